Source: an optimization exercise on an open RTL-to-GDS flow (aim: small area). Production flows keep margins and buffers that such runs may drop. Where RTL was checked, it was by simulation tests only, not by an equivalence proof against the original. Order is by start time. A run may have started before the one above it ended, and the first run may already hold edits. The series may have gaps, and a smaller design here may also do less where the tests do not look. For runs 3 to 7, only the layout was checked, not whether the RTL still works. No activity file was given, so power comes from the tool's default toggle rates.

$ cat flow/design.v
module uart_tx_top(
input clk, rst, baud_pulse, pen, thre, stb, sticky_parity, eps, set_break,
input [7:0] din,
input [1:0] wls,
output reg pop, sreg_empty,tx
);
typedef enum logic [1:0] {idle = 0, start = 1 , send = 2 , parity = 3} state_type;
state_type state;
 reg [7:0] shft_reg;
 reg tx_data;
 reg d_parity;
 reg [2:0] bitcnt;
 reg [4:0] count;
 reg parity_out;
 always@(posedge clk, posedge rst)
 begin
     if(rst)
       begin
       state  <= idle;
       count  <= 5'd15;
       bitcnt <= 0;
       shft_reg   <= 8'h00;
       pop        <= 1'b0;
       sreg_empty <= 1'b1;
       tx_data    <= 1'b1;  
       d_parity   <= 1'b0;
       parity_out <= 1'b0;
       end
     else
      begin
       pop <= 1'b0;   
       if(baud_pulse)
        begin
           case(state)
             idle:
              begin
                if(thre == 1'b0)  
                begin
                    if(count != 0)
                      begin
                      count <= count - 1;
                      state <= idle;
                      end
                    else
                      begin
                      count <= 5'd15;
                      state <= start;
                      bitcnt  <= {1'b1,wls};
                         pop         <= 1'b1;   
                         shft_reg    <= din;    
                         sreg_empty  <= 1'b0;
                         tx_data <= 1'b0;  
                      end
                 end
              end
             start:
               begin
                     if( count != 0)
                      begin
                      count <= count - 1;
                      state <= start;
                      end
                    else
                      begin
                      count  <= 5'd15;
                      state  <= send;
                         case(wls)
                         2'b00: d_parity <= ^shft_reg[4:0];
                         2'b01: d_parity <= ^shft_reg[5:0];
                         2'b10: d_parity <= ^shft_reg[6:0];
                         2'b11: d_parity <= ^shft_reg[7:0];
                         endcase
                      tx_data    <= shft_reg[0];
                      shft_reg   <= shft_reg >> 1;
                      end
               end
             send:
               begin
                       case({sticky_parity, eps})
                        2'b00: parity_out <= ~d_parity;
                        2'b01: parity_out <= d_parity;
                        2'b10: parity_out <= 1'b1;
                        2'b11: parity_out <= 1'b0;
                        endcase
                     if(bitcnt != 0)
                          begin
                                if(count != 0)
                                  begin
                                  count <= count - 1;
                                  state <= send;
                                  end
                                else
                                  begin
                                  count <= 5'd15;
                                  bitcnt <= bitcnt - 1;
                                  tx_data    <= shft_reg[0];
                                  shft_reg   <= shft_reg >> 1;
                                  state <= send;
                                  end
                             end
                       else
                          begin
                                if(count != 0)
                                  begin
                                  count <= count - 1;
                                  state <= send;
                                  end
                                else
                                  begin
                                   count <= 5'd15;
                                   sreg_empty <= 1'b1;
                                      if(pen == 1'b1)
                                       begin
                                         state <= parity;
                                         count <= 5'd15;
                                         tx_data <= parity_out;
                                       end
                                      else
                                       begin
                                         tx_data <= 1'b1;
                                         count   <= (stb == 1'b0 )? 5'd15 :(wls == 2'b00) ? 5'd23 : 5'd31;
                                         state   <= idle;
                                       end
                                  end
                        end 
               end
             parity:
               begin
                     if(count != 0)
                      begin
                      count <= count - 1;
                      state <= parity;
                      end
                    else
                      begin
                      tx_data <= 1'b1;
                      count   <= (stb == 1'b0 )? 5'd15 :(wls == 2'b00) ? 5'd17 : 5'd31;
                      state <= idle;
                      end
               end
             default: ;
            endcase
        end
      end
 end
always@(posedge clk, posedge rst)
begin
if(rst)
  tx <= 1'b1;
else
  tx <= tx_data & ~set_break;
end
endmodule
module uart_rx_top(
input clk, rst, baud_pulse, rx, sticky_parity, eps,
input pen,
input [1:0] wls,
output reg push,
output reg pe, fe, bi,
output reg [7:0] dout
    );
typedef enum logic [2:0] {idle = 0, start = 1, read = 2, parity = 3, stop = 4} state_type;
state_type state;
reg rx_reg;
wire fall_edge;
always@(posedge clk, posedge rst)
begin
if(rst)
  rx_reg <= 1'b1;
else
  rx_reg <= rx;
end
assign fall_edge = rx_reg;
 reg [2:0] bitcnt;
 reg [3:0] count;
 reg par_bit;  
 wire exp_parity;  
 assign exp_parity = sticky_parity ? ~eps : (eps ? ^dout : ~^dout);
always@(posedge clk, posedge rst)
 begin
 if(rst)
  begin
  state <= idle;
  push  <= 1'b0;
  pe    <= 1'b0;
  fe    <= 1'b0;
  bi    <= 1'b0;
  bitcnt <= 3'h0;
  count  <= 4'h0;
  dout   <= 8'h00;
  par_bit <= 1'b0;
  end
 else
   begin
      push  <= 1'b0;
      if(baud_pulse)
         begin
                   case(state)
                           idle :
                           begin
                             if(!fall_edge)
                             begin
                             state <= start;
                             count <= 4'd15;
                             end
                             else
                             begin
                             state <= idle;
                             end
                           end
                           start:
                           begin
                           count <= count - 1;
                           if(count == 4'd7)
                                begin
                                     if(rx == 1'b1)
                                       begin
                                       state <= idle;
                                       count <= 4'd15;
                                       end
                                      else
                                       begin
                                       state <= start;
                                       end
                                end
                           else if (count == 0)
                                 begin
                                 state <= read;
                                 count <= 4'd15;
                                 bitcnt <= {1'b1,wls};
                                 pe      <= 1'b0;
                                 par_bit <= 1'b0;
                                 end
                           end
                           read: begin
                               count <= count - 1;
                                if(count == 4'd7)
                                begin
                                            case(wls)
                                            2'b00: dout <= {3'b000, rx, dout[4:1]};
                                            2'b01: dout <= {2'b00 , rx, dout[5:1]};
                                            2'b10: dout <= {1'b0  , rx, dout[6:1]};
                                            2'b11: dout <= {        rx, dout[7:1]};
                                            endcase
                                            state <= read;
                                end
                               else if (count == 0)
                                begin
                                        if(bitcnt == 0)
                                               begin
                                                       if(pen == 1'b1)
                                                             begin
                                                                 state <= parity;
                                                                 count  <= 4'd15;
                                                              end
                                                          else
                                                                begin
                                                                state <= stop;
                                                                count  <= 4'd15;
                                                                end
                                                         end   
                                           else
                                                      begin
                                                      bitcnt <= bitcnt - 1;
                                                      state  <= read;
                                                      count  <= 4'd15;
                                                      end   
                                 end
                           end
                           parity:
                           begin
                                 count <= count - 1;
                                         if(count == 4'd7)
                                            begin
                                             pe      <= rx ^ exp_parity;
                                             par_bit <= rx;
                                             state <= parity;
                                            end
                                       else if (count == 0)
                                             begin
                                             state <= stop;
                                             count <= 4'd15;
                                             end
                           end
                           stop : begin
                                  count <= count - 1;
                                      if(count == 4'd7)
                                            begin
                                             fe    <= ~rx;
                                             bi    <= ~rx & ~|dout & ~par_bit;
                                             push  <= 1'b1;
                                             state <= stop;
                                            end
                                       else if (count == 0)
                                             begin
                                             state <= idle;
                                             count <= 4'd15;
                                             end
                                  end
                           default: state <= idle;
                   endcase
         end
   end
 end
endmodule
   typedef struct packed {
    logic  [1:0] rx_trigger;         
    logic [1:0] reserved;           
    logic       dma_mode;           
    logic       tx_rst;             
    logic       rx_rst;             
    logic       ena;                
  } fcr_t;  
   typedef struct packed {
    logic       dlab;
    logic       set_break;
    logic       stick_parity;
    logic       eps;
    logic       pen;
    logic       stb;
    logic [1:0] wls;
  } lcr_t;
   typedef struct packed {
    logic       rx_fifo_error;
    logic       temt;               
    logic       thre;               
    logic       bi;                 
    logic       fe;                 
    logic       pe;                 
    logic       oe;                 
    logic       dr;                 
  } lsr_t;  
 typedef struct packed {
 fcr_t       fcr;
 lcr_t       lcr;
 lsr_t       lsr;
 logic [7:0] scr;
 } csr_t;
 typedef struct packed {
    logic [7:0] dmsb;                
    logic [7:0] dlsb;                
  } div_t;
module regs_uart(
input clk, rst,
input wr_i,rd_i,
input rx_fifo_empty_i,
input rx_oe, rx_pe, rx_fe, rx_bi,
input tx_fifo_empty_i, tx_sreg_empty_i,
input [2:0] addr_i,
input [7:0] din_i,
output tx_push_o,  
output rx_pop_o,  
output baud_out,  
output tx_rst, rx_rst,
output [3:0] rx_fifo_threshold,
output reg [7:0] dout_o,
output csr_t csr_o,
input [7:0] rx_fifo_in
);
csr_t csr;  
wire tx_fifo_wr;
assign tx_fifo_wr = wr_i & (addr_i == 3'b000) & (csr.lcr.dlab == 1'b0);
assign tx_push_o = tx_fifo_wr;   
wire rx_fifo_rd;
assign rx_fifo_rd = rd_i & (addr_i == 3'b000) & (csr.lcr.dlab == 1'b0);
assign rx_pop_o = rx_fifo_rd;  
  div_t dl;
   always @(posedge clk, posedge rst)
     begin
     if (rst)
        dl.dlsb <= 8'h00;
     else if ( wr_i && addr_i == 3'b000 && csr.lcr.dlab == 1'b1)
        begin
        dl.dlsb <= din_i;
        end
     end
   always @(posedge clk, posedge rst)
     begin
     if (rst)
        dl.dmsb <= 8'h00;
     else if ( wr_i && addr_i == 3'b001 && csr.lcr.dlab == 1'b1)
        begin
        dl.dmsb <= din_i;
        end
     end
 reg update_baud;
 reg [15:0] baud_cnt;
 reg baud_pulse;
    always @(posedge clk, posedge rst)
    begin
       if (rst)
         update_baud <= 1'b0;
       else
         update_baud <=  wr_i & (csr.lcr.dlab == 1'b1) & ((addr_i == 3'b000) | (addr_i == 3'b001));
    end
   always @(posedge clk, posedge rst)
   begin
    if (rst)
      baud_cnt  <= 16'h0;
    else if (update_baud || baud_cnt == 16'h0000)
      baud_cnt <= dl;
    else
      baud_cnt <= baud_cnt -1;
   end
   always @(posedge clk, posedge rst)
    begin
      if (rst)
        baud_pulse <= 1'b0;
      else
        baud_pulse <= |dl & ~|baud_cnt;
    end
assign baud_out = baud_pulse;  
   always @(posedge clk, posedge rst)
   begin
     if(rst)
       begin
       csr.fcr <= 8'h00;
       end
      else if (wr_i == 1'b1 && addr_i == 3'h2)
       begin
       csr.fcr.rx_trigger <= din_i[7:6];
       csr.fcr.dma_mode   <= din_i[3];
       csr.fcr.tx_rst     <= din_i[2];
       csr.fcr.rx_rst     <= din_i[1];
       csr.fcr.ena        <= din_i[0];
       end
       else
       begin
       csr.fcr.tx_rst     <= 1'b0;
       csr.fcr.rx_rst     <= 1'b0;
       end
   end
assign tx_rst = csr.fcr.tx_rst;   
assign rx_rst = csr.fcr.rx_rst;
reg [3:0] rx_fifo_th_count;
always_comb
begin
if(csr.fcr.ena == 1'b0)
 begin
  rx_fifo_th_count = 4'd0;
 end
else
 case(csr.fcr.rx_trigger)
  2'b00: rx_fifo_th_count = 4'd1;
  2'b01: rx_fifo_th_count = 4'd4;
  2'b10: rx_fifo_th_count = 4'd8;
  2'b11: rx_fifo_th_count = 4'd14;
 endcase
end
assign rx_fifo_threshold = rx_fifo_th_count;    
 always @(posedge clk, posedge rst)
   begin
     if(rst)
       begin
       csr.lcr <= 8'h00;
       end
     else if (wr_i == 1'b1 && addr_i == 3'h3)
       begin
       csr.lcr <= din_i;
       end
   end
 wire read_lsr;
 assign read_lsr = (rd_i == 1) & (addr_i == 3'h5);
always@(posedge clk, posedge rst)
begin
if(rst)
begin
csr.lsr <= 8'h60;  
end
else
begin
csr.lsr.dr   <=  ~rx_fifo_empty_i;
csr.lsr.oe   <=   rx_oe | (csr.lsr.oe & ~read_lsr);  
csr.lsr.pe   <=   rx_pe;
csr.lsr.fe   <=   rx_fe;
csr.lsr.bi   <=   rx_bi;
csr.lsr.thre <=   tx_fifo_empty_i;
csr.lsr.temt <=   tx_fifo_empty_i & tx_sreg_empty_i;
csr.lsr.rx_fifo_error <= 1'b0;
end
end
 always @(posedge clk, posedge rst)
   begin
     if(rst)
       begin
       csr.scr <= 8'h00;
       end
     else if (wr_i == 1'b1 && addr_i == 3'h7)
       begin
       csr.scr <= din_i;
       end
   end
always@(posedge clk, posedge rst)
begin
if (rst)
  dout_o <= 8'h00;
else
case(addr_i)
0: dout_o <= csr.lcr.dlab ? dl.dlsb : (rx_fifo_empty_i ? 8'h00 : rx_fifo_in);
1: dout_o <= csr.lcr.dlab ? dl.dmsb : 8'h00;  
2: dout_o <= 8'h00;  
3: dout_o <= csr.lcr;  
4: dout_o <= 8'h00;  
5: dout_o <= csr.lsr;  
6: dout_o <= 8'h00;  
7: dout_o <= csr.scr;  
default: ;
endcase
end
assign csr_o = csr;
endmodule
module fifo_top(
input rst, clk, en, clr, push_in, pop_in,
input [7:0] din,
output [7:0] dout,
output empty, full, overrun, underrun,
input [3:0] threshold,
output thre_trigger
);
reg [7:0] mem [16];
reg [4:0] cnt;   
logic push , pop ;
wire empty_t, full_t;
assign empty_t = (cnt == 5'd0);
assign full_t  = en ? (cnt == 5'd16) : (cnt != 5'd0);
assign push = push_in & ~full_t;
assign pop  = pop_in  & ~empty_t;
assign dout = mem[0];
always@(posedge clk, posedge rst)
begin
if(rst)
  cnt <= 5'd0;
else if(clr)
  cnt <= 5'd0;
else
  case({push, pop})
  2'b10: cnt <= cnt + 5'd1;
  2'b01: cnt <= cnt - 5'd1;
  default: ;
  endcase
end
wire [4:0] widx;
assign widx = pop ? cnt - 5'd1 : cnt;
always@(posedge clk)
begin
if(pop)
  begin
  for(int i = 0; i < 15; i++)
    begin
    mem[i] <= mem[i+1];
    end
  end
if(push)
  mem[widx[3:0]] <= din;
end
reg underrun_t;
always@(posedge clk, posedge rst)
begin
 if(rst)
  underrun_t <= 1'b0;
 else if(pop_in == 1'b1 && empty_t == 1'b1)
  underrun_t <= 1'b1;
 else
  underrun_t <= 1'b0;
end
reg overrun_t;
always@(posedge clk, posedge rst)
begin
if(rst)
   overrun_t <= 1'b0;
  else if(push_in == 1'b1 && full_t == 1'b1)
   overrun_t <= 1'b1;
  else
   overrun_t <= 1'b0;
end
reg thre_t;
always@(posedge clk, posedge rst)
begin
if(rst)
  begin
  thre_t <= 1'b0;
  end
  else if(push ^ pop)
  begin
  thre_t <= (cnt >= {1'b0, threshold}) ? 1'b1 : 1'b0;
  end
end
assign empty = empty_t;
assign full = full_t;
assign overrun = overrun_t;
assign underrun = underrun_t;
assign thre_trigger = thre_t;
endmodule
module all_mod(
input clk, rst, wr, rd,
input rx,
input [2:0] addr,
input [7:0] din,
output tx,
output [7:0] dout
    );
 csr_t       csr;
 wire baud_pulse;
 wire tx_fifo_pop;
 wire [7:0] tx_fifo_out;
 wire tx_fifo_push;
 wire tx_fifo_empty;
 wire tx_sreg_empty;
 wire r_oe, r_pe, r_fe, r_bi;
 wire rx_fifo_push, rx_fifo_pop;
 wire rx_fifo_empty;
 wire [7:0] rx_out;
 wire [7:0] rx_fifo_out;
 wire [3:0] rx_fifo_threshold;
 wire tx_rst, rx_rst;
regs_uart uart_regs_inst (
    .clk (clk),
    .rst (rst),
    .wr_i (wr),
    .rd_i (rd),
    .rx_fifo_empty_i (rx_fifo_empty),
    .rx_oe (r_oe),
    .rx_pe (r_pe),
    .rx_fe (r_fe),
    .rx_bi (r_bi),
    .tx_fifo_empty_i (tx_fifo_empty),
    .tx_sreg_empty_i (tx_sreg_empty),
    .addr_i (addr),
    .din_i (din),
    .tx_push_o (tx_fifo_push),
    .rx_pop_o (rx_fifo_pop),
    .baud_out (baud_pulse),
    .tx_rst (tx_rst),
    .rx_rst (rx_rst),
    .rx_fifo_threshold (rx_fifo_threshold),
    .dout_o (dout),
    .csr_o (csr),
    .rx_fifo_in(rx_fifo_out)
);
uart_tx_top uart_tx_inst (
    .clk (clk),
    .rst (rst),
    .baud_pulse (baud_pulse),
    .pen (csr.lcr.pen),
    .thre (tx_fifo_empty),
    .stb (csr.lcr.stb),
    .sticky_parity (csr.lcr.stick_parity),
    .eps (csr.lcr.eps),
    .set_break (csr.lcr.set_break),
    .din (tx_fifo_out),
    .wls (csr.lcr.wls),
    .pop (tx_fifo_pop),
    .sreg_empty (tx_sreg_empty),
    .tx (tx)
);
fifo_top tx_fifo_inst (
    .rst (rst),
    .clk (clk),
    .en (csr.fcr.ena),
    .clr (tx_rst),
    .push_in (tx_fifo_push),
    .pop_in (tx_fifo_pop),
    .din (din),
    .dout (tx_fifo_out),
    .empty (tx_fifo_empty),
    .full (),
    .overrun (),
    .underrun (),
    .threshold (4'h0),
    .thre_trigger ()
);
 uart_rx_top uart_rx_inst (
    .clk (clk),
    .rst (rst),
    .baud_pulse (baud_pulse),
    .rx (rx),
    .sticky_parity (csr.lcr.stick_parity),
    .eps (csr.lcr.eps),
    .pen (csr.lcr.pen),
    .wls (csr.lcr.wls),
    .push (rx_fifo_push),
    .pe (r_pe),
    .fe (r_fe),
    .bi (r_bi),
    .dout(rx_out)
);
fifo_top rx_fifo_inst (
    .rst (rst),
    .clk (clk),
    .en (csr.fcr.ena),
    .clr (rx_rst),
    .push_in (rx_fifo_push),
    .pop_in (rx_fifo_pop),
    .din (rx_out),
    .dout (rx_fifo_out),
    .empty (rx_fifo_empty),
    .full (),
    .overrun (r_oe),
    .underrun (),
    .threshold (rx_fifo_threshold),
    .thre_trigger ()
);
endmodule
$ cat flow/run.sh
#!/bin/bash
# synth_recipe.tcl (not shown) runs the flow's synth.tcl, then flattens the netlist and writes it again
# the make line also repeats each setting of config.mk as NAME=value (left out here)
make -C /OpenROAD-flow-scripts/flow DESIGN_CONFIG=/design/flow/config.mk WORK_HOME=/design/flow/orfs CLKGATE_MAP_FILE= SYNTH_SCRIPT=/design/flow/synth_recipe.tcl finish
$ cat flow/config.mk
export PLATFORM = sky130hd
export DESIGN_NAME = all_mod
export DESIGN_NICKNAME = all_mod
export VERILOG_FILES = /design/flow/design.v
export SDC_FILE = /design/flow/constraint.sdc
export NUM_CORES = 4
export LEC_CHECK = 0
export CAP_MARGIN = 20
export CORE_MARGIN = 2
export CORE_UTILIZATION = 40
export SLEW_MARGIN = 20
$ cat flow/constraint.sdc
create_clock -name core_clock -period 10.0 [get_ports {clk}]
set_input_delay 2.0000 -clock core_clock [delete_from_list [all_inputs] [get_ports {clk}]]
set_output_delay 2.0000 -clock core_clock [all_outputs]
set_load 0.01 [all_outputs]
==> flow_metrics.py, run 1 <==
metrics = {
    "place": {
        "postPlaceCellArea_um2": 19300,
        "io_buffers": 24,
        "placedCellCount": 1923,
        "routabilityCongestion": 0.788,
        "dp.final_hpwl_um": 24000,
    },
    "floorplan": {
        "core_um2": 45500,
        "die_w_um": 219,
        "dieArea_um2": 48000,
        "rows": 78,
        "ioPinCount": 25,
        "start_util": 0.407,
        "die_height_um": 219,
    },
    "power_and_ir_drop": {
        "irDropWorstVdd_mv": 0.120,
        "p_leak_nw": 7.21,
        "cellPowerDensity_nw_per_um2": 195,
    },
    "yosys": {
        "ys_top_cells_by_count": "mux2_2 (289), edfxtp_1 (256), dfrtp_1 (117), nand2_1 (74), nor2_1 (64)",
        "yosysSeqAreaShare": 0.588,
        "synthArstFlopShare": 0.332,
        "yosysUniqueCellTypes": 84,
        "yosysTopAreaCell": "edfxtp_1",
        "yosys_warnings": 4,
        "syn_area_um2": 18500,
        "synth-edff-count": 256,
        "syn_nets": 1403,
        "synth.most_common_cell": "mux2_2",
        "avgSynthCellArea_um2": 13.5,
        "ys.flop_type": "edfxtp_1",
        "synthTopCellsByArea": "edfxtp_1 (42%), mux2_2 (18%), dfrtp_1 (16%)",
        "ys_ff_latch": 383,
        "syn_inst": 1366,
        "synth_top_area_frac": 0.415,
    },
    "timing": {
        "grt_setup_unrepaired": "false",
        "skew_ns": 0.0225,
        "finalCritPeriodShare": 0.567,
        "fin_crit_ns": 5.67,
        "finalMaxSlewViolations": 0,
        "timing.slew.headroom": 0.282,
        "fmax_mhz": 176,
        "hold_violations": 0,
        "worst_pin_slew_ns": 1.07,
        "final.setup.tns_ns": 0,
        "setup_violations": 0,
    },
    "clock_network": {
        "clk_latency_ns": 0.57,
        "cts_buffers": 42,
        "post_cts_buffers": 0,
        "cts.clk_slew.worst_paths_ns": 0.06,
        "root_buffer": "clkbuf_16",
        "clock_path_buffers": 3,
        "cts_hold_buffers": 0,
        "clock-sinks": 383,
        "cts_tree": "done",
        "cts_resized": 0,
        "htreeDepth": 2,
    },
    "global_route": {
        "antenna_found_initial": 0,
        "grt_overflow": 0,
        "grt_pass1_wl_um": 59900,
        "grt_pass1_vias": 10800,
        "gr-usage-all-layers": 0.158,
        "grt_max_degree": 67,
    },
    "hold_path": {
        "hold_class": "reg2reg",
        "holdPathStages": 0,
    },
    "setup_path": {
        "startpoint_type": "input port",
        "crit_path_end_kind": "flop",
        "worstPathArrival_ns": 5.97,
        "reg2reg_depth": 7,
        "crit_fanout": 23,
        "required_ns": 10.30,
        "critical_path_class": "in2reg",
    },
    "layout": {
        "reg_top3": "rx_fifo_inst.mem x128, tx_fifo_inst.mem x128, uart_regs_inst.csr x26",
        "fillers": 4135,
        "synthToLayoutAreaGrowth_pct": 11.2,
        "layout-drive-gt1-share": 0.318,
        "diodes": 0,
        "finalNonFillerCells": 1999,
        "final_cell_area_um2": 20600,
        "nNetsFinal": 1405,
    },
    "drt": {
        "drt_first_pass_iters": 8,
        "via_per_inst": 5.37,
        "drt-wirelength-per-cell_um": 18.4,
        "vias": 10700,
        "drc": 0,
        "antenna_left": 0,
        "routed_wl_um": 36800,
        "dr.first_iter.drc_count": 682,
    },
    "job": {
        "max_cap_violations": 0,
    },
    "run_status": {
        "status": "no timing/DRC/antenna violations",
    },
}
routing by layer:
metal,up-vias,wire length (µm),GRT usage
met1,5410,17000,0.212
met5,-,0,0
met3,51,1320,0.0290
met2,151,17700,0.262
li1,5116,-,-
met4,0,735,0.0457
cell families after synthesis:
kind of cell,after synthesis,share of synthesized area
AOI/OAI and AO/OA,183,0.0648
muxes,310,0.188
adders and majority gates,21,0.0142
and+or+nand+nor,315,0.103
DFF,383,0.588
xor gates and xnor gates,33,0.0166
buffers and inverters,121,0.0255
metrics by stage:
step | worst slack (ns) | utilization | total power, mW | hold slack (ns)
global placement | 3.82 | 0.424 | 2.55 | 0.364
CTS | 4.34 | 0.453 | 4.05 | 0.384
detailed placement | 3.75 | 0.424 | 2.56 | 0.368
global route | 4.12 | 0.453 | 4.19 | 0.399
finish | 4.33 | 0.453 | 4.01 | 0.386
floorplan | 4.63 | - | 2.41 | 0.354
area by class of cell:
| type | count | area [µm²] | area share |
|---|---|---|---|
| Clock buffer | 59 | 1190 | 0.0577 |
| Clock inverter | 16 | 115 | 0.00559 |
| Inverter | 45 | 174 | 0.00845 |
| Multi-Input combinational cell | 862 | 7180 | 0.349 |
| Sequential cell | 383 | 10900 | 0.528 |
| Tap cell | 600 | 751 | 0.0365 |
| Timing Repair Buffer | 34 | 308 | 0.0149 |
critical path, cell delays in order:
cell and delay, ns:
clkdlybuf4s50_1 0.81, or4b_1 0.84, nor3_2 0.78, mux2_2 0.53, nor3_2 0.59, mux2_2 0.41
final timing paths:
kind                                      from                          to  slack [ns]
max                                    addr[0]     rx_fifo_inst.mem[13][7]        4.33
min in group asynchronous                  rst  uart_regs_inst.baud_cnt[5]        1.89
max in group asynchronous                  rst    uart_tx_inst.shft_reg[6]        6.85
min reg2reg                    uart_rx_inst.fe      uart_regs_inst.csr[11]        0.39
min                            uart_rx_inst.fe      uart_regs_inst.csr[11]        0.39
max reg2reg                rx_fifo_inst.cnt[0]      rx_fifo_inst.mem[9][4]        6.02
where the power goes:
| group | total (mW) | internal [mW] | switching, mW |
|---|---|---|---|
| registers | 1.95 | 1.80 | 0.153 |
| logic | 0.580 | 0.250 | 0.330 |
| clock network | 1.48 | 0.855 | 0.621 |
| total | 4.01 | 2.91 | 1.10 |
cell usage in the layout, fill, tap and decap left out, types with 6 or more instances in the layout:
master and instances:
a21oi_1 52, a221oi_1 9, a22o_1 11, buf_4 9
clkbuf_1 13, clkbuf_16 45, clkdlybuf4s50_1 23, clkinv_2 6
dfrtp_1 117, dfstp_2 10, edfxtp_1 256, ha_1 21
inv_1 42, mux2_2 289, mux2i_1 16, nand2_1 74
nand2b_1 7, nand3_1 22, nand3b_1 8, nor2_1 64
nor2b_1 9, nor3_1 22, nor3_2 9, nor3_4 6
nor4_1 8, o21ai_0 53, or2_2 25, or3_1 11
xnor2_1 25, xor2_1 7
==> run 2, diff against run 1 <==
--- a/flow/design.v
+++ b/flow/design.v
@@ -515,15 +515,11 @@
 output [7:0] dout,
-output empty, full, overrun, underrun,
-input [3:0] threshold,
-output thre_trigger
+output empty, overrun
 );
 reg [7:0] mem [16];
-reg [4:0] cnt;   
-logic push , pop ;
-wire empty_t, full_t;
-assign empty_t = (cnt == 5'd0);
-assign full_t  = en ? (cnt == 5'd16) : (cnt != 5'd0);
-assign push = push_in & ~full_t;
-assign pop  = pop_in  & ~empty_t;
-assign dout = mem[0];
+reg [4:0] hd;   
+wire empty_t = hd[4];
+wire full_t  = en ? (hd == 5'd15) : ~hd[4];
+wire push = push_in & ~full_t;
+wire pop  = pop_in  & ~empty_t;
+assign dout = mem[hd[3:0]];
 always@(posedge clk, posedge rst)
@@ -531,35 +527,18 @@
 if(rst)
-  cnt <= 5'd0;
+  hd <= 5'h1f;
 else if(clr)
-  cnt <= 5'd0;
-else
-  case({push, pop})
-  2'b10: cnt <= cnt + 5'd1;
-  2'b01: cnt <= cnt - 5'd1;
-  default: ;
-  endcase
+  hd <= 5'h1f;
+else if(push & ~pop)
+  hd <= hd + 5'd1;
+else if(pop & ~push)
+  hd <= hd - 5'd1;
 end
-wire [4:0] widx;
-assign widx = pop ? cnt - 5'd1 : cnt;
 always@(posedge clk)
 begin
-if(pop)
+if(push)
   begin
-  for(int i = 0; i < 15; i++)
-    begin
-    mem[i] <= mem[i+1];
-    end
+  for(int i = 15; i > 0; i--)
+    mem[i] <= mem[i-1];
+  mem[0] <= din;
   end
-if(push)
-  mem[widx[3:0]] <= din;
-end
-reg underrun_t;
-always@(posedge clk, posedge rst)
-begin
- if(rst)
-  underrun_t <= 1'b0;
- else if(pop_in == 1'b1 && empty_t == 1'b1)
-  underrun_t <= 1'b1;
- else
-  underrun_t <= 1'b0;
 end
@@ -570,24 +549,7 @@
    overrun_t <= 1'b0;
-  else if(push_in == 1'b1 && full_t == 1'b1)
-   overrun_t <= 1'b1;
-  else
-   overrun_t <= 1'b0;
-end
-reg thre_t;
-always@(posedge clk, posedge rst)
-begin
-if(rst)
-  begin
-  thre_t <= 1'b0;
-  end
-  else if(push ^ pop)
-  begin
-  thre_t <= (cnt >= {1'b0, threshold}) ? 1'b1 : 1'b0;
-  end
+else
+   overrun_t <= push_in & full_t;
 end
 assign empty = empty_t;
-assign full = full_t;
 assign overrun = overrun_t;
-assign underrun = underrun_t;
-assign thre_trigger = thre_t;
 endmodule
@@ -665,7 +627,3 @@
     .empty (tx_fifo_empty),
-    .full (),
-    .overrun (),
-    .underrun (),
-    .threshold (4'h0),
-    .thre_trigger ()
+    .overrun ()
 );
@@ -696,7 +654,3 @@
     .empty (rx_fifo_empty),
-    .full (),
-    .overrun (r_oe),
-    .underrun (),
-    .threshold (rx_fifo_threshold),
-    .thre_trigger ()
+    .overrun (r_oe)
 );
--- a/flow/config.mk
+++ b/flow/config.mk
@@ -7,5 +7,6 @@
 export LEC_CHECK = 0
+export ABC_AREA = 1
 export CAP_MARGIN = 20
 export CORE_MARGIN = 2
-export CORE_UTILIZATION = 40
+export CORE_UTILIZATION = 65
 export SLEW_MARGIN = 20
==> run 2 against run 1 <==
  * Largest power group unchanged
  * Via count is 12% higher
  * Fmax rose by 21%
  * Wire length grew 5.1%
  * Design area decreased by 10%
  * Global-route usage is 14 points higher
  * Final cell count is 3.4% higher
  * Sequential share of layout area grew 6.1 points
  * Synthesized area down 10%
==> flow_metrics.py, run 2 <==
metrics = {
    "clock_network": {
        "cts_tree": "done",
        "cts_hold_buffers": 0,
        "cts_resized": 0,
        "cts.clk_slew.worst_paths_ns": 0.06,
        "clk_latency_ns": 0.54,
        "cts_buffers": 39,
        "clock_path_buffers": 3,
        "htreeDepth": 2,
        "clock-sinks": 383,
        "root_buffer": "clkbuf_16",
        "post_cts_buffers": 0,
    },
    "setup_path": {
        "cpPeakStageDelay_ns": 0.52,
        "reg2reg_depth": 14,
        "required_ns": 10.48,
        "startpoint_type": "input port",
        "crit_path_end_kind": "flop",
        "critical_path_class": "in2reg",
        "timing.critical_path.mode_cell": "nand2_1",
        "slowest_stage": "clkdlybuf4s50_1",
        "worstPathArrival_ns": 5.17,
        "crit_chain": "clkdlybuf4s50_1, inv_1, nand2_1, nor2_1, inv_1, nor2_4, buf_4, o21ai_2, ha_1, a21oi_1, o21ai_0, or2_2, nand3_1, nand2_1, nand2_1",
        "crit_fanout": 50,
    },
    "yosys": {
        "yosysUniqueCellTypes": 46,
        "ys_ff_latch": 383,
        "syn_inst": 1659,
        "yosysSeqAreaShare": 0.655,
        "synth-edff-count": 256,
        "yosys_warnings": 5,
        "synthTopCellsByArea": "edfxtp_1 (46%), dfrtp_1 (16%), nand2_1 (13%)",
        "ys.flop_type": "edfxtp_1",
        "syn_area_um2": 16600,
        "yosysTopAreaCell": "edfxtp_1",
        "ys_top_cells_by_count": "nand2_1 (596), edfxtp_1 (256), nor2_1 (162), inv_1 (135), o21ai_0 (110)",
        "syn_nets": 1700,
        "synth_top_area_frac": 0.463,
        "synthArstFlopShare": 0.332,
        "avgSynthCellArea_um2": 10.0,
        "synth.most_common_cell": "nand2_1",
    },
    "drt": {
        "drt_first_pass_iters": 6,
        "via_per_inst": 5.82,
        "vias": 12000,
        "antenna_left": 0,
        "dr.first_iter.drc_count": 1405,
        "drt-wirelength-per-cell_um": 18.7,
        "drc": 0,
        "routed_wl_um": 38700,
    },
    "power_and_ir_drop": {
        "p_leak_nw": 7.76,
        "cellPowerDensity_nw_per_um2": 237,
        "switching_share": 0.321,
        "irDropWorstVdd_mv": 0.282,
        "switching_power_mw": 1.40,
        "p_clk_frac": 0.330,
        "internal_power_mw": 2.98,
        "power_frac_comb": 0.227,
        "p_seq_frac": 0.443,
    },
    "floorplan": {
        "die_w_um": 164,
        "dieArea_um2": 26900,
        "rows": 58,
        "die_height_um": 164,
        "ioPinCount": 25,
        "core_um2": 25100,
        "start_util": 0.662,
    },
    "layout": {
        "layout-drive-gt1-share": 0.0558,
        "final_cell_area_um2": 18500,
        "reg_top3": "rx_fifo_inst.mem x128, tx_fifo_inst.mem x128, uart_regs_inst.csr x26",
        "nNetsFinal": 1749,
        "most-common-layout-cells": "nand2_1 (596), edfxtp_1 (256), nor2_1 (161)",
        "finalNonFillerCells": 2067,
        "synthToLayoutAreaGrowth_pct": 11.3,
        "fillers": 1800,
        "diodes": 0,
        "final_common_cell": "nand2_1",
    },
    "timing": {
        "setup_violations": 0,
        "timing.slew.headroom": 0.190,
        "fin_crit_ns": 4.69,
        "finalMaxSlewViolations": 0,
        "hold_violations": 0,
        "finalWorstSetupSlack_ns": 5.31,
        "final.setup.tns_ns": 0,
        "grt_setup_unrepaired": "false",
        "skew_ns": 0.0262,
        "finalCritPeriodShare": 0.469,
        "worst_pin_slew_ns": 1.21,
        "hold_slack_ns": 0.385,
        "fmax_mhz": 213,
    },
    "place": {
        "routabilityCongestion": 0.877,
        "dp_slack_ns": 4.77,
        "postPlaceCellArea_um2": 17200,
        "placedCellCount": 1997,
        "io_buffers": 24,
        "dp.final_hpwl_um": 25500,
    },
    "hold_path": {
        "hold_class": "reg2reg",
        "holdPathStages": 0,
    },
    "run_status": {
        "status": "no timing/DRC/antenna violations",
    },
    "global_route": {
        "grt_max_degree": 81,
        "grt_pass1_vias": 11200,
        "gr-usage-all-layers": 0.294,
        "grt_pass1_wl_um": 60000,
        "grt_overflow": 0,
        "antenna_found_initial": 0,
    },
    "job": {
        "max_cap_violations": 0,
    },
}
-- run 2: critical path, delay by kind of cell --
kind / cells / cell delay [ns]
compound gates: 3 / 0.52
fa+ha+maj: 1 / 0.35
buf+inv: 4 / 1.37
simple gates: 7 / 0.92
-- run 2: cell type report --
type / count / area [µm²] / area share
tap: 330 / 413 / 0.0223
timing repair buffer: 28 / 270 / 0.0146
clock buffer: 50 / 1080 / 0.0583
clock inverter: 20 / 188 / 0.0101
sequential: 383 / 10900 / 0.589
multi-input combinational: 1118 / 5130 / 0.277
inverter: 138 / 524 / 0.0283
-- run 2: kinds of logic (layout without fill, tap and decap cells) --
family,Yosys count,count (layout),synth area share
AND/OR/NAND/NOR,861,861,0.207
flip-flops,383,383,0.655
AO/OA/AOI/OAI,214,214,0.0720
buffers and inverters,158,236,0.0366
adder cells (fa/ha/maj),25,25,0.0197
XOR/XNOR,18,18,0.00949
-- run 2: path summary, 6_finish.rpt --
path	from	end	slack, ns
max	addr[0]	tx_fifo_inst.hd[3]	5.31
min	uart_rx_inst.pe	uart_regs_inst.csr[10]	0.38
max in group asynchronous	rst	uart_regs_inst.baud_cnt[1]	6.66
max reg2reg	uart_regs_inst.csr[23]	tx_fifo_inst.hd[3]	6.78
min in group asynchronous	rst	uart_rx_inst.count[1]	1.92
min reg2reg	uart_rx_inst.pe	uart_regs_inst.csr[10]	0.38
-- run 2: stage by stage --
stage / util / power, mW
floorplan: - / 2.62
CTS: 0.737 / 4.38
global placement: 0.686 / 2.91
global route: 0.737 / 4.60
finish: 0.737 / 4.38
detailed placement: 0.686 / 2.94
-- run 2: per-layer routing --
metal	track usage	share of wire	wire (µm)
met4	0.0849	0.024	933
met2	0.469	0.47	18100
met5	0	0	0
met3	0.0518	0.088	3400
met1	0.422	0.42	16200
-- run 2: power by group through the flow --
stage                     combinational, mW  clock, mW  sequential, mW
after global placement                0.945          0            1.97
final                                 0.995       1.45            1.94
after floorplan                       0.691          0            1.93
after CTS                             0.984       1.46            1.94
after detailed placement              0.975          0            1.97
after global routing                   1.12       1.53            1.96
==> run 3, diff against run 2 <==
==> flow/design.v (replaced) <==
module uart_tx_top(
input clk, rst, baud_pulse, pen, thre, stb, sticky_parity, eps, set_break,
input [7:0] din,
input [1:0] wls,
output reg pop, sreg_empty,tx
);
localparam [1:0] IDLE = 2'd0, START = 2'd1, SEND = 2'd2, PARITY = 2'd3;
reg [1:0] state;
reg [7:0] shft_reg;
reg tx_data;
reg d_parity;
reg [2:0] bitcnt;
reg [4:0] count;
reg parity_out;
wire cz = (count == 5'd0);
always@(posedge clk, posedge rst)
begin
  if(rst)
    begin
    state      <= IDLE;
    count      <= 5'd15;
    pop        <= 1'b0;
    sreg_empty <= 1'b1;
    tx_data    <= 1'b1;
    end
  else
    begin
    pop <= 1'b0;
    if(baud_pulse)
      case(state)
      IDLE:
        if(!thre)
          begin
          if(!cz)
            count <= count - 5'd1;
          else
            begin
            count      <= 5'd15;
            state      <= START;
            pop        <= 1'b1;
            sreg_empty <= 1'b0;
            tx_data    <= 1'b0;
            end
          end
      START:
        if(!cz)
          count <= count - 5'd1;
        else
          begin
          count   <= 5'd15;
          state   <= SEND;
          tx_data <= shft_reg[0];
          end
      SEND:
        if(!cz)
          count <= count - 5'd1;
        else if(bitcnt != 3'd0)
          begin
          count   <= 5'd15;
          tx_data <= shft_reg[0];
          end
        else
          begin
          sreg_empty <= 1'b1;
          if(pen)
            begin
            state   <= PARITY;
            count   <= 5'd15;
            tx_data <= parity_out;
            end
          else
            begin
            state   <= IDLE;
            tx_data <= 1'b1;
            count   <= !stb ? 5'd15 : (wls == 2'b00) ? 5'd23 : 5'd31;
            end
          end
      PARITY:
        if(!cz)
          count <= count - 5'd1;
        else
          begin
          state   <= IDLE;
          tx_data <= 1'b1;
          count   <= !stb ? 5'd15 : (wls == 2'b00) ? 5'd17 : 5'd31;
          end
      endcase
    end
end
always@(posedge clk)
begin
  if(baud_pulse)
    case(state)
    IDLE:
      if(!thre && cz)
        begin
        bitcnt   <= {1'b1, wls};
        shft_reg <= din;
        end
    START:
      if(cz)
        begin
        d_parity <= ^(shft_reg & {wls == 2'b11, wls[1], |wls, 5'h1f});
        shft_reg <= shft_reg >> 1;
        end
    SEND:
      begin
      parity_out <= sticky_parity ? ~eps : ~(d_parity ^ eps);
      if(cz && bitcnt != 3'd0)
        begin
        bitcnt   <= bitcnt - 3'd1;
        shft_reg <= shft_reg >> 1;
        end
      end
    default: ;
    endcase
end
always@(posedge clk, posedge rst)
begin
if(rst)
  tx <= 1'b1;
else
  tx <= tx_data & ~set_break;
end
endmodule
module uart_rx_top(
input clk, rst, baud_pulse, rx, sticky_parity, eps,
input pen,
input [1:0] wls,
output reg push,
output reg pe, fe, bi,
output reg [7:0] dout
    );
localparam [2:0] IDLE = 3'd0, START = 3'd1, READ = 3'd2, PARITY = 3'd3, STOP = 3'd4;
reg [2:0] state;
reg rx_reg;
reg [2:0] bitcnt;
reg [3:0] count;
reg par_bit;
wire exp_parity = sticky_parity ? ~eps : (eps ? ^dout : ~^dout);
wire c7 = (count == 4'd7);
wire c0 = (count == 4'd0);
always@(posedge clk, posedge rst)
begin
if(rst)
  begin
  rx_reg <= 1'b1;
  state  <= IDLE;
  push   <= 1'b0;
  pe     <= 1'b0;
  fe     <= 1'b0;
  bi     <= 1'b0;
  dout   <= 8'h00;
  end
else
  begin
  rx_reg <= rx;
  push   <= 1'b0;
  if(baud_pulse)
    case(state)
    IDLE:
      if(!rx_reg)
        state <= START;
    START:
      if(c7)
        begin
        if(rx)
          state <= IDLE;
        end
      else if(c0)
        begin
        state <= READ;
        pe    <= 1'b0;
        end
    READ:
      if(c7)
        case(wls)
        2'b00: dout <= {3'b000, rx, dout[4:1]};
        2'b01: dout <= {2'b00 , rx, dout[5:1]};
        2'b10: dout <= {1'b0  , rx, dout[6:1]};
        2'b11: dout <= {        rx, dout[7:1]};
        endcase
      else if(c0 && bitcnt == 3'd0)
        state <= pen ? PARITY : STOP;
    PARITY:
      if(c7)
        pe <= rx ^ exp_parity;
      else if(c0)
        state <= STOP;
    STOP:
      if(c7)
        begin
        fe   <= ~rx;
        bi   <= ~rx & ~|dout & ~par_bit;
        push <= 1'b1;
        end
      else if(c0)
        state <= IDLE;
    default: state <= IDLE;
    endcase
  end
end
always@(posedge clk)
begin
if(baud_pulse)
  begin
  count <= (state == IDLE) ? 4'd15 : count - 4'd1;
  if(state == START && c0)
    begin
    bitcnt  <= {1'b1, wls};
    par_bit <= 1'b0;
    end
  if(state == READ && c0 && bitcnt != 3'd0)
    bitcnt <= bitcnt - 3'd1;
  if(state == PARITY && c7)
    par_bit <= rx;
  end
end
endmodule
   typedef struct packed {
    logic  [1:0] rx_trigger;         
    logic [1:0] reserved;           
    logic       dma_mode;           
    logic       tx_rst;             
    logic       rx_rst;             
    logic       ena;                
  } fcr_t;  
   typedef struct packed {
    logic       dlab;
    logic       set_break;
    logic       stick_parity;
    logic       eps;
    logic       pen;
    logic       stb;
    logic [1:0] wls;
  } lcr_t;
   typedef struct packed {
    logic       rx_fifo_error;
    logic       temt;               
    logic       thre;               
    logic       bi;                 
    logic       fe;                 
    logic       pe;                 
    logic       oe;                 
    logic       dr;                 
  } lsr_t;  
 typedef struct packed {
 fcr_t       fcr;
 lcr_t       lcr;
 lsr_t       lsr;
 logic [7:0] scr;
 } csr_t;
 typedef struct packed {
    logic [7:0] dmsb;                
    logic [7:0] dlsb;                
  } div_t;
module regs_uart(
input clk, rst,
input wr_i,rd_i,
input rx_fifo_empty_i,
input rx_oe, rx_pe, rx_fe, rx_bi,
input tx_fifo_empty_i, tx_sreg_empty_i,
input [2:0] addr_i,
input [7:0] din_i,
output tx_push_o,  
output rx_pop_o,  
output baud_out,  
output tx_rst, rx_rst,
output [3:0] rx_fifo_threshold,
output reg [7:0] dout_o,
output csr_t csr_o,
input [7:0] rx_fifo_in
);
csr_t csr;  
wire tx_fifo_wr;
assign tx_fifo_wr = wr_i & (addr_i == 3'b000) & (csr.lcr.dlab == 1'b0);
assign tx_push_o = tx_fifo_wr;   
wire rx_fifo_rd;
assign rx_fifo_rd = rd_i & (addr_i == 3'b000) & (csr.lcr.dlab == 1'b0);
assign rx_pop_o = rx_fifo_rd;  
  div_t dl;
   always @(posedge clk, posedge rst)
     begin
     if (rst)
        dl.dlsb <= 8'h00;
     else if ( wr_i && addr_i == 3'b000 && csr.lcr.dlab == 1'b1)
        begin
        dl.dlsb <= din_i;
        end
     end
   always @(posedge clk, posedge rst)
     begin
     if (rst)
        dl.dmsb <= 8'h00;
     else if ( wr_i && addr_i == 3'b001 && csr.lcr.dlab == 1'b1)
        begin
        dl.dmsb <= din_i;
        end
     end
 reg update_baud;
 reg [15:0] baud_cnt;
 reg baud_pulse;
    always @(posedge clk, posedge rst)
    begin
       if (rst)
         update_baud <= 1'b0;
       else
         update_baud <=  wr_i & (csr.lcr.dlab == 1'b1) & ((addr_i == 3'b000) | (addr_i == 3'b001));
    end
   always @(posedge clk, posedge rst)
   begin
    if (rst)
      baud_cnt  <= 16'h0;
    else if (update_baud || baud_cnt == 16'h0000)
      baud_cnt <= dl;
    else
      baud_cnt <= baud_cnt -1;
   end
   always @(posedge clk, posedge rst)
    begin
      if (rst)
        baud_pulse <= 1'b0;
      else
        baud_pulse <= |dl & ~|baud_cnt;
    end
assign baud_out = baud_pulse;  
   always @(posedge clk, posedge rst)
   begin
     if(rst)
       begin
       csr.fcr <= 8'h00;
       end
      else if (wr_i == 1'b1 && addr_i == 3'h2)
       begin
       csr.fcr.rx_trigger <= din_i[7:6];
       csr.fcr.dma_mode   <= din_i[3];
       csr.fcr.tx_rst     <= din_i[2];
       csr.fcr.rx_rst     <= din_i[1];
       csr.fcr.ena        <= din_i[0];
       end
       else
       begin
       csr.fcr.tx_rst     <= 1'b0;
       csr.fcr.rx_rst     <= 1'b0;
       end
   end
assign tx_rst = csr.fcr.tx_rst;   
assign rx_rst = csr.fcr.rx_rst;
reg [3:0] rx_fifo_th_count;
always_comb
begin
if(csr.fcr.ena == 1'b0)
 begin
  rx_fifo_th_count = 4'd0;
 end
else
 case(csr.fcr.rx_trigger)
  2'b00: rx_fifo_th_count = 4'd1;
  2'b01: rx_fifo_th_count = 4'd4;
  2'b10: rx_fifo_th_count = 4'd8;
  2'b11: rx_fifo_th_count = 4'd14;
 endcase
end
assign rx_fifo_threshold = rx_fifo_th_count;    
 always @(posedge clk, posedge rst)
   begin
     if(rst)
       begin
       csr.lcr <= 8'h00;
       end
     else if (wr_i == 1'b1 && addr_i == 3'h3)
       begin
       csr.lcr <= din_i;
       end
   end
 wire read_lsr;
 assign read_lsr = (rd_i == 1) & (addr_i == 3'h5);
always@(posedge clk, posedge rst)
begin
if(rst)
begin
csr.lsr <= 8'h60;  
end
else
begin
csr.lsr.dr   <=  ~rx_fifo_empty_i;
csr.lsr.oe   <=   rx_oe | (csr.lsr.oe & ~read_lsr);  
csr.lsr.pe   <=   rx_pe;
csr.lsr.fe   <=   rx_fe;
csr.lsr.bi   <=   rx_bi;
csr.lsr.thre <=   tx_fifo_empty_i;
csr.lsr.temt <=   tx_fifo_empty_i & tx_sreg_empty_i;
csr.lsr.rx_fifo_error <= 1'b0;
end
end
 always @(posedge clk, posedge rst)
   begin
     if(rst)
       begin
       csr.scr <= 8'h00;
       end
     else if (wr_i == 1'b1 && addr_i == 3'h7)
       begin
       csr.scr <= din_i;
       end
   end
always@(posedge clk, posedge rst)
begin
if (rst)
  dout_o <= 8'h00;
else
case(addr_i)
0: dout_o <= csr.lcr.dlab ? dl.dlsb : (rx_fifo_empty_i ? 8'h00 : rx_fifo_in);
1: dout_o <= csr.lcr.dlab ? dl.dmsb : 8'h00;  
2: dout_o <= 8'h00;  
3: dout_o <= csr.lcr;  
4: dout_o <= 8'h00;  
5: dout_o <= csr.lsr;  
6: dout_o <= 8'h00;  
7: dout_o <= csr.scr;  
default: ;
endcase
end
assign csr_o = csr;
endmodule
module fifo_top(
input rst, clk, en, clr, push_in, pop_in,
input [7:0] din,
output [7:0] dout,
output empty, overrun
);
reg [7:0] mem [16];
reg [4:0] hd;   
wire empty_t = hd[4];
wire full_t  = en ? (hd == 5'd15) : ~hd[4];
wire push = push_in & ~full_t;
wire pop  = pop_in  & ~empty_t;
assign dout = mem[hd[3:0]];
always@(posedge clk, posedge rst)
begin
if(rst)
  hd <= 5'h1f;
else if(clr)
  hd <= 5'h1f;
else if(push & ~pop)
  hd <= hd + 5'd1;
else if(pop & ~push)
  hd <= hd - 5'd1;
end
always@(posedge clk)
begin
if(push)
  begin
  for(int i = 15; i > 0; i--)
    mem[i] <= mem[i-1];
  mem[0] <= din;
  end
end
reg overrun_t;
always@(posedge clk, posedge rst)
begin
if(rst)
   overrun_t <= 1'b0;
else
   overrun_t <= push_in & full_t;
end
assign empty = empty_t;
assign overrun = overrun_t;
endmodule
module all_mod(
input clk, rst, wr, rd,
input rx,
input [2:0] addr,
input [7:0] din,
output tx,
output [7:0] dout
    );
 csr_t       csr;
 wire baud_pulse;
 wire tx_fifo_pop;
 wire [7:0] tx_fifo_out;
 wire tx_fifo_push;
 wire tx_fifo_empty;
 wire tx_sreg_empty;
 wire r_oe, r_pe, r_fe, r_bi;
 wire rx_fifo_push, rx_fifo_pop;
 wire rx_fifo_empty;
 wire [7:0] rx_out;
 wire [7:0] rx_fifo_out;
 wire [3:0] rx_fifo_threshold;
 wire tx_rst, rx_rst;
regs_uart uart_regs_inst (
    .clk (clk),
    .rst (rst),
    .wr_i (wr),
    .rd_i (rd),
    .rx_fifo_empty_i (rx_fifo_empty),
    .rx_oe (r_oe),
    .rx_pe (r_pe),
    .rx_fe (r_fe),
    .rx_bi (r_bi),
    .tx_fifo_empty_i (tx_fifo_empty),
    .tx_sreg_empty_i (tx_sreg_empty),
    .addr_i (addr),
    .din_i (din),
    .tx_push_o (tx_fifo_push),
    .rx_pop_o (rx_fifo_pop),
    .baud_out (baud_pulse),
    .tx_rst (tx_rst),
    .rx_rst (rx_rst),
    .rx_fifo_threshold (rx_fifo_threshold),
    .dout_o (dout),
    .csr_o (csr),
    .rx_fifo_in(rx_fifo_out)
);
uart_tx_top uart_tx_inst (
    .clk (clk),
    .rst (rst),
    .baud_pulse (baud_pulse),
    .pen (csr.lcr.pen),
    .thre (tx_fifo_empty),
    .stb (csr.lcr.stb),
    .sticky_parity (csr.lcr.stick_parity),
    .eps (csr.lcr.eps),
    .set_break (csr.lcr.set_break),
    .din (tx_fifo_out),
    .wls (csr.lcr.wls),
    .pop (tx_fifo_pop),
    .sreg_empty (tx_sreg_empty),
    .tx (tx)
);
fifo_top tx_fifo_inst (
    .rst (rst),
    .clk (clk),
    .en (csr.fcr.ena),
    .clr (tx_rst),
    .push_in (tx_fifo_push),
    .pop_in (tx_fifo_pop),
    .din (din),
    .dout (tx_fifo_out),
    .empty (tx_fifo_empty),
    .overrun ()
);
 uart_rx_top uart_rx_inst (
    .clk (clk),
    .rst (rst),
    .baud_pulse (baud_pulse),
    .rx (rx),
    .sticky_parity (csr.lcr.stick_parity),
    .eps (csr.lcr.eps),
    .pen (csr.lcr.pen),
    .wls (csr.lcr.wls),
    .push (rx_fifo_push),
    .pe (r_pe),
    .fe (r_fe),
    .bi (r_bi),
    .dout(rx_out)
);
fifo_top rx_fifo_inst (
    .rst (rst),
    .clk (clk),
    .en (csr.fcr.ena),
    .clr (rx_rst),
    .push_in (rx_fifo_push),
    .pop_in (rx_fifo_pop),
    .din (rx_out),
    .dout (rx_fifo_out),
    .empty (rx_fifo_empty),
    .overrun (r_oe)
);
endmodule
--- a/flow/config.mk
+++ b/flow/config.mk
@@ -11,2 +11,4 @@
 export CORE_UTILIZATION = 65
+export CTS_BUF_LIST = sky130_fd_sc_hd__clkbuf_8
+export CTS_CLUSTER_SIZE = 30
 export SLEW_MARGIN = 20
==> run 3 against run 2 <==
  * Worst setup slack improved by 0.13 ns
  * Sequential share of layout area increased by 1.1 points
  * Sequential cell count unchanged
  * Global-route usage is 0.066 points lower
  * Largest power group unchanged
  * Still clean on timing, DRC and antenna
  * Synthesized area is 0.19% higher
  * Clock skew decreased by 0.0063 ns
  * Fmax grew 2.9%
  * Core utilization is 0.80 points lower
  * Highest routed layer unchanged
  * Hold slack worse by 0.0030 ns
  * Total power fell by 2.6%
  * Non-clock buffer count increased by 6
==> flow_metrics.py, run 3 <==
metrics = {
    "timing": {
        "worst_pin_slew_ns": 1.01,
        "fmax_mhz": 219,
        "fin_crit_ns": 4.56,
        "skew_ns": 0.0199,
        "finalMaxSlewViolations": 0,
        "grt_setup_unrepaired": "false",
        "timing.slew.headroom": 0.325,
        "final.setup.tns_ns": 0,
        "hold_slack_ns": 0.382,
        "setup_violations": 0,
        "finalCritPeriodShare": 0.456,
        "finalWorstSetupSlack_ns": 5.44,
        "hold_violations": 0,
    },
    "clock_network": {
        "cts.clk_slew.worst_paths_ns": 0.06,
        "root_buffer": "clkbuf_8",
        "cts_hold_buffers": 0,
        "cts_tree": "done",
        "clock_path_buffers": 3,
        "post_cts_buffers": 0,
        "htreeDepth": 2,
        "clk_latency_ns": 0.61,
        "cts_resized": 0,
        "clock-sinks": 383,
        "cts_buffers": 61,
    },
    "yosys": {
        "synth_xor_area_frac": 0.0137,
        "synth-edff-count": 277,
        "yosys.area_share.simple": 0.206,
        "synthAdderAreaFrac": 0.0197,
        "synth_top_family_by_area": "simple AND/OR/NAND/NOR gates",
        "synthArstFlopShare": 0.277,
        "yosysUniqueCellTypes": 50,
        "synth.most_common_cell": "nand2_1",
        "yosys_warnings": 5,
        "synth_top_area_frac": 0.500,
        "ys_ff_latch": 383,
        "syn_nets": 1638,
        "ys_top_cells_by_count": "nand2_1 (490), edfxtp_1 (277), inv_1 (142), nor2_1 (135), nand3_1 (113)",
        "avgSynthCellArea_um2": 10.4,
        "syn_inst": 1597,
        "synthTopCellsByArea": "edfxtp_1 (50%), dfrtp_1 (13%), nand2_1 (11%)",
        "yosysTopAreaCell": "edfxtp_1",
        "ys.flop_type": "edfxtp_1",
        "yosysSeqAreaShare": 0.660,
        "synth-compound-area-share": 0.0573,
        "syn_area_um2": 16700,
        "synth.area.mux_share": 0,
    },
    "layout": {
        "diodes": 0,
        "synthToLayoutAreaGrowth_pct": 10.2,
        "final_common_cell": "nand2_1",
        "finalNonFillerCells": 2043,
        "nNetsFinal": 1705,
        "final_util": 0.729,
        "fillers": 1790,
        "most-common-layout-cells": "nand2_1 (490), edfxtp_1 (277), inv_1 (165)",
        "reg_top3": "rx_fifo_inst.mem x128, tx_fifo_inst.mem x128, uart_regs_inst.csr x26",
        "layout-drive-gt1-share": 0.0741,
    },
    "setup_path": {
        "startpoint_type": "input port",
        "regToRegSetupSlack_ns": 6.86,
        "cpPeakStageDelay_ns": 0.62,
        "rr_startpoint": "uart_regs_inst.csr[23]",
        "timing.critical_path.mode_cell": "nand2_1",
        "crit_path_end_kind": "flop",
        "slowest_stage": "nor2_4",
        "rr_endpoint": "tx_fifo_inst.hd[4]",
        "crit_fanout": 22,
        "reg2reg_depth": 14,
        "critical_path_class": "in2reg",
        "required_ns": 10.53,
        "crit_chain": "clkdlybuf4s50_1, clkinv_4, nand2_1, nor2_1, inv_1, nor2_4, o21ai_4, ha_1, a21o_1, a31oi_1, inv_1, nand2_1, nand3_1, nand2_1, nand2_1",
        "worstPathArrival_ns": 5.09,
    },
    "power_and_ir_drop": {
        "p_seq_frac": 0.462,
        "power_frac_comb": 0.255,
        "p_clk_frac": 0.282,
        "irDropWorstVdd_mv": 0.140,
        "switching_share": 0.350,
        "internal_power_mw": 2.78,
        "cellPowerDensity_nw_per_um2": 233,
        "switching_power_mw": 1.49,
        "p_leak_nw": 7.69,
    },
    "drt": {
        "routed_wl_um": 38300,
        "via_per_inst": 5.79,
        "dr.first_iter.drc_count": 1409,
        "drc": 0,
        "drt-wirelength-per-cell_um": 18.7,
        "drt_first_pass_iters": 6,
        "antenna_left": 0,
        "vias": 11800,
    },
    "global_route": {
        "grt_pass1_wl_um": 60400,
        "gr-usage-all-layers": 0.294,
        "grt_overflow": 0,
        "antenna_found_initial": 0,
        "grt_max_degree": 89,
        "grt_pass1_vias": 11400,
    },
    "place": {
        "dp.final_hpwl_um": 25500,
        "routabilityCongestion": 0.902,
        "placedCellCount": 1930,
        "io_buffers": 24,
        "dp_slack_ns": 4.46,
    },
    "hold_path": {
        "hold_path.startpoint": "uart_rx_inst.pe",
        "holdPathStages": 0,
        "hold_class": "reg2reg",
        "holdPathEnd": "uart_regs_inst.csr[10]",
    },
    "run_status": {
        "status": "no timing/DRC/antenna violations",
    },
    "floorplan": {
        "core_um2": 25200,
        "die_w_um": 164,
        "die_height_um": 164,
        "rows": 58,
        "start_util": 0.661,
        "dieArea_um2": 26900,
        "ioPinCount": 25,
    },
    "job": {
        "max_cap_violations": 0,
    },
}
run 3: power by group through the flow:
| stage | Sequential, mW | Combinational, mW | Clock (mW) |
|---|---|---|---|
| 4_1_cts | 1.97 | 1.07 | 1.22 |
| 2_1_floorplan | 1.95 | 0.770 | 0 |
| 5_1_grt | 1.99 | 1.22 | 1.29 |
| 3_5_place_dp | 2.00 | 1.06 | 0 |
| 6_report | 1.97 | 1.09 | 1.21 |
| 3_3_place_gp | 2.00 | 1.04 | 0 |
run 3: metrics by stage:
stage               total power, mW  cell area [µm²]
global route                   4.50            18300
detailed placement             3.06            17200
CTS                            4.27            18300
finish                         4.27            18300
floorplan                      2.72            16700
global placement               3.03            17200
run 3: layout make-up:
| type | instances | area [µm²] | share of cell area |
|---|---|---|---|
| Clock buffer | 65 | 895 | 0.0488 |
| Clock inverter | 47 | 198 | 0.0108 |
| Inverter | 147 | 562 | 0.0306 |
| Multi-Input combinational cell | 1037 | 4940 | 0.269 |
| Sequential cell | 383 | 11000 | 0.599 |
| Tap cell | 330 | 413 | 0.0225 |
| Timing Repair Buffer | 34 | 343 | 0.0187 |
run 3: worst max path at each step:
| stage | cells past startpoint | from | end | slack, ns |
|---|---|---|---|---|
| global placement | 7 | addr[0] | tx_fifo_inst.mem[10][2] | 4.54 |
| finish | 15 | addr[0] | tx_fifo_inst.hd[4] | 5.44 |
| detailed placement | 7 | addr[0] | tx_fifo_inst.mem[10][2] | 4.46 |
| floorplan | 15 | addr[0] | tx_fifo_inst.hd[4] | 0.45 |
| CTS | 7 | addr[0] | tx_fifo_inst.mem[6][3] | 5.14 |
| global route | 15 | addr[0] | tx_fifo_inst.hd[4] | 5.28 |
run 3: kinds of logic after synthesis:
| kind of cell | Yosys count |
|---|---|
| DFF | 383 |
| xor gates and xnor gates | 26 |
| AOI/OAI and AO/OA | 171 |
| adders and majority gates | 25 |
| and+or+nand+nor | 815 |
| buffers and inverters | 177 |
run 3: worst max-delay path: cells and delay by family:
kind / cells / cell delay, ns
AOI/OAI and AO/OA: 3 / 0.60
buffers and inverters: 4 / 0.92
adders and majority gates: 1 / 0.39
and+or+nand+nor: 7 / 1.17
run 3: layer usage:
layer,GRT usage,vias up,share of wire
met2,0.437,540,0.45
li1,-,5539,-
met4,0.100,0,0.029
met3,0.0694,94,0.095
met5,0,-,0
met1,0.429,5647,0.43
==> run 4, diff against run 3 <==
--- a/flow/config.mk
+++ b/flow/config.mk
@@ -11,4 +11,3 @@
 export CORE_UTILIZATION = 65
-export CTS_BUF_LIST = sky130_fd_sc_hd__clkbuf_8
-export CTS_CLUSTER_SIZE = 30
+export CTS_BUF_LIST = sky130_fd_sc_hd__clkbuf_4
 export SLEW_MARGIN = 20
==> run 4 against run 3 <==
  * Highest routed layer unchanged
  * Largest cell class unchanged
  * Synthesized area unchanged
  * Global-route usage up 0.18 points
  * Die area unchanged
  * Still clean
  * Clock skew up 0.025 ns
==> flow_metrics.py, run 4 <==
metrics = {
    "run_status": {
        "status": "no timing/DRC/antenna violations",
    },
    "yosys": {
        "syn_nets": 1638,
        "avgSynthCellArea_um2": 10.4,
        "yosysTopAreaCell": "edfxtp_1",
        "ys.flop_type": "edfxtp_1",
        "synthArstFlopShare": 0.277,
        "synth_top_area_frac": 0.500,
        "synthTopCellsByArea": "edfxtp_1 (50%), dfrtp_1 (13%), nand2_1 (11%)",
        "syn_inst": 1597,
        "synth-edff-count": 277,
        "yosysSeqAreaShare": 0.660,
        "synth.most_common_cell": "nand2_1",
        "ys_ff_latch": 383,
        "ys_top_cells_by_count": "nand2_1 (490), edfxtp_1 (277), inv_1 (142), nor2_1 (135), nand3_1 (113)",
        "yosys_warnings": 5,
        "syn_area_um2": 16700,
        "yosysUniqueCellTypes": 50,
    },
    "clock_network": {
        "cts_resized": 0,
        "clock_path_buffers": 3,
        "root_buffer": "clkbuf_4",
        "clk_latency_ns": 0.73,
        "clock-sinks": 383,
        "htreeDepth": 3,
        "cts.clk_slew.worst_paths_ns": 0.07,
        "cts_buffers": 97,
        "cts_hold_buffers": 0,
        "cts_tree": "done",
        "post_cts_buffers": 0,
    },
    "timing": {
        "worst_pin_slew_ns": 1.07,
        "timing.slew.headroom": 0.281,
        "fmax_mhz": 229,
        "finalMaxSlewViolations": 0,
        "fin_crit_ns": 4.36,
        "grt_setup_unrepaired": "false",
        "final.setup.tns_ns": 0,
        "skew_ns": 0.0451,
        "hold_slack_ns": 0.372,
        "hold_violations": 0,
        "finalCritPeriodShare": 0.436,
        "setup_violations": 0,
    },
    "drt": {
        "drt_first_pass_iters": 6,
        "drt-wirelength-per-cell_um": 18.2,
        "via_per_inst": 5.76,
        "vias": 12200,
        "dr.first_iter.drc_count": 1451,
        "routed_wl_um": 38400,
        "antenna_left": 0,
        "drc": 0,
    },
    "setup_path": {
        "startpoint_type": "input port",
        "worstPathArrival_ns": 5.01,
        "required_ns": 10.64,
        "crit_fanout": 19,
        "critical_path_class": "in2reg",
        "crit_path_end_kind": "flop",
    },
    "job": {
        "max_cap_violations": 0,
    },
    "layout": {
        "synthToLayoutAreaGrowth_pct": 11.1,
        "final_util": 0.734,
        "layout-drive-gt1-share": 0.115,
        "final_common_cell": "nand2_1",
        "most-common-layout-cells": "nand2_1 (490), edfxtp_1 (277), inv_1 (140)",
        "reg_top3": "rx_fifo_inst.mem x128, tx_fifo_inst.mem x128, uart_regs_inst.csr x26",
        "nNetsFinal": 1741,
    },
    "floorplan": {
        "start_util": 0.661,
        "dieArea_um2": 26900,
        "ioPinCount": 25,
        "die_height_um": 164,
        "core_um2": 25200,
        "rows": 58,
        "die_w_um": 164,
    },
    "global_route": {
        "gr-usage-all-layers": 0.295,
        "antenna_found_initial": 1,
        "grt_max_degree": 89,
        "grt_overflow": 0,
        "grt_pass1_vias": 11600,
        "grt_pass1_wl_um": 60600,
    },
    "place": {
        "io_buffers": 24,
        "routabilityCongestion": 0.902,
        "dp.final_hpwl_um": 25500,
    },
    "hold_path": {
        "hold_class": "reg2reg",
    },
    "power_and_ir_drop": {
        "p_leak_nw": 7.77,
        "cellPowerDensity_nw_per_um2": 236,
        "irDropWorstVdd_mv": 0.143,
    },
}
## run 4: cell counts after synthesis
No cell type changed its count.
## run 4: per-stage QoR
stage                     instance area [µm²]  cells  setup WS (ns)  power (mW)
after global routing                    18500   2110           5.51        4.61
after floorplan                         16700   1597          0.449        2.72
after global placement                  17200   1929           4.54        3.03
final                                   18500   2110           5.64        4.36
after CTS                               18500   2108           5.26        4.37
after detailed placement                17200   1930           4.46        3.06
## run 4: area by class of cell
class | instances | area [µm²]
well taps | 330 | 413
fillers | 1825 | 6690
clock inverters | 40 | 201
flip-flops and latches | 383 | 11000
inverters | 147 | 562
repair buffers | 34 | 343
multi-input cells | 1037 | 4940
diodes | 1 | 2.50
clock buffers | 138 | 1040
## run 4: metal layers
layer  vias up  wire length (µm)  track usage
met4         0              1070        0.109
met5         -                 0            0
met3       101              3610       0.0697
li1       5689                 -            -
met1      5740             16500        0.432
met2       622             17200        0.436
## run 4: worst paths after layout
check / from / to / slack [ns] / cells after the start
worst max-delay path: addr[0] / tx_fifo_inst.hd[4] / 5.64 / 15
worst min register to register: uart_rx_inst.fe / uart_regs_inst.csr[11] / 0.37 / 0
worst max register to register: uart_regs_inst.csr[23] / tx_fifo_inst.hd[4] / 6.95 / 14
min in group asynchronous: rst / uart_tx_inst.count[4] / 1.69 / 2
max in group asynchronous: rst / uart_regs_inst.dout_o[1] / 7.08 / 3
worst min-delay path: uart_rx_inst.fe / uart_regs_inst.csr[11] / 0.37 / 0
## run 4: cells by family (layout without fill, tap and decap cells)
kind of cell	Yosys count	count (layout)	synth area share
adder cells (fa/ha/maj)	25	25	0.0197
XOR/XNOR	26	26	0.0137
AO/OA/AOI/OAI	171	171	0.0573
other	0	1	0
AND/OR/NAND/NOR	815	815	0.205
flip-flops	383	383	0.660
buffers and inverters	177	359	0.0436
## run 4: where the power goes
part | internal (mW) | leakage, nW | switching (mW)
Sequential | 1.84 | 3.74 | 0.131
Clock | 0.667 | 0.729 | 0.639
Combinational | 0.337 | 3.30 | 0.747
Total | 2.84 | 7.77 | 1.52
## run 4: worst max-delay path: stages
cell	delay (ns)
clkdlybuf4s50_1	0.58
clkinv_4	0.13
nand2_1	0.06
nor2_1	0.24
inv_1	0.16
nor2_4	0.59
o21ai_4	0.21
ha_1	0.37
a21o_1	0.17
a31oi_1	0.19
inv_1	0.06
nand2_1	0.07
nand3_1	0.06
nand2_1	0.07
nand2_1	0.05
==> run 5, diff against run 4 <==
--- a/flow/design.v
+++ b/flow/design.v
@@ -2,5 +2,7 @@
 input clk, rst, baud_pulse, pen, thre, stb, sticky_parity, eps, set_break,
-input [7:0] din,
+input cap,               
+input [7:0] din,         
 input [1:0] wls,
-output reg pop, sreg_empty,tx
+output dec,              
+output reg sreg_empty,tx
 );
@@ -15,2 +17,3 @@
 wire cz = (count == 5'd0);
+assign dec = baud_pulse & (state == IDLE) & ~thre & cz;
 always@(posedge clk, posedge rst)
@@ -21,3 +24,2 @@
     count      <= 5'd15;
-    pop        <= 1'b0;
     sreg_empty <= 1'b1;
@@ -27,3 +29,2 @@
     begin
-    pop <= 1'b0;
     if(baud_pulse)
@@ -39,3 +40,2 @@
             state      <= START;
-            pop        <= 1'b1;
             sreg_empty <= 1'b0;
@@ -91,2 +91,4 @@
 begin
+  if(cap)
+    shft_reg <= din;
   if(baud_pulse)
@@ -95,6 +97,3 @@
       if(!thre && cz)
-        begin
         bitcnt   <= {1'b1, wls};
-        shft_reg <= din;
-        end
     START:
@@ -425,15 +424,18 @@
 endmodule
-module fifo_top(
-input rst, clk, en, clr, push_in, pop_in,
+module tx_fifo(
+input rst, clk, en, clr, push_in, dec,
 input [7:0] din,
 output [7:0] dout,
-output empty, overrun
+output empty,
+output cap
 );
 reg [7:0] mem [16];
-reg [4:0] hd;   
-wire empty_t = hd[4];
-wire full_t  = en ? (hd == 5'd15) : ~hd[4];
-wire push = push_in & ~full_t;
-wire pop  = pop_in  & ~empty_t;
-assign dout = mem[hd[3:0]];
+reg [4:0] m;       
+reg pend;          
+reg [3:0] fc;      
+reg act;
+wire [4:0] n = m + {4'd0, pend};    
+assign empty = (m == 5'd0) & ~pend;
+wire full = en ? n[4] : ~empty;
+wire push = push_in & ~full;
 always@(posedge clk, posedge rst)
@@ -441,19 +443,83 @@
 if(rst)
-  hd <= 5'h1f;
-else if(clr)
-  hd <= 5'h1f;
-else if(push & ~pop)
-  hd <= hd + 5'd1;
-else if(pop & ~push)
-  hd <= hd - 5'd1;
+  begin
+  m    <= 5'd0;
+  pend <= 1'b0;
+  act  <= 1'b0;
+  end
+else
+  begin
+  pend <= dec & ~clr;
+  if(clr)
+    m <= 5'd0;
+  else
+    m <= m + {4'd0, push} - {4'd0, dec};
+  if(dec)
+    act <= 1'b1;
+  else if(fc == 4'd0)
+    act <= 1'b0;
+  end
 end
+wire [4:0] pos = m + {4'd0, push} - 5'd1;    
 always@(posedge clk)
 begin
-if(push)
-  begin
-  for(int i = 15; i > 0; i--)
-    mem[i] <= mem[i-1];
+if(dec)
+  fc <= 4'd15 - pos[3:0];
+else
+  fc <= fc - 4'd1;
+end
+assign cap = act & (fc == 4'd0);
+assign dout = mem[15];
+always@(posedge clk)
+begin
+if(push | (m == 5'd0))
   mem[0] <= din;
+for(int i = 1; i < 16; i++)
+  if(push | (m <= i))
+    mem[i] <= mem[i-1];
+end
+endmodule
+module rx_fifo(
+input rst, clk, en, clr, push_in, pop_in,
+input [7:0] din,
+output [7:0] dout,
+output empty, overrun
+);
+reg [7:0] mem [16];
+reg [4:0] n;      
+reg [4:0] fl;     
+assign empty = (n == 5'd0);
+wire full = en ? n[4] : ~empty;
+wire push = push_in & ~full;
+wire pop  = pop_in & ~empty;
+wire flush = (fl != 5'd0);
+always@(posedge clk, posedge rst)
+begin
+if(rst)
+  begin
+  n  <= 5'd0;
+  fl <= 5'd0;
   end
+else
+  begin
+  if(clr)
+    n <= 5'd0;
+  else if(push & ~pop)
+    n <= n + 5'd1;
+  else if(pop & ~push)
+    n <= n - 5'd1;
+  if(clr)
+    fl <= 5'd16;
+  else if(flush)
+    fl <= fl - 5'd1;
+  end
+end
+always@(posedge clk)
+begin
+for(int i = 0; i < 15; i++)
+  if(pop | flush | (n <= i))
+    mem[i] <= mem[i+1];
+if(pop | flush | (n <= 15))
+  mem[15] <= din;
 end
+assign dout = flush ? din : mem[0];
 reg overrun_t;
@@ -464,5 +530,4 @@
 else
-   overrun_t <= push_in & full_t;
+   overrun_t <= push_in & full;
 end
-assign empty = empty_t;
 assign overrun = overrun_t;
@@ -479,3 +544,3 @@
  wire baud_pulse;
- wire tx_fifo_pop;
+ wire tx_dec, tx_cap;
  wire [7:0] tx_fifo_out;
@@ -525,5 +590,6 @@
     .set_break (csr.lcr.set_break),
+    .cap (tx_cap),
     .din (tx_fifo_out),
     .wls (csr.lcr.wls),
-    .pop (tx_fifo_pop),
+    .dec (tx_dec),
     .sreg_empty (tx_sreg_empty),
@@ -531,3 +597,3 @@
 );
-fifo_top tx_fifo_inst (
+tx_fifo tx_fifo_inst (
     .rst (rst),
@@ -537,3 +603,3 @@
     .push_in (tx_fifo_push),
-    .pop_in (tx_fifo_pop),
+    .dec (tx_dec),
     .din (din),
@@ -541,3 +607,3 @@
     .empty (tx_fifo_empty),
-    .overrun ()
+    .cap (tx_cap)
 );
@@ -558,3 +624,3 @@
 );
-fifo_top rx_fifo_inst (
+rx_fifo rx_fifo_inst (
     .rst (rst),
--- a/flow/config.mk
+++ b/flow/config.mk
@@ -11,3 +11,5 @@
 export CORE_UTILIZATION = 65
-export CTS_BUF_LIST = sky130_fd_sc_hd__clkbuf_4
+export CTS_BUF_LIST = sky130_fd_sc_hd__clkbuf_8
+export CTS_CLUSTER_DIAMETER = 100
+export CTS_CLUSTER_SIZE = 20
 export SLEW_MARGIN = 20
==> run 5 against run 4 <==
  * Still clean
  * Hold slack improved by 0.0085 ns
  * Combinational power fell by about 30%
  * Synthesized area fell by 6.9%
  * Non-clock buffer count fell by 9
  * Global-route usage decreased by 7.1 points
  * Critical endpoint is now tx_fifo_inst.m[4]
==> flow_metrics.py, run 5 <==
metrics = {
    "layout": {
        "final_cell_area_um2": 16400,
        "fillers": 1663,
        "most-common-layout-cells": "edfxtp_1 (269), nand2_1 (243), inv_1 (137)",
        "regArea_um2": 11100,
        "layout-drive-gt1-share": 0.0675,
        "diodes": 0,
        "final_common_cell": "edfxtp_1",
        "synthToLayoutAreaGrowth_pct": 6.06,
        "nNetsFinal": 1307,
        "multiInputGateArea_um2": 3780,
        "reg_top3": "rx_fifo_inst.mem x128, tx_fifo_inst.mem x128, uart_regs_inst.csr x26",
    },
    "yosys": {
        "yosysUniqueCellTypes": 52,
        "yosysSeqAreaShare": 0.718,
        "synthTopCellsByArea": "edfxtp_1 (52%), dfrtp_1 (16%), nand2_1 (5.9%)",
        "syn_area_um2": 15500,
        "syn_inst": 1228,
        "ys_ff_latch": 393,
        "synth.most_common_cell": "edfxtp_1",
        "avgSynthCellArea_um2": 12.6,
        "synthArstFlopShare": 0.285,
        "ys_top_cells_by_count": "edfxtp_1 (269), nand2_1 (243), inv_1 (121), o21ai_0 (103), dfrtp_1 (102)",
        "synth_top_area_frac": 0.521,
        "ys.flop_type": "edfxtp_1",
        "yosysTopAreaCell": "edfxtp_1",
        "yosys_warnings": 7,
        "syn_nets": 1277,
        "synth-edff-count": 269,
    },
    "floorplan": {
        "die_height_um": 158,
        "die_w_um": 158,
        "ioPinCount": 25,
        "dieArea_um2": 25100,
        "core_um2": 23500,
        "rows": 56,
        "start_util": 0.661,
    },
    "clock_network": {
        "cts_tree": "done",
        "cts.clk_slew.worst_paths_ns": 0.12,
        "htreeDepth": 1,
        "clock_path_buffers": 3,
        "root_buffer": "clkbuf_8",
        "clock-sinks": 393,
        "cts_hold_buffers": 0,
        "post_cts_buffers": 0,
        "cts_resized": 0,
        "cts_buffers": 23,
        "clk_latency_ns": 0.57,
    },
    "hold_path": {
        "holdPathStages": 0,
        "holdPathEnd": "uart_regs_inst.csr[11]",
        "hold_class": "reg2reg",
        "hold_path.startpoint": "uart_rx_inst.fe",
    },
    "drt": {
        "drt_first_pass_iters": 5,
        "vias": 8721,
        "antenna_left": 0,
        "dr.first_iter.drc_count": 739,
        "drt-wirelength-per-cell_um": 17.3,
        "via_per_inst": 5.47,
        "routed_wl_um": 27600,
        "drc": 0,
    },
    "place": {
        "io_buffers": 24,
        "postPlaceCellArea_um2": 16000,
        "dp.final_hpwl_um": 19300,
        "routabilityCongestion": 0.859,
    },
    "global_route": {
        "grt_max_degree": 67,
        "antenna_found_initial": 0,
        "grt_pass1_vias": 8228,
        "grt_pass1_wl_um": 42800,
        "gr-usage-all-layers": 0.224,
        "grt_overflow": 0,
    },
    "setup_path": {
        "crit_path_end_kind": "flop",
        "crit_chain": "clkdlybuf4s50_1, inv_2, nand3_4, inv_4, nand2_4, nor2_1, nand3_2, inv_1, ha_1, inv_1, ha_1, ha_1, nand2_1, o21a_1, nor3_1",
        "startpoint_type": "input port",
        "slowest_stage": "clkdlybuf4s50_1",
        "required_ns": 10.47,
        "critical_path_class": "in2reg",
        "worstPathArrival_ns": 4.89,
        "timing.critical_path.mode_cell": "ha_1",
        "crit_fanout": 10,
        "cpPeakStageDelay_ns": 0.52,
        "rr_startpoint": "tx_fifo_inst.m[4]",
        "reg2reg_depth": 12,
        "regToRegSetupSlack_ns": 6.96,
        "rr_endpoint": "tx_fifo_inst.m[4]",
    },
    "power_and_ir_drop": {
        "p_seq_frac": 0.643,
        "switching_share": 0.300,
        "cellPowerDensity_nw_per_um2": 244,
        "p_leak_nw": 6.68,
        "internal_power_mw": 2.81,
        "p_clk_frac": 0.168,
        "switching_power_mw": 1.20,
        "irDropWorstVdd_mv": 0.160,
        "power_frac_comb": 0.189,
    },
    "timing": {
        "fin_crit_ns": 4.42,
        "hold_violations": 0,
        "finalMaxSlewViolations": 0,
        "grt_setup_unrepaired": "false",
        "skew_ns": 0.0200,
        "finalCritPeriodShare": 0.442,
        "setup_violations": 0,
        "final.setup.tns_ns": 0,
        "worst_pin_slew_ns": 0.840,
        "fmax_mhz": 226,
        "timing.slew.headroom": 0.440,
    },
    "run_status": {
        "status": "no timing/DRC/antenna violations",
    },
    "job": {
        "max_cap_violations": 0,
    },
}
-- run 5: cell types whose count changed after synthesis, moves of 11 or more --
cell     before  now
inv_1       142  121
a21oi_1      31   14
dfxtp_1       0   12
xnor2_1      12   23
nand2_1     490  243
nor2_1      135   78
nand3_1     113   57
dfrtp_1      86  102
nand4_1      29   13
-- run 5: logic make-up (layout without fill, tap and decap cells) --
group	after synthesis	count (layout)	share of synthesized area
xor+xnor	41	41	0.0232
simple gates	447	447	0.132
buf+inv	149	195	0.0389
mux	2	2	0.00145
compound gates	163	163	0.0598
fa+ha+maj	33	33	0.0266
flops	393	393	0.718
-- run 5: worst max-delay path by stage --
stage | startpoint | to | cells after the start
floorplan | rst | rx_fifo_inst.fl[0] | 1
global placement | addr[2] | tx_fifo_inst.m[4] | 15
detailed placement | addr[2] | tx_fifo_inst.m[4] | 15
CTS | addr[2] | tx_fifo_inst.m[4] | 15
global route | addr[2] | tx_fifo_inst.m[4] | 15
finish | addr[2] | tx_fifo_inst.m[4] | 15
-- run 5: routing by layer --
layer / part of all wire / up-vias / GRT usage
li1: - / 4272 / -
met1: 0.46 / 4210 / 0.325
met2: 0.47 / 197 / 0.371
met3: 0.044 / 42 / 0.0297
met4: 0.023 / 0 / 0.0502
met5: 0 / - / 0
-- run 5: cell type report --
type / instances / area share
sequential: 393 / 0.677
inverter: 129 / 0.0299
clock inverter: 18 / 0.00441
clock buffer: 23 / 0.0192
timing repair buffer: 25 / 0.0151
tap: 319 / 0.0243
multi-input combinational: 686 / 0.230
-- run 5: worst max-delay path: cells and delay by family --
kind | cells | cell delay (ns)
AOI/OAI and AO/OA | 1 | 0.19
and+or+nand+nor | 6 | 1.02
adders and majority gates | 3 | 0.58
buffers and inverters | 5 | 1.08
-- run 5: power by group through the flow --
stage / Clock (mW) / Combinational, mW / Sequential (mW)
finish: 0.673 / 0.757 / 2.58
global route: 0.753 / 0.871 / 2.63
CTS: 0.698 / 0.759 / 2.58
detailed placement: 0 / 0.755 / 2.61
global placement: 0 / 0.734 / 2.60
floorplan: 0 / 0.608 / 2.49
-- run 5: metrics by stage --
step / cells / hold slack [ns] / setup WS, ns / total power, mW / util
2_1_floorplan: 1228 / 0.350 / 5.06 / 3.10 / -
3_3_place_gp: 1552 / 0.360 / 5.10 / 3.34 / 0.683
3_5_place_dp: 1552 / 0.365 / 5.00 / 3.36 / 0.684
4_1_cts: 1593 / 0.387 / 5.60 / 4.04 / 0.700
5_1_grt: 1593 / 0.411 / 5.37 / 4.25 / 0.701
6_report: 1593 / 0.381 / 5.58 / 4.01 / 0.701
==> run 6, diff against run 5 <==
--- a/flow/config.mk
+++ b/flow/config.mk
@@ -7,3 +7,2 @@
 export LEC_CHECK = 0
-export ABC_AREA = 1
 export CAP_MARGIN = 20
@@ -11,5 +10,5 @@
 export CORE_UTILIZATION = 65
-export CTS_BUF_LIST = sky130_fd_sc_hd__clkbuf_8
+export CTS_BUF_LIST = sky130_fd_sc_hd__clkbuf_16
 export CTS_CLUSTER_DIAMETER = 100
-export CTS_CLUSTER_SIZE = 20
+export CTS_CLUSTER_SIZE = 25
 export SLEW_MARGIN = 20
==> run 6 against run 5 <==
  * Still clean
  * Wire length shrank 2.8%
  * Sequential power decreased by 5%
  * Non-clock buffer count is 4 higher
  * Via count shrank 6.1%
  * Sequential cell count did not move
  * Design area is 0.18% lower
  * Total power down 8.1%
  * Largest power group unchanged
==> flow_metrics.py, run 6 <==
metrics = {
    "timing": {
        "grt_setup_unrepaired": "false",
        "setup_violations": 0,
        "finalCritPeriodShare": 0.503,
        "hold_slack_ns": 0.388,
        "finalMaxSlewViolations": 0,
        "fin_crit_ns": 5.03,
        "skew_ns": 0.0139,
        "worst_pin_slew_ns": 0.947,
        "fmax_mhz": 199,
        "final.setup.tns_ns": 0,
        "timing.slew.headroom": 0.360,
        "hold_violations": 0,
    },
    "layout": {
        "final_common_cell": "edfxtp_1",
        "final_util": 0.704,
        "regArea_um2": 11100,
        "layout-drive-gt1-share": 0.0727,
        "final_cell_area_um2": 16400,
        "most-common-layout-cells": "edfxtp_1 (269), dfrtp_1 (102), nand2_1 (99)",
        "diodes": 0,
        "synthToLayoutAreaGrowth_pct": 6.67,
        "fillers": 1594,
        "multiInputGateArea_um2": 3910,
        "reg_top3": "rx_fifo_inst.mem x128, tx_fifo_inst.mem x128, uart_regs_inst.csr x26",
        "nNetsFinal": 1138,
    },
    "clock_network": {
        "clock-sinks": 393,
        "cts_resized": 0,
        "htreeDepth": 1,
        "cts_tree": "done",
        "root_buffer": "clkbuf_16",
        "clk_latency_ns": 0.52,
        "cts_buffers": 19,
        "clock_path_buffers": 3,
        "cts_hold_buffers": 0,
        "cts.clk_slew.worst_paths_ns": 0.10,
        "post_cts_buffers": 0,
    },
    "floorplan": {
        "core_um2": 23300,
        "ioPinCount": 25,
        "dieArea_um2": 24900,
        "rows": 56,
        "die_w_um": 158,
        "start_util": 0.660,
        "die_height_um": 158,
    },
    "global_route": {
        "grt_pass1_vias": 7831,
        "grt_max_degree": 76,
        "grt_pass1_wl_um": 41900,
        "antenna_found_initial": 0,
        "gr-usage-all-layers": 0.221,
        "grt_overflow": 0,
    },
    "yosys": {
        "yosysUniqueCellTypes": 67,
        "synthArstFlopShare": 0.285,
        "synthTopCellsByArea": "edfxtp_1 (52%), dfrtp_1 (17%), ha_1 (2.7%)",
        "ys.flop_type": "edfxtp_1",
        "yosys_warnings": 7,
        "synth-edff-count": 269,
        "syn_nets": 1137,
        "ys_top_cells_by_count": "edfxtp_1 (269), dfrtp_1 (102), nand2_1 (99), nor2_1 (82), a21oi_1 (67)",
        "yosysSeqAreaShare": 0.723,
        "avgSynthCellArea_um2": 14.1,
        "ys_ff_latch": 393,
        "yosysTopAreaCell": "edfxtp_1",
        "syn_area_um2": 15400,
        "syn_inst": 1088,
        "synth.most_common_cell": "edfxtp_1",
        "synth_top_area_frac": 0.525,
    },
    "place": {
        "routabilityCongestion": 0.850,
        "io_buffers": 24,
        "postPlaceCellArea_um2": 15900,
        "dp.final_hpwl_um": 18300,
    },
    "hold_path": {
        "hold_class": "reg2reg",
    },
    "drt": {
        "drc": 0,
        "drt-wirelength-per-cell_um": 18.9,
        "vias": 8186,
        "antenna_left": 0,
        "drt_first_pass_iters": 5,
        "routed_wl_um": 26800,
        "via_per_inst": 5.76,
        "dr.first_iter.drc_count": 628,
    },
    "run_status": {
        "status": "no timing/DRC/antenna violations",
    },
    "setup_path": {
        "cpPeakStageDelay_ns": 0.76,
        "startpoint_type": "input port",
        "required_ns": 10.46,
        "path_delay_family": "buffers and inverters",
        "crit_path_end_kind": "flop",
        "timing.critical_path.mode_cell": "ha_1",
        "slowest_stage": "clkdlybuf4s50_1",
        "worstPathArrival_ns": 5.49,
        "crit_chain": "clkdlybuf4s50_1, nor3_1, buf_4, nand2_1, or3_1, inv_2, ha_1, inv_1, ha_1, ha_1, o31ai_1, xor2_1, nor2b_1",
        "critPathBufInv": 4,
        "crit_fanout": 23,
        "critical_path_class": "in2reg",
    },
    "job": {
        "max_cap_violations": 0,
    },
    "power_and_ir_drop": {
        "cellPowerDensity_nw_per_um2": 224,
        "design_power_total_mw": 3.68,
        "p_leak_nw": 6.41,
        "irDropWorstVdd_mv": 0.162,
    },
}
==> run 6: changes by cell type in the layout (fill, tap and decap cells not counted), moves of 10 or more <==
cell	before	now
nand3_1	57	8
a21oi_1	14	67
nor2_2	10	0
nand2_1	243	99
o21ai_1	13	32
clkbuf_8	23	0
nor3_1	13	25
mux2_2	2	34
clkbuf_16	0	19
nor2b_1	0	14
o21ai_0	97	28
mux2i_1	0	14
inv_1	137	53
==> run 6: final cells by class <==
class,instances,share of cell area
clock buffer,19,0.0290
sequential,393,0.678
timing repair buffer,29,0.0169
clock inverter,14,0.00351
multi-input combinational,603,0.238
tap,319,0.0243
inverter,43,0.00998
==> run 6: logic make-up after synthesis <==
| group | count (synthesis) | share of synthesized area |
|---|---|---|
| xor gates and xnor gates | 42 | 0.0239 |
| AOI/OAI and AO/OA | 183 | 0.0715 |
| adders and majority gates | 33 | 0.0268 |
| and+or+nand+nor | 288 | 0.0903 |
| buffers and inverters | 92 | 0.0235 |
| DFF | 393 | 0.723 |
| muxes | 57 | 0.0406 |
==> run 6: metal layers <==
layer  vias to the layer above  GRT usage  wire length [µm]
met2                       167      0.359             12700
met5                         -          0                 0
met3                        37     0.0266              1070
met1                      4048      0.328             12500
li1                       3934          -                 -
met4                         0     0.0468               497
==> run 6: worst register-to-register path, cell delays in order (launching register included) <==
cell     delay, ns
dfrtp_1       0.78
nand4_1       0.18
or3_1         0.35
a31oi_1       0.22
or3_1         0.58
inv_2         0.08
ha_1          0.37
inv_1         0.08
ha_1          0.21
ha_1          0.23
o31ai_1       0.29
xor2_1        0.15
nor2b_1       0.13
==> run 6: through the flow <==
step	instances	setup slack, ns
after global placement	1387	4.51
after global routing	1420	4.68
after CTS	1420	5.01
after detailed placement	1387	4.45
final	1420	4.97
after floorplan	1088	5.06
==> run 6: power breakdown <==
group          switching [mW]  total (mW)  internal, mW
clock network           0.461       0.812         0.351
logic                   0.232       0.427         0.195
registers               0.231        2.44          2.21
==> run 6: final timing paths <==
check / from / to / slack (ns) / depth (start not counted)
max in group asynchronous: rst / tx_fifo_inst.m[4] / 6.84 / 3
max reg2reg: tx_fifo_inst.m[2] / tx_fifo_inst.m[4] / 6.28 / 12
max: addr[0] / tx_fifo_inst.m[4] / 4.97 / 13
min reg2reg: uart_rx_inst.fe / uart_regs_inst.csr[11] / 0.39 / 0
min: uart_rx_inst.fe / uart_regs_inst.csr[11] / 0.39 / 0
min in group asynchronous: rst / uart_regs_inst.baud_cnt[9] / 1.85 / 2
==> run 7, diff against run 6 <==
--- a/flow/config.mk
+++ b/flow/config.mk
@@ -10,5 +10,5 @@
 export CORE_UTILIZATION = 65
-export CTS_BUF_LIST = sky130_fd_sc_hd__clkbuf_16
-export CTS_CLUSTER_DIAMETER = 100
-export CTS_CLUSTER_SIZE = 25
+export CTS_BUF_LIST = sky130_fd_sc_hd__clkbuf_8
+export CTS_CLUSTER_DIAMETER = 80
+export CTS_CLUSTER_SIZE = 16
 export SLEW_MARGIN = 20
==> run 7 against run 6 <==
  * Combinational power about the same
  * Die area unchanged
  * Fmax up 0.25%
  * Critical endpoint unchanged
  * Largest power group unchanged
  * Highest routed layer unchanged
==> flow_metrics.py, run 7 <==
metrics = {
    "run_status": {
        "status": "no timing/DRC/antenna violations",
    },
    "clock_network": {
        "root_buffer": "clkbuf_8",
        "cts_tree": "done",
        "cts.clk_slew.worst_paths_ns": 0.09,
        "clock-sinks": 393,
        "clk_latency_ns": 0.57,
        "clock_path_buffers": 3,
        "cts_hold_buffers": 0,
        "cts_buffers": 28,
        "cts_resized": 0,
        "post_cts_buffers": 0,
        "htreeDepth": 1,
    },
    "global_route": {
        "grt_pass1_vias": 7914,
        "gr-usage-all-layers": 0.224,
        "antenna_found_initial": 0,
        "grt_max_degree": 76,
        "grt_pass1_wl_um": 42400,
        "grt_overflow": 0,
    },
    "timing": {
        "fmax_mhz": 199,
        "hold_violations": 0,
        "setup_violations": 0,
        "grt_setup_unrepaired": "false",
        "finalWorstSetupSlack_ns": 4.98,
        "hold_slack_ns": 0.386,
        "worst_pin_slew_ns": 0.952,
        "final.setup.tns_ns": 0,
        "fin_crit_ns": 5.02,
        "skew_ns": 0.0185,
        "finalMaxSlewViolations": 0,
        "timing.slew.headroom": 0.366,
        "finalCritPeriodShare": 0.502,
    },
    "drt": {
        "drc": 0,
        "drt_first_pass_iters": 5,
        "via_per_inst": 5.71,
        "routed_wl_um": 27000,
        "dr.first_iter.drc_count": 653,
        "vias": 8207,
        "drt-wirelength-per-cell_um": 18.8,
        "antenna_left": 0,
    },
    "yosys": {
        "yosysTopAreaCell": "edfxtp_1",
        "ys_top_cells_by_count": "edfxtp_1 (269), dfrtp_1 (102), nand2_1 (99), nor2_1 (82), a21oi_1 (67)",
        "ys_ff_latch": 393,
        "yosys_warnings": 7,
        "synth.most_common_cell": "edfxtp_1",
        "yosysSeqAreaShare": 0.723,
        "avgSynthCellArea_um2": 14.1,
        "yosysUniqueCellTypes": 67,
        "synth_top_area_frac": 0.525,
        "ys.flop_type": "edfxtp_1",
        "synth-edff-count": 269,
        "synthTopCellsByArea": "edfxtp_1 (52%), dfrtp_1 (17%), ha_1 (2.7%)",
        "syn_inst": 1088,
        "syn_area_um2": 15400,
        "synthArstFlopShare": 0.285,
        "syn_nets": 1137,
    },
    "place": {
        "postPlaceCellArea_um2": 15900,
        "dp_slack_ns": 4.45,
        "placedCellCount": 1387,
        "routabilityCongestion": 0.850,
        "io_buffers": 24,
        "dp.final_hpwl_um": 18300,
    },
    "floorplan": {
        "die_height_um": 158,
        "start_util": 0.660,
        "rows": 56,
        "die_w_um": 158,
        "ioPinCount": 25,
        "core_um2": 23300,
        "dieArea_um2": 24900,
    },
    "setup_path": {
        "timing.critical_path.mode_cell": "ha_1",
        "startpoint_type": "input port",
        "required_ns": 10.50,
        "slowest_stage": "clkdlybuf4s50_1",
        "crit_path_end_kind": "flop",
        "crit_chain": "clkdlybuf4s50_1, nor3_1, buf_4, nand2_1, or3_1, inv_2, ha_1, inv_1, ha_1, ha_1, o31ai_1, xor2_1, nor2b_1",
        "critical_path_class": "in2reg",
        "crit_fanout": 23,
        "worstPathArrival_ns": 5.52,
        "cpPeakStageDelay_ns": 0.75,
    },
    "layout": {
        "finalNonFillerCells": 1438,
        "diodes": 0,
        "fillers": 1581,
        "layout-drive-gt1-share": 0.0804,
        "reg_top3": "rx_fifo_inst.mem x128, tx_fifo_inst.mem x128, uart_regs_inst.csr x26",
        "final_cell_area_um2": 16400,
        "nNetsFinal": 1147,
        "synthToLayoutAreaGrowth_pct": 6.37,
        "final_common_cell": "edfxtp_1",
        "most-common-layout-cells": "edfxtp_1 (269), dfrtp_1 (102), nand2_1 (99)",
    },
    "job": {
        "max_cap_violations": 0,
    },
    "power_and_ir_drop": {
        "irDropWorstVdd_mv": 0.151,
        "p_leak_nw": 6.43,
        "cellPowerDensity_nw_per_um2": 221,
    },
    "hold_path": {
        "hold_class": "reg2reg",
    },
}
## run 7: stage by stage
step	total power, mW	util
final	3.61	0.702
after global routing	3.80	0.702
after CTS	3.65	0.702
after detailed placement	2.90	0.681
after global placement	2.88	0.681
after floorplan	2.71	-
## run 7: layout make-up
type                            count  area, µm²  area share
Multi-Input combinational cell    603       3910       0.239
Timing Repair Buffer               29        278      0.0170
Tap cell                          319        399      0.0244
Inverter                           43        164      0.0100
Clock buffer                       29        399      0.0244
Clock inverter                     22       87.6     0.00535
Sequential cell                   393      11100       0.680
## run 7: report_power, final
group	total (mW)	switching, mW	internal, mW
registers	2.44	0.230	2.21
logic	0.429	0.234	0.195
clock network	0.738	0.466	0.272
total	3.61	0.930	2.68
## run 7: final timing paths
path,from,endpoint,slack [ns],cells past startpoint
min,uart_rx_inst.fe,uart_regs_inst.csr[11],0.39,0
min in group asynchronous,rst,uart_rx_inst.dout[4],1.78,2
max,addr[0],tx_fifo_inst.m[4],4.98,13
max reg2reg,tx_fifo_inst.m[2],tx_fifo_inst.m[4],6.28,12
max in group asynchronous,rst,tx_fifo_inst.m[2],6.90,3
min reg2reg,uart_rx_inst.fe,uart_regs_inst.csr[11],0.39,0
## run 7: critical path, delay by kind of cell
kind	cells	cell delay, ns
xor gates and xnor gates	1	0.16
AOI/OAI and AO/OA	1	0.29
buffers and inverters	4	1.21
adders and majority gates	3	0.67
and+or+nand+nor	4	1.19
## run 7: routing by layer
| layer | track usage | wire length [µm] | vias up | share of wire |
|---|---|---|---|---|
| li1 | - | - | 3957 | - |
| met1 | 0.335 | 12600 | 4055 | 0.47 |
| met2 | 0.359 | 12900 | 155 | 0.48 |
| met3 | 0.0271 | 989 | 40 | 0.037 |
| met4 | 0.0494 | 573 | 0 | 0.021 |
| met5 | 0 | 0 | - | 0 |
## run 7: logic make-up (layout without fill, tap and decap cells)
group,Yosys count,in the layout,synth area share
adders and majority gates,33,33,0.0268
AOI/OAI and AO/OA,183,183,0.0715
muxes,57,57,0.0406
buffers and inverters,92,123,0.0235
DFF,393,393,0.723
xor gates and xnor gates,42,42,0.0239
and+or+nand+nor,288,288,0.0903
==> run 8, diff against run 7 <==
--- a/flow/design.v
+++ b/flow/design.v
@@ -129,2 +129,3 @@
 output reg push,
+output fend,             
 output reg pe, fe, bi,
@@ -141,2 +142,3 @@
 wire c0 = (count == 4'd0);
+assign fend = baud_pulse & (state == START) & c7;
 always@(posedge clk, posedge rst)
@@ -481,3 +483,3 @@
 module rx_fifo(
-input rst, clk, en, clr, push_in, pop_in,
+input rst, clk, en, clr, push_in, pop_in, fend,
 input [7:0] din,
@@ -488,3 +490,3 @@
 reg [4:0] n;      
-reg [4:0] fl;     
+reg flush;
 assign empty = (n == 5'd0);
@@ -493,3 +495,2 @@
 wire pop  = pop_in & ~empty;
-wire flush = (fl != 5'd0);
 always@(posedge clk, posedge rst)
@@ -498,4 +499,4 @@
   begin
-  n  <= 5'd0;
-  fl <= 5'd0;
+  n     <= 5'd0;
+  flush <= 1'b0;
   end
@@ -510,5 +511,5 @@
   if(clr)
-    fl <= 5'd16;
-  else if(flush)
-    fl <= fl - 5'd1;
+    flush <= 1'b1;
+  else if(fend)
+    flush <= 1'b0;
   end
@@ -545,2 +546,3 @@
  wire tx_dec, tx_cap;
+ wire rx_fend;
  wire [7:0] tx_fifo_out;
@@ -619,2 +621,3 @@
     .push (rx_fifo_push),
+    .fend (rx_fend),
     .pe (r_pe),
@@ -631,2 +634,3 @@
     .pop_in (rx_fifo_pop),
+    .fend (rx_fend),
     .din (rx_out),
==> run 8 against run 7 <==
  * Core utilization rose by 0.94 points
  * Still clean on timing, DRC and antenna
  * Die area fell by 1.4%
  * Sequential power rose by about 10%
  * Fmax up 0.73%
  * Combinational power rose by 24%
  * Clock skew up 0.0066 ns
  * Design area shrank 1.1%
  * Sequential cell count is 4 lower
  * Non-clock buffer count increased by 1
  * Critical endpoint is now tx_fifo_inst.fc[3]
  * Total power up 9.6%
  * Synthesized cell count shrank 4.5%
==> flow_metrics.py, run 8 <==
metrics = {
    "yosys": {
        "yosysUniqueCellTypes": 72,
        "yosysSeqAreaShare": 0.727,
        "syn_area_um2": 15200,
        "ys.flop_type": "edfxtp_1",
        "synthArstFlopShare": 0.278,
        "ys_top_cells_by_count": "edfxtp_1 (269), nand2_1 (114), dfrtp_1 (98), nor2_1 (61), o21ai_0 (57)",
        "avgSynthCellArea_um2": 14.6,
        "synth.most_common_cell": "edfxtp_1",
        "ys_ff_latch": 389,
        "syn_nets": 1086,
        "syn_inst": 1039,
        "yosysTopAreaCell": "edfxtp_1",
        "synth-edff-count": 269,
        "synth_top_area_frac": 0.532,
        "yosys_warnings": 7,
        "synthTopCellsByArea": "edfxtp_1 (53%), dfrtp_1 (16%), mux2_2 (3.6%)",
    },
    "setup_path": {
        "required_ns": 10.46,
        "crit_path_end_kind": "flop",
        "crit_fanout": 24,
        "critical_path_class": "in2reg",
        "startpoint_type": "input port",
        "worstPathArrival_ns": 5.44,
    },
    "timing": {
        "timing.slew.headroom": 0.302,
        "finalWorstSetupSlack_ns": 5.02,
        "final.setup.tns_ns": 0,
        "finalMaxSlewViolations": 0,
        "grt_setup_unrepaired": "false",
        "skew_ns": 0.0251,
        "setup_violations": 0,
        "hold_violations": 0,
        "fmax_mhz": 201,
        "finalCritPeriodShare": 0.498,
        "worst_pin_slew_ns": 1.04,
        "fin_crit_ns": 4.98,
    },
    "place": {
        "io_buffers": 24,
        "routabilityCongestion": 0.873,
        "dp_slack_ns": 4.44,
        "dp.final_hpwl_um": 18000,
    },
    "layout": {
        "reg_top3": "rx_fifo_inst.mem x128, tx_fifo_inst.mem x128, uart_regs_inst.csr x26",
        "synthToLayoutAreaGrowth_pct": 6.75,
        "most-common-layout-cells": "edfxtp_1 (269), nand2_1 (114), dfrtp_1 (98)",
        "layout-drive-gt1-share": 0.113,
        "final_common_cell": "edfxtp_1",
        "nNetsFinal": 1112,
        "diodes": 0,
    },
    "floorplan": {
        "rows": 55,
        "ioPinCount": 25,
        "start_util": 0.666,
        "die_w_um": 157,
        "core_um2": 22800,
        "die_height_um": 157,
        "dieArea_um2": 24600,
    },
    "drt": {
        "dr.first_iter.drc_count": 519,
        "drt-wirelength-per-cell_um": 18.6,
        "via_per_inst": 5.67,
        "drt_first_pass_iters": 5,
        "antenna_left": 0,
        "vias": 7938,
        "routed_wl_um": 26000,
        "drc": 0,
    },
    "global_route": {
        "grt_pass1_wl_um": 41100,
        "grt_max_degree": 65,
        "grt_overflow": 0,
        "grt_pass1_vias": 7616,
        "gr-usage-all-layers": 0.221,
        "antenna_found_initial": 0,
    },
    "power_and_ir_drop": {
        "irDropWorstVdd_mv": 0.156,
        "cellPowerDensity_nw_per_um2": 244,
        "p_leak_nw": 6.29,
    },
    "clock_network": {
        "clock_path_buffers": 3,
        "cts_resized": 0,
        "clk_latency_ns": 0.58,
        "clock-sinks": 389,
        "post_cts_buffers": 0,
        "root_buffer": "clkbuf_8",
        "cts_tree": "done",
        "cts.clk_slew.worst_paths_ns": 0.10,
        "cts_hold_buffers": 0,
        "cts_buffers": 28,
        "htreeDepth": 1,
    },
    "job": {
        "max_cap_violations": 0,
    },
    "hold_path": {
        "hold_class": "reg2reg",
    },
    "run_status": {
        "status": "no timing/DRC/antenna violations",
    },
}
[run 8: cell types whose count changed after synthesis, sizes merged, moves of 6 or more]
cell | before | now
a21oi | 67 | 37
nor2 | 82 | 65
clkbuf | 42 | 26
nand2 | 99 | 114
nor3 | 26 | 17
mux2 | 43 | 50
xnor2 | 30 | 23
a22o | 7 | 1
a31oi | 3 | 9
and2 | 6 | 12
o211ai | 1 | 7
[run 8: area by class of cell]
class	instances	area, µm²
inverters	42	160
clock inverters	23	98.8
flip-flops and latches	389	11000
well taps	313	392
multi-input cells	574	3830
fillers	1571	6580
repair buffers	30	280
clock buffers	29	399
[run 8: power breakdown]
part | total (mW) | internal, mW | switching (mW)
combinational | 0.530 | 0.213 | 0.316
sequential | 2.69 | 2.40 | 0.289
clock | 0.738 | 0.273 | 0.465
[run 8: cells by family (layout without fill, tap and decap cells)]
family,Yosys count,in the layout,share of synthesized area
compound gates,151,151,0.0636
xor+xnor,39,39,0.0225
fa+ha+maj,31,31,0.0256
buf+inv,76,124,0.0205
flops,389,389,0.727
mux,62,62,0.0453
simple gates,291,291,0.0953
[run 8: path summary, 6_finish.rpt]
kind                                         from                     endpoint  slack [ns]  depth (start not counted)
worst max-delay path                      addr[0]           tx_fifo_inst.fc[3]        5.02                         13
worst min-delay path              uart_rx_inst.bi       uart_regs_inst.csr[12]        0.38                          0
worst max register to register  rx_fifo_inst.n[1]      rx_fifo_inst.mem[12][1]        6.66                          5
worst min register to register    uart_rx_inst.bi       uart_regs_inst.csr[12]        0.38                          0
max in group asynchronous                     rst  uart_regs_inst.baud_cnt[15]        6.90                          3
min in group asynchronous                     rst     uart_regs_inst.dout_o[1]        1.81                          2
[run 8: layer usage]
metal	up-vias	part of all wire	GRT usage
met5	-	0	0
met4	0	0.012	0.0411
met3	30	0.072	0.0573
met2	169	0.43	0.317
met1	3918	0.48	0.347
li1	3821	-	-
[run 8: stage by stage]
| step | cells | total power [mW] | instance area [µm²] | utilization | hold slack [ns] |
|---|---|---|---|---|---|
| floorplan | 1039 | 3.00 | 15200 | - | 0.350 |
| global placement | 1346 | 3.21 | 15700 | 0.688 | 0.359 |
| detailed placement | 1346 | 3.24 | 15700 | 0.688 | 0.360 |
| CTS | 1398 | 3.99 | 16200 | 0.710 | 0.384 |
| global route | 1400 | 4.17 | 16200 | 0.711 | 0.416 |
| finish | 1400 | 3.95 | 16200 | 0.711 | 0.382 |
[run 8: worst max-delay path: stages]
cell and delay [ns]:
clkdlybuf4s50_1 0.81, nor4_4 0.66, nand2_1 0.15, nor3_1 0.15, a21oi_1 0.06, buf_4 0.19, inv_1 0.09, ha_1 0.27
or4b_2 0.61, o21ai_0 0.09, a21oi_1 0.10, xnor2_1 0.15, mux2i_1 0.08
==> run 9, diff against run 8 <==
--- a/flow/config.mk
+++ b/flow/config.mk
@@ -9,3 +9,3 @@
 export CORE_MARGIN = 2
-export CORE_UTILIZATION = 65
+export CORE_UTILIZATION = 80
 export CTS_BUF_LIST = sky130_fd_sc_hd__clkbuf_8
==> run 9 against run 8 <==
  * Global-route usage grew 7.1 points
  * First-iteration DRC count grew 65%
  * Fmax down 2.0%
  * Critical path depth unchanged
  * Largest cell class unchanged
  * Still clean on timing, DRC and antenna
  * Clock skew decreased by 0.0044 ns
==> flow_metrics.py, run 9 <==
metrics = {
    "drt": {
        "antenna_left": 0,
        "vias": 8458,
        "drt_first_pass_iters": 5,
        "dr.first_iter.drc_count": 856,
        "drt-wirelength-per-cell_um": 21.5,
        "routed_wl_um": 28400,
        "via_per_inst": 6.41,
        "drc": 0,
    },
    "yosys": {
        "synthTopCellsByArea": "edfxtp_1 (53%), dfrtp_1 (16%), mux2_2 (3.6%)",
        "synth-edff-count": 269,
        "syn_inst": 1039,
        "syn_area_um2": 15200,
        "ys.flop_type": "edfxtp_1",
        "ys_ff_latch": 389,
        "avgSynthCellArea_um2": 14.6,
        "ys_top_cells_by_count": "edfxtp_1 (269), nand2_1 (114), dfrtp_1 (98), nor2_1 (61), o21ai_0 (57)",
        "synthArstFlopShare": 0.278,
        "yosysUniqueCellTypes": 72,
        "synth.most_common_cell": "edfxtp_1",
        "yosys_warnings": 7,
        "yosysTopAreaCell": "edfxtp_1",
        "syn_nets": 1086,
        "synth_top_area_frac": 0.532,
        "yosysSeqAreaShare": 0.727,
    },
    "clock_network": {
        "htreeDepth": 1,
        "root_buffer": "clkbuf_8",
        "cts_buffers": 28,
        "post_cts_buffers": 0,
        "clock_path_buffers": 3,
        "cts_resized": 0,
        "cts_hold_buffers": 0,
        "clk_latency_ns": 0.59,
        "cts_tree": "done",
        "cts.clk_slew.worst_paths_ns": 0.10,
        "clock-sinks": 389,
    },
    "global_route": {
        "antenna_found_initial": 0,
        "grt_overflow": 0,
        "gr-usage-all-layers": 0.292,
        "grt_pass1_wl_um": 44400,
        "grt_max_degree": 56,
        "grt_pass1_vias": 8243,
    },
    "power_and_ir_drop": {
        "design_power_total_mw": 4.00,
        "p_clk_frac": 0.185,
        "irDropWorstVdd_mv": 0.234,
        "switching_power_mw": 1.11,
        "p_seq_frac": 0.677,
        "cellPowerDensity_nw_per_um2": 248,
        "switching_share": 0.278,
        "p_leak_nw": 6.29,
        "power_frac_comb": 0.138,
        "internal_power_mw": 2.89,
    },
    "place": {
        "dp.final_hpwl_um": 19300,
        "routabilityCongestion": 0.882,
        "postPlaceCellArea_um2": 15600,
        "io_buffers": 24,
        "dp_slack_ns": 4.36,
        "placedCellCount": 1267,
    },
    "timing": {
        "fin_crit_ns": 5.09,
        "final.setup.tns_ns": 0,
        "finalCritPeriodShare": 0.509,
        "finalWorstSetupSlack_ns": 4.91,
        "fmax_mhz": 197,
        "finalMaxSlewViolations": 0,
        "grt_setup_unrepaired": "false",
        "hold_slack_ns": 0.390,
        "worst_pin_slew_ns": 1.03,
        "setup_violations": 0,
        "skew_ns": 0.0207,
        "timing.slew.headroom": 0.308,
        "hold_violations": 0,
    },
    "hold_path": {
        "hold_class": "reg2reg",
        "hold_path.startpoint": "uart_rx_inst.fe",
        "holdPathEnd": "uart_regs_inst.csr[11]",
        "holdPathStages": 0,
    },
    "setup_path": {
        "reg2reg_depth": 12,
        "startpoint_type": "input port",
        "critical_path_class": "in2reg",
        "regToRegSetupSlack_ns": 6.47,
        "rr_startpoint": "tx_fifo_inst.m[2]",
        "crit_fanout": 24,
        "worstPathArrival_ns": 5.55,
        "required_ns": 10.47,
        "crit_path_end_kind": "flop",
        "rr_endpoint": "tx_fifo_inst.fc[3]",
    },
    "layout": {
        "final_common_cell": "edfxtp_1",
        "nNetsFinal": 1110,
        "reg_top3": "rx_fifo_inst.mem x128, tx_fifo_inst.mem x128, uart_regs_inst.csr x26",
        "synthToLayoutAreaGrowth_pct": 6.04,
        "finalNonFillerCells": 1319,
        "layout-drive-gt1-share": 0.112,
        "most-common-layout-cells": "edfxtp_1 (269), nand2_1 (114), dfrtp_1 (98)",
        "fillers": 878,
        "diodes": 0,
        "final_cell_area_um2": 16100,
        "final_util": 0.863,
    },
    "floorplan": {
        "die_w_um": 142,
        "die_height_um": 142,
        "rows": 50,
        "core_um2": 18600,
        "ioPinCount": 25,
        "start_util": 0.814,
        "dieArea_um2": 20100,
    },
    "job": {
        "max_cap_violations": 0,
    },
    "run_status": {
        "status": "no timing/DRC/antenna violations",
    },
}
## run 9: cell type report
type,instances,area (µm²),share of cell area
multi-input combinational,574,3830,0.238
inverter,42,160,0.00996
sequential,389,11000,0.686
tap,234,293,0.0182
timing repair buffer,28,270,0.0168
clock inverter,23,98.8,0.00614
clock buffer,29,399,0.0248
## run 9: critical path, cell delays in order
cell and delay, ns:
clkdlybuf4s50_1 0.85, nor4_4 0.64, nand2_1 0.16, nor3_1 0.16, a21oi_1 0.06, buf_4 0.20
inv_1 0.10, ha_1 0.29, or4b_2 0.62, o21ai_0 0.09, a21oi_1 0.10, xnor2_1 0.18
mux2i_1 0.09
## run 9: how the worst max path moves through the flow
stage / from / to / depth (start not counted)
finish: addr[0] / tx_fifo_inst.fc[3] / 13
global route: addr[0] / tx_fifo_inst.m[4] / 14
CTS: addr[0] / tx_fifo_inst.fc[3] / 13
detailed placement: addr[0] / tx_fifo_inst.fc[3] / 13
global placement: addr[0] / tx_fifo_inst.fc[3] / 13
floorplan: rst / rx_fifo_inst.flush / 1
## run 9: power by group through the flow
stage / logic [mW] / clock network (mW) / registers, mW
after floorplan: 0.437 / 0 / 2.56
after global placement: 0.505 / 0 / 2.68
after detailed placement: 0.542 / 0 / 2.72
after CTS: 0.547 / 0.752 / 2.70
after global routing: 0.610 / 0.810 / 2.75
final: 0.552 / 0.739 / 2.71
## run 9: logic make-up (layout without fill, tap and decap cells)
group | count (synthesis) | in the layout | synth area share
buffers and inverters | 76 | 122 | 0.0205
AND/OR/NAND/NOR | 291 | 291 | 0.0953
adder cells (fa/ha/maj) | 31 | 31 | 0.0256
flip-flops | 389 | 389 | 0.727
XOR/XNOR | 39 | 39 | 0.0225
AO/OA/AOI/OAI | 151 | 151 | 0.0636
multiplexers | 62 | 62 | 0.0453
## run 9: layer usage
| metal | part of all wire | vias up | GRT usage |
|---|---|---|---|
| li1 | - | 3815 | - |
| met1 | 0.40 | 4123 | 0.430 |
| met2 | 0.48 | 455 | 0.462 |
| met3 | 0.096 | 65 | 0.0587 |
| met4 | 0.025 | 0 | 0.0758 |
| met5 | 0 | - | 0 |
==> run 10, diff against run 9 <==
--- a/flow/design.v
+++ b/flow/design.v
@@ -139,2 +139,4 @@
 reg par_bit;
+always@(posedge clk)
+  rx_reg <= rx;
 wire exp_parity = sticky_parity ? ~eps : (eps ? ^dout : ~^dout);
@@ -147,3 +149,2 @@
   begin
-  rx_reg <= 1'b1;
   state  <= IDLE;
@@ -157,3 +158,2 @@
   begin
-  rx_reg <= rx;
   push   <= 1'b0;
@@ -303,9 +303,4 @@
  reg baud_pulse;
-    always @(posedge clk, posedge rst)
-    begin
-       if (rst)
-         update_baud <= 1'b0;
-       else
+    always @(posedge clk)
          update_baud <=  wr_i & (csr.lcr.dlab == 1'b1) & ((addr_i == 3'b000) | (addr_i == 3'b001));
-    end
    always @(posedge clk, posedge rst)
@@ -498,19 +493,16 @@
 if(rst)
-  begin
-  n     <= 5'd0;
+  n <= 5'd0;
+else if(clr)
+  n <= 5'd0;
+else if(push & ~pop)
+  n <= n + 5'd1;
+else if(pop & ~push)
+  n <= n - 5'd1;
+end
+always@(posedge clk)
+begin
+if(clr)
+  flush <= 1'b1;
+else if(fend)
   flush <= 1'b0;
-  end
-else
-  begin
-  if(clr)
-    n <= 5'd0;
-  else if(push & ~pop)
-    n <= n + 5'd1;
-  else if(pop & ~push)
-    n <= n - 5'd1;
-  if(clr)
-    flush <= 1'b1;
-  else if(fend)
-    flush <= 1'b0;
-  end
 end
==> run 10 against run 9 <==
  * Still clean on timing, DRC and antenna
  * Sequential share of layout area is 0.23 points higher
  * Clock power hardly changed
  * Core utilization is 0.12 points lower
  * Global-route usage is 1.7 points lower
  * Critical path depth stayed put
  * Hold slack better by 0.0020 ns
  * Synthesized area is 0.56% lower
  * Die area is 0.55% lower
  * Register-to-register slack worse by 0.27 ns
  * Sequential power is 3% lower
  * Combinational power is 3% lower
  * Clock skew is 0.0024 ns higher
  * Critical path type unchanged
  * Critical endpoint unchanged
==> flow_metrics.py, run 10 <==
metrics = {
    "layout": {
        "synthToLayoutAreaGrowth_pct": 6.13,
        "layout-drive-gt1-share": 0.102,
        "fillers": 847,
        "final_common_cell": "edfxtp_1",
        "most-common-layout-cells": "edfxtp_1 (269), dfrtp_1 (96), nand2_1 (74)",
        "diodes": 0,
        "reg_top3": "rx_fifo_inst.mem x128, tx_fifo_inst.mem x128, uart_regs_inst.csr x26",
        "nNetsFinal": 1089,
    },
    "power_and_ir_drop": {
        "p_leak_nw": 6.19,
        "p_clk_frac": 0.188,
        "irDropWorstVdd_mv": 0.197,
        "p_seq_frac": 0.674,
        "switching_power_mw": 1.06,
        "cellPowerDensity_nw_per_um2": 244,
        "power_frac_comb": 0.138,
        "switching_share": 0.272,
        "internal_power_mw": 2.85,
    },
    "clock_network": {
        "cts_tree": "done",
        "clock-sinks": 389,
        "clk_latency_ns": 0.58,
        "cts.clk_slew.worst_paths_ns": 0.11,
        "clock_path_buffers": 3,
        "root_buffer": "clkbuf_8",
        "cts_buffers": 28,
        "post_cts_buffers": 0,
        "cts_hold_buffers": 0,
        "cts_resized": 0,
        "htreeDepth": 1,
    },
    "floorplan": {
        "die_w_um": 141,
        "core_um2": 18600,
        "rows": 50,
        "die_height_um": 141,
        "ioPinCount": 25,
        "dieArea_um2": 20000,
        "start_util": 0.812,
    },
    "place": {
        "dp.final_hpwl_um": 18500,
        "io_buffers": 24,
        "routabilityCongestion": 0.910,
    },
    "drt": {
        "antenna_left": 0,
        "routed_wl_um": 26800,
        "dr.first_iter.drc_count": 748,
        "drt-wirelength-per-cell_um": 20.7,
        "drt_first_pass_iters": 5,
        "vias": 8205,
        "via_per_inst": 6.32,
        "drc": 0,
    },
    "timing": {
        "finalMaxSlewViolations": 0,
        "timing.slew.headroom": 0.253,
        "hold_slack_ns": 0.392,
        "grt_setup_unrepaired": "false",
        "hold_violations": 0,
        "finalCritPeriodShare": 0.503,
        "final.setup.tns_ns": 0,
        "setup_violations": 0,
        "skew_ns": 0.0231,
        "fmax_mhz": 199,
        "fin_crit_ns": 5.03,
        "worst_pin_slew_ns": 1.12,
    },
    "yosys": {
        "ys_top_cells_by_count": "edfxtp_1 (269), dfrtp_1 (96), nand2_1 (74), nor2_1 (71), inv_1 (46)",
        "syn_nets": 1071,
        "ys.flop_type": "edfxtp_1",
        "yosys_warnings": 7,
        "ys_ff_latch": 389,
        "yosysSeqAreaShare": 0.730,
        "yosysTopAreaCell": "edfxtp_1",
        "synthTopCellsByArea": "edfxtp_1 (54%), dfrtp_1 (16%), mux2_2 (3.2%)",
        "syn_inst": 1024,
        "synth.most_common_cell": "edfxtp_1",
        "syn_area_um2": 15100,
        "synthArstFlopShare": 0.270,
        "avgSynthCellArea_um2": 14.7,
        "synth_top_area_frac": 0.535,
        "yosysUniqueCellTypes": 65,
        "synth-edff-count": 269,
    },
    "global_route": {
        "grt_overflow": 0,
        "gr-usage-all-layers": 0.275,
        "grt_pass1_wl_um": 41900,
        "antenna_found_initial": 0,
        "grt_pass1_vias": 8019,
        "grt_max_degree": 61,
    },
    "setup_path": {
        "required_ns": 10.44,
        "crit_path_end_kind": "flop",
        "cpPeakStageDelay_ns": 0.73,
        "rr_endpoint": "tx_fifo_inst.fc[3]",
        "crit_chain": "clkdlybuf4s50_1, nor4_1, nand2_1, nor3_1, a41oi_1, buf_4, inv_1, ha_1, or4b_2, o21ai_0, a21oi_1, xnor2_1, mux2i_1",
        "slowest_stage": "clkdlybuf4s50_1",
        "path_delay_family": "simple AND/OR/NAND/NOR gates",
        "reg2reg_depth": 12,
        "critPathBufInv": 3,
        "worstPathArrival_ns": 5.47,
        "startpoint_type": "input port",
        "crit_fanout": 17,
        "rr_startpoint": "tx_fifo_inst.m[3]",
        "critical_path_class": "in2reg",
        "regToRegSetupSlack_ns": 6.20,
    },
    "hold_path": {
        "hold_path.startpoint": "uart_rx_inst.fe",
        "hold_class": "reg2reg",
        "holdPathEnd": "uart_regs_inst.csr[11]",
        "holdPathStages": 0,
    },
    "run_status": {
        "status": "no timing/DRC/antenna violations",
    },
    "job": {
        "max_cap_violations": 0,
    },
}
run 10: cell count changes after synthesis, moves of 6 or more:
cell / before / now
nand2_1: 114 / 74
a21oi_1: 29 / 45
o21ai_0: 57 / 42
mux2i_1: 12 / 22
nor2_1: 61 / 71
a21oi_2: 8 / 0
clkbuf_1: 26 / 34
a221o_1: 0 / 7
nor3_1: 16 / 23
o31ai_1: 3 / 10
mux2_2: 49 / 43
run 10: cells by family after synthesis:
family | after synthesis | synth area share
and+or+nand+nor | 261 | 0.0862
AOI/OAI and AO/OA | 148 | 0.0629
adders and majority gates | 31 | 0.0257
DFF | 389 | 0.730
buffers and inverters | 87 | 0.0229
muxes | 66 | 0.0477
xor gates and xnor gates | 42 | 0.0244
run 10: worst max-delay path by stage:
stage	endpoint	depth (start not counted)	start	slack [ns]
floorplan	rx_fifo_inst.n[0]	1	rst	5.25
CTS	tx_fifo_inst.fc[3]	13	addr[1]	5.04
global placement	tx_fifo_inst.fc[3]	13	addr[1]	4.75
finish	tx_fifo_inst.fc[3]	13	addr[1]	4.97
global route	tx_fifo_inst.fc[3]	13	addr[1]	4.75
detailed placement	tx_fifo_inst.fc[3]	13	addr[1]	4.53
run 10: final cells by class:
| cell class | instances | area (µm²) | share of cell area |
|---|---|---|---|
| repair buffers | 29 | 278 | 0.0173 |
| inverters | 46 | 175 | 0.0109 |
| flip-flops and latches | 389 | 11000 | 0.688 |
| well taps | 234 | 293 | 0.0183 |
| clock inverters | 23 | 98.8 | 0.00617 |
| clock buffers | 29 | 399 | 0.0249 |
| multi-input cells | 548 | 3750 | 0.234 |
run 10: power groups by stage:
stage / Clock (mW) / Combinational, mW / Sequential [mW]
finish: 0.736 / 0.538 / 2.63
global route: 0.804 / 0.589 / 2.68
CTS: 0.750 / 0.533 / 2.63
detailed placement: 0 / 0.528 / 2.66
global placement: 0 / 0.493 / 2.62
floorplan: 0 / 0.413 / 2.52
run 10: per-stage QoR:
stage	power, mW	cells	area, µm²	setup WS, ns	utilization
4_1_cts	3.92	1298	16000	5.04	0.861
6_report	3.91	1298	16000	4.97	0.862
3_5_place_dp	3.19	1246	15500	4.53	0.834
3_3_place_gp	3.11	1246	15500	4.75	0.834
5_1_grt	4.07	1298	16000	4.75	0.862
2_1_floorplan	2.93	1024	15100	5.25	-
run 10: layer usage:
layer | wire, µm | share of wire | track usage | vias to the layer above
li1 | - | - | - | 3765
met1 | 11100 | 0.41 | 0.398 | 4044
met2 | 13000 | 0.48 | 0.452 | 346
met3 | 2260 | 0.084 | 0.0493 | 50
met4 | 523 | 0.019 | 0.0653 | 0
met5 | 0 | 0 | 0 | -
==> run 11, diff against run 10 <==
--- a/flow/config.mk
+++ b/flow/config.mk
@@ -9,6 +9,6 @@
 export CORE_MARGIN = 2
-export CORE_UTILIZATION = 80
-export CTS_BUF_LIST = sky130_fd_sc_hd__clkbuf_8
-export CTS_CLUSTER_DIAMETER = 80
-export CTS_CLUSTER_SIZE = 16
+export CORE_UTILIZATION = 65
+export CTS_BUF_LIST = sky130_fd_sc_hd__clkbuf_4 sky130_fd_sc_hd__clkbuf_8
+export CTS_CLUSTER_DIAMETER = 60
+export CTS_CLUSTER_SIZE = 12
 export SLEW_MARGIN = 20
==> run 11 against run 10 <==
  * Still clean on timing, DRC and antenna
  * Total power up 6.5%
  * Clock-buffer cell count up 32
  * Hold slack worse by 0.010 ns
  * Synthesized cell count unchanged
  * Non-clock buffer count is 1 lower
  * Register-to-register slack got worse by 0.02 ns
  * Critical path depth down 1
  * Critical path type unchanged
  * Critical endpoint unchanged
==> flow_metrics.py, run 11 <==
metrics = {
    "power_and_ir_drop": {
        "cellPowerDensity_nw_per_um2": 254,
        "p_clk_frac": 0.243,
        "power_frac_comb": 0.123,
        "irDropWorstVdd_mv": 0.196,
        "internal_power_mw": 3.08,
        "p_leak_nw": 6.27,
        "switching_power_mw": 1.08,
        "switching_share": 0.260,
        "p_seq_frac": 0.634,
    },
    "place": {
        "routabilityCongestion": 0.821,
        "io_buffers": 24,
        "placedCellCount": 1296,
        "dp.final_hpwl_um": 17700,
    },
    "clock_network": {
        "clock_path_buffers": 3,
        "cts_tree": "done",
        "cts_resized": 0,
        "clock-sinks": 389,
        "cts_hold_buffers": 0,
        "clk_latency_ns": 0.56,
        "post_cts_buffers": 0,
        "cts.clk_slew.worst_paths_ns": 0.08,
        "htreeDepth": 2,
        "cts_buffers": 39,
        "root_buffer": "clkbuf_8",
    },
    "drt": {
        "antenna_left": 0,
        "vias": 7870,
        "dr.first_iter.drc_count": 581,
        "via_per_inst": 5.78,
        "drt_first_pass_iters": 5,
        "routed_wl_um": 26000,
        "drc": 0,
        "drt-wirelength-per-cell_um": 19.1,
    },
    "setup_path": {
        "required_ns": 10.43,
        "startpoint_type": "input port",
        "critical_path_class": "in2reg",
        "worstPathArrival_ns": 5.60,
        "crit_path_end_kind": "flop",
        "crit_fanout": 17,
    },
    "yosys": {
        "yosysTopAreaCell": "edfxtp_1",
        "syn_inst": 1024,
        "syn_nets": 1071,
        "synth.most_common_cell": "edfxtp_1",
        "ys.flop_type": "edfxtp_1",
        "syn_area_um2": 15100,
        "yosysUniqueCellTypes": 65,
        "synthTopCellsByArea": "edfxtp_1 (54%), dfrtp_1 (16%), mux2_2 (3.2%)",
        "yosysSeqAreaShare": 0.730,
        "synth-edff-count": 269,
        "ys_ff_latch": 389,
        "ys_top_cells_by_count": "edfxtp_1 (269), dfrtp_1 (96), nand2_1 (74), nor2_1 (71), inv_1 (46)",
        "synthArstFlopShare": 0.270,
        "synth_top_area_frac": 0.535,
        "avgSynthCellArea_um2": 14.7,
        "yosys_warnings": 7,
    },
    "timing": {
        "finalCritPeriodShare": 0.517,
        "timing.slew.headroom": 0.303,
        "grt_setup_unrepaired": "false",
        "final.setup.tns_ns": 0,
        "fmax_mhz": 193,
        "skew_ns": 0.0235,
        "hold_slack_ns": 0.382,
        "setup_violations": 0,
        "fin_crit_ns": 5.17,
        "hold_violations": 0,
        "finalMaxSlewViolations": 0,
        "worst_pin_slew_ns": 1.03,
    },
    "layout": {
        "nNetsFinal": 1099,
        "finalNonFillerCells": 1362,
        "synthToLayoutAreaGrowth_pct": 8.56,
        "final_common_cell": "edfxtp_1",
        "diodes": 0,
        "most-common-layout-cells": "edfxtp_1 (269), dfrtp_1 (96), nand2_1 (74)",
        "layout-drive-gt1-share": 0.133,
        "reg_top3": "rx_fifo_inst.mem x128, tx_fifo_inst.mem x128, uart_regs_inst.csr x26",
    },
    "global_route": {
        "met3_usage": 0.0413,
        "grtUsageMet1": 0.359,
        "grt_util_met2": 0.321,
        "grt_overflow": 0,
        "grt_pass1_wl_um": 41600,
        "grt_pass1_vias": 7694,
        "grt_max_degree": 60,
        "gr-usage-all-layers": 0.224,
        "gr-max-usage-layer": "met1",
        "antenna_found_initial": 0,
    },
    "job": {
        "max_cap_violations": 0,
    },
    "floorplan": {
        "die_w_um": 156,
        "die_height_um": 156,
        "start_util": 0.664,
        "rows": 55,
        "dieArea_um2": 24400,
        "ioPinCount": 25,
        "core_um2": 22700,
    },
    "run_status": {
        "status": "no timing/DRC/antenna violations",
    },
    "hold_path": {
        "hold_class": "reg2reg",
    },
}
run 11: cell counts after synthesis:
Identical to the previous run, type by type.
run 11: layout make-up:
class,instances,area [µm²]
Multi-Input combinational cell,548,3760
Fill cell,1537,6330
Sequential cell,389,11000
Clock buffer,61,721
Tap cell,285,357
Timing Repair Buffer,28,270
Clock inverter,5,75.1
Inverter,46,175
run 11: stage by stage:
stage / power, mW / setup slack [ns] / util / instance area (µm²)
global placement: 3.14 / 4.12 / 0.685 / 15500
floorplan: 2.93 / 5.25 / - / 15100
global route: 4.36 / 4.56 / 0.721 / 16400
finish: 4.16 / 4.83 / 0.721 / 16400
detailed placement: 3.17 / 4.39 / 0.685 / 15600
CTS: 4.19 / 4.98 / 0.720 / 16400
run 11: critical path: stages:
cell	delay, ns
clkdlybuf4s50_1	0.92
nor4_1	0.20
nand2_1	0.11
nor3_1	0.05
a41oi_2	0.67
inv_1	0.16
ha_1	0.40
or4b_2	0.62
o21ai_0	0.10
a21oi_1	0.10
xnor2_1	0.17
mux2i_1	0.08
run 11: power groups by stage:
stage	clock network (mW)	registers, mW	logic (mW)
after floorplan	0	2.52	0.413
after global placement	0	2.65	0.493
after detailed placement	0	2.66	0.506
after CTS	1.04	2.64	0.509
after global routing	1.10	2.69	0.577
final	1.01	2.64	0.513
run 11: logic make-up (layout without fill, tap and decap cells):
logic type / count (synthesis) / count (layout) / share of synthesized area
buffers and inverters: 87 / 140 / 0.0229
XOR/XNOR: 42 / 42 / 0.0244
flip-flops: 389 / 389 / 0.730
AND/OR/NAND/NOR: 261 / 261 / 0.0862
multiplexers: 66 / 66 / 0.0477
adder cells (fa/ha/maj): 31 / 31 / 0.0257
AO/OA/AOI/OAI: 148 / 148 / 0.0629
run 11: worst paths after layout:
| path | to | slack [ns] | cells past startpoint | from |
|---|---|---|---|---|
| min in group asynchronous | tx_fifo_inst.m[2] | 1.87 | 2 | rst |
| max in group asynchronous | uart_regs_inst.baud_cnt[1] | 6.93 | 3 | rst |
| worst max-delay path | tx_fifo_inst.fc[3] | 4.83 | 12 | addr[1] |
| worst min-delay path | uart_regs_inst.csr[10] | 0.38 | 0 | uart_rx_inst.pe |
| worst min register to register | uart_regs_inst.csr[10] | 0.38 | 0 | uart_rx_inst.pe |
| worst max register to register | tx_fifo_inst.fc[3] | 6.18 | 11 | tx_fifo_inst.m[1] |
run 11: metal layers:
layer	wire [µm]	vias to the layer above
met4	558	0
li1	-	3785
met2	11200	221
met5	0	-
met1	12600	3811
met3	1640	53
==> run 12, diff against run 11 <==
--- a/flow/design.v
+++ b/flow/design.v
@@ -130,3 +130,4 @@
 output fend,             
-output reg pe, fe, bi,
+output reg pe,
+output fe, bi,           
 output reg [7:0] dout
@@ -144,2 +145,4 @@
 wire c0 = (count == 4'd0);
+assign fe = ~rx_reg;
+assign bi = ~rx_reg & ~|dout & ~par_bit;
 assign fend = baud_pulse & (state == START) & c7;
@@ -152,4 +155,2 @@
   pe     <= 1'b0;
-  fe     <= 1'b0;
-  bi     <= 1'b0;
   dout   <= 8'h00;
@@ -193,4 +194,2 @@
         begin
-        fe   <= ~rx;
-        bi   <= ~rx & ~|dout & ~par_bit;
         push <= 1'b1;
@@ -262,2 +261,3 @@
 input rx_oe, rx_pe, rx_fe, rx_bi,
+input rx_push,
 input tx_fifo_empty_i, tx_sreg_empty_i,
@@ -384,4 +384,7 @@
 csr.lsr.pe   <=   rx_pe;
-csr.lsr.fe   <=   rx_fe;
-csr.lsr.bi   <=   rx_bi;
+if(rx_push)
+  begin
+  csr.lsr.fe <= rx_fe;
+  csr.lsr.bi <= rx_bi;
+  end
 csr.lsr.thre <=   tx_fifo_empty_i;
@@ -560,2 +563,3 @@
     .rx_bi (r_bi),
+    .rx_push (rx_fifo_push),
     .tx_fifo_empty_i (tx_fifo_empty),
--- a/flow/config.mk
+++ b/flow/config.mk
@@ -9,6 +9,6 @@
 export CORE_MARGIN = 2
-export CORE_UTILIZATION = 65
-export CTS_BUF_LIST = sky130_fd_sc_hd__clkbuf_4 sky130_fd_sc_hd__clkbuf_8
-export CTS_CLUSTER_DIAMETER = 60
-export CTS_CLUSTER_SIZE = 12
+export CORE_UTILIZATION = 80
+export CTS_BUF_LIST = sky130_fd_sc_hd__clkbuf_16
+export CTS_CLUSTER_DIAMETER = 80
+export CTS_CLUSTER_SIZE = 30
 export SLEW_MARGIN = 20
==> run 12 against run 11 <==
  * Fmax rose by 0.61%
  * Global-route usage grew 7.3 points
  * Sequential cell count shrank 2
  * Core utilization increased by 13 points
  * Still clean
  * Wire length increased by 11%
  * Sequential share of layout area up 1.8 points
  * Synthesized area is 0.52% lower
  * Clock skew shrank 0.0075 ns
  * Clock power shrank 25%
  * First-iteration DRC count is 79% higher
  * Die area is 19% lower
  * Hold slack better by 0.017 ns
==> flow_metrics.py, run 12 <==
metrics = {
    "timing": {
        "finalCritPeriodShare": 0.514,
        "skew_ns": 0.0160,
        "finalWorstSetupSlack_ns": 4.86,
        "fin_crit_ns": 5.14,
        "final.setup.tns_ns": 0,
        "finalMaxSlewViolations": 0,
        "grt_setup_unrepaired": "false",
        "worst_pin_slew_ns": 1.11,
        "hold_slack_ns": 0.399,
        "fmax_mhz": 195,
        "setup_violations": 0,
        "timing.slew.headroom": 0.254,
        "hold_violations": 0,
    },
    "yosys": {
        "ys_top_cells_by_count": "edfxtp_1 (269), dfrtp_1 (94), nor2_1 (72), nand2_1 (69), o21ai_0 (57)",
        "ys_ff_latch": 387,
        "syn_inst": 1017,
        "syn_nets": 1064,
        "yosysTopAreaCell": "edfxtp_1",
        "yosysUniqueCellTypes": 67,
        "yosysSeqAreaShare": 0.731,
        "syn_area_um2": 15000,
        "synth_top_area_frac": 0.538,
        "synthTopCellsByArea": "edfxtp_1 (54%), dfrtp_1 (16%), mux2_2 (3.2%)",
        "synth-edff-count": 269,
        "yosys_warnings": 7,
        "synth.most_common_cell": "edfxtp_1",
        "ys.flop_type": "edfxtp_1",
        "synthArstFlopShare": 0.266,
        "avgSynthCellArea_um2": 14.8,
    },
    "setup_path": {
        "critical_path_class": "in2reg",
        "startpoint_type": "input port",
        "critPathBufInv": 3,
        "crit_path_end_kind": "flop",
        "slowest_stage": "clkdlybuf4s50_1",
        "cpPeakStageDelay_ns": 0.74,
        "path_delay_family": "simple AND/OR/NAND/NOR gates",
        "crit_chain": "clkdlybuf4s50_1, nor3_1, nand2_1, nor4_1, a31oi_1, buf_4, inv_1, ha_1, or4b_2, o21ai_0, a21oi_1, xnor2_1, mux2i_1",
        "required_ns": 10.39,
        "cp_num_cells": 13,
        "regToRegSetupSlack_ns": 6.31,
        "crit_fanout": 19,
        "worstPathArrival_ns": 5.53,
        "rr_startpoint": "tx_fifo_inst.m[2]",
        "rr_endpoint": "tx_fifo_inst.fc[3]",
        "reg2reg_depth": 12,
    },
    "floorplan": {
        "start_util": 0.808,
        "die_w_um": 141,
        "rows": 50,
        "die_height_um": 141,
        "core_um2": 18600,
        "dieArea_um2": 19900,
        "ioPinCount": 25,
    },
    "drt": {
        "antenna_left": 0,
        "routed_wl_um": 28800,
        "drc": 0,
        "drt_first_pass_iters": 6,
        "dr.first_iter.drc_count": 1039,
        "vias": 8446,
        "drt-wirelength-per-cell_um": 22.7,
        "via_per_inst": 6.65,
    },
    "layout": {
        "final_cell_area_um2": 15900,
        "synthToLayoutAreaGrowth_pct": 5.86,
        "final_common_cell": "edfxtp_1",
        "reg_top3": "rx_fifo_inst.mem x128, tx_fifo_inst.mem x128, uart_regs_inst.csr x26",
        "layout-drive-gt1-share": 0.0907,
        "final_util": 0.855,
        "nNetsFinal": 1073,
        "most-common-layout-cells": "edfxtp_1 (269), dfrtp_1 (94), nor2_1 (71)",
        "diodes": 0,
    },
    "clock_network": {
        "cts_tree": "done",
        "clock-sinks": 387,
        "post_cts_buffers": 0,
        "cts_resized": 0,
        "cts.clk_slew.worst_paths_ns": 0.12,
        "root_buffer": "clkbuf_16",
        "clock_path_buffers": 3,
        "clk_latency_ns": 0.51,
        "cts_hold_buffers": 0,
        "htreeDepth": 1,
        "cts_buffers": 16,
    },
    "run_status": {
        "status": "no timing/DRC/antenna violations",
    },
    "global_route": {
        "grt_overflow": 0,
        "grt_pass1_vias": 8320,
        "gr-usage-all-layers": 0.298,
        "grt_pass1_wl_um": 45200,
        "grt_max_degree": 58,
        "antenna_found_initial": 0,
    },
    "place": {
        "postPlaceCellArea_um2": 15400,
        "io_buffers": 24,
        "dp.final_hpwl_um": 18700,
        "routabilityCongestion": 0.925,
        "dp_slack_ns": 4.62,
    },
    "power_and_ir_drop": {
        "p_leak_nw": 6.09,
        "irDropWorstVdd_mv": 0.231,
        "cellPowerDensity_nw_per_um2": 247,
    },
    "hold_path": {
        "holdPathEnd": "uart_regs_inst.csr[10]",
        "holdPathStages": 0,
        "hold_class": "reg2reg",
        "hold_path.startpoint": "uart_rx_inst.pe",
    },
    "job": {
        "max_cap_violations": 0,
    },
}
==> run 12: logic make-up after synthesis <==
| kind of cell | count (synthesis) | synth area share |
|---|---|---|
| flops | 387 | 0.731 |
| mux | 64 | 0.0469 |
| simple gates | 253 | 0.0860 |
| xor+xnor | 36 | 0.0210 |
| compound gates | 167 | 0.0681 |
| buf+inv | 79 | 0.0214 |
| fa+ha+maj | 31 | 0.0258 |
==> run 12: layout make-up <==
class                           instances  area, µm²
Sequential cell                       387      11000
Multi-Input combinational cell        551       3730
Fill cell                             850       2690
Clock buffer                           17        425
Tap cell                              234        293
Timing Repair Buffer                   29        275
Inverter                               41        156
Clock inverter                         11       42.5
==> run 12: routing by layer <==
metal  global-route usage  vias to the layer above  routed length (µm)
met3               0.0384                       52                2240
met1                0.425                     4203               11600
li1                     -                     3735                   -
met2                0.503                      456               14300
met4               0.0768                        0                 722
met5                    0                        -                   0
==> run 12: worst max path at each step <==
stage,start,end,slack [ns]
floorplan,rst,rx_fifo_inst.n[0],5.31
global placement,addr[1],tx_fifo_inst.fc[3],4.73
detailed placement,addr[1],tx_fifo_inst.fc[3],4.62
CTS,addr[1],tx_fifo_inst.fc[3],4.98
global route,addr[1],tx_fifo_inst.fc[3],4.56
finish,addr[1],tx_fifo_inst.fc[3],4.86
==> run 12: per-stage QoR <==
| step | cells | power, mW |
|---|---|---|
| after floorplan | 1017 | 2.90 |
| final | 1270 | 3.92 |
| after detailed placement | 1242 | 3.16 |
| after CTS | 1270 | 3.92 |
| after global routing | 1270 | 4.07 |
| after global placement | 1241 | 3.08 |
==> run 12: report_power, final <==
| part | total, mW | switching [mW] | internal, mW |
|---|---|---|---|
| Clock | 0.754 | 0.441 | 0.313 |
| Combinational | 0.522 | 0.316 | 0.205 |
| Sequential | 2.65 | 0.301 | 2.35 |
==> run 13, diff against run 12 <==
--- a/flow/config.mk
+++ b/flow/config.mk
@@ -10,5 +10,5 @@
 export CORE_UTILIZATION = 80
-export CTS_BUF_LIST = sky130_fd_sc_hd__clkbuf_16
+export CTS_BUF_LIST = sky130_fd_sc_hd__clkbuf_8
 export CTS_CLUSTER_DIAMETER = 80
-export CTS_CLUSTER_SIZE = 30
+export CTS_CLUSTER_SIZE = 16
 export SLEW_MARGIN = 20
==> run 13 against run 12 <==
  * Still clean
  * Final cell count grew 2.1%
  * Combinational power shrank 2%
  * Total power shrank 0.84%
  * Wire length shrank 3.2%
  * Clock-buffer cell count grew 12
  * Critical path type unchanged
  * Critical endpoint unchanged
  * Highest routed layer unchanged
==> flow_metrics.py, run 13 <==
metrics = {
    "run_status": {
        "status": "no timing/DRC/antenna violations",
    },
    "layout": {
        "fillers": 837,
        "reg_top3": "rx_fifo_inst.mem x128, tx_fifo_inst.mem x128, uart_regs_inst.csr x26",
        "diodes": 0,
        "final_common_cell": "edfxtp_1",
        "nNetsFinal": 1088,
        "synthToLayoutAreaGrowth_pct": 6.14,
        "most-common-layout-cells": "edfxtp_1 (269), dfrtp_1 (94), nor2_1 (72)",
        "layout-drive-gt1-share": 0.102,
    },
    "yosys": {
        "avgSynthCellArea_um2": 14.8,
        "ys_top_cells_by_count": "edfxtp_1 (269), dfrtp_1 (94), nor2_1 (72), nand2_1 (69), o21ai_0 (57)",
        "yosysSeqAreaShare": 0.731,
        "ys_ff_latch": 387,
        "ys.flop_type": "edfxtp_1",
        "syn_area_um2": 15000,
        "synth.most_common_cell": "edfxtp_1",
        "syn_inst": 1017,
        "yosysUniqueCellTypes": 67,
        "synthArstFlopShare": 0.266,
        "synth-edff-count": 269,
        "synth_top_area_frac": 0.538,
        "syn_nets": 1064,
        "yosysTopAreaCell": "edfxtp_1",
        "yosys_warnings": 7,
        "synthTopCellsByArea": "edfxtp_1 (54%), dfrtp_1 (16%), mux2_2 (3.2%)",
    },
    "clock_network": {
        "cts_tree": "done",
        "post_cts_buffers": 0,
        "clock-sinks": 387,
        "cts_resized": 0,
        "cts_buffers": 28,
        "root_buffer": "clkbuf_8",
        "clock_path_buffers": 3,
        "cts_hold_buffers": 0,
        "htreeDepth": 1,
        "cts.clk_slew.worst_paths_ns": 0.10,
        "clk_latency_ns": 0.59,
    },
    "drt": {
        "antenna_left": 0,
        "routed_wl_um": 27900,
        "dr.first_iter.drc_count": 789,
        "via_per_inst": 6.38,
        "drt_first_pass_iters": 6,
        "vias": 8279,
        "drc": 0,
        "drt-wirelength-per-cell_um": 21.5,
    },
    "floorplan": {
        "dieArea_um2": 19900,
        "ioPinCount": 25,
        "rows": 50,
        "die_w_um": 141,
        "start_util": 0.808,
        "core_um2": 18600,
        "die_height_um": 141,
    },
    "global_route": {
        "grt_max_degree": 58,
        "grt_pass1_vias": 8272,
        "grt_overflow": 0,
        "gr-usage-all-layers": 0.291,
        "grt_pass1_wl_um": 44000,
        "antenna_found_initial": 0,
    },
    "place": {
        "routabilityCongestion": 0.925,
        "io_buffers": 24,
        "dp.final_hpwl_um": 18700,
        "dp_slack_ns": 4.62,
    },
    "timing": {
        "timing.slew.headroom": 0.252,
        "worst_pin_slew_ns": 1.11,
        "finalWorstSetupSlack_ns": 5.11,
        "finalMaxSlewViolations": 0,
        "setup_violations": 0,
        "skew_ns": 0.0382,
        "fin_crit_ns": 4.89,
        "grt_setup_unrepaired": "false",
        "finalCritPeriodShare": 0.489,
        "hold_violations": 0,
        "final.setup.tns_ns": 0,
        "fmax_mhz": 204,
    },
    "setup_path": {
        "crit_path_end_kind": "flop",
        "startpoint_type": "input port",
        "slowest_stage": "clkdlybuf4s50_1",
        "critical_path_class": "in2reg",
        "required_ns": 10.47,
        "worstPathArrival_ns": 5.37,
        "regToRegSetupSlack_ns": 6.42,
        "path_delay_family": "simple AND/OR/NAND/NOR gates",
        "crit_chain": "clkdlybuf4s50_1, nor3_1, nand2_1, nor4_1, a31oi_1, buf_4, inv_1, ha_1, or4b_2, o21ai_0, a21oi_1, xnor2_1, mux2i_1",
        "critPathBufInv": 3,
        "crit_fanout": 19,
        "cpPeakStageDelay_ns": 0.75,
    },
    "job": {
        "max_cap_violations": 0,
    },
    "power_and_ir_drop": {
        "cellPowerDensity_nw_per_um2": 244,
        "irDropWorstVdd_mv": 0.174,
        "p_leak_nw": 6.17,
        "design_power_total_mw": 3.89,
    },
    "hold_path": {
        "hold_class": "reg2reg",
    },
}
run 13: cell counts after synthesis:
Identical to the previous run, type by type.
run 13: logic make-up after synthesis:
group | after synthesis | share of synthesized area
flops | 387 | 0.731
simple gates | 253 | 0.0860
compound gates | 167 | 0.0681
buf+inv | 79 | 0.0214
mux | 64 | 0.0469
xor+xnor | 36 | 0.0210
fa+ha+maj | 31 | 0.0258
run 13: per-stage QoR:
| stage | instance area (µm²) | std cells | util | hold slack (ns) |
|---|---|---|---|---|
| 2_1_floorplan | 15000 | 1017 | - | 0.354 |
| 3_3_place_gp | 15400 | 1241 | 0.829 | 0.373 |
| 3_5_place_dp | 15400 | 1242 | 0.830 | 0.364 |
| 4_1_cts | 15900 | 1294 | 0.856 | 0.397 |
| 5_1_grt | 15900 | 1297 | 0.857 | 0.401 |
| 6_report | 15900 | 1297 | 0.857 | 0.393 |
run 13: path summary, 6_finish.rpt:
kind,depth (start not counted),start,endpoint
worst max-delay path,13,addr[1],tx_fifo_inst.fc[3]
worst min-delay path,0,rx_fifo_inst.mem[13][6],rx_fifo_inst.mem[12][6]
worst max register to register,12,tx_fifo_inst.m[2],tx_fifo_inst.fc[3]
worst min register to register,0,rx_fifo_inst.mem[13][6],rx_fifo_inst.mem[12][6]
max in group asynchronous,3,rst,uart_regs_inst.baud_cnt[4]
min in group asynchronous,2,rst,rx_fifo_inst.n[3]
run 13: cell type report:
class / count / area [µm²] / share of cell area
clock buffers: 29 / 399 / 0.0251
clock inverters: 23 / 98.8 / 0.00621
inverters: 41 / 156 / 0.00982
multi-input cells: 551 / 3720 / 0.234
flip-flops and latches: 387 / 11000 / 0.688
well taps: 234 / 293 / 0.0184
repair buffers: 32 / 290 / 0.0182
run 13: power by group:
group          switching, mW  internal, mW
Sequential             0.294          2.35
Combinational          0.308         0.205
Clock                  0.462         0.273
Total                   1.06          2.82
run 13: routing by layer:
layer	up-vias	GRT usage	part of all wire
li1	3769	-	-
met1	4120	0.413	0.41
met2	325	0.475	0.49
met3	65	0.0472	0.068
met4	0	0.0953	0.028
met5	-	0	0
==> run 14, diff against run 13 <==
--- a/flow/config.mk
+++ b/flow/config.mk
@@ -10,5 +10,5 @@
 export CORE_UTILIZATION = 80
-export CTS_BUF_LIST = sky130_fd_sc_hd__clkbuf_8
-export CTS_CLUSTER_DIAMETER = 80
-export CTS_CLUSTER_SIZE = 16
+export CTS_BUF_LIST = sky130_fd_sc_hd__clkbuf_8 sky130_fd_sc_hd__clkbuf_16
+export CTS_CLUSTER_DIAMETER = 70
+export CTS_CLUSTER_SIZE = 20
 export SLEW_MARGIN = 20
==> run 14 against run 13 <==
  * Worst setup slack worse by 0.15 ns
  * Sequential share of layout area is 0.69 points lower
  * Via count is 2.6% higher
  * Clock-buffer cell count is 6 lower
==> flow_metrics.py, run 14 <==
metrics = {
    "power_and_ir_drop": {
        "p_leak_nw": 6.22,
        "cellPowerDensity_nw_per_um2": 254,
        "design_power_total_mw": 4.08,
        "irDropWorstVdd_mv": 0.241,
    },
    "layout": {
        "final_util": 0.866,
        "multiInputGateArea_um2": 3720,
        "final_cell_area_um2": 16100,
        "layout-drive-gt1-share": 0.0970,
        "synthToLayoutAreaGrowth_pct": 7.21,
        "fillers": 804,
        "final_common_cell": "edfxtp_1",
        "reg_top3": "rx_fifo_inst.mem x128, tx_fifo_inst.mem x128, uart_regs_inst.csr x26",
        "most-common-layout-cells": "edfxtp_1 (269), dfrtp_1 (94), nor2_1 (72)",
        "regArea_um2": 11000,
        "nNetsFinal": 1083,
        "diodes": 0,
    },
    "drt": {
        "via_per_inst": 6.61,
        "drc": 0,
        "drt-wirelength-per-cell_um": 22.9,
        "routed_wl_um": 29500,
        "dr.first_iter.drc_count": 926,
        "vias": 8495,
        "antenna_left": 0,
        "drt_first_pass_iters": 5,
    },
    "clock_network": {
        "clock_path_buffers": 3,
        "cts.clk_slew.worst_paths_ns": 0.09,
        "cts_buffers": 23,
        "root_buffer": "clkbuf_16",
        "cts_hold_buffers": 0,
        "post_cts_buffers": 0,
        "clock-sinks": 387,
        "cts_resized": 0,
        "htreeDepth": 1,
        "clk_latency_ns": 0.52,
        "cts_tree": "done",
    },
    "setup_path": {
        "crit_path_end_kind": "flop",
        "worstPathArrival_ns": 5.44,
        "reg2reg_depth": 12,
        "startpoint_type": "input port",
        "required_ns": 10.39,
        "crit_fanout": 19,
        "critical_path_class": "in2reg",
    },
    "yosys": {
        "ys_top_cells_by_count": "edfxtp_1 (269), dfrtp_1 (94), nor2_1 (72), nand2_1 (69), o21ai_0 (57)",
        "synthArstFlopShare": 0.266,
        "avgSynthCellArea_um2": 14.8,
        "synth.most_common_cell": "edfxtp_1",
        "yosysUniqueCellTypes": 67,
        "yosysSeqAreaShare": 0.731,
        "yosys_warnings": 7,
        "ys.flop_type": "edfxtp_1",
        "syn_nets": 1064,
        "ys_ff_latch": 387,
        "synthTopCellsByArea": "edfxtp_1 (54%), dfrtp_1 (16%), mux2_2 (3.2%)",
        "syn_inst": 1017,
        "yosysTopAreaCell": "edfxtp_1",
        "syn_area_um2": 15000,
        "synth_top_area_frac": 0.538,
        "synth-edff-count": 269,
    },
    "floorplan": {
        "start_util": 0.808,
        "rows": 50,
        "die_w_um": 141,
        "die_height_um": 141,
        "dieArea_um2": 19900,
        "core_um2": 18600,
        "ioPinCount": 25,
    },
    "place": {
        "routabilityCongestion": 0.925,
        "dp_slack_ns": 4.62,
        "dp.final_hpwl_um": 18700,
        "postPlaceCellArea_um2": 15400,
        "io_buffers": 24,
    },
    "timing": {
        "finalCritPeriodShare": 0.504,
        "timing.slew.headroom": 0.271,
        "finalWorstSetupSlack_ns": 4.96,
        "grt_setup_unrepaired": "false",
        "fmax_mhz": 198,
        "worst_pin_slew_ns": 1.08,
        "fin_crit_ns": 5.04,
        "finalMaxSlewViolations": 0,
        "hold_violations": 0,
        "skew_ns": 0.0150,
        "setup_violations": 0,
        "final.setup.tns_ns": 0,
    },
    "job": {
        "max_cap_violations": 0,
    },
    "hold_path": {
        "hold_class": "reg2reg",
        "holdPathStages": 0,
    },
    "run_status": {
        "status": "no timing/DRC/antenna violations",
    },
    "global_route": {
        "grt_max_degree": 58,
        "grt_pass1_vias": 8436,
        "grt_pass1_wl_um": 45700,
        "gr-usage-all-layers": 0.304,
        "grt_overflow": 0,
        "antenna_found_initial": 0,
    },
}
-- run 14: cell count changes in the layout (fill, tap and decap cells not counted), sizes merged --
| cell | change |
|---|---|
| buf | +1 |
| clkbuf | -7 |
| inv | -5 |
-- run 14: area by class of cell --
class,instances,area share
Sequential cell,387,0.682
Clock buffer,23,0.0358
Tap cell,234,0.0182
Inverter,41,0.00972
Timing Repair Buffer,32,0.0182
Clock inverter,18,0.00498
Multi-Input combinational cell,551,0.232
-- run 14: worst paths after layout --
kind | from | to | slack [ns]
worst max-delay path | addr[1] | tx_fifo_inst.fc[3] | 4.96
worst min-delay path | uart_rx_inst.pe | uart_regs_inst.csr[10] | 0.40
worst max register to register | uart_tx_inst.count[0] | tx_fifo_inst.m[4] | 6.18
worst min register to register | uart_rx_inst.pe | uart_regs_inst.csr[10] | 0.40
max in group asynchronous | rst | uart_regs_inst.dl[12] | 6.90
min in group asynchronous | rst | uart_tx_inst.count[4] | 1.97
-- run 14: cell families (layout without fill, tap and decap cells) --
group	count (synthesis)	in the layout	synth area share
fa+ha+maj	31	31	0.0258
buf+inv	79	114	0.0214
mux	64	64	0.0469
xor+xnor	36	36	0.0210
compound gates	167	167	0.0681
simple gates	253	253	0.0860
flops	387	387	0.731
-- run 14: per-stage QoR --
step           hold slack [ns]  cells
3_5_place_dp             0.364   1242
2_1_floorplan            0.354   1017
4_1_cts                  0.391   1283
3_3_place_gp             0.373   1241
6_report                 0.397   1286
5_1_grt                  0.396   1286
-- run 14: report_power, final --
group / internal (mW) / leakage, nW / switching (mW)
Clock: 0.421 / 0.381 / 0.482
Sequential: 2.35 / 4.07 / 0.304
Combinational: 0.207 / 1.77 / 0.320
Total: 2.98 / 6.22 / 1.11
-- run 14: routing by layer --
| layer | share of wire | GRT usage | vias up |
|---|---|---|---|
| met2 | 0.50 | 0.508 | 476 |
| met5 | 0 | 0 | - |
| li1 | - | - | 3769 |
| met4 | 0.024 | 0.0821 | 0 |
| met1 | 0.39 | 0.424 | 4192 |
| met3 | 0.088 | 0.0550 | 58 |
-- run 14: worst max-delay path, stage by stage --
cell	delay [ns]
clkdlybuf4s50_1	0.75
nor3_1	0.38
nand2_1	0.12
nor4_1	0.24
a31oi_1	0.07
buf_4	0.21
inv_1	0.11
ha_1	0.29
or4b_2	0.62
o21ai_0	0.16
a21oi_1	0.18
xnor2_1	0.20
mux2i_1	0.09
==> run 15, diff against run 14 <==
==> flow/flow/run.sh (new file) <==
#!/bin/bash
# The standard layout, with the smallest buffer as the port buffer that
# global placement puts on every input and output.
set -euo pipefail
export BUFFER_PORTS_ARGS="-buffer_cell sky130_fd_sc_hd__buf_1"
bash standard.sh > standard.log 2>&1
==> flow/standard.sh (new file) <==
#!/bin/bash
# synth_recipe.tcl (not shown) runs the flow's synth.tcl, then flattens the netlist and writes it again
# the make line also repeats each setting of config.mk as NAME=value (left out here)
make -C /OpenROAD-flow-scripts/flow DESIGN_CONFIG=/design/flow/config.mk WORK_HOME=/design/flow/orfs CLKGATE_MAP_FILE= SYNTH_SCRIPT=/design/flow/synth_recipe.tcl "${@:-finish}"
--- a/flow/config.mk
+++ b/flow/config.mk
@@ -10,5 +10,5 @@
 export CORE_UTILIZATION = 80
-export CTS_BUF_LIST = sky130_fd_sc_hd__clkbuf_8 sky130_fd_sc_hd__clkbuf_16
-export CTS_CLUSTER_DIAMETER = 70
-export CTS_CLUSTER_SIZE = 20
+export CTS_BUF_LIST = sky130_fd_sc_hd__clkbuf_8
+export CTS_CLUSTER_DIAMETER = 80
+export CTS_CLUSTER_SIZE = 16
 export SLEW_MARGIN = 20
removed: flow/run.sh
==> run 15 against run 14 <==
  * Sequential power barely moved
  * Global-route usage fell by 2.2 points
  * Fmax rose by 10%
  * Clock power fell by 18%
  * Design area fell by 2.0%
  * Final cell count rose by 0.70%
  * Highest routed layer is now met5
==> flow_metrics.py, run 15 <==
metrics = {
    "layout": {
        "final_common_cell": "edfxtp_1",
        "reg_top3": "rx_fifo_inst.mem x128, tx_fifo_inst.mem x128, uart_regs_inst.csr x26",
        "synthToLayoutAreaGrowth_pct": 5.09,
        "nNetsFinal": 1085,
        "final_util": 0.849,
        "layout-drive-gt1-share": 0.100,
        "most-common-layout-cells": "edfxtp_1 (269), dfrtp_1 (94), nor2_1 (72)",
    },
    "setup_path": {
        "critical_path_class": "in2reg",
        "worstPathArrival_ns": 5.10,
        "cpPeakStageDelay_ns": 0.66,
        "required_ns": 10.52,
        "crit_chain": "buf_1, nor3_1, nand2_1, nor2_1, a31oi_1, buf_4, inv_1, ha_1, inv_1, ha_1, ha_1, o31ai_1, xor2_1, nor2b_1",
        "rr_startpoint": "tx_fifo_inst.m[2]",
        "startpoint_type": "input port",
        "rr_endpoint": "tx_fifo_inst.fc[3]",
        "timing.critical_path.mode_cell": "ha_1",
        "slowest_stage": "buf_1",
        "critPathBufInv": 4,
        "crit_fanout": 19,
        "path_delay_family": "buffers and inverters",
        "crit_path_end_kind": "flop",
        "reg2reg_depth": 12,
        "regToRegSetupSlack_ns": 6.21,
    },
    "clock_network": {
        "post_cts_buffers": 0,
        "clock-sinks": 387,
        "root_buffer": "clkbuf_8",
        "clk_latency_ns": 0.59,
        "cts.clk_slew.worst_paths_ns": 0.11,
        "cts_buffers": 28,
        "cts_hold_buffers": 0,
        "htreeDepth": 1,
        "clock_path_buffers": 3,
        "cts_tree": "done",
        "cts_resized": 0,
    },
    "drt": {
        "via_per_inst": 6.33,
        "wl_met3_um": 2490,
        "drt-wirelength-per-cell_um": 21.0,
        "wl_met2_um": 13000,
        "drc": 0,
        "vias": 8199,
        "antenna_left": 0,
        "drt_first_pass_iters": 6,
        "wl_met1_um": 11100,
        "dr.first_iter.drc_count": 881,
        "top_layer_used": "met5",
        "routed_wl_um": 27100,
    },
    "power_and_ir_drop": {
        "irDropWorstVdd_mv": 0.234,
        "cellPowerDensity_nw_per_um2": 245,
        "p_leak_nw": 6.10,
    },
    "timing": {
        "finalWorstSetupSlack_ns": 5.42,
        "final.setup.tns_ns": 0,
        "finalCritPeriodShare": 0.458,
        "setup_violations": 0,
        "fin_crit_ns": 4.58,
        "fmax_mhz": 218,
        "finalMaxSlewViolations": 0,
        "worst_pin_slew_ns": 1.07,
        "skew_ns": 0.0337,
        "hold_violations": 0,
        "grt_setup_unrepaired": "false",
        "timing.slew.headroom": 0.284,
    },
    "global_route": {
        "gr-usage-all-layers": 0.282,
        "grt_max_degree": 54,
        "grt_overflow": 0,
        "grt_pass1_wl_um": 42600,
        "antenna_found_initial": 2,
        "grt_pass1_vias": 8019,
    },
    "place": {
        "routabilityCongestion": 0.880,
        "dp_slack_ns": 4.90,
        "dp.final_hpwl_um": 18700,
        "io_buffers": 24,
    },
    "yosys": {
        "synthTopCellsByArea": "edfxtp_1 (54%), dfrtp_1 (16%), mux2_2 (3.2%)",
        "synth_top_area_frac": 0.538,
        "synth.most_common_cell": "edfxtp_1",
        "avgSynthCellArea_um2": 14.8,
        "yosysTopAreaCell": "edfxtp_1",
        "yosys_warnings": 7,
        "synth-edff-count": 269,
        "ys.flop_type": "edfxtp_1",
        "syn_area_um2": 15000,
        "synthArstFlopShare": 0.266,
        "syn_inst": 1017,
        "ys_ff_latch": 387,
        "yosysUniqueCellTypes": 67,
        "syn_nets": 1064,
        "ys_top_cells_by_count": "edfxtp_1 (269), dfrtp_1 (94), nor2_1 (72), nand2_1 (69), o21ai_0 (57)",
        "yosysSeqAreaShare": 0.731,
    },
    "floorplan": {
        "die_height_um": 141,
        "die_w_um": 141,
        "core_um2": 18600,
        "dieArea_um2": 19900,
        "rows": 50,
        "ioPinCount": 25,
        "start_util": 0.808,
    },
    "hold_path": {
        "holdPathEnd": "uart_regs_inst.csr[10]",
        "holdPathStages": 0,
        "hold_path.startpoint": "uart_rx_inst.pe",
        "hold_class": "reg2reg",
    },
    "job": {
        "max_cap_violations": 0,
    },
    "run_status": {
        "status": "no timing/DRC/antenna violations",
    },
}
[run 15: cell counts after synthesis]
No cell type changed its count.
[run 15: report_power, final]
group	internal (mW)	switching (mW)
combinational	0.193	0.306
clock	0.273	0.462
sequential	2.35	0.282
total	2.81	1.05
[run 15: worst max-delay path by stage]
| stage | startpoint | end | cells after the start |
|---|---|---|---|
| 5_1_grt | addr[1] | tx_fifo_inst.m[4] | 14 |
| 3_3_place_gp | addr[1] | tx_fifo_inst.fc[3] | 13 |
| 6_report | addr[1] | tx_fifo_inst.m[4] | 14 |
| 4_1_cts | addr[1] | tx_fifo_inst.m[4] | 14 |
| 2_1_floorplan | rst | rx_fifo_inst.n[0] | 1 |
| 3_5_place_dp | addr[1] | tx_fifo_inst.m[4] | 14 |
[run 15: stage by stage]
| step | hold slack (ns) | cells | power (mW) | cell area (µm²) |
|---|---|---|---|---|
| final | 0.387 | 1295 | 3.86 | 15800 |
| after detailed placement | 0.378 | 1241 | 3.14 | 15300 |
| after global placement | 0.362 | 1241 | 3.06 | 15300 |
| after CTS | 0.388 | 1293 | 3.87 | 15800 |
| after floorplan | 0.354 | 1017 | 2.90 | 15000 |
| after global routing | 0.406 | 1294 | 4.03 | 15800 |
[run 15: per-layer routing]
| metal | track usage | vias to the layer above |
|---|---|---|
| met3 | 0.0622 | 47 |
| met4 | 0.0658 | 2 |
| met1 | 0.409 | 3978 |
| met2 | 0.453 | 404 |
| met5 | 0 | - |
| li1 | - | 3768 |
[run 15: cells by family (layout without fill, tap and decap cells)]
kind of cell,Yosys count,count (layout),share of synthesized area
and+or+nand+nor,253,253,0.0860
DFF,387,387,0.731
muxes,64,64,0.0469
other,0,1,0
adders and majority gates,31,31,0.0258
xor gates and xnor gates,36,36,0.0210
AOI/OAI and AO/OA,167,167,0.0681
buffers and inverters,79,122,0.0214
[run 15: area by class of cell]
class	count	area, µm²
fill	901	2810
antenna	1	2.50
multi-input combinational	551	3730
clock inverter	23	98.8
sequential	387	11000
tap	234	293
clock buffer	29	399
timing repair buffer	29	125
inverter	41	156
==> run 16, diff against run 15 <==
==> flow/flow/run.sh (replaced) <==
#!/bin/bash
# The standard layout, with the smallest buffer as the port buffer that
# global placement puts on every input and output, and small buffers in the
# upper levels of the clock tree.
set -euo pipefail
export BUFFER_PORTS_ARGS="-buffer_cell sky130_fd_sc_hd__buf_1"
export CTS_ARGS="-sink_clustering_enable -repair_clock_nets -sink_clustering_size 16 -sink_clustering_max_diameter 80 -buf_list sky130_fd_sc_hd__clkbuf_8 -sink_clustering_buffer sky130_fd_sc_hd__clkbuf_8 -root_buf sky130_fd_sc_hd__clkbuf_4 -tree_buf sky130_fd_sc_hd__clkbuf_4"
bash standard.sh > standard.log 2>&1
==> run 16 against run 15 <==
  * Still clean
  * Design area decreased by 0.10%
  * Die area unchanged
  * Sequential share of layout area increased by 0.072 points
  * Highest routed layer unchanged
==> flow_metrics.py, run 16 <==
metrics = {
    "setup_path": {
        "cpPeakStageDelay_ns": 0.66,
        "critical_path_class": "in2reg",
        "startpoint_type": "input port",
        "crit_chain": "buf_1, nor3_1, nand2_1, nor2_1, a31oi_1, buf_4, inv_1, ha_1, inv_1, ha_1, ha_1, o31ai_1, xor2_1, nor2b_1",
        "slowest_stage": "buf_1",
        "required_ns": 10.66,
        "worstPathArrival_ns": 5.11,
        "critPathBufInv": 4,
        "crit_path_end_kind": "flop",
        "crit_fanout": 19,
        "path_delay_family": "buffers and inverters",
        "timing.critical_path.mode_cell": "ha_1",
    },
    "yosys": {
        "synthTopCellsByArea": "edfxtp_1 (54%), dfrtp_1 (16%), mux2_2 (3.2%)",
        "yosysUniqueCellTypes": 67,
        "synth-edff-count": 269,
        "synthArstFlopShare": 0.266,
        "syn_area_um2": 15000,
        "yosysSeqAreaShare": 0.731,
        "synth_top_area_frac": 0.538,
        "syn_inst": 1017,
        "yosysTopAreaCell": "edfxtp_1",
        "syn_nets": 1064,
        "ys_ff_latch": 387,
        "avgSynthCellArea_um2": 14.8,
        "ys.flop_type": "edfxtp_1",
        "yosys_warnings": 7,
        "ys_top_cells_by_count": "edfxtp_1 (269), dfrtp_1 (94), nor2_1 (72), nand2_1 (69), o21ai_0 (57)",
        "synth.most_common_cell": "edfxtp_1",
    },
    "power_and_ir_drop": {
        "p_seq_frac": 0.683,
        "irDropWorstVdd_mv": 0.232,
        "cellPowerDensity_nw_per_um2": 244,
        "switching_power_mw": 1.05,
        "p_leak_nw": 6.09,
        "p_clk_frac": 0.187,
        "internal_power_mw": 2.80,
        "switching_share": 0.273,
        "power_frac_comb": 0.130,
    },
    "timing": {
        "hold_slack_ns": 0.384,
        "finalMaxSlewViolations": 0,
        "hold_violations": 0,
        "grt_setup_unrepaired": "false",
        "setup_violations": 0,
        "final.setup.tns_ns": 0,
        "finalCritPeriodShare": 0.445,
        "fin_crit_ns": 4.45,
        "skew_ns": 0.0359,
        "timing.slew.headroom": 0.289,
        "worst_pin_slew_ns": 1.06,
        "fmax_mhz": 225,
    },
    "job": {
        "max_cap_violations": 0,
    },
    "floorplan": {
        "core_um2": 18600,
        "dieArea_um2": 19900,
        "die_w_um": 141,
        "die_height_um": 141,
        "rows": 50,
        "ioPinCount": 25,
        "start_util": 0.808,
    },
    "layout": {
        "nNetsFinal": 1085,
        "final_cell_area_um2": 15800,
        "finalNonFillerCells": 1296,
        "layout-drive-gt1-share": 0.100,
        "reg_top3": "rx_fifo_inst.mem x128, tx_fifo_inst.mem x128, uart_regs_inst.csr x26",
        "final_common_cell": "edfxtp_1",
        "most-common-layout-cells": "edfxtp_1 (269), dfrtp_1 (94), nor2_1 (72)",
        "final_util": 0.848,
        "synthToLayoutAreaGrowth_pct": 4.99,
    },
    "global_route": {
        "gr-usage-all-layers": 0.282,
        "antenna_found_initial": 3,
        "grt_max_degree": 54,
        "grt_pass1_vias": 8031,
        "grt_overflow": 0,
        "grt_pass1_wl_um": 42600,
    },
    "clock_network": {
        "cts_tree": "done",
        "clk_latency_ns": 0.74,
        "post_cts_buffers": 0,
        "clock_path_buffers": 3,
        "clock-sinks": 387,
        "root_buffer": "clkbuf_4",
        "cts_hold_buffers": 0,
        "cts_buffers": 28,
        "htreeDepth": 1,
        "cts_resized": 0,
        "cts.clk_slew.worst_paths_ns": 0.11,
    },
    "drt": {
        "routed_wl_um": 27200,
        "dr.first_iter.drc_count": 803,
        "drt-wirelength-per-cell_um": 21.0,
        "antenna_left": 0,
        "via_per_inst": 6.34,
        "drt_first_pass_iters": 5,
        "drc": 0,
        "vias": 8218,
    },
    "place": {
        "routabilityCongestion": 0.880,
        "postPlaceCellArea_um2": 15300,
        "dp.final_hpwl_um": 18700,
        "io_buffers": 24,
        "placedCellCount": 1241,
    },
    "hold_path": {
        "hold_class": "reg2reg",
    },
    "run_status": {
        "status": "no timing/DRC/antenna violations",
    },
}
==> run 16: cell families (layout without fill, tap and decap cells) <==
family | Yosys count | count (layout) | synth area share
AO/OA/AOI/OAI | 167 | 167 | 0.0681
XOR/XNOR | 36 | 36 | 0.0210
adder cells (fa/ha/maj) | 31 | 31 | 0.0258
buffers and inverters | 79 | 122 | 0.0214
flip-flops | 387 | 387 | 0.731
multiplexers | 64 | 64 | 0.0469
other | 0 | 2 | 0
AND/OR/NAND/NOR | 253 | 253 | 0.0860
==> run 16: area by class of cell <==
class	instances	area (µm²)
multi-input cells	551	3730
flip-flops and latches	387	11000
diodes	2	5.00
clock buffers	29	380
clock inverters	23	98.8
inverters	41	156
repair buffers	29	125
well taps	234	293
fillers	904	2830
==> run 16: final timing paths <==
kind | from | endpoint | slack [ns] | depth (start not counted)
min reg2reg | uart_rx_inst.pe | uart_regs_inst.csr[10] | 0.38 | 0
max | addr[1] | tx_fifo_inst.m[4] | 5.55 | 14
max in group asynchronous | rst | uart_regs_inst.baud_cnt[14] | 7.50 | 3
min in group asynchronous | rst | uart_rx_inst.dout[7] | 1.36 | 2
max reg2reg | tx_fifo_inst.m[2] | tx_fifo_inst.fc[3] | 6.19 | 12
min | uart_rx_inst.pe | uart_regs_inst.csr[10] | 0.38 | 0
==> run 16: routing by layer <==
metal | wire length, µm | part of all wire | global-route usage | vias to the layer above
met2 | 13000 | 0.48 | 0.454 | 405
met3 | 2520 | 0.093 | 0.0625 | 52
met4 | 601 | 0.022 | 0.0689 | 2
met1 | 11100 | 0.41 | 0.409 | 3992
li1 | - | - | - | 3767
met5 | 13 | 0.00048 | 0 | -
==> run 16: power by group through the flow <==
stage	clock network (mW)	registers [mW]	logic, mW
6_report	0.719	2.63	0.500
5_1_grt	0.786	2.67	0.551
4_1_cts	0.731	2.63	0.492
3_5_place_dp	0	2.65	0.488
3_3_place_gp	0	2.61	0.459
2_1_floorplan	0	2.50	0.400
==> run 16: per-stage QoR <==
step / power, mW / worst slack [ns]
after global placement: 3.06 / 5.12
after floorplan: 2.90 / 5.31
after detailed placement: 3.14 / 4.90
final: 3.84 / 5.55
after CTS: 3.85 / 5.68
after global routing: 4.01 / 5.31
==> run 17, diff against run 16 <==
--- a/flow/flow/run.sh
+++ b/flow/flow/run.sh
@@ -7,2 +7,3 @@
 export CTS_ARGS="-sink_clustering_enable -repair_clock_nets -sink_clustering_size 16 -sink_clustering_max_diameter 80 -buf_list sky130_fd_sc_hd__clkbuf_8 -sink_clustering_buffer sky130_fd_sc_hd__clkbuf_8 -root_buf sky130_fd_sc_hd__clkbuf_4 -tree_buf sky130_fd_sc_hd__clkbuf_4"
+export RECOVER_POWER=100
 bash standard.sh > standard.log 2>&1
==> run 17 against run 16 <==
  * Now fails the layout checks on max-capacitance violations, max-slew violations
  * Synthesized cell count unchanged
  * Fmax shrank 16%
  * Clock-buffer cell count did not move
  * Worst setup slack got worse by 0.83 ns
  * Die area stayed put
  * Critical path depth fell by 11
  * Non-clock buffer count unchanged
  * Global-route usage unchanged
  * Critical path type is now in2async
  * Critical endpoint is now uart_regs_inst.baud_cnt[15]
==> flow_metrics.py, run 17 <==
metrics = {
    "clock_network": {
        "post_cts_buffers": 0,
        "clock_path_buffers": 3,
        "cts_buffers": 28,
        "cts.clk_slew.worst_paths_ns": 0.11,
        "cts_hold_buffers": 0,
        "clk_latency_ns": 0.74,
        "root_buffer": "clkbuf_4",
        "clock-sinks": 387,
        "htreeDepth": 1,
        "cts_tree": "done",
        "cts_resized": 0,
    },
    "yosys": {
        "avgSynthCellArea_um2": 14.8,
        "yosys_warnings": 7,
        "synth-edff-count": 269,
        "syn_inst": 1017,
        "synthTopCellsByArea": "edfxtp_1 (54%), dfrtp_1 (16%), mux2_2 (3.2%)",
        "synthArstFlopShare": 0.266,
        "syn_area_um2": 15000,
        "ys.flop_type": "edfxtp_1",
        "syn_nets": 1064,
        "yosysSeqAreaShare": 0.731,
        "ys_ff_latch": 387,
        "yosysTopAreaCell": "edfxtp_1",
        "synth_top_area_frac": 0.538,
        "synth.most_common_cell": "edfxtp_1",
        "ys_top_cells_by_count": "edfxtp_1 (269), dfrtp_1 (94), nor2_1 (72), nand2_1 (69), o21ai_0 (57)",
        "yosysUniqueCellTypes": 67,
    },
    "run_status": {
        "violations": "max-capacitance violations, max-slew violations",
        "status": "complete, but fails checks",
    },
    "setup_path": {
        "worstPathArrival_ns": 5.52,
        "reg2reg_depth": 12,
        "crit_path_end_kind": "async pin",
        "cpPeakStageDelay_ns": 2.01,
        "regToRegSetupSlack_ns": 6.02,
        "crit_start": "rst",
        "rr_endpoint": "tx_fifo_inst.fc[3]",
        "crit_fanout": 53,
        "required_ns": 10.24,
        "slowest_stage": "clkbuf_1",
        "startpoint_type": "input port",
        "crit_chain": "buf_1, clkinvlp_2, clkbuf_1",
        "critical_path_class": "in2async",
        "rr_startpoint": "tx_fifo_inst.m[2]",
    },
    "floorplan": {
        "rows": 50,
        "dieArea_um2": 19900,
        "start_util": 0.808,
        "ioPinCount": 25,
        "core_um2": 18600,
        "die_height_um": 141,
        "die_w_um": 141,
    },
    "drt": {
        "routed_wl_um": 27200,
        "drt-wirelength-per-cell_um": 21.0,
        "drc": 0,
        "drt_first_pass_iters": 5,
        "vias": 8217,
        "dr.first_iter.drc_count": 889,
        "antenna_left": 0,
        "via_per_inst": 6.34,
    },
    "layout": {
        "most-common-layout-cells": "edfxtp_1 (269), dfrtp_1 (94), nor2_1 (72)",
        "synthToLayoutAreaGrowth_pct": 4.53,
        "reg_top3": "rx_fifo_inst.mem x128, tx_fifo_inst.mem x128, uart_regs_inst.csr x26",
        "layout-drive-gt1-share": 0.0858,
        "finalNonFillerCells": 1296,
        "nNetsFinal": 1085,
        "fillers": 921,
        "final_common_cell": "edfxtp_1",
        "final_cell_area_um2": 15700,
        "final_util": 0.844,
    },
    "timing": {
        "worst_pin_slew_ns": 2.71,
        "fmax_mhz": 189,
        "grt_setup_unrepaired": "false",
        "skew_ns": 0.0341,
        "finalMaxSlewViolations": 106,
        "hold_slack_ns": 0.385,
        "final.setup.tns_ns": 0,
        "hold_violations": 0,
        "fin_crit_ns": 5.28,
        "finalCritPeriodShare": 0.528,
        "setup_violations": 0,
        "timing.slew.headroom": -0.806,
    },
    "power_and_ir_drop": {
        "cellPowerDensity_nw_per_um2": 244,
        "irDropWorstVdd_mv": 0.233,
        "p_leak_nw": 6.05,
    },
    "place": {
        "routabilityCongestion": 0.880,
        "postPlaceCellArea_um2": 15300,
        "placedCellCount": 1241,
        "io_buffers": 24,
        "dp.final_hpwl_um": 18700,
    },
    "hold_path": {
        "hold_path.startpoint": "uart_rx_inst.pe",
        "hold_class": "reg2reg",
        "holdPathEnd": "uart_regs_inst.csr[10]",
        "holdPathStages": 0,
    },
    "global_route": {
        "gr-usage-all-layers": 0.282,
        "grt_pass1_wl_um": 42600,
        "grt_overflow": 0,
        "grt_max_degree": 54,
        "antenna_found_initial": 3,
        "grt_pass1_vias": 8031,
    },
    "job": {
        "max_cap_violations": 2,
    },
}
[run 17: critical path, delay by kind of cell]
kind / cells / cell delay (ns)
buffers and inverters: 3 / 3.44
[run 17: cell families (layout without fill, tap and decap cells)]
group           Yosys count  after routing  share of synthesized area
mux                      64             64                     0.0469
buf+inv                  79            122                     0.0214
other cells               0              2                          0
flops                   387            387                      0.731
simple gates            253            253                     0.0860
xor+xnor                 36             36                     0.0210
compound gates          167            167                     0.0681
fa+ha+maj                31             31                     0.0258
[run 17: worst max path at each step]
stage	to	slack, ns	cells past startpoint
floorplan	rx_fifo_inst.n[0]	5.31	1
global placement	tx_fifo_inst.fc[3]	5.12	13
detailed placement	tx_fifo_inst.m[4]	4.90	14
CTS	tx_fifo_inst.m[4]	5.68	14
global route	uart_regs_inst.baud_cnt[15]	3.73	3
finish	uart_regs_inst.baud_cnt[15]	4.72	3
[run 17: where the power goes]
| group | switching, mW | leakage (nW) | internal (mW) |
|---|---|---|---|
| clock network | 0.460 | 0.325 | 0.257 |
| logic | 0.301 | 1.66 | 0.189 |
| registers | 0.278 | 4.07 | 2.35 |
| total | 1.04 | 6.05 | 2.79 |
[run 17: layout make-up]
cell class,count,area [µm²],area share
Inverter,41,155,0.00989
Timing Repair Buffer,29,109,0.00694
Clock buffer,29,380,0.0242
Sequential cell,387,11000,0.699
Multi-Input combinational cell,551,3680,0.235
Tap cell,234,293,0.0187
Antenna cell,2,5.00,0.000319
Clock inverter,23,98.8,0.00630
[run 17: metrics by stage]
step / setup WS (ns) / power [mW]
floorplan: 5.31 / 2.90
global placement: 5.12 / 3.06
detailed placement: 4.90 / 3.14
CTS: 5.68 / 3.85
global route: 3.73 / 4.00
finish: 4.72 / 3.83
[run 17: layer usage]
metal  share of wire  track usage
met5         0.00048            0
met4           0.022       0.0689
met3           0.092       0.0625
met2            0.48        0.454
met1            0.41        0.409
==> run 18, diff against run 17 <==
--- a/flow/design.v
+++ b/flow/design.v
@@ -6,3 +6,4 @@
 output dec,              
-output reg sreg_empty,tx
+output sreg_empty,
+output reg tx
 );
@@ -10,5 +11,4 @@
 reg [1:0] state;
-reg [7:0] shft_reg;
-reg tx_data;
-reg d_parity;
+reg [7:0] shft_reg;      
+reg d_parity;            
 reg [2:0] bitcnt;
@@ -18,2 +18,4 @@
 assign dec = baud_pulse & (state == IDLE) & ~thre & cz;
+assign sreg_empty = (state == IDLE) | (state == PARITY);
+wire tx_data = (state == IDLE) | ((state == SEND) & shft_reg[0]) | ((state == PARITY) & d_parity);
 always@(posedge clk, posedge rst)
@@ -22,6 +24,4 @@
     begin
-    state      <= IDLE;
-    count      <= 5'd15;
-    sreg_empty <= 1'b1;
-    tx_data    <= 1'b1;
+    state <= IDLE;
+    count <= 5'd15;
     end
@@ -38,6 +38,4 @@
             begin
-            count      <= 5'd15;
-            state      <= START;
-            sreg_empty <= 1'b0;
-            tx_data    <= 1'b0;
+            count <= 5'd15;
+            state <= START;
             end
@@ -49,5 +47,4 @@
           begin
-          count   <= 5'd15;
-          state   <= SEND;
-          tx_data <= shft_reg[0];
+          count <= 5'd15;
+          state <= SEND;
           end
@@ -57,5 +54,7 @@
         else if(bitcnt != 3'd0)
+          count <= 5'd15;
+        else if(pen)
           begin
-          count   <= 5'd15;
-          tx_data <= shft_reg[0];
+          state <= PARITY;
+          count <= 5'd15;
           end
@@ -63,15 +62,4 @@
           begin
-          sreg_empty <= 1'b1;
-          if(pen)
-            begin
-            state   <= PARITY;
-            count   <= 5'd15;
-            tx_data <= parity_out;
-            end
-          else
-            begin
-            state   <= IDLE;
-            tx_data <= 1'b1;
-            count   <= !stb ? 5'd15 : (wls == 2'b00) ? 5'd23 : 5'd31;
-            end
+          state <= IDLE;
+          count <= !stb ? 5'd15 : (wls == 2'b00) ? 5'd23 : 5'd31;
           end
@@ -82,5 +70,4 @@
           begin
-          state   <= IDLE;
-          tx_data <= 1'b1;
-          count   <= !stb ? 5'd15 : (wls == 2'b00) ? 5'd17 : 5'd31;
+          state <= IDLE;
+          count <= !stb ? 5'd15 : (wls == 2'b00) ? 5'd17 : 5'd31;
           end
@@ -97,9 +84,6 @@
       if(!thre && cz)
-        bitcnt   <= {1'b1, wls};
+        bitcnt <= {1'b1, wls};
     START:
       if(cz)
-        begin
         d_parity <= ^(shft_reg & {wls == 2'b11, wls[1], |wls, 5'h1f});
-        shft_reg <= shft_reg >> 1;
-        end
     SEND:
@@ -107,6 +91,11 @@
       parity_out <= sticky_parity ? ~eps : ~(d_parity ^ eps);
-      if(cz && bitcnt != 3'd0)
+      if(cz)
         begin
-        bitcnt   <= bitcnt - 3'd1;
-        shft_reg <= shft_reg >> 1;
+        if(bitcnt != 3'd0)
+          begin
+          bitcnt   <= bitcnt - 3'd1;
+          shft_reg <= shft_reg >> 1;
+          end
+        else
+          d_parity <= parity_out;
         end
--- a/flow/flow/run.sh
+++ b/flow/flow/run.sh
@@ -7,3 +7,2 @@
 export CTS_ARGS="-sink_clustering_enable -repair_clock_nets -sink_clustering_size 16 -sink_clustering_max_diameter 80 -buf_list sky130_fd_sc_hd__clkbuf_8 -sink_clustering_buffer sky130_fd_sc_hd__clkbuf_8 -root_buf sky130_fd_sc_hd__clkbuf_4 -tree_buf sky130_fd_sc_hd__clkbuf_4"
-export RECOVER_POWER=100
 bash standard.sh > standard.log 2>&1
==> run 18 against run 17 <==
  * Now clean on timing, DRC and antenna
  * Design area fell by 0.41%
  * Critical path depth rose by 10
  * Synthesized cell count shrank 1.7%
  * Sequential cell count is 2 lower
  * Final cell count shrank 2.0%
  * Clock power grew 0.7%
  * Total power rose by 2.9%
  * Highest routed layer is now met4
  * Fmax increased by 16%
  * Critical path type is now in2reg
  * Synthesized area down 0.90%
==> flow_metrics.py, run 18 <==
metrics = {
    "clock_network": {
        "root_buffer": "clkbuf_4",
        "htreeDepth": 1,
        "cts_buffers": 28,
        "clock_path_buffers": 3,
        "post_cts_buffers": 0,
        "clock-sinks": 385,
        "cts_resized": 0,
        "cts_hold_buffers": 0,
        "cts_tree": "done",
        "cts.clk_slew.worst_paths_ns": 0.11,
        "clk_latency_ns": 0.77,
    },
    "layout": {
        "reg_top3": "rx_fifo_inst.mem x128, tx_fifo_inst.mem x128, uart_regs_inst.csr x26",
        "finalNonFillerCells": 1270,
        "layout-drive-gt1-share": 0.0952,
        "final_util": 0.864,
        "nNetsFinal": 1066,
        "most-common-layout-cells": "edfxtp_1 (269), dfrtp_1 (94), nand2_1 (69)",
        "synthToLayoutAreaGrowth_pct": 5.05,
        "final_common_cell": "edfxtp_1",
    },
    "timing": {
        "hold_violations": 0,
        "hold_slack_ns": 0.418,
        "final.setup.tns_ns": 0,
        "fmax_mhz": 220,
        "setup_violations": 0,
        "skew_ns": 0.0543,
        "grt_setup_unrepaired": "false",
        "fin_crit_ns": 4.55,
        "finalCritPeriodShare": 0.455,
        "timing.slew.headroom": 0.267,
        "finalMaxSlewViolations": 0,
        "worst_pin_slew_ns": 1.09,
    },
    "run_status": {
        "status": "no timing/DRC/antenna violations",
    },
    "yosys": {
        "syn_nets": 1048,
        "synth-edff-count": 269,
        "synth.most_common_cell": "edfxtp_1",
        "ys_ff_latch": 385,
        "yosysTopAreaCell": "edfxtp_1",
        "ys.flop_type": "edfxtp_1",
        "synthArstFlopShare": 0.262,
        "syn_inst": 1000,
        "synthTopCellsByArea": "edfxtp_1 (54%), dfrtp_1 (16%), mux2_2 (3.3%)",
        "syn_area_um2": 14900,
        "yosysUniqueCellTypes": 64,
        "ys_top_cells_by_count": "edfxtp_1 (269), dfrtp_1 (94), nand2_1 (69), nor2_1 (68), o21ai_0 (53)",
        "synth_top_area_frac": 0.543,
        "avgSynthCellArea_um2": 14.9,
        "yosysSeqAreaShare": 0.734,
        "yosys_warnings": 7,
    },
    "place": {
        "placedCellCount": 1216,
        "routabilityCongestion": 1.00,
        "io_buffers": 24,
        "dp.final_hpwl_um": 19400,
    },
    "global_route": {
        "grt_util_met2": 0.474,
        "grtUsageMet1": 0.438,
        "gr-usage-all-layers": 0.296,
        "grt_pass1_vias": 8139,
        "grt_overflow": 0,
        "grt_max_degree": 59,
        "gr-max-usage-layer": "met2",
        "grt_pass1_wl_um": 44400,
        "antenna_found_initial": 1,
        "met3_usage": 0.0526,
    },
    "setup_path": {
        "required_ns": 10.67,
        "cpPeakStageDelay_ns": 0.55,
        "timing.critical_path.mode_cell": "ha_1",
        "path_delay_family": "simple AND/OR/NAND/NOR gates",
        "crit_fanout": 19,
        "worstPathArrival_ns": 5.21,
        "critical_path_class": "in2reg",
        "crit_chain": "buf_1, or3_1, nor3b_1, o21ai_2, inv_1, ha_1, inv_1, ha_1, ha_1, nand3b_1, o21ai_0, xor2_1, nor2b_1",
        "startpoint_type": "input port",
        "critPathBufInv": 3,
        "crit_path_end_kind": "flop",
        "slowest_stage": "or3_1",
    },
    "power_and_ir_drop": {
        "switching_power_mw": 1.09,
        "p_clk_frac": 0.183,
        "irDropWorstVdd_mv": 0.253,
        "p_leak_nw": 6.12,
        "design_power_total_mw": 3.94,
        "power_frac_comb": 0.128,
        "internal_power_mw": 2.85,
        "cellPowerDensity_nw_per_um2": 252,
        "switching_share": 0.276,
        "p_seq_frac": 0.688,
    },
    "drt": {
        "dr.first_iter.drc_count": 1030,
        "routed_wl_um": 28400,
        "drc": 0,
        "via_per_inst": 6.57,
        "antenna_left": 0,
        "vias": 8350,
        "drt-wirelength-per-cell_um": 22.3,
        "drt_first_pass_iters": 5,
    },
    "floorplan": {
        "dieArea_um2": 19700,
        "die_height_um": 140,
        "core_um2": 18100,
        "die_w_um": 140,
        "rows": 49,
        "ioPinCount": 25,
        "start_util": 0.822,
    },
    "job": {
        "max_cap_violations": 0,
    },
    "hold_path": {
        "hold_class": "reg2reg",
    },
}
==> run 18: cell count changes in the layout (fill, tap and decap cells not counted), sizes merged, moves of 4 or more <==
cell / before / now
o21a: 5 / 10
a2bb2oi: 2 / 7
nor2: 72 / 68
or3: 10 / 6
buf: 13 / 25
xnor2: 26 / 31
clkbuf: 45 / 30
a31oi: 10 / 5
nor2b: 15 / 6
o31ai: 14 / 3
==> run 18: metrics by stage <==
stage,area [µm²],setup WS (ns)
finish,15600,5.45
global route,15600,5.32
CTS,15600,5.31
detailed placement,15100,4.53
global placement,15100,4.86
floorplan,14900,5.36
==> run 18: layout make-up <==
class	instances	area, µm²
timing repair buffer	26	103
clock buffer	29	380
tap	229	287
clock inverter	23	98.8
inverter	39	149
antenna	1	2.50
sequential	385	10900
multi-input combinational	538	3690
fill	803	2460
==> run 18: worst paths after layout <==
check | start | endpoint | slack [ns] | cells after the start
worst min-delay path | tx_fifo_inst.mem[5][6] | tx_fifo_inst.mem[6][6] | 0.42 | 0
min in group asynchronous | rst | uart_regs_inst.dout_o[6] | 1.26 | 2
max in group asynchronous | rst | uart_tx_inst.count[4] | 7.56 | 3
worst min register to register | tx_fifo_inst.mem[5][6] | tx_fifo_inst.mem[6][6] | 0.42 | 0
worst max-delay path | addr[2] | tx_fifo_inst.m[4] | 5.45 | 13
worst max register to register | tx_fifo_inst.m[3] | tx_fifo_inst.m[4] | 6.07 | 13
==> run 18: metal layers <==
metal  wire length (µm)  up-vias
li1                   -     3707
met1              11300     4078
met2              13500      492
met3               2840       73
met4                766        0
met5                  0        -
==> run 18: power groups by stage <==
stage          logic, mW  registers, mW  clock network [mW]
6_report           0.507           2.71               0.722
5_1_grt            0.554           2.76               0.787
4_1_cts            0.496           2.71               0.730
3_5_place_dp       0.488           2.73                   0
3_3_place_gp       0.451           2.69                   0
2_1_floorplan      0.401           2.55                   0
==> run 18: cells by family after synthesis <==
logic type               after synthesis  share of synthesized area
AO/OA/AOI/OAI                        165                     0.0681
XOR/XNOR                              41                     0.0241
adder cells (fa/ha/maj)               32                     0.0269
buffers and inverters                 77                     0.0203
flip-flops                           385                      0.734
multiplexers                          63                     0.0460
AND/OR/NAND/NOR                      237                     0.0807
==> run 19, diff against run 18 <==
--- a/flow/design.v
+++ b/flow/design.v
@@ -290,3 +290,3 @@
  reg update_baud;
- reg [15:0] baud_cnt;
+ reg [15:0] baud_cnt_n;    
  reg baud_pulse;
@@ -297,7 +297,7 @@
     if (rst)
-      baud_cnt  <= 16'h0;
-    else if (update_baud || baud_cnt == 16'h0000)
-      baud_cnt <= dl;
+      baud_cnt_n <= 16'hffff;
+    else if (update_baud || &baud_cnt_n)
+      baud_cnt_n <= ~dl;
     else
-      baud_cnt <= baud_cnt -1;
+      baud_cnt_n <= baud_cnt_n + 16'd1;
    end
@@ -308,3 +308,3 @@
       else
-        baud_pulse <= |dl & ~|baud_cnt;
+        baud_pulse <= |dl & (&baud_cnt_n);
     end
==> run 19 against run 18 <==
  * Still clean on timing, DRC and antenna
  * Clock power is 1% lower
  * Non-clock buffer count unchanged
  * Synthesized area shrank 0.35%
  * Wire length fell by 7.2%
  * Clock-buffer cell count unchanged
  * First-iteration DRC count is 38% lower
  * Sequential power decreased by 2%
  * Total power decreased by 3.4%
  * Via count decreased by 5.3%
  * Core utilization fell by 0.28 points
  * Largest cell class unchanged
  * Largest power group unchanged
==> flow_metrics.py, run 19 <==
metrics = {
    "timing": {
        "finalWorstSetupSlack_ns": 5.77,
        "skew_ns": 0.0219,
        "timing.slew.headroom": 0.264,
        "final.setup.tns_ns": 0,
        "hold_violations": 0,
        "fmax_mhz": 237,
        "setup_violations": 0,
        "fin_crit_ns": 4.23,
        "grt_setup_unrepaired": "false",
        "finalMaxSlewViolations": 0,
        "finalCritPeriodShare": 0.423,
        "worst_pin_slew_ns": 1.10,
    },
    "clock_network": {
        "cts_hold_buffers": 0,
        "cts_resized": 0,
        "post_cts_buffers": 0,
        "clock_path_buffers": 3,
        "cts_buffers": 28,
        "clock-sinks": 385,
        "htreeDepth": 1,
        "root_buffer": "clkbuf_4",
        "cts_tree": "done",
        "cts.clk_slew.worst_paths_ns": 0.10,
        "clk_latency_ns": 0.73,
    },
    "floorplan": {
        "start_util": 0.819,
        "core_um2": 18100,
        "ioPinCount": 25,
        "die_height_um": 140,
        "die_w_um": 140,
        "rows": 49,
        "dieArea_um2": 19600,
    },
    "setup_path": {
        "crit_fanout": 23,
        "slowest_stage": "nor4_1",
        "rr_startpoint": "tx_fifo_inst.m[1]",
        "worstPathArrival_ns": 4.83,
        "crit_chain": "buf_1, nor4_1, o211ai_1, buf_4, inv_1, ha_1, inv_1, ha_1, ha_1, nor3_1, a31oi_1, xor2_1, nor2_1",
        "startpoint_type": "input port",
        "path_delay_family": "buffers and inverters",
        "required_ns": 10.60,
        "cpPeakStageDelay_ns": 0.63,
        "timing.critical_path.mode_cell": "ha_1",
        "critical_path_class": "in2reg",
        "critPathBufInv": 4,
        "crit_start": "addr[2]",
        "crit_path_end_kind": "flop",
    },
    "global_route": {
        "grt_overflow": 0,
        "grt_pass1_vias": 7832,
        "gr-usage-all-layers": 0.276,
        "grt_max_degree": 54,
        "grt_pass1_wl_um": 41800,
        "antenna_found_initial": 1,
    },
    "place": {
        "postPlaceCellArea_um2": 15100,
        "io_buffers": 24,
        "routabilityCongestion": 0.899,
        "dp.final_hpwl_um": 18500,
        "placedCellCount": 1193,
        "dp_slack_ns": 5.02,
    },
    "drt": {
        "dr.first_iter.drc_count": 640,
        "via_per_inst": 6.35,
        "routed_wl_um": 26300,
        "drt-wirelength-per-cell_um": 21.1,
        "drt_first_pass_iters": 5,
        "drc": 0,
        "vias": 7910,
        "antenna_left": 0,
    },
    "layout": {
        "finalNonFillerCells": 1246,
        "final_cell_area_um2": 15600,
        "final_common_cell": "edfxtp_1",
        "reg_top3": "rx_fifo_inst.mem x128, tx_fifo_inst.mem x128, uart_regs_inst.csr x26",
        "synthToLayoutAreaGrowth_pct": 5.07,
        "most-common-layout-cells": "edfxtp_1 (269), dfrtp_1 (78), inv_1 (62)",
        "nNetsFinal": 1039,
        "layout-drive-gt1-share": 0.117,
        "fillers": 843,
    },
    "yosys": {
        "syn_inst": 971,
        "yosys_warnings": 7,
        "ys.flop_type": "edfxtp_1",
        "synth_top_area_frac": 0.545,
        "synth.most_common_cell": "edfxtp_1",
        "synthTopCellsByArea": "edfxtp_1 (55%), dfrtp_1 (13%), dfstp_2 (4.1%)",
        "syn_nets": 1016,
        "yosysUniqueCellTypes": 62,
        "synthArstFlopShare": 0.262,
        "synth-edff-count": 269,
        "avgSynthCellArea_um2": 15.3,
        "ys_top_cells_by_count": "edfxtp_1 (269), dfrtp_1 (78), nand2_1 (53), a21oi_1 (52), nor2_1 (51)",
        "ys_ff_latch": 385,
        "yosysTopAreaCell": "edfxtp_1",
        "syn_area_um2": 14800,
        "yosysSeqAreaShare": 0.738,
    },
    "hold_path": {
        "hold_class": "reg2reg",
        "hold_path.startpoint": "uart_rx_inst.pe",
    },
    "power_and_ir_drop": {
        "irDropWorstVdd_mv": 0.234,
        "p_leak_nw": 6.15,
        "cellPowerDensity_nw_per_um2": 244,
        "design_power_total_mw": 3.81,
    },
    "run_status": {
        "status": "no timing/DRC/antenna violations",
    },
    "job": {
        "max_cap_violations": 0,
    },
}
==> run 19: cell count changes after synthesis, sizes merged, moves of 7 or more <==
| cell | delta |
|---|---|
| a21oi | +7 |
| dfstp | +16 |
| dfrtp | -16 |
| mux2i | +18 |
| nand3 | +10 |
| nor2 | -17 |
| nand2 | -16 |
==> run 19: worst paths after layout <==
| path | end | slack (ns) | depth (start not counted) |
|---|---|---|---|
| max | tx_fifo_inst.m[4] | 5.77 | 13 |
| min | uart_regs_inst.csr[10] | 0.39 | 0 |
| max reg2reg | tx_fifo_inst.m[4] | 6.51 | 14 |
| min reg2reg | uart_regs_inst.csr[10] | 0.39 | 0 |
| max in group asynchronous | tx_fifo_inst.m[2] | 7.53 | 3 |
| min in group asynchronous | uart_regs_inst.csr[3] | 1.33 | 2 |
==> run 19: cell families after synthesis <==
logic type | after synthesis | share of synthesized area
DFF | 385 | 0.738
and+or+nand+nor | 206 | 0.0713
AOI/OAI and AO/OA | 154 | 0.0628
muxes | 83 | 0.0599
buffers and inverters | 74 | 0.0201
xor gates and xnor gates | 40 | 0.0236
adders and majority gates | 29 | 0.0245
==> run 19: power by group <==
group	switching, mW	total, mW	internal (mW)	leakage [nW]
Combinational	0.267	0.437	0.171	1.73
Clock	0.454	0.712	0.258	0.325
Sequential	0.274	2.66	2.38	4.10
Total	0.994	3.81	2.81	6.15
==> run 19: metrics by stage <==
stage	hold WS, ns	util
6_report	0.392	0.861
5_1_grt	0.405	0.861
4_1_cts	0.394	0.860
3_5_place_dp	0.362	0.833
3_3_place_gp	0.368	0.833
2_1_floorplan	0.354	-
==> run 19: cell type report <==
type	count	area [µm²]	share of cell area
sequential	385	10900	0.702
clock buffer	29	380	0.0244
multi-input combinational	512	3610	0.232
clock inverter	23	98.8	0.00635
inverter	41	156	0.0100
timing repair buffer	26	106	0.00683
antenna	1	2.50	0.000161
tap	229	287	0.0184
==> run 19: per-layer routing <==
metal	wire (µm)	vias to the layer above	share of wire	GRT usage
li1	-	3615	-	-
met1	11100	3947	0.42	0.403
met4	590	0	0.022	0.0643
met5	0	-	0	0
met3	1810	45	0.069	0.0400
met2	12800	303	0.49	0.459
==> run 20, diff against run 19 <==
--- a/flow/config.mk
+++ b/flow/config.mk
@@ -9,3 +9,3 @@
 export CORE_MARGIN = 2
-export CORE_UTILIZATION = 80
+export CORE_UTILIZATION = 84
 export CTS_BUF_LIST = sky130_fd_sc_hd__clkbuf_8
==> run 20 against run 19 <==
  * Synthesized area is the same
  * Synthesized cell count is the same
  * The flow now stops in detailed placement (3_5_place_dp)
==> flow_metrics.py, run 20 <==
metrics = {
    "yosys": {
        "synthAdderAreaFrac": 0.0245,
        "yosys_warnings": 7,
        "syn_inst": 971,
        "syn_nets": 1016,
        "ys_ff_latch": 385,
        "synth.area.mux_share": 0.0599,
        "synth-edff-count": 269,
        "yosys.area_share.simple": 0.0713,
        "ys.flop_type": "edfxtp_1",
        "yosysUniqueCellTypes": 62,
        "synth-compound-area-share": 0.0628,
        "synth_top_area_frac": 0.545,
        "yosysSeqAreaShare": 0.738,
        "avgSynthCellArea_um2": 15.3,
        "synthArstFlopShare": 0.262,
        "yosysTopAreaCell": "edfxtp_1",
        "syn_area_um2": 14800,
        "ys_top_cells_by_count": "edfxtp_1 (269), dfrtp_1 (78), nand2_1 (53), a21oi_1 (52), nor2_1 (51)",
        "synthTopCellsByArea": "edfxtp_1 (55%), dfrtp_1 (13%), dfstp_2 (4.1%)",
        "synth_xor_area_frac": 0.0236,
        "synth.most_common_cell": "edfxtp_1",
        "synth_top_family_by_area": "simple AND/OR/NAND/NOR gates",
    },
    "floorplan": {
        "rows": 48,
        "die_height_um": 137,
        "ioPinCount": 25,
        "die_w_um": 137,
        "start_util": 0.857,
    },
    "place": {
        "routabilityCongestion": 0.976,
        "io_buffers": 24,
        "dp.final_hpwl_um": 21900,
    },
    "run_status": {
        "status": "stopped before the end",
        "firstError": "[ERROR DPL-0033] detailed placement checks failed during check placement.",
        "haltStage": "detailed placement (3_5_place_dp)",
    },
}
[run 20: cell counts after synthesis]
No cell type changed its count.
[run 20: worst max path at each step]
stage / start / to / slack, ns / depth (start not counted)
floorplan: rst / rx_fifo_inst.n[0] / 5.39 / 1
global placement: addr[1] / tx_fifo_inst.m[4] / 5.18 / 13
[run 20: power groups by stage]
stage,sequential (mW),combinational [mW],clock [mW]
floorplan,2.54,0.348,0
global placement,2.64,0.398,0
[run 20: kinds of logic after synthesis]
group | Yosys count
AND/OR/NAND/NOR | 206
buffers and inverters | 74
adder cells (fa/ha/maj) | 29
AO/OA/AOI/OAI | 154
XOR/XNOR | 40
flip-flops | 385
multiplexers | 83
[run 20: stage by stage]
step | cell area [µm²] | worst slack, ns | hold slack [ns]
after floorplan | 14800 | 5.39 | 0.354
after global placement | 15100 | 5.18 | 0.369
==> run 21, diff against run 20 <==
==> flow/flow/run.sh (replaced) <==
#!/bin/bash
# The standard layout, with the smallest buffer as the port buffer that
# global placement puts on every input and output, and small buffers in the
# upper levels of the clock tree.
set -euo pipefail
export BUFFER_PORTS_ARGS="-buffer_cell sky130_fd_sc_hd__buf_1"
export CTS_ARGS="-sink_clustering_enable -repair_clock_nets -sink_clustering_size 18 -sink_clustering_max_diameter 70 -buf_list sky130_fd_sc_hd__clkbuf_8 -sink_clustering_buffer sky130_fd_sc_hd__clkbuf_8 -root_buf sky130_fd_sc_hd__clkbuf_4 -tree_buf sky130_fd_sc_hd__clkbuf_4"
bash standard.sh > standard.log 2>&1
--- a/flow/config.mk
+++ b/flow/config.mk
@@ -9,6 +9,6 @@
 export CORE_MARGIN = 2
-export CORE_UTILIZATION = 84
+export CORE_UTILIZATION = 80
 export CTS_BUF_LIST = sky130_fd_sc_hd__clkbuf_8
-export CTS_CLUSTER_DIAMETER = 80
-export CTS_CLUSTER_SIZE = 16
+export CTS_CLUSTER_DIAMETER = 70
+export CTS_CLUSTER_SIZE = 18
 export SLEW_MARGIN = 20
==> run 21 against run 20 <==
  * The run now finishes clean
  * Synthesized area is the same
  * Synthesized cell count is the same
==> flow_metrics.py, run 21 <==
metrics = {
    "layout": {
        "final_util": 0.858,
        "synthToLayoutAreaGrowth_pct": 4.68,
        "reg_top3": "rx_fifo_inst.mem x128, tx_fifo_inst.mem x128, uart_regs_inst.csr x26",
        "layout-drive-gt1-share": 0.115,
        "final_cell_area_um2": 15500,
        "most-common-layout-cells": "edfxtp_1 (269), dfrtp_1 (78), inv_1 (59)",
        "finalNonFillerCells": 1240,
        "final_common_cell": "edfxtp_1",
        "nNetsFinal": 1036,
    },
    "setup_path": {
        "critical_path_class": "in2reg",
        "regToRegSetupSlack_ns": 6.52,
        "crit_chain": "buf_1, nor4_1, o211ai_1, buf_4, inv_1, ha_1, inv_1, ha_1, ha_1, nor3_1, a31oi_1, xor2_1, nor2_1",
        "rr_startpoint": "tx_fifo_inst.m[1]",
        "crit_fanout": 23,
        "worstPathArrival_ns": 4.82,
        "timing.critical_path.mode_cell": "ha_1",
        "reg2reg_depth": 14,
        "cp-endpoint": "tx_fifo_inst.m[4]",
        "rr_endpoint": "tx_fifo_inst.m[4]",
        "crit_path_end_kind": "flop",
        "required_ns": 10.61,
        "cpPeakStageDelay_ns": 0.65,
        "startpoint_type": "input port",
        "crit_start": "addr[2]",
        "slowest_stage": "nor4_1",
    },
    "floorplan": {
        "core_um2": 18100,
        "die_w_um": 140,
        "dieArea_um2": 19600,
        "ioPinCount": 25,
        "rows": 49,
        "start_util": 0.819,
        "die_height_um": 140,
    },
    "clock_network": {
        "clock_path_buffers": 3,
        "clock-sinks": 385,
        "cts_tree": "done",
        "cts.clk_slew.worst_paths_ns": 0.12,
        "clk_latency_ns": 0.74,
        "cts_hold_buffers": 0,
        "htreeDepth": 1,
        "root_buffer": "clkbuf_4",
        "post_cts_buffers": 0,
        "cts_resized": 0,
        "cts_buffers": 25,
    },
    "yosys": {
        "avgSynthCellArea_um2": 15.3,
        "ys.flop_type": "edfxtp_1",
        "synth-edff-count": 269,
        "syn_area_um2": 14800,
        "synth_top_area_frac": 0.545,
        "yosysTopAreaCell": "edfxtp_1",
        "yosysSeqAreaShare": 0.738,
        "syn_inst": 971,
        "syn_nets": 1016,
        "ys_top_cells_by_count": "edfxtp_1 (269), dfrtp_1 (78), nand2_1 (53), a21oi_1 (52), nor2_1 (51)",
        "ys_ff_latch": 385,
        "synthTopCellsByArea": "edfxtp_1 (55%), dfrtp_1 (13%), dfstp_2 (4.1%)",
        "yosys_warnings": 7,
        "synth.most_common_cell": "edfxtp_1",
        "yosysUniqueCellTypes": 62,
        "synthArstFlopShare": 0.262,
    },
    "timing": {
        "finalMaxSlewViolations": 0,
        "fin_crit_ns": 4.21,
        "grt_setup_unrepaired": "false",
        "hold_violations": 0,
        "worst_pin_slew_ns": 1.11,
        "timing.slew.headroom": 0.261,
        "final.setup.tns_ns": 0,
        "finalCritPeriodShare": 0.421,
        "fmax_mhz": 238,
        "setup_violations": 0,
        "skew_ns": 0.0335,
    },
    "global_route": {
        "grt_overflow": 0,
        "grt_pass1_wl_um": 41900,
        "antenna_found_initial": 2,
        "gr-usage-all-layers": 0.277,
        "grt_max_degree": 54,
        "grt_pass1_vias": 7853,
    },
    "drt": {
        "drt_first_pass_iters": 5,
        "via_per_inst": 6.41,
        "drc": 0,
        "routed_wl_um": 26500,
        "drt-wirelength-per-cell_um": 21.4,
        "antenna_left": 0,
        "vias": 7950,
        "dr.first_iter.drc_count": 725,
    },
    "power_and_ir_drop": {
        "irDropWorstVdd_mv": 0.239,
        "cellPowerDensity_nw_per_um2": 243,
        "p_leak_nw": 6.10,
    },
    "place": {
        "dp.final_hpwl_um": 18500,
        "io_buffers": 24,
        "routabilityCongestion": 0.899,
        "postPlaceCellArea_um2": 15100,
        "placedCellCount": 1193,
    },
    "run_status": {
        "status": "no timing/DRC/antenna violations",
    },
    "hold_path": {
        "hold_class": "reg2reg",
        "holdPathStages": 0,
    },
    "job": {
        "max_cap_violations": 0,
    },
}
## run 21: cell counts after synthesis
No cell type changed its count.
## run 21: critical path, delay by kind of cell
family | cells | cell delay [ns]
XOR/XNOR | 1 | 0.17
AO/OA/AOI/OAI | 2 | 0.35
buffers and inverters | 4 | 0.83
AND/OR/NAND/NOR | 3 | 0.77
adder cells (fa/ha/maj) | 3 | 0.70
## run 21: power breakdown
group          leakage [nW]  total, mW  switching, mW  internal, mW
combinational          1.73      0.436          0.265         0.171
sequential             4.10       2.66          0.277          2.38
clock                 0.280      0.670          0.447         0.223
## run 21: area by class of cell
class | count | area (µm²)
diodes | 1 | 2.50
clock buffers | 25 | 325
inverters | 41 | 156
repair buffers | 26 | 106
well taps | 229 | 287
flip-flops and latches | 385 | 10900
multi-input cells | 512 | 3610
clock inverters | 21 | 95.1
fillers | 848 | 2570
## run 21: cells by family after synthesis
kind of cell | Yosys count | synth area share
AO/OA/AOI/OAI | 154 | 0.0628
XOR/XNOR | 40 | 0.0236
adder cells (fa/ha/maj) | 29 | 0.0245
buffers and inverters | 74 | 0.0201
flip-flops | 385 | 0.738
multiplexers | 83 | 0.0599
AND/OR/NAND/NOR | 206 | 0.0713
## run 21: worst min-delay path by stage
stage	startpoint	to	slack, ns
after floorplan	uart_rx_inst.pe	uart_regs_inst.csr[10]	0.35
after global placement	uart_rx_inst.pe	uart_regs_inst.csr[10]	0.37
after detailed placement	uart_rx_inst.pe	uart_regs_inst.csr[10]	0.36
after CTS	uart_rx_inst.pe	uart_regs_inst.csr[10]	0.40
after global routing	uart_rx_inst.pe	uart_regs_inst.csr[10]	0.41
final	tx_fifo_inst.mem[4][0]	tx_fifo_inst.mem[5][0]	0.40
## run 21: routing by layer
metal | wire [µm] | vias to the layer above | track usage
met5 | 8 | - | 0
met4 | 613 | 2 | 0.0696
met3 | 2020 | 50 | 0.0376
met2 | 12800 | 349 | 0.464
met1 | 11100 | 3940 | 0.401
li1 | - | 3609 | -
## run 21: metrics by stage
step           hold WS [ns]  power, mW  worst slack (ns)
6_report              0.398       3.77              5.79
3_3_place_gp          0.368       3.05              5.14
4_1_cts               0.397       3.78              5.77
3_5_place_dp          0.362       3.11              5.02
5_1_grt               0.408       3.92              5.62
2_1_floorplan         0.354       2.88              5.39

static timing again, ports no longer ideal:
The results above use ideal ports. As a check the final layouts listed here were re-extracted and re-timed, cells and wires unchanged. Step 1, drivers: a clkbuf_16 drives clk and a buf_2 each remaining input, both assumed. Step 2 times the ports against the registers' clock, not the clock port: input delays grow and output delays shrink by t, the midpoint of the rising clock arrivals with the driver on. Three values: ideal ports, drivers, drivers and shift; two values: the first two.
| run | t (ns) | setup WS [ns] | clock arrival spread, ns |
|---|---|---|---|
| run 1 | 0.605 | 4.329 / 4.347 / 3.742 | 0.022 / 0.022 |
| run 2 | 0.576 | 5.307 / 5.329 / 4.753 | 0.027 / 0.028 |
| run 3 | 0.643 | 5.441 / 5.464 / 4.821 | 0.021 / 0.021 |
| run 4 | 0.752 | 5.636 / 5.660 / 4.908 | 0.051 / 0.050 |
| run 5 | 0.599 | 5.584 / 5.603 / 5.003 | 0.021 / 0.021 |
| run 6 | 0.560 | 4.966 / 4.984 / 4.424 | 0.021 / 0.021 |
| run 7 | 0.610 | 4.979 / 4.994 / 4.384 | 0.024 / 0.024 |
| run 8 | 0.615 | 5.015 / 5.036 / 4.421 | 0.026 / 0.026 |
| run 9 | 0.623 | 4.914 / 4.934 / 4.311 | 0.022 / 0.021 |
| run 10 | 0.615 | 4.969 / 4.992 / 4.377 | 0.028 / 0.028 |
| run 11 | 0.591 | 4.829 / 4.849 / 4.257 | 0.024 / 0.023 |
| run 12 | 0.548 | 4.860 / 4.884 / 4.336 | 0.021 / 0.021 |
| run 13 | 0.607 | 5.106 / 5.126 / 4.520 | 0.055 / 0.055 |
| run 14 | 0.564 | 4.959 / 4.975 / 4.411 | 0.019 / 0.018 |
| run 15 | 0.613 | 5.417 / 5.417 / 4.803 | 0.035 / 0.035 |
| run 16 | 0.765 | 5.552 / 5.549 / 4.784 | 0.044 / 0.044 |
| run 17 | 0.764 | 4.722 / 4.739 / 3.974 | 0.036 / 0.035 |
| run 18 | 0.780 | 5.455 / 5.419 / 4.638 | 0.056 / 0.055 |
| run 19 | 0.758 | 5.774 / 5.795 / 5.037 | 0.022 / 0.022 |
| run 21 | 0.760 | 5.792 / 5.815 / 5.055 | 0.043 / 0.043 |
The setup slack of run 18, which loses most, moves by -0.036 ns with the drivers and by -0.817 ns with both steps. The worst setup slack also covers recovery checks on asynchronous resets.
